This is an optimization exercise on Yosys and OpenROAD, whose aim is small area, a short achievable clock period and few clock cycles per item, not a production implementation. RTL that was checked went through simulation tests only; none was proved equivalent to the original. The runs stand in the order in which they began. Some may have run side by side, so a run need not build on the results above it, and the first need not be the original design. The series may have gaps, and a smaller design here may also do less where the tests do not look. No functional check of the RTL was part of run 2.

==> flow/design.v <==
module full_adder(S, Cout, A, B, Cin);
   output S;
   output Cout;
   input  A;
   input  B;
   input  Cin;
   wire   w1;
   wire   w2;
   wire   w3;
   wire   w4;
   xor(w1, A, B);
   xor(S, Cin, w1);
   and(w2, A, B);   
   and(w3, A, Cin);
   and(w4, B, Cin);   
   or(Cout, w2, w3, w4);
endmodule  
module adder_4bit(Cout, S, A, B, Cin);
   output [3:0] S;    
   output 	Cout;    
   input [3:0] 	A;    
   input [3:0] 	B;    
   input	Cin;
   wire 	C0;  
   wire 	C1;  
   wire 	C2;  
   wire 	C3;  
   wire 	B0;  
   wire 	B1;  
   wire 	B2;  
   wire 	B3;  
   xor(B0, B[0], 1'b0);
   xor(B1, B[1], 1'b0);
   xor(B2, B[2], 1'b0);
   xor(B3, B[3], 1'b0);
   xor(Cout, C3, 1'b0);      
   full_adder fa0(S[0], C0, A[0], B0, Cin);     
   full_adder fa1(S[1], C1, A[1], B1, C0);
   full_adder fa2(S[2], C2, A[2], B2, C1);
   full_adder fa3(S[3], C3, A[3], B3, C2);     
endmodule  
module adder_16bit(Cout, S, A, B, Cin);
   output [15:0] S;
   output 	Cout;
   input [15:0] A;
   input [15:0] B;
   input 	Cin;
   wire 	Ca0; 
   wire 	Ca1; 
   wire 	Ca2; 
   wire 	Ca3;
   wire [3:0] carry;
   xor(Ca0, carry[0], 1'b0);
   xor(Ca1, carry[1], 1'b0);
   xor(Ca2, carry[2], 1'b0);
   xor(Ca3, carry[3], 1'b0);
   xor(Cout, Ca3, 1'b0);
   adder_4bit ad0(.Cout(carry[0]), .S(S[3:0]), .A(A[3:0]), .B(B[3:0]), .Cin(Cin));
   adder_4bit ad1(carry[1], S[7:4], A[7:4], B[7:4], Ca0);
   adder_4bit ad2(carry[2], S[11:8], A[11:8], B[11:8], Ca1);
   adder_4bit ad3(carry[3], S[15:12], A[15:12], B[15:12], Ca2);
endmodule
module adder_32bit(Cout, S, A, B, Cin);
   output [31:0] S;
   output 	Cout;
   input [31:0] A;
   input [31:0] B;
   input 	Cin;
   wire 	Ca0; 
   wire		Ca1;
   wire [1:0] carry;
   xor(Ca0, carry[0], 1'b0);
   xor(Ca1, carry[1], 1'b0);
   xor(Cout, Ca1, 1'b0);
   adder_16bit adder0(carry[0], S[15:0], A[15:0], B[15:0], Cin);
   adder_16bit adder1(carry[1], S[31:16], A[31:16], B[31:16], Ca0);
endmodule
module adder_64bit(Cout, S, A, B, Cin);
   output[63:0] S;
   output 	Cout;
   input [63:0] A;
   input [63:0] B;
   input 	Cin;
   wire 	Ca0; 
   wire		Ca1;
   wire 	Ca2; 
   wire		Ca3;
   wire [3:0] carry;
   xor(Ca0, carry[0], 1'b0);
   xor(Ca1, carry[1], 1'b0);
   xor(Ca2, carry[2], 1'b0);
   xor(Ca3, carry[3], 1'b0);
   xor(Cout, Ca3, 1'b0);
   adder_16bit adder_0(carry[0], S[15:0], A[15:0], B[15:0], Cin);
   adder_16bit adder_1(carry[1], S[31:16], A[31:16], B[31:16], Ca0);
   adder_16bit adder_2(carry[2], S[47:32], A[47:32], B[47:32], Ca1);
   adder_16bit adder_3(carry[3], S[63:48], A[63:48], B[63:48], Ca2);
endmodule
module subtractor_4bit(Cout, S, A, B, Cin);
   output [3:0] S;    
   output 	Cout;    
   input [3:0] 	A;    
   input [3:0] 	B;    
   input	Cin;
   wire 	C0;  
   wire 	C1;  
   wire 	C2;  
   wire 	C3;  
   wire 	B0;  
   wire 	B1;  
   wire 	B2;  
   wire 	B3;  
   xor(B0, B[0], 1'b1);
   xor(B1, B[1], 1'b1);
   xor(B2, B[2], 1'b1);
   xor(B3, B[3], 1'b1);
   xor(Cout, C3, 1'b1);      
   full_adder fa0(S[0], C0, A[0], B0, Cin);     
   full_adder fa1(S[1], C1, A[1], B1, C0);
   full_adder fa2(S[2], C2, A[2], B2, C1);
   full_adder fa3(S[3], C3, A[3], B3, C2);     
endmodule  
module subtractor_16bit(Cout, S, A, B, Cin);
   output [15:0] S;
   output 	Cout;
   input [15:0] A;
   input [15:0] B;
   input 	Cin;
   wire 	Ca0; 
   wire 	Ca1; 
   wire 	Ca2; 
   wire 	Ca3;
   wire [3:0] carry;
   xor(Ca0, carry[0], 1'b1);
   xor(Ca1, carry[1], 1'b1);
   xor(Ca2, carry[2], 1'b1);
   xor(Ca3, carry[3], 1'b1);
   xor(Cout, Ca3, 1'b1);
   subtractor_4bit su0(.Cout(carry[0]), .S(S[3:0]), .A(A[3:0]), .B(B[3:0]), .Cin(Cin));
   subtractor_4bit su1(carry[1], S[7:4], A[7:4], B[7:4], Ca0);
   subtractor_4bit su2(carry[2], S[11:8], A[11:8], B[11:8], Ca1);
   subtractor_4bit su3(carry[3], S[15:12], A[15:12], B[15:12], Ca2);
endmodule
module subtractor_32bit(Cout, S, A, B, Cin);
   output [31:0] S;
   output 	Cout;
   input [31:0] A;
   input [31:0] B;
   input 	Cin;
   wire 	Ca0; 
   wire		Ca1;
   wire [1:0] carry;
   xor(Ca0, carry[0], 1'b1);
   xor(Ca1, carry[1], 1'b1);
   xor(Cout, Ca1, 1'b1);
   subtractor_16bit subt0(carry[0], S[15:0], A[15:0], B[15:0], Cin);
   subtractor_16bit subt1(carry[1], S[31:16], A[31:16], B[31:16], Ca0);
endmodule
module subtractor_64bit(Cout, S, A, B, Cin);
   output [63:0] S;
   output 	Cout;
   input [63:0] A;
   input [63:0] B;
   input 	Cin;
   wire 	Ca0; 
   wire		Ca1;
   wire		Ca2;
   wire		Ca3;
   wire [3:0] carry;
   xor(Ca0, carry[0], 1'b1);
   xor(Ca1, carry[1], 1'b1);
   xor(Ca2, carry[2], 1'b1);
   xor(Ca3, carry[3], 1'b1);
   xor(Cout, Ca3, 1'b1);
   subtractor_16bit subtrac0(carry[0], S[15:0], A[15:0], B[15:0], Cin);
   subtractor_16bit subtrac1(carry[1], S[31:16], A[31:16], B[31:16], Ca0);
   subtractor_16bit subtrac2(carry[2], S[47:32], A[47:32], B[47:32], Ca1);
   subtractor_16bit subtrac3(carry[3], S[63:48], A[63:48], B[63:48], Ca2);
endmodule
module comparator(O, A, B);   
   input [63:0] 	A;   
   input [63:0] 	B;      
   output		O;
   wire [63:0]		Bnot,S;
   wire			Cout;
   xor(Bnot[0], B[0], 1'b1);
   xor(Bnot[1], B[1], 1'b1);
   xor(Bnot[2], B[2], 1'b1);
   xor(Bnot[3], B[3], 1'b1);
   xor(Bnot[4], B[4], 1'b1);
   xor(Bnot[5], B[5], 1'b1);
   xor(Bnot[6], B[6], 1'b1);
   xor(Bnot[7], B[7], 1'b1);
   xor(Bnot[8], B[8], 1'b1);
   xor(Bnot[9], B[9], 1'b1);
   xor(Bnot[10], B[10], 1'b1);
   xor(Bnot[11], B[11], 1'b1);
   xor(Bnot[12], B[12], 1'b1);
   xor(Bnot[13], B[13], 1'b1);
   xor(Bnot[14], B[14], 1'b1);
   xor(Bnot[15], B[15], 1'b1);
   xor(Bnot[16], B[16], 1'b1);
   xor(Bnot[17], B[17], 1'b1);
   xor(Bnot[18], B[18], 1'b1);
   xor(Bnot[19], B[19], 1'b1);
   xor(Bnot[20], B[20], 1'b1);
   xor(Bnot[21], B[21], 1'b1);
   xor(Bnot[22], B[22], 1'b1);
   xor(Bnot[23], B[23], 1'b1);
   xor(Bnot[24], B[24], 1'b1);
   xor(Bnot[25], B[25], 1'b1);
   xor(Bnot[26], B[26], 1'b1);
   xor(Bnot[27], B[27], 1'b1);
   xor(Bnot[28], B[28], 1'b1);
   xor(Bnot[29], B[29], 1'b1);
   xor(Bnot[30], B[30], 1'b1);
   xor(Bnot[31], B[31], 1'b1);
   xor(Bnot[32], B[32], 1'b1);
   xor(Bnot[33], B[33], 1'b1);
   xor(Bnot[34], B[34], 1'b1);
   xor(Bnot[35], B[35], 1'b1);
   xor(Bnot[36], B[36], 1'b1);
   xor(Bnot[37], B[37], 1'b1);
   xor(Bnot[38], B[38], 1'b1);
   xor(Bnot[39], B[39], 1'b1);
   xor(Bnot[40], B[40], 1'b1);
   xor(Bnot[41], B[41], 1'b1);
   xor(Bnot[42], B[42], 1'b1);
   xor(Bnot[43], B[43], 1'b1);
   xor(Bnot[44], B[44], 1'b1);
   xor(Bnot[45], B[45], 1'b1);
   xor(Bnot[46], B[46], 1'b1);
   xor(Bnot[47], B[47], 1'b1);
   xor(Bnot[48], B[48], 1'b1);
   xor(Bnot[49], B[49], 1'b1);
   xor(Bnot[50], B[50], 1'b1);
   xor(Bnot[51], B[51], 1'b1);
   xor(Bnot[52], B[52], 1'b1);
   xor(Bnot[53], B[53], 1'b1);
   xor(Bnot[54], B[54], 1'b1);
   xor(Bnot[55], B[55], 1'b1);
   xor(Bnot[56], B[56], 1'b1);
   xor(Bnot[57], B[57], 1'b1);
   xor(Bnot[58], B[58], 1'b1);
   xor(Bnot[59], B[59], 1'b1);
   xor(Bnot[60], B[60], 1'b1);
   xor(Bnot[61], B[61], 1'b1);
   xor(Bnot[62], B[62], 1'b1);
   xor(Bnot[63], B[63], 1'b1); 
   adder_64bit adder64c(Cout, S, A, Bnot, 1'b1);
   assign O= Cout?1'b0:1'b1;
endmodule 
module multiplier_32bit(Q, A, B);
    input [31:0]	A;
    input [31:0]	B;
    output [63:0]	Q;
    wire [63:0]		P;
    wire		carry;
    wire [31:0]	w0,w1,w3,w4,w6,w7,w9,w10,w12,w13,w15,w16,w18,w19,w21,w22,w24,w25,w27,w28,w30,w31,w33,w34,w36,w37,w39,w40,w42,w43,w45,w46,w48,w49,w51,w52,w54,w55,w57,w58,w60,w61,w63,w64,w66,w67,w69,w70,w72,w73,w75,w76,w78,w79,w81,w82,w84,w85,w87,w88,w90,w91;
    wire [32:0]	w2,w5,w8,w11,w14,w17,w20,w23,w26,w29,w32,w35,w38,w41,w44,w47,w50,w53,w56,w59,w62,w65,w68,w71,w74,w77,w80,w83,w86,w89;
and(P[0],A[0],B[0]);
and(w0[0],A[1],B[0]);
and(w0[1],A[2],B[0]);
and(w0[2],A[3],B[0]);
and(w0[3],A[4],B[0]);
and(w0[4],A[5],B[0]);
and(w0[5],A[6],B[0]);
and(w0[6],A[7],B[0]);
and(w0[7],A[8],B[0]);
and(w0[8],A[9],B[0]);
and(w0[9],A[10],B[0]);
and(w0[10],A[11],B[0]);
and(w0[11],A[12],B[0]);
and(w0[12],A[13],B[0]);
and(w0[13],A[14],B[0]);
and(w0[14],A[15],B[0]);
and(w0[15],A[16],B[0]);
and(w0[16],A[17],B[0]);
and(w0[17],A[18],B[0]);
and(w0[18],A[19],B[0]);
and(w0[19],A[20],B[0]);
and(w0[20],A[21],B[0]);
and(w0[21],A[22],B[0]);
and(w0[22],A[23],B[0]);
and(w0[23],A[24],B[0]);
and(w0[24],A[25],B[0]);
and(w0[25],A[26],B[0]);
and(w0[26],A[27],B[0]);
and(w0[27],A[28],B[0]);
and(w0[28],A[29],B[0]);
and(w0[29],A[30],B[0]);
nand(w0[30],A[31],B[0]);
and(w0[31],1'b1,1'b1);
and(w1[0],A[0],B[1]);
and(w1[1],A[1],B[1]);
and(w1[2],A[2],B[1]);
and(w1[3],A[3],B[1]);
and(w1[4],A[4],B[1]);
and(w1[5],A[5],B[1]);
and(w1[6],A[6],B[1]);
and(w1[7],A[7],B[1]);
and(w1[8],A[8],B[1]);
and(w1[9],A[9],B[1]);
and(w1[10],A[10],B[1]);
and(w1[11],A[11],B[1]);
and(w1[12],A[12],B[1]);
and(w1[13],A[13],B[1]);
and(w1[14],A[14],B[1]);
and(w1[15],A[15],B[1]);
and(w1[16],A[16],B[1]);
and(w1[17],A[17],B[1]);
and(w1[18],A[18],B[1]);
and(w1[19],A[19],B[1]);
and(w1[20],A[20],B[1]);
and(w1[21],A[21],B[1]);
and(w1[22],A[22],B[1]);
and(w1[23],A[23],B[1]);
and(w1[24],A[24],B[1]);
and(w1[25],A[25],B[1]);
and(w1[26],A[26],B[1]);
and(w1[27],A[27],B[1]);
and(w1[28],A[28],B[1]);
and(w1[29],A[29],B[1]);
and(w1[30],A[30],B[1]);
nand(w1[31],A[31],B[1]);
and(w3[0],A[0],B[2]);
and(w3[1],A[1],B[2]);
and(w3[2],A[2],B[2]);
and(w3[3],A[3],B[2]);
and(w3[4],A[4],B[2]);
and(w3[5],A[5],B[2]);
and(w3[6],A[6],B[2]);
and(w3[7],A[7],B[2]);
and(w3[8],A[8],B[2]);
and(w3[9],A[9],B[2]);
and(w3[10],A[10],B[2]);
and(w3[11],A[11],B[2]);
and(w3[12],A[12],B[2]);
and(w3[13],A[13],B[2]);
and(w3[14],A[14],B[2]);
and(w3[15],A[15],B[2]);
and(w3[16],A[16],B[2]);
and(w3[17],A[17],B[2]);
and(w3[18],A[18],B[2]);
and(w3[19],A[19],B[2]);
and(w3[20],A[20],B[2]);
and(w3[21],A[21],B[2]);
and(w3[22],A[22],B[2]);
and(w3[23],A[23],B[2]);
and(w3[24],A[24],B[2]);
and(w3[25],A[25],B[2]);
and(w3[26],A[26],B[2]);
and(w3[27],A[27],B[2]);
and(w3[28],A[28],B[2]);
and(w3[29],A[29],B[2]);
and(w3[30],A[30],B[2]);
nand(w3[31],A[31],B[2]);
and(w6[0],A[0],B[3]);
and(w6[1],A[1],B[3]);
and(w6[2],A[2],B[3]);
and(w6[3],A[3],B[3]);
and(w6[4],A[4],B[3]);
and(w6[5],A[5],B[3]);
and(w6[6],A[6],B[3]);
and(w6[7],A[7],B[3]);
and(w6[8],A[8],B[3]);
and(w6[9],A[9],B[3]);
and(w6[10],A[10],B[3]);
and(w6[11],A[11],B[3]);
and(w6[12],A[12],B[3]);
and(w6[13],A[13],B[3]);
and(w6[14],A[14],B[3]);
and(w6[15],A[15],B[3]);
and(w6[16],A[16],B[3]);
and(w6[17],A[17],B[3]);
and(w6[18],A[18],B[3]);
and(w6[19],A[19],B[3]);
and(w6[20],A[20],B[3]);
and(w6[21],A[21],B[3]);
and(w6[22],A[22],B[3]);
and(w6[23],A[23],B[3]);
and(w6[24],A[24],B[3]);
and(w6[25],A[25],B[3]);
and(w6[26],A[26],B[3]);
and(w6[27],A[27],B[3]);
and(w6[28],A[28],B[3]);
and(w6[29],A[29],B[3]);
and(w6[30],A[30],B[3]);
nand(w6[31],A[31],B[3]);
and(w9[0],A[0],B[4]);
and(w9[1],A[1],B[4]);
and(w9[2],A[2],B[4]);
and(w9[3],A[3],B[4]);
and(w9[4],A[4],B[4]);
and(w9[5],A[5],B[4]);
and(w9[6],A[6],B[4]);
and(w9[7],A[7],B[4]);
and(w9[8],A[8],B[4]);
and(w9[9],A[9],B[4]);
and(w9[10],A[10],B[4]);
and(w9[11],A[11],B[4]);
and(w9[12],A[12],B[4]);
and(w9[13],A[13],B[4]);
and(w9[14],A[14],B[4]);
and(w9[15],A[15],B[4]);
and(w9[16],A[16],B[4]);
and(w9[17],A[17],B[4]);
and(w9[18],A[18],B[4]);
and(w9[19],A[19],B[4]);
and(w9[20],A[20],B[4]);
and(w9[21],A[21],B[4]);
and(w9[22],A[22],B[4]);
and(w9[23],A[23],B[4]);
and(w9[24],A[24],B[4]);
and(w9[25],A[25],B[4]);
and(w9[26],A[26],B[4]);
and(w9[27],A[27],B[4]);
and(w9[28],A[28],B[4]);
and(w9[29],A[29],B[4]);
and(w9[30],A[30],B[4]);
nand(w9[31],A[31],B[4]);
and(w12[0],A[0],B[5]);
and(w12[1],A[1],B[5]);
and(w12[2],A[2],B[5]);
and(w12[3],A[3],B[5]);
and(w12[4],A[4],B[5]);
and(w12[5],A[5],B[5]);
and(w12[6],A[6],B[5]);
and(w12[7],A[7],B[5]);
and(w12[8],A[8],B[5]);
and(w12[9],A[9],B[5]);
and(w12[10],A[10],B[5]);
and(w12[11],A[11],B[5]);
and(w12[12],A[12],B[5]);
and(w12[13],A[13],B[5]);
and(w12[14],A[14],B[5]);
and(w12[15],A[15],B[5]);
and(w12[16],A[16],B[5]);
and(w12[17],A[17],B[5]);
and(w12[18],A[18],B[5]);
and(w12[19],A[19],B[5]);
and(w12[20],A[20],B[5]);
and(w12[21],A[21],B[5]);
and(w12[22],A[22],B[5]);
and(w12[23],A[23],B[5]);
and(w12[24],A[24],B[5]);
and(w12[25],A[25],B[5]);
and(w12[26],A[26],B[5]);
and(w12[27],A[27],B[5]);
and(w12[28],A[28],B[5]);
and(w12[29],A[29],B[5]);
and(w12[30],A[30],B[5]);
nand(w12[31],A[31],B[5]);
and(w15[0],A[0],B[6]);
and(w15[1],A[1],B[6]);
and(w15[2],A[2],B[6]);
and(w15[3],A[3],B[6]);
and(w15[4],A[4],B[6]);
and(w15[5],A[5],B[6]);
and(w15[6],A[6],B[6]);
and(w15[7],A[7],B[6]);
and(w15[8],A[8],B[6]);
and(w15[9],A[9],B[6]);
and(w15[10],A[10],B[6]);
and(w15[11],A[11],B[6]);
and(w15[12],A[12],B[6]);
and(w15[13],A[13],B[6]);
and(w15[14],A[14],B[6]);
and(w15[15],A[15],B[6]);
and(w15[16],A[16],B[6]);
and(w15[17],A[17],B[6]);
and(w15[18],A[18],B[6]);
and(w15[19],A[19],B[6]);
and(w15[20],A[20],B[6]);
and(w15[21],A[21],B[6]);
and(w15[22],A[22],B[6]);
and(w15[23],A[23],B[6]);
and(w15[24],A[24],B[6]);
and(w15[25],A[25],B[6]);
and(w15[26],A[26],B[6]);
and(w15[27],A[27],B[6]);
and(w15[28],A[28],B[6]);
and(w15[29],A[29],B[6]);
and(w15[30],A[30],B[6]);
nand(w15[31],A[31],B[6]);
and(w18[0],A[0],B[7]);
and(w18[1],A[1],B[7]);
and(w18[2],A[2],B[7]);
and(w18[3],A[3],B[7]);
and(w18[4],A[4],B[7]);
and(w18[5],A[5],B[7]);
and(w18[6],A[6],B[7]);
and(w18[7],A[7],B[7]);
and(w18[8],A[8],B[7]);
and(w18[9],A[9],B[7]);
and(w18[10],A[10],B[7]);
and(w18[11],A[11],B[7]);
and(w18[12],A[12],B[7]);
and(w18[13],A[13],B[7]);
and(w18[14],A[14],B[7]);
and(w18[15],A[15],B[7]);
and(w18[16],A[16],B[7]);
and(w18[17],A[17],B[7]);
and(w18[18],A[18],B[7]);
and(w18[19],A[19],B[7]);
and(w18[20],A[20],B[7]);
and(w18[21],A[21],B[7]);
and(w18[22],A[22],B[7]);
and(w18[23],A[23],B[7]);
and(w18[24],A[24],B[7]);
and(w18[25],A[25],B[7]);
and(w18[26],A[26],B[7]);
and(w18[27],A[27],B[7]);
and(w18[28],A[28],B[7]);
and(w18[29],A[29],B[7]);
and(w18[30],A[30],B[7]);
nand(w18[31],A[31],B[7]);
and(w21[0],A[0],B[8]);
and(w21[1],A[1],B[8]);
and(w21[2],A[2],B[8]);
and(w21[3],A[3],B[8]);
and(w21[4],A[4],B[8]);
and(w21[5],A[5],B[8]);
and(w21[6],A[6],B[8]);
and(w21[7],A[7],B[8]);
and(w21[8],A[8],B[8]);
and(w21[9],A[9],B[8]);
and(w21[10],A[10],B[8]);
and(w21[11],A[11],B[8]);
and(w21[12],A[12],B[8]);
and(w21[13],A[13],B[8]);
and(w21[14],A[14],B[8]);
and(w21[15],A[15],B[8]);
and(w21[16],A[16],B[8]);
and(w21[17],A[17],B[8]);
and(w21[18],A[18],B[8]);
and(w21[19],A[19],B[8]);
and(w21[20],A[20],B[8]);
and(w21[21],A[21],B[8]);
and(w21[22],A[22],B[8]);
and(w21[23],A[23],B[8]);
and(w21[24],A[24],B[8]);
and(w21[25],A[25],B[8]);
and(w21[26],A[26],B[8]);
and(w21[27],A[27],B[8]);
and(w21[28],A[28],B[8]);
and(w21[29],A[29],B[8]);
and(w21[30],A[30],B[8]);
nand(w21[31],A[31],B[8]);
and(w24[0],A[0],B[9]);
and(w24[1],A[1],B[9]);
and(w24[2],A[2],B[9]);
and(w24[3],A[3],B[9]);
and(w24[4],A[4],B[9]);
and(w24[5],A[5],B[9]);
and(w24[6],A[6],B[9]);
and(w24[7],A[7],B[9]);
and(w24[8],A[8],B[9]);
and(w24[9],A[9],B[9]);
and(w24[10],A[10],B[9]);
and(w24[11],A[11],B[9]);
and(w24[12],A[12],B[9]);
and(w24[13],A[13],B[9]);
and(w24[14],A[14],B[9]);
and(w24[15],A[15],B[9]);
and(w24[16],A[16],B[9]);
and(w24[17],A[17],B[9]);
and(w24[18],A[18],B[9]);
and(w24[19],A[19],B[9]);
and(w24[20],A[20],B[9]);
and(w24[21],A[21],B[9]);
and(w24[22],A[22],B[9]);
and(w24[23],A[23],B[9]);
and(w24[24],A[24],B[9]);
and(w24[25],A[25],B[9]);
and(w24[26],A[26],B[9]);
and(w24[27],A[27],B[9]);
and(w24[28],A[28],B[9]);
and(w24[29],A[29],B[9]);
and(w24[30],A[30],B[9]);
nand(w24[31],A[31],B[9]);
and(w27[0],A[0],B[10]);
and(w27[1],A[1],B[10]);
and(w27[2],A[2],B[10]);
and(w27[3],A[3],B[10]);
and(w27[4],A[4],B[10]);
and(w27[5],A[5],B[10]);
and(w27[6],A[6],B[10]);
and(w27[7],A[7],B[10]);
and(w27[8],A[8],B[10]);
and(w27[9],A[9],B[10]);
and(w27[10],A[10],B[10]);
and(w27[11],A[11],B[10]);
and(w27[12],A[12],B[10]);
and(w27[13],A[13],B[10]);
and(w27[14],A[14],B[10]);
and(w27[15],A[15],B[10]);
and(w27[16],A[16],B[10]);
and(w27[17],A[17],B[10]);
and(w27[18],A[18],B[10]);
and(w27[19],A[19],B[10]);
and(w27[20],A[20],B[10]);
and(w27[21],A[21],B[10]);
and(w27[22],A[22],B[10]);
and(w27[23],A[23],B[10]);
and(w27[24],A[24],B[10]);
and(w27[25],A[25],B[10]);
and(w27[26],A[26],B[10]);
and(w27[27],A[27],B[10]);
and(w27[28],A[28],B[10]);
and(w27[29],A[29],B[10]);
and(w27[30],A[30],B[10]);
nand(w27[31],A[31],B[10]);
and(w30[0],A[0],B[11]);
and(w30[1],A[1],B[11]);
and(w30[2],A[2],B[11]);
and(w30[3],A[3],B[11]);
and(w30[4],A[4],B[11]);
and(w30[5],A[5],B[11]);
and(w30[6],A[6],B[11]);
and(w30[7],A[7],B[11]);
and(w30[8],A[8],B[11]);
and(w30[9],A[9],B[11]);
and(w30[10],A[10],B[11]);
and(w30[11],A[11],B[11]);
and(w30[12],A[12],B[11]);
and(w30[13],A[13],B[11]);
and(w30[14],A[14],B[11]);
and(w30[15],A[15],B[11]);
and(w30[16],A[16],B[11]);
and(w30[17],A[17],B[11]);
and(w30[18],A[18],B[11]);
and(w30[19],A[19],B[11]);
and(w30[20],A[20],B[11]);
and(w30[21],A[21],B[11]);
and(w30[22],A[22],B[11]);
and(w30[23],A[23],B[11]);
and(w30[24],A[24],B[11]);
and(w30[25],A[25],B[11]);
and(w30[26],A[26],B[11]);
and(w30[27],A[27],B[11]);
and(w30[28],A[28],B[11]);
and(w30[29],A[29],B[11]);
and(w30[30],A[30],B[11]);
nand(w30[31],A[31],B[11]);
and(w33[0],A[0],B[12]);
and(w33[1],A[1],B[12]);
and(w33[2],A[2],B[12]);
and(w33[3],A[3],B[12]);
and(w33[4],A[4],B[12]);
and(w33[5],A[5],B[12]);
and(w33[6],A[6],B[12]);
and(w33[7],A[7],B[12]);
and(w33[8],A[8],B[12]);
and(w33[9],A[9],B[12]);
and(w33[10],A[10],B[12]);
and(w33[11],A[11],B[12]);
and(w33[12],A[12],B[12]);
and(w33[13],A[13],B[12]);
and(w33[14],A[14],B[12]);
and(w33[15],A[15],B[12]);
and(w33[16],A[16],B[12]);
and(w33[17],A[17],B[12]);
and(w33[18],A[18],B[12]);
and(w33[19],A[19],B[12]);
and(w33[20],A[20],B[12]);
and(w33[21],A[21],B[12]);
and(w33[22],A[22],B[12]);
and(w33[23],A[23],B[12]);
and(w33[24],A[24],B[12]);
and(w33[25],A[25],B[12]);
and(w33[26],A[26],B[12]);
and(w33[27],A[27],B[12]);
and(w33[28],A[28],B[12]);
and(w33[29],A[29],B[12]);
and(w33[30],A[30],B[12]);
nand(w33[31],A[31],B[12]);
and(w36[0],A[0],B[13]);
and(w36[1],A[1],B[13]);
and(w36[2],A[2],B[13]);
and(w36[3],A[3],B[13]);
and(w36[4],A[4],B[13]);
and(w36[5],A[5],B[13]);
and(w36[6],A[6],B[13]);
and(w36[7],A[7],B[13]);
and(w36[8],A[8],B[13]);
and(w36[9],A[9],B[13]);
and(w36[10],A[10],B[13]);
and(w36[11],A[11],B[13]);
and(w36[12],A[12],B[13]);
and(w36[13],A[13],B[13]);
and(w36[14],A[14],B[13]);
and(w36[15],A[15],B[13]);
and(w36[16],A[16],B[13]);
and(w36[17],A[17],B[13]);
and(w36[18],A[18],B[13]);
and(w36[19],A[19],B[13]);
and(w36[20],A[20],B[13]);
and(w36[21],A[21],B[13]);
and(w36[22],A[22],B[13]);
and(w36[23],A[23],B[13]);
and(w36[24],A[24],B[13]);
and(w36[25],A[25],B[13]);
and(w36[26],A[26],B[13]);
and(w36[27],A[27],B[13]);
and(w36[28],A[28],B[13]);
and(w36[29],A[29],B[13]);
and(w36[30],A[30],B[13]);
nand(w36[31],A[31],B[13]);
and(w39[0],A[0],B[14]);
and(w39[1],A[1],B[14]);
and(w39[2],A[2],B[14]);
and(w39[3],A[3],B[14]);
and(w39[4],A[4],B[14]);
and(w39[5],A[5],B[14]);
and(w39[6],A[6],B[14]);
and(w39[7],A[7],B[14]);
and(w39[8],A[8],B[14]);
and(w39[9],A[9],B[14]);
and(w39[10],A[10],B[14]);
and(w39[11],A[11],B[14]);
and(w39[12],A[12],B[14]);
and(w39[13],A[13],B[14]);
and(w39[14],A[14],B[14]);
and(w39[15],A[15],B[14]);
and(w39[16],A[16],B[14]);
and(w39[17],A[17],B[14]);
and(w39[18],A[18],B[14]);
and(w39[19],A[19],B[14]);
and(w39[20],A[20],B[14]);
and(w39[21],A[21],B[14]);
and(w39[22],A[22],B[14]);
and(w39[23],A[23],B[14]);
and(w39[24],A[24],B[14]);
and(w39[25],A[25],B[14]);
and(w39[26],A[26],B[14]);
and(w39[27],A[27],B[14]);
and(w39[28],A[28],B[14]);
and(w39[29],A[29],B[14]);
and(w39[30],A[30],B[14]);
nand(w39[31],A[31],B[14]);
and(w42[0],A[0],B[15]);
and(w42[1],A[1],B[15]);
and(w42[2],A[2],B[15]);
and(w42[3],A[3],B[15]);
and(w42[4],A[4],B[15]);
and(w42[5],A[5],B[15]);
and(w42[6],A[6],B[15]);
and(w42[7],A[7],B[15]);
and(w42[8],A[8],B[15]);
and(w42[9],A[9],B[15]);
and(w42[10],A[10],B[15]);
and(w42[11],A[11],B[15]);
and(w42[12],A[12],B[15]);
and(w42[13],A[13],B[15]);
and(w42[14],A[14],B[15]);
and(w42[15],A[15],B[15]);
and(w42[16],A[16],B[15]);
and(w42[17],A[17],B[15]);
and(w42[18],A[18],B[15]);
and(w42[19],A[19],B[15]);
and(w42[20],A[20],B[15]);
and(w42[21],A[21],B[15]);
and(w42[22],A[22],B[15]);
and(w42[23],A[23],B[15]);
and(w42[24],A[24],B[15]);
and(w42[25],A[25],B[15]);
and(w42[26],A[26],B[15]);
and(w42[27],A[27],B[15]);
and(w42[28],A[28],B[15]);
and(w42[29],A[29],B[15]);
and(w42[30],A[30],B[15]);
nand(w42[31],A[31],B[15]);
and(w45[0],A[0],B[16]);
and(w45[1],A[1],B[16]);
and(w45[2],A[2],B[16]);
and(w45[3],A[3],B[16]);
and(w45[4],A[4],B[16]);
and(w45[5],A[5],B[16]);
and(w45[6],A[6],B[16]);
and(w45[7],A[7],B[16]);
and(w45[8],A[8],B[16]);
and(w45[9],A[9],B[16]);
and(w45[10],A[10],B[16]);
and(w45[11],A[11],B[16]);
and(w45[12],A[12],B[16]);
and(w45[13],A[13],B[16]);
and(w45[14],A[14],B[16]);
and(w45[15],A[15],B[16]);
and(w45[16],A[16],B[16]);
and(w45[17],A[17],B[16]);
and(w45[18],A[18],B[16]);
and(w45[19],A[19],B[16]);
and(w45[20],A[20],B[16]);
and(w45[21],A[21],B[16]);
and(w45[22],A[22],B[16]);
and(w45[23],A[23],B[16]);
and(w45[24],A[24],B[16]);
and(w45[25],A[25],B[16]);
and(w45[26],A[26],B[16]);
and(w45[27],A[27],B[16]);
and(w45[28],A[28],B[16]);
and(w45[29],A[29],B[16]);
and(w45[30],A[30],B[16]);
nand(w45[31],A[31],B[16]);
and(w48[0],A[0],B[17]);
and(w48[1],A[1],B[17]);
and(w48[2],A[2],B[17]);
and(w48[3],A[3],B[17]);
and(w48[4],A[4],B[17]);
and(w48[5],A[5],B[17]);
and(w48[6],A[6],B[17]);
and(w48[7],A[7],B[17]);
and(w48[8],A[8],B[17]);
and(w48[9],A[9],B[17]);
and(w48[10],A[10],B[17]);
and(w48[11],A[11],B[17]);
and(w48[12],A[12],B[17]);
and(w48[13],A[13],B[17]);
and(w48[14],A[14],B[17]);
and(w48[15],A[15],B[17]);
and(w48[16],A[16],B[17]);
and(w48[17],A[17],B[17]);
and(w48[18],A[18],B[17]);
and(w48[19],A[19],B[17]);
and(w48[20],A[20],B[17]);
and(w48[21],A[21],B[17]);
and(w48[22],A[22],B[17]);
and(w48[23],A[23],B[17]);
and(w48[24],A[24],B[17]);
and(w48[25],A[25],B[17]);
and(w48[26],A[26],B[17]);
and(w48[27],A[27],B[17]);
and(w48[28],A[28],B[17]);
and(w48[29],A[29],B[17]);
and(w48[30],A[30],B[17]);
nand(w48[31],A[31],B[17]);
and(w51[0],A[0],B[18]);
and(w51[1],A[1],B[18]);
and(w51[2],A[2],B[18]);
and(w51[3],A[3],B[18]);
and(w51[4],A[4],B[18]);
and(w51[5],A[5],B[18]);
and(w51[6],A[6],B[18]);
and(w51[7],A[7],B[18]);
and(w51[8],A[8],B[18]);
and(w51[9],A[9],B[18]);
and(w51[10],A[10],B[18]);
and(w51[11],A[11],B[18]);
and(w51[12],A[12],B[18]);
and(w51[13],A[13],B[18]);
and(w51[14],A[14],B[18]);
and(w51[15],A[15],B[18]);
and(w51[16],A[16],B[18]);
and(w51[17],A[17],B[18]);
and(w51[18],A[18],B[18]);
and(w51[19],A[19],B[18]);
and(w51[20],A[20],B[18]);
and(w51[21],A[21],B[18]);
and(w51[22],A[22],B[18]);
and(w51[23],A[23],B[18]);
and(w51[24],A[24],B[18]);
and(w51[25],A[25],B[18]);
and(w51[26],A[26],B[18]);
and(w51[27],A[27],B[18]);
and(w51[28],A[28],B[18]);
and(w51[29],A[29],B[18]);
and(w51[30],A[30],B[18]);
nand(w51[31],A[31],B[18]);
and(w54[0],A[0],B[19]);
and(w54[1],A[1],B[19]);
and(w54[2],A[2],B[19]);
and(w54[3],A[3],B[19]);
and(w54[4],A[4],B[19]);
and(w54[5],A[5],B[19]);
and(w54[6],A[6],B[19]);
and(w54[7],A[7],B[19]);
and(w54[8],A[8],B[19]);
and(w54[9],A[9],B[19]);
and(w54[10],A[10],B[19]);
and(w54[11],A[11],B[19]);
and(w54[12],A[12],B[19]);
and(w54[13],A[13],B[19]);
and(w54[14],A[14],B[19]);
and(w54[15],A[15],B[19]);
and(w54[16],A[16],B[19]);
and(w54[17],A[17],B[19]);
and(w54[18],A[18],B[19]);
and(w54[19],A[19],B[19]);
and(w54[20],A[20],B[19]);
and(w54[21],A[21],B[19]);
and(w54[22],A[22],B[19]);
and(w54[23],A[23],B[19]);
and(w54[24],A[24],B[19]);
and(w54[25],A[25],B[19]);
and(w54[26],A[26],B[19]);
and(w54[27],A[27],B[19]);
and(w54[28],A[28],B[19]);
and(w54[29],A[29],B[19]);
and(w54[30],A[30],B[19]);
nand(w54[31],A[31],B[19]);
and(w57[0],A[0],B[20]);
and(w57[1],A[1],B[20]);
and(w57[2],A[2],B[20]);
and(w57[3],A[3],B[20]);
and(w57[4],A[4],B[20]);
and(w57[5],A[5],B[20]);
and(w57[6],A[6],B[20]);
and(w57[7],A[7],B[20]);
and(w57[8],A[8],B[20]);
and(w57[9],A[9],B[20]);
and(w57[10],A[10],B[20]);
and(w57[11],A[11],B[20]);
and(w57[12],A[12],B[20]);
and(w57[13],A[13],B[20]);
and(w57[14],A[14],B[20]);
and(w57[15],A[15],B[20]);
and(w57[16],A[16],B[20]);
and(w57[17],A[17],B[20]);
and(w57[18],A[18],B[20]);
and(w57[19],A[19],B[20]);
and(w57[20],A[20],B[20]);
and(w57[21],A[21],B[20]);
and(w57[22],A[22],B[20]);
and(w57[23],A[23],B[20]);
and(w57[24],A[24],B[20]);
and(w57[25],A[25],B[20]);
and(w57[26],A[26],B[20]);
and(w57[27],A[27],B[20]);
and(w57[28],A[28],B[20]);
and(w57[29],A[29],B[20]);
and(w57[30],A[30],B[20]);
nand(w57[31],A[31],B[20]);
and(w60[0],A[0],B[21]);
and(w60[1],A[1],B[21]);
and(w60[2],A[2],B[21]);
and(w60[3],A[3],B[21]);
and(w60[4],A[4],B[21]);
and(w60[5],A[5],B[21]);
and(w60[6],A[6],B[21]);
and(w60[7],A[7],B[21]);
and(w60[8],A[8],B[21]);
and(w60[9],A[9],B[21]);
and(w60[10],A[10],B[21]);
and(w60[11],A[11],B[21]);
and(w60[12],A[12],B[21]);
and(w60[13],A[13],B[21]);
and(w60[14],A[14],B[21]);
and(w60[15],A[15],B[21]);
and(w60[16],A[16],B[21]);
and(w60[17],A[17],B[21]);
and(w60[18],A[18],B[21]);
and(w60[19],A[19],B[21]);
and(w60[20],A[20],B[21]);
and(w60[21],A[21],B[21]);
and(w60[22],A[22],B[21]);
and(w60[23],A[23],B[21]);
and(w60[24],A[24],B[21]);
and(w60[25],A[25],B[21]);
and(w60[26],A[26],B[21]);
and(w60[27],A[27],B[21]);
and(w60[28],A[28],B[21]);
and(w60[29],A[29],B[21]);
and(w60[30],A[30],B[21]);
nand(w60[31],A[31],B[21]);
and(w63[0],A[0],B[22]);
and(w63[1],A[1],B[22]);
and(w63[2],A[2],B[22]);
and(w63[3],A[3],B[22]);
and(w63[4],A[4],B[22]);
and(w63[5],A[5],B[22]);
and(w63[6],A[6],B[22]);
and(w63[7],A[7],B[22]);
and(w63[8],A[8],B[22]);
and(w63[9],A[9],B[22]);
and(w63[10],A[10],B[22]);
and(w63[11],A[11],B[22]);
and(w63[12],A[12],B[22]);
and(w63[13],A[13],B[22]);
and(w63[14],A[14],B[22]);
and(w63[15],A[15],B[22]);
and(w63[16],A[16],B[22]);
and(w63[17],A[17],B[22]);
and(w63[18],A[18],B[22]);
and(w63[19],A[19],B[22]);
and(w63[20],A[20],B[22]);
and(w63[21],A[21],B[22]);
and(w63[22],A[22],B[22]);
and(w63[23],A[23],B[22]);
and(w63[24],A[24],B[22]);
and(w63[25],A[25],B[22]);
and(w63[26],A[26],B[22]);
and(w63[27],A[27],B[22]);
and(w63[28],A[28],B[22]);
and(w63[29],A[29],B[22]);
and(w63[30],A[30],B[22]);
nand(w63[31],A[31],B[22]);
and(w66[0],A[0],B[23]);
and(w66[1],A[1],B[23]);
and(w66[2],A[2],B[23]);
and(w66[3],A[3],B[23]);
and(w66[4],A[4],B[23]);
and(w66[5],A[5],B[23]);
and(w66[6],A[6],B[23]);
and(w66[7],A[7],B[23]);
and(w66[8],A[8],B[23]);
and(w66[9],A[9],B[23]);
and(w66[10],A[10],B[23]);
and(w66[11],A[11],B[23]);
and(w66[12],A[12],B[23]);
and(w66[13],A[13],B[23]);
and(w66[14],A[14],B[23]);
and(w66[15],A[15],B[23]);
and(w66[16],A[16],B[23]);
and(w66[17],A[17],B[23]);
and(w66[18],A[18],B[23]);
and(w66[19],A[19],B[23]);
and(w66[20],A[20],B[23]);
and(w66[21],A[21],B[23]);
and(w66[22],A[22],B[23]);
and(w66[23],A[23],B[23]);
and(w66[24],A[24],B[23]);
and(w66[25],A[25],B[23]);
and(w66[26],A[26],B[23]);
and(w66[27],A[27],B[23]);
and(w66[28],A[28],B[23]);
and(w66[29],A[29],B[23]);
and(w66[30],A[30],B[23]);
nand(w66[31],A[31],B[23]);
and(w69[0],A[0],B[24]);
and(w69[1],A[1],B[24]);
and(w69[2],A[2],B[24]);
and(w69[3],A[3],B[24]);
and(w69[4],A[4],B[24]);
and(w69[5],A[5],B[24]);
and(w69[6],A[6],B[24]);
and(w69[7],A[7],B[24]);
and(w69[8],A[8],B[24]);
and(w69[9],A[9],B[24]);
and(w69[10],A[10],B[24]);
and(w69[11],A[11],B[24]);
and(w69[12],A[12],B[24]);
and(w69[13],A[13],B[24]);
and(w69[14],A[14],B[24]);
and(w69[15],A[15],B[24]);
and(w69[16],A[16],B[24]);
and(w69[17],A[17],B[24]);
and(w69[18],A[18],B[24]);
and(w69[19],A[19],B[24]);
and(w69[20],A[20],B[24]);
and(w69[21],A[21],B[24]);
and(w69[22],A[22],B[24]);
and(w69[23],A[23],B[24]);
and(w69[24],A[24],B[24]);
and(w69[25],A[25],B[24]);
and(w69[26],A[26],B[24]);
and(w69[27],A[27],B[24]);
and(w69[28],A[28],B[24]);
and(w69[29],A[29],B[24]);
and(w69[30],A[30],B[24]);
nand(w69[31],A[31],B[24]);
and(w72[0],A[0],B[25]);
and(w72[1],A[1],B[25]);
and(w72[2],A[2],B[25]);
and(w72[3],A[3],B[25]);
and(w72[4],A[4],B[25]);
and(w72[5],A[5],B[25]);
and(w72[6],A[6],B[25]);
and(w72[7],A[7],B[25]);
and(w72[8],A[8],B[25]);
and(w72[9],A[9],B[25]);
and(w72[10],A[10],B[25]);
and(w72[11],A[11],B[25]);
and(w72[12],A[12],B[25]);
and(w72[13],A[13],B[25]);
and(w72[14],A[14],B[25]);
and(w72[15],A[15],B[25]);
and(w72[16],A[16],B[25]);
and(w72[17],A[17],B[25]);
and(w72[18],A[18],B[25]);
and(w72[19],A[19],B[25]);
and(w72[20],A[20],B[25]);
and(w72[21],A[21],B[25]);
and(w72[22],A[22],B[25]);
and(w72[23],A[23],B[25]);
and(w72[24],A[24],B[25]);
and(w72[25],A[25],B[25]);
and(w72[26],A[26],B[25]);
and(w72[27],A[27],B[25]);
and(w72[28],A[28],B[25]);
and(w72[29],A[29],B[25]);
and(w72[30],A[30],B[25]);
nand(w72[31],A[31],B[25]);
and(w75[0],A[0],B[26]);
and(w75[1],A[1],B[26]);
and(w75[2],A[2],B[26]);
and(w75[3],A[3],B[26]);
and(w75[4],A[4],B[26]);
and(w75[5],A[5],B[26]);
and(w75[6],A[6],B[26]);
and(w75[7],A[7],B[26]);
and(w75[8],A[8],B[26]);
and(w75[9],A[9],B[26]);
and(w75[10],A[10],B[26]);
and(w75[11],A[11],B[26]);
and(w75[12],A[12],B[26]);
and(w75[13],A[13],B[26]);
and(w75[14],A[14],B[26]);
and(w75[15],A[15],B[26]);
and(w75[16],A[16],B[26]);
and(w75[17],A[17],B[26]);
and(w75[18],A[18],B[26]);
and(w75[19],A[19],B[26]);
and(w75[20],A[20],B[26]);
and(w75[21],A[21],B[26]);
and(w75[22],A[22],B[26]);
and(w75[23],A[23],B[26]);
and(w75[24],A[24],B[26]);
and(w75[25],A[25],B[26]);
and(w75[26],A[26],B[26]);
and(w75[27],A[27],B[26]);
and(w75[28],A[28],B[26]);
and(w75[29],A[29],B[26]);
and(w75[30],A[30],B[26]);
nand(w75[31],A[31],B[26]);
and(w78[0],A[0],B[27]);
and(w78[1],A[1],B[27]);
and(w78[2],A[2],B[27]);
and(w78[3],A[3],B[27]);
and(w78[4],A[4],B[27]);
and(w78[5],A[5],B[27]);
and(w78[6],A[6],B[27]);
and(w78[7],A[7],B[27]);
and(w78[8],A[8],B[27]);
and(w78[9],A[9],B[27]);
and(w78[10],A[10],B[27]);
and(w78[11],A[11],B[27]);
and(w78[12],A[12],B[27]);
and(w78[13],A[13],B[27]);
and(w78[14],A[14],B[27]);
and(w78[15],A[15],B[27]);
and(w78[16],A[16],B[27]);
and(w78[17],A[17],B[27]);
and(w78[18],A[18],B[27]);
and(w78[19],A[19],B[27]);
and(w78[20],A[20],B[27]);
and(w78[21],A[21],B[27]);
and(w78[22],A[22],B[27]);
and(w78[23],A[23],B[27]);
and(w78[24],A[24],B[27]);
and(w78[25],A[25],B[27]);
and(w78[26],A[26],B[27]);
and(w78[27],A[27],B[27]);
and(w78[28],A[28],B[27]);
and(w78[29],A[29],B[27]);
and(w78[30],A[30],B[27]);
nand(w78[31],A[31],B[27]);
and(w81[0],A[0],B[28]);
and(w81[1],A[1],B[28]);
and(w81[2],A[2],B[28]);
and(w81[3],A[3],B[28]);
and(w81[4],A[4],B[28]);
and(w81[5],A[5],B[28]);
and(w81[6],A[6],B[28]);
and(w81[7],A[7],B[28]);
and(w81[8],A[8],B[28]);
and(w81[9],A[9],B[28]);
and(w81[10],A[10],B[28]);
and(w81[11],A[11],B[28]);
and(w81[12],A[12],B[28]);
and(w81[13],A[13],B[28]);
and(w81[14],A[14],B[28]);
and(w81[15],A[15],B[28]);
and(w81[16],A[16],B[28]);
and(w81[17],A[17],B[28]);
and(w81[18],A[18],B[28]);
and(w81[19],A[19],B[28]);
and(w81[20],A[20],B[28]);
and(w81[21],A[21],B[28]);
and(w81[22],A[22],B[28]);
and(w81[23],A[23],B[28]);
and(w81[24],A[24],B[28]);
and(w81[25],A[25],B[28]);
and(w81[26],A[26],B[28]);
and(w81[27],A[27],B[28]);
and(w81[28],A[28],B[28]);
and(w81[29],A[29],B[28]);
and(w81[30],A[30],B[28]);
nand(w81[31],A[31],B[28]);
and(w84[0],A[0],B[29]);
and(w84[1],A[1],B[29]);
and(w84[2],A[2],B[29]);
and(w84[3],A[3],B[29]);
and(w84[4],A[4],B[29]);
and(w84[5],A[5],B[29]);
and(w84[6],A[6],B[29]);
and(w84[7],A[7],B[29]);
and(w84[8],A[8],B[29]);
and(w84[9],A[9],B[29]);
and(w84[10],A[10],B[29]);
and(w84[11],A[11],B[29]);
and(w84[12],A[12],B[29]);
and(w84[13],A[13],B[29]);
and(w84[14],A[14],B[29]);
and(w84[15],A[15],B[29]);
and(w84[16],A[16],B[29]);
and(w84[17],A[17],B[29]);
and(w84[18],A[18],B[29]);
and(w84[19],A[19],B[29]);
and(w84[20],A[20],B[29]);
and(w84[21],A[21],B[29]);
and(w84[22],A[22],B[29]);
and(w84[23],A[23],B[29]);
and(w84[24],A[24],B[29]);
and(w84[25],A[25],B[29]);
and(w84[26],A[26],B[29]);
and(w84[27],A[27],B[29]);
and(w84[28],A[28],B[29]);
and(w84[29],A[29],B[29]);
and(w84[30],A[30],B[29]);
nand(w84[31],A[31],B[29]);
and(w87[0],A[0],B[30]);
and(w87[1],A[1],B[30]);
and(w87[2],A[2],B[30]);
and(w87[3],A[3],B[30]);
and(w87[4],A[4],B[30]);
and(w87[5],A[5],B[30]);
and(w87[6],A[6],B[30]);
and(w87[7],A[7],B[30]);
and(w87[8],A[8],B[30]);
and(w87[9],A[9],B[30]);
and(w87[10],A[10],B[30]);
and(w87[11],A[11],B[30]);
and(w87[12],A[12],B[30]);
and(w87[13],A[13],B[30]);
and(w87[14],A[14],B[30]);
and(w87[15],A[15],B[30]);
and(w87[16],A[16],B[30]);
and(w87[17],A[17],B[30]);
and(w87[18],A[18],B[30]);
and(w87[19],A[19],B[30]);
and(w87[20],A[20],B[30]);
and(w87[21],A[21],B[30]);
and(w87[22],A[22],B[30]);
and(w87[23],A[23],B[30]);
and(w87[24],A[24],B[30]);
and(w87[25],A[25],B[30]);
and(w87[26],A[26],B[30]);
and(w87[27],A[27],B[30]);
and(w87[28],A[28],B[30]);
and(w87[29],A[29],B[30]);
and(w87[30],A[30],B[30]);
nand(w87[31],A[31],B[30]);
nand(w90[0],A[0],B[31]);
nand(w90[1],A[1],B[31]);
nand(w90[2],A[2],B[31]);
nand(w90[3],A[3],B[31]);
nand(w90[4],A[4],B[31]);
nand(w90[5],A[5],B[31]);
nand(w90[6],A[6],B[31]);
nand(w90[7],A[7],B[31]);
nand(w90[8],A[8],B[31]);
nand(w90[9],A[9],B[31]);
nand(w90[10],A[10],B[31]);
nand(w90[11],A[11],B[31]);
nand(w90[12],A[12],B[31]);
nand(w90[13],A[13],B[31]);
nand(w90[14],A[14],B[31]);
nand(w90[15],A[15],B[31]);
nand(w90[16],A[16],B[31]);
nand(w90[17],A[17],B[31]);
nand(w90[18],A[18],B[31]);
nand(w90[19],A[19],B[31]);
nand(w90[20],A[20],B[31]);
nand(w90[21],A[21],B[31]);
nand(w90[22],A[22],B[31]);
nand(w90[23],A[23],B[31]);
nand(w90[24],A[24],B[31]);
nand(w90[25],A[25],B[31]);
nand(w90[26],A[26],B[31]);
nand(w90[27],A[27],B[31]);
nand(w90[28],A[28],B[31]);
nand(w90[29],A[29],B[31]);
nand(w90[30],A[30],B[31]);
and(w90[31],A[31],B[31]);
assign P[1]= w2[0];
assign w4[30:0]=w2[31:1];
assign w4[31]=w2[32];
assign P[2]= w5[0];
assign w7[30:0]=w5[31:1];
assign w7[31]=w5[32];
assign P[3]= w8[0];
assign w10[30:0]=w8[31:1];
assign w10[31]=w8[32];
assign P[4]= w11[0];
assign w13[30:0]=w11[31:1];
assign w13[31]=w11[32];
assign P[5]= w14[0];
assign w16[30:0]=w14[31:1];
assign w16[31]=w14[32];
assign P[6]= w17[0];
assign w19[30:0]=w17[31:1];
assign w19[31]=w17[32];
assign P[7]= w20[0];
assign w22[30:0]=w20[31:1];
assign w22[31]=w20[32];
assign P[8]= w23[0];
assign w25[30:0]=w23[31:1];
assign w25[31]=w23[32];
assign P[9]= w26[0];
assign w28[30:0]=w26[31:1];
assign w28[31]=w26[32];
assign P[10]= w29[0];
assign w31[30:0]=w29[31:1];
assign w31[31]=w29[32];
assign P[11]= w32[0];
assign w34[30:0]=w32[31:1];
assign w34[31]=w32[32];
assign P[12]= w35[0];
assign w37[30:0]=w35[31:1];
assign w37[31]=w35[32];
assign P[13]= w38[0];
assign w40[30:0]=w38[31:1];
assign w40[31]=w38[32];
assign P[14]= w41[0];
assign w43[30:0]=w41[31:1];
assign w43[31]=w41[32];
assign P[15]= w44[0];
assign w46[30:0]=w44[31:1];
assign w46[31]=w44[32];
assign P[16]= w47[0];
assign w49[30:0]=w47[31:1];
assign w49[31]=w47[32];
assign P[17]= w50[0];
assign w52[30:0]=w50[31:1];
assign w52[31]=w50[32];
assign P[18]= w53[0];
assign w55[30:0]=w53[31:1];
assign w55[31]=w53[32];
assign P[19]= w56[0];
assign w58[30:0]=w56[31:1];
assign w58[31]=w56[32];
assign P[20]= w59[0];
assign w61[30:0]=w59[31:1];
assign w61[31]=w59[32];
assign P[21]= w62[0];
assign w64[30:0]=w62[31:1];
assign w64[31]=w62[32];
assign P[22]= w65[0];
assign w67[30:0]=w65[31:1];
assign w67[31]=w65[32];
assign P[23]= w68[0];
assign w70[30:0]=w68[31:1];
assign w70[31]=w68[32];
assign P[24]= w71[0];
assign w73[30:0]=w71[31:1];
assign w73[31]=w71[32];
assign P[25]= w74[0];
assign w76[30:0]=w74[31:1];
assign w76[31]=w74[32];
assign P[26]= w77[0];
assign w79[30:0]=w77[31:1];
assign w79[31]=w77[32];
assign P[27]= w80[0];
assign w82[30:0]=w80[31:1];
assign w82[31]=w80[32];
assign P[28]= w83[0];
assign w85[30:0]=w83[31:1];
assign w85[31]=w83[32];
assign P[29]= w86[0];
assign w88[30:0]=w86[31:1];
assign w88[31]=w86[32];
assign P[30]= w89[0];
assign w91[30:0]=w89[31:1];
assign w91[31]=w89[32];
adder_32bit add1(w2[32],w2[31:0],w1,w0,0);
adder_32bit add2(w5[32],w5[31:0],w4,w3,0);
adder_32bit add3(w8[32],w8[31:0],w7,w6,0);
adder_32bit add4(w11[32],w11[31:0],w10,w9,0);
adder_32bit add5(w14[32],w14[31:0],w13,w12,0);
adder_32bit add6(w17[32],w17[31:0],w16,w15,0);
adder_32bit add7(w20[32],w20[31:0],w19,w18,0);
adder_32bit add8(w23[32],w23[31:0],w22,w21,0);
adder_32bit add9(w26[32],w26[31:0],w25,w24,0);
adder_32bit add10(w29[32],w29[31:0],w28,w27,0);
adder_32bit add11(w32[32],w32[31:0],w31,w30,0);
adder_32bit add12(w35[32],w35[31:0],w34,w33,0);
adder_32bit add13(w38[32],w38[31:0],w37,w36,0);
adder_32bit add14(w41[32],w41[31:0],w40,w39,0);
adder_32bit add15(w44[32],w44[31:0],w43,w42,0);
adder_32bit add16(w47[32],w47[31:0],w46,w45,0);
adder_32bit add17(w50[32],w50[31:0],w49,w48,0);
adder_32bit add18(w53[32],w53[31:0],w52,w51,0);
adder_32bit add19(w56[32],w56[31:0],w55,w54,0);
adder_32bit add20(w59[32],w59[31:0],w58,w57,0);
adder_32bit add21(w62[32],w62[31:0],w61,w60,0);
adder_32bit add22(w65[32],w65[31:0],w64,w63,0);
adder_32bit add23(w68[32],w68[31:0],w67,w66,0);
adder_32bit add24(w71[32],w71[31:0],w70,w69,0);
adder_32bit add25(w74[32],w74[31:0],w73,w72,0);
adder_32bit add26(w77[32],w77[31:0],w76,w75,0);
adder_32bit add27(w80[32],w80[31:0],w79,w78,0);
adder_32bit add28(w83[32],w83[31:0],w82,w81,0);
adder_32bit add29(w86[32],w86[31:0],w85,w84,0);
adder_32bit add30(w89[32],w89[31:0],w88,w87,0);
adder_32bit add31(P[63],P[62:31],w91,w90,0);
adder_64bit add32(carry,Q,P,64'b1000000000000000000000000000000000000000000000000000000000000000,0);
endmodule
module coll_det(x1, y1, x2, y2, vx1, vy1, vx2, vy2, r2, trial, clock, reset, in_rdy, out_rdy);
input [15:0] x1, y1, x2, y2, vx1, vy1, vx2, vy2;
input [31:0] r2;
output trial;
input clock,reset,in_rdy;
output out_rdy;
reg [31:0] X1,Y1,X2,Y2,VX1,VY1,VX2,VY2,R2;     
reg trial;  
reg [31:0] e,f,g,h;
reg [31:0] a,b,c,d,r_sq,vab_sq,M0A,M0B,M1A,M1B,P0,Q0,P1,Q1,P2,Q2,P3,Q3,P4,Q4,P5,Q5,P6,Q6;
reg [63:0] C1,C2,P7,Q7;
wire [0:10] carry;
reg [3:0] count;
wire C0;
wire[63:0] M0P,M1P,S7;
wire [31:0] S0,S1,S2,S3,S4,S5,S6;
reg output_ready;
assign out_rdy=output_ready;
multiplier_32bit mult0(M0P, M0A, M0B);
multiplier_32bit mult1(M1P, M1A, M1B);
adder_32bit add0(carry[0],S0,P0,Q0,1'b0);
adder_32bit add1(carry[1],S1,P1,Q1,1'b0);
adder_32bit add2(carry[2],S2,P2,Q2,1'b0);
subtractor_32bit sub0(carry[3],S3,P3,Q3,1'b1);
subtractor_32bit sub1(carry[4],S4,P4,Q4,1'b1);
subtractor_32bit sub2(carry[5],S5,P5,Q5,1'b1);
subtractor_32bit sub3(carry[6],S6,P6,Q6,1'b1);
subtractor_64bit sub4(carry[7],S7,P7,Q7,1'b1);
comparator comp1(C0,C1,C2);
always @(posedge clock)
 if(reset)
  begin
  count<=4'd0;
  output_ready<=1'b0;
  end
 else
  begin
  output_ready<=1'b0;      
  if(in_rdy)
  begin
  case(count)
  4'd0: begin
      X1<={{16{x1[15]}},x1};     
      Y1<={{16{y1[15]}},y1};
      X2<={{16{x2[15]}},x2};
      Y2<={{16{y2[15]}},y2};
      VX1<={{16{vx1[15]}},vx1};
      VY1<={{16{vy1[15]}},vy1};
      VX2<={{16{vx2[15]}},vx2};
      VY2<={{16{vy2[15]}},vy2};
      R2<=r2;      
     end
  4'd1:begin
     P3<=X1; Q3<=X2;
     P4<=Y1; Q4<=Y2;
     P5<=VX1; Q5<=VX2;
     P6<=VY1; Q6<=VY2;
    end
  4'd2:begin
     a<=S3;
     b<=S4;
     c<=S5;
     d<=S6;
     M0A<=S3; M0B<=S3;
     M1A<=S4; M1B<=S4;
    end
  4'd3:begin
     e<=M0P[31:0];
     f<=M1P[31:0];
     M0A<=c; M0B<=c;
     M1A<=d; M1B<=d;
    end
  4'd4:begin
     g<=M0P[31:0];
     h<=M1P[31:0];
     M0A<=a; M0B<=c;
     M1A<=b; M1B<=d;
     end
  4'd5:begin
     P0<=e; Q0<=f;
     P1<=g; Q1<=h;
     P2<=M0P[31:0]; Q2<=M1P[31:0];
    end
  4'd6:begin
     r_sq<=S0;
     vab_sq<=S1;
     M0A<=S2; M0B<=S2;
     M1A<=S0; M1B<=S1;
    end
  4'd7:begin
     P7<=M1P; Q7<=M0P;
     M0A<=vab_sq; M0B<=R2;
    end
  4'd8:begin
    if(S7<64'd1759218604)
     begin
     C1<={32'b0,r_sq}; C2<={32'b0,R2};
     end
     else
     begin
     C1<=S7; C2<=M0P;
     end
    end
  4'd9:begin
        trial<=C0;
        output_ready<=1'b1;          
    end
  default: ;
  endcase
  if(count==4'd9)
   count<=4'd0;
  else
   count<=count+4'd1;
  end
  end
endmodule
==> flow/run.sh <==
#!/bin/bash
# synth_recipe.tcl (not shown) runs the flow's synth.tcl, then flattens the netlist and writes it again
# the make line also repeats each setting of config.mk as NAME=value (left out here)
make -C /OpenROAD-flow-scripts/flow DESIGN_CONFIG=/design/flow/config.mk WORK_HOME=/design/flow/orfs CLKGATE_MAP_FILE= SYNTH_SCRIPT=/design/flow/synth_recipe.tcl finish
==> flow/config.mk <==
export PLATFORM = sky130hd
export DESIGN_NAME = coll_det
export DESIGN_NICKNAME = coll_det
export VERILOG_FILES = /design/flow/design.v
export SDC_FILE = /design/flow/constraint.sdc
export NUM_CORES = 4
export LEC_CHECK = 0
export CAP_MARGIN = 20
export CORE_MARGIN = 2
export CORE_UTILIZATION = 40
export SLEW_MARGIN = 20
==> flow/constraint.sdc <==
create_clock -name core_clock -period 45.0 [get_ports {clock}]
set_input_delay 9.0000 -clock core_clock [delete_from_list [all_inputs] [get_ports {clock}]]
set_output_delay 9.0000 -clock core_clock [all_outputs]
set_load 0.01 [all_outputs]
==> results of run 1 <==
## metal layers
metal	part of all wire (%)	routed length (um)	track usage, %	vias to the layer above
met2	49	109000	30.1	1116
met4	1.6	3590	3.60	0
li1	-	-	-	23370
met1	45	98900	25.6	29982
met3	4.7	10300	1.75	187
met5	0	0	0	-
## placed cells by master, fill, tap and decap left out, types with 14 or more instances in the layout
master / synthesis / routed
sky130_fd_sc_hd__a21oi_1: 18 / 17
sky130_fd_sc_hd__a221o_1: 26 / 26
sky130_fd_sc_hd__a222oi_1: 54 / 54
sky130_fd_sc_hd__a22oi_1: 43 / 43
sky130_fd_sc_hd__and2_1: 1549 / 1549
sky130_fd_sc_hd__buf_4: 4 / 79
sky130_fd_sc_hd__buf_8: 0 / 24
sky130_fd_sc_hd__bufinv_16: 0 / 14
sky130_fd_sc_hd__clkbuf_1: 425 / 29
sky130_fd_sc_hd__clkbuf_16: 0 / 120
sky130_fd_sc_hd__clkdlybuf4s50_1: 0 / 164
sky130_fd_sc_hd__clkinv_1: 0 / 22
sky130_fd_sc_hd__clkinv_2: 0 / 21
sky130_fd_sc_hd__edfxtp_1: 1173 / 1173
sky130_fd_sc_hd__fa_1: 2223 / 2092
sky130_fd_sc_hd__fa_2: 0 / 131
sky130_fd_sc_hd__ha_1: 72 / 72
sky130_fd_sc_hd__inv_1: 1016 / 1012
sky130_fd_sc_hd__maj3_1: 14 / 14
sky130_fd_sc_hd__mux2_1: 55 / 55
sky130_fd_sc_hd__nand2_1: 567 / 567
sky130_fd_sc_hd__nand2b_1: 51 / 51
sky130_fd_sc_hd__nor2_1: 57 / 54
sky130_fd_sc_hd__nor2b_1: 20 / 20
sky130_fd_sc_hd__o21ai_0: 54 / 54
sky130_fd_sc_hd__o22ai_1: 27 / 27
## stage by stage
step | hold slack [ns] | instance area (sq um) | std cells | setup TNS, ns | setup WS (ns)
floorplan | 0.400 | 102000 | 7594 | 0 | 2.81
global placement | 0.400 | 107000 | 10758 | -0.106 | -0.0630
detailed placement | 0.405 | 107000 | 10760 | -0.233 | -0.0971
CTS | 0.371 | 111000 | 10981 | 0 | 0.00675
global route | 0.380 | 112000 | 11015 | -0.0184 | -0.0184
finish | 0.388 | 112000 | 11015 | 0 | 1.30
## cell families after synthesis
group,synth area share [%]
compound gates,2.08
xor+xnor,0.0858
fa+ha+maj,44.6
buf+inv,5.45
flops,34.6
mux,0.685
simple gates,12.5
## sequential cells by signal, indices dropped and copies added, names as in the netlist, 64 cells and up
name  count
C1       64
Q7       64
C2       64
P7       64
## worst paths after layout
| path | startpoint | to | slack [ns] | depth (start not counted) |
|---|---|---|---|---|
| max | M0A[0] | C2[62] | 1.30 | 100 |
| min | e[0] | P0[0] | 0.39 | 0 |
| max reg2reg | M0A[0] | C2[62] | 1.30 | 100 |
| min reg2reg | e[0] | P0[0] | 0.39 | 0 |
## final cells by class
cell class | count | area [sq um]
inverters | 1016 | 3810
clock buffers | 146 | 3040
multi-input cells | 4952 | 61700
repair buffers | 277 | 2810
clock inverters | 75 | 902
flip-flops and latches | 1178 | 35300
diodes | 5 | 12.5
well taps | 3366 | 4210
fillers | 22872 | 142000
## what timing repair did
item | 4_1_cts | 5_1_grt
pin swaps | 0 | 45
endpoints found under the hold margin | 0 | 0
resized for setup | 20 | 125
endpoints found under the setup margin | 5 | 10
gates cloned | 0 | 3
setup buffers | 0 | 3
## critical path: cells and delay by family, from the launching register on
| kind | cells | cell delay [ns] |
|---|---|---|
| adder cells (fa/ha/maj) | 92 | 42.18 |
| buffers and inverters | 6 | 0.54 |
| flip-flops | 1 | 0.40 |
| AND/OR/NAND/NOR | 2 | 0.19 |
==> summary.txt, run 1 <==
Outcome
  – Run status: complete, no violations

Logic synthesis
  – Most frequent cell after synthesis: sky130_fd_sc_hd__fa_1
  – Number of flip-flops and latches in the synthesized netlist: approximately 1200
  – Share of the synthesized area in the top cell type: around 44%
  – Seq/Total Area, Yosys: about 35%
  – Top area cells in the synthesized netlist: sky130_fd_sc_hd__fa_1 (44%), sky130_fd_sc_hd__edfxtp_1 (34%), sky130_fd_sc_hd__and2_1 (9.5%)
  – Gate count of the mapped netlist: roughly 7600
  – Synthesized area divided by synthesized cell count: about 13 sq um
  – Cell type with the largest total area after synthesis: sky130_fd_sc_hd__fa_1
  – Most common flop cell mapped by yosys: sky130_fd_sc_hd__edfxtp_1
  – Cell area after synthesis: roughly 100000 sq um
  – Number of synthesized flops with an enable pin: approximately 1200
  – Leading post-synthesis cells by instance count: sky130_fd_sc_hd__fa_1 (2223), sky130_fd_sc_hd__and2_1 (1549), sky130_fd_sc_hd__edfxtp_1 (1173)
  – Yosys synthesis warning count: 33
  – Post-synth cell types: 53
  – Asr flop ratio synth: 0%

CTS
  – Insertion delay to the later sink of the worst-skew pair: between 0.7 and 0.8 ns
  – Number of CTS-inserted buffers: approximately 120
  – Root buffer selected by CTS: sky130_fd_sc_hd__clkbuf_16
  – TritonCTS sink count: between 1000 and 1500
  – Buffers from clock root to sink, at most: 3
  – Number of H-tree levels: 3
  – Number of buffers inserted for hold repair after clock tree synthesis: 0
  – Clock edge transition at the registers on the reported setup and hold paths: roughly 0.060 ns
  – CTS tree: built

Die
  – Std cell rows: about 190
  – Top-level I/O count: around 170
  – Horiz. Die Dim: around 510 um
  – Initial Util: 40.2%
  – Die span in y: roughly 500 um
  – Die area: between 200000 and 300000 sq um
  – Area of the core region: approximately 250000 sq um

Drt
  – Final Routed Wirelength: roughly 220000 um
  – Residual DRC count: 0
  – DR vias/cell: 4.96
  – Detailed Routing Iterations Pass 1: 9
  – Average routed wire per standard cell: ~20 um
  – ANT nets after route: 0
  – DR vias: 54655
  – Number of DRC markers in iteration 0: a little under 4000

Worst setup path
  – Setup CP Type: flop to flop
  – CP Launch Type: flop
  – Required arrival time at the worst endpoint: ~45 ns
  – Largest fanout on the critical path: 16
  – Cell type of the slowest stage on the worst timing path: sky130_fd_sc_hd__fa_2
  – CP most frequent cell: sky130_fd_sc_hd__fa_1
  – Worst setup EP type: flop
  – Arr. time, crit path: 44.14 ns
  – Largest stage delay on the critical path: 0.64 ns

STA
  – Relative slew margins: ~27%
  – Fraction of the cycle the final worst path needs: between 90% and 100%
  – Number of max-slew violations in the final report: 0
  – Clock period minus worst slack: around 44 ns
  – Slew of the pin with the lowest slew margin: roughly 1.1 ns
  – Max Clock Skew: 0.102 ns
  – Final Hold Viols: 0
  – Highest achievable clock rate: 22.9 MHz
  – Number of endpoints failing setup at the final stage: 0

Final layout
  – Utilization of the core after routing: between 40% and 50%
  – Post-layout net count: 10000
  – Share of cells above drive strength 1: between 5 and 6%
  – Synth-to-Final Area Change: 9.48%

Place
  – Placed wire-length estimate after detailed placement: approximately 170000 um
  – Weighted congestion reported at the end of routability-driven placement: approximately 0.84
  – Number of port buffers: about 160

Global routing
  – Vias in the first global route: approximately 62000
  – Pin count of the biggest net entering global routing: about 190
  – First-pass GRT wire length: about 360000 um
  – Initial antenna violation count: 12
  – Overflow left after global routing: 0
  – Total routing usage reported by global routing: 18.0%

Run
  – Total of max-cap violations: 0

Worst hold path
  – Min-Delay Path Class: flop to flop
Testbench counts, summed over its fixed seeds: cycles 9,600, items 960.
Power of run 1 is left out: the tool's default activity adds up to more than one toggle a clock period on the data nets, which glitch-free logic cannot reach.
==> inputs of run 2 (changes only) <==
==> flow/design.v (replaced) <==
module coll_det(x1, y1, x2, y2, vx1, vy1, vx2, vy2, r2, trial, clock, reset, in_rdy, out_rdy);
input [15:0] x1, y1, x2, y2, vx1, vy1, vx2, vy2;
input [31:0] r2;
output reg trial;
input clock, reset, in_rdy;
output reg out_rdy;
wire [31:0] a = {{16{x1[15]}}, x1} - {{16{x2[15]}}, x2};
wire [31:0] b = {{16{y1[15]}}, y1} - {{16{y2[15]}}, y2};
wire [31:0] c = {{16{vx1[15]}}, vx1} - {{16{vx2[15]}}, vx2};
wire [31:0] d = {{16{vy1[15]}}, vy1} - {{16{vy2[15]}}, vy2};
wire [31:0] r_sq   = a * a + b * b;
wire [31:0] vab_sq = c * c + d * d;
wire [31:0] k      = a * c + b * d;
wire signed [63:0] l   = $signed(r_sq) * $signed(vab_sq);
wire signed [63:0] kk  = $signed(k) * $signed(k);
wire signed [63:0] vr  = $signed(vab_sq) * $signed(r2);
wire [63:0] s7 = l - kk;
wire res = (s7 < 64'd1759218604) ? (r_sq < r2) : (s7 < vr);
always @(posedge clock)
  if (reset) out_rdy <= 1'b0;
  else begin
    out_rdy <= in_rdy;
    trial <= res;
  end
endmodule
==> summary.txt, run 2 <==
Outcome
  – Run status: complete, no violations (unchanged)

Worst setup path
  – Setup CP Type: primary input to flop (was flop to flop)
  – CP Launch Type: primary input (was flop)
  – Worst setup EP type: flop (unchanged)
  – Largest stage delay on the critical path: 0.88 ns (was 0.64 ns)
  – Cell type of the slowest stage on the worst timing path: sky130_fd_sc_hd__a2111oi_0 (was sky130_fd_sc_hd__fa_2)
  – Arr. time, crit path: 31.59 ns (was 44.14 ns)
  – Largest fanout on the critical path: 24 (was 16)
  – CP most frequent cell: sky130_fd_sc_hd__fa_1 (unchanged)
  – Origin of the worst setup path: x2[5] (was M0A[0])
  – Required arrival time at the worst endpoint: 44.95 ns (was 45.45 ns)

Final layout
  – Number of fill cells: 40607 (was 22872)
  – Post-layout net count: 24106 (was 10000)
  – Most frequent cells in the layout: sky130_fd_sc_hd__inv_1 (5438), sky130_fd_sc_hd__fa_1 (5121), sky130_fd_sc_hd__nand2_1 (2440), sky130_fd_sc_hd__nor2_1 (1244), sky130_fd_sc_hd__ha_1 (1069) (was sky130_fd_sc_hd__fa_1 (2092), sky130_fd_sc_hd__and2_1 (1549), sky130_fd_sc_hd__edfxtp_1 (1173), sky130_fd_sc_hd__inv_1 (1012), sky130_fd_sc_hd__nand2_1 (567))
  – Synth-to-Final Area Change: 5.81% (was 9.48%)
  – Commonest non-fill, non-tap cell in the layout: sky130_fd_sc_hd__inv_1 (was sky130_fd_sc_hd__fa_1)
  – Share of cells above drive strength 1: 2.99% (was 5.77%)
  – Leading registers by flop count: out_rdy (1), trial (1)

Logic synthesis
  – Most frequent cell after synthesis: sky130_fd_sc_hd__inv_1 (was sky130_fd_sc_hd__fa_1)
  – Most common flop cell mapped by yosys: sky130_fd_sc_hd__edfxtp_1 (unchanged)
  – Share of the synthesized area in the top cell type: 61.8% (was 43.6%)
  – Gate count of the mapped netlist: 17921 (was 7594)
  – Mux cell area share after synthesis: 0.0520% (was 0.685%)
  – Adder-cell share of the synthesized area: 69.9% (was 44.6%)
  – Fraction of synthesized cell area in xor and xnor cells: 2.20% (was 0.0858%)
  – Dominant combinational cell family by area after synthesis: adder cells (unchanged)
  – Cell type with the largest total area after synthesis: sky130_fd_sc_hd__fa_1 (unchanged)
  – Number of synthesized flops with an enable pin: 1 (was 1173)
  – Synthesized area divided by synthesized cell count: 9.26 sq um (was 13.4 sq um)
  – Post-synth cell types: 96 (was 53)
  – Number of flip-flops and latches in the synthesized netlist: 2 (was 1178)
  – Yosys synthesis warning count: 1 (was 33)
  – Fraction of the mapped netlist area in compound gates: 2.94% (was 2.08%)
  – Seq/Total Area, Yosys: 0.0302% (was 34.6%)
  – Asr flop ratio synth: 0% (unchanged)
  – Cell area after synthesis: 166000 sq um (was 102000 sq um)
  – Simple-Gate Fraction of Synth Area: 10.9% (was 12.5%)
  – Leading post-synthesis cells by instance count: sky130_fd_sc_hd__inv_1 (5440), sky130_fd_sc_hd__fa_1 (5122), sky130_fd_sc_hd__nand2_1 (2440) (was sky130_fd_sc_hd__fa_1 (2223), sky130_fd_sc_hd__and2_1 (1549), sky130_fd_sc_hd__edfxtp_1 (1173))
  – Top area cells in the synthesized netlist: sky130_fd_sc_hd__fa_1 (62%), sky130_fd_sc_hd__inv_1 (12%), sky130_fd_sc_hd__ha_1 (8.1%) (was sky130_fd_sc_hd__fa_1 (44%), sky130_fd_sc_hd__edfxtp_1 (34%), sky130_fd_sc_hd__and2_1 (9.5%))

Drt
  – DR vias: 118153 (was 54655)
  – Final Routed Wirelength: 525000 um (was 221000 um)
  – Residual DRC count: 0 (unchanged)
  – ANT nets after route: 0 (unchanged)
  – Number of DRC markers in iteration 0: 8579 (was 3929)
  – Average routed wire per standard cell: 22.6 um (was 20.1 um)
  – Detailed Routing Iterations Pass 1: 6 (was 9)
  – DR vias/cell: 5.09 (was 4.96)

Place
  – Placed wire-length estimate after detailed placement: 437000 um (was 175000 um)
  – Number of port buffers: 164 (unchanged)
  – Weighted congestion reported at the end of routability-driven placement: 0.955 (was 0.843)

Global routing
  – Initial antenna violation count: 27 (was 12)
  – Overflow left after global routing: 0 (unchanged)
  – Total routing usage reported by global routing: 26.1% (was 18.0%)
  – First-pass GRT wire length: 820000 um (was 362000 um)
  – Pin count of the biggest net entering global routing: 63 (was 193)
  – Vias in the first global route: 133290 (was 62244)

Worst hold path
  – Number of cells traversed by the worst hold path: 2 (was 0)
  – Worst Hold Endpoint: out_rdy (was P0[0])
  – Min-Delay Path Class: primary input to flop (was flop to flop)
  – Worst hold start: in_rdy (was e[0])

Die
  – Top-level I/O count: 165 (unchanged)
  – Die span in y: 648 um (was 509 um)
  – Area of the core region: 413000 sq um (was 254000 sq um)
  – Die area: 420000 sq um (was 259000 sq um)
  – Horiz. Die Dim: 648 um (was 509 um)
  – Std cell rows: 236 (was 185)
  – Initial Util: 40.2% (about the same)

CTS
  – Number of buffers inserted for hold repair after clock tree synthesis: 0 (unchanged)
  – TritonCTS sink count: 2 (was 1178)
  – Buffers from clock root to sink, at most: 2 (was 3)
  – Setup bufs post-CTS: 0 (unchanged)
  – Number of H-tree levels: 1 (was 3)
  – Clock edge transition at the registers on the reported setup and hold paths: 0.03 ns (was 0.06 ns)
  – Number of CTS-inserted buffers: 3 (was 117)
  – Root buffer selected by CTS: sky130_fd_sc_hd__clkbuf_16 (unchanged)
  – CTS tree: built (unchanged)
  – Number of gates resized after cts: 0 (was 20)

STA
  – Unrepaired setup endpoints after global routing: no
  – Number of max-slew violations in the final report: 0 (unchanged)
  – Slew of the pin with the lowest slew margin: 1.18 ns (was 1.10 ns)
  – Setup TNS: 0 ns (unchanged)
  – Highest achievable clock rate: 31.6 MHz (was 22.9 MHz)
  – Final Hold Viols: 0 (unchanged)
  – Fraction of the cycle the final worst path needs: 70.3% (was 97.1%)
  – Relative slew margins: 21.2% (was 26.9%)
  – Worst-case hold slack: 9.33 ns (was 0.388 ns)
  – Number of endpoints failing setup at the final stage: 0 (unchanged)
  – Clock period minus worst slack: 31.64 ns (was 43.70 ns)

Run
  – Total of max-cap violations: 0 (unchanged)
-- run 2: cell count changes after synthesis, moves of 214 or more --
| cell | previous run | this run |
|---|---|---|
| sky130_fd_sc_hd__and2_1 | 1549 | 287 |
| sky130_fd_sc_hd__nor2_1 | 57 | 1247 |
| sky130_fd_sc_hd__fa_1 | 2223 | 5122 |
| sky130_fd_sc_hd__edfxtp_1 | 1173 | 1 |
| sky130_fd_sc_hd__xnor2_1 | 6 | 303 |
| sky130_fd_sc_hd__clkbuf_1 | 425 | 654 |
| sky130_fd_sc_hd__inv_1 | 1016 | 5440 |
| sky130_fd_sc_hd__a21oi_1 | 18 | 232 |
| sky130_fd_sc_hd__nand2_1 | 567 | 2440 |
| sky130_fd_sc_hd__ha_1 | 72 | 1075 |
-- run 2: layout make-up --
| cell class | count | area (sq um) | share of cell area [%] |
|---|---|---|---|
| multi-input cells | 11750 | 144000 | 81.9 |
| inverters | 5477 | 20600 | 11.7 |
| well taps | 5474 | 6850 | 3.90 |
| repair buffers | 512 | 4260 | 2.42 |
| clock buffers | 4 | 78.8 | 0.0449 |
| flip-flops and latches | 2 | 50.0 | 0.0285 |
| diodes | 11 | 27.5 | 0.0157 |
-- run 2: cells by family after synthesis --
kind of cell | count (synthesis)
adders and majority gates | 6197
muxes | 8
xor gates and xnor gates | 416
and+or+nand+nor | 4388
buffers and inverters | 6169
DFF | 2
AOI/OAI and AO/OA | 741
-- run 2: worst max-delay path by stage --
stage                        to  cells after the start
final                     trial                     77
after global routing      trial                     71
after CTS                 trial                     76
after detailed placement  trial                     76
after global placement    trial                     76
after floorplan           trial                     75
-- run 2: metrics by stage --
step           util (%)  setup slack, ns  cells  area (sq um)
2_1_floorplan         -            15.74  17921        166000
3_3_place_gp       42.5            13.51  23213        176000
3_5_place_dp       42.5            13.42  23214        176000
4_1_cts            42.5            13.54  23218        176000
5_1_grt            42.5            12.23  23220        176000
6_report           42.5            13.36  23230        176000
-- run 2: routing by layer --
layer | GRT usage, % | wire [um] | up-vias | share of wire [%]
met5 | 0 | 80 | - | 0.015
met4 | 11.6 | 30000 | 12 | 5.7
met1 | 33.4 | 203000 | 62493 | 39
li1 | - | - | 49685 | -
met2 | 43.8 | 252000 | 4922 | 48
met3 | 3.75 | 39900 | 1041 | 7.6
-- run 2: critical path: cells and delay by family --
family          cells  cell delay (ns)
fa+ha+maj          22            11.12
buf+inv            18             3.13
simple gates       15             3.34
compound gates     19             4.16
xor+xnor            2             0.64
mux                 1             0.11
Power of run 2 is left out for the same reason.
==> run 3: too many edits to list; what changed since run 2 <==
flow/design.v: 25 -> 6926 lines; modules unchanged: 0
  coll_det: edited, 25 -> 6926 lines, shown in part
==> module coll_det, changes in run 3, first 56 of 6942 lines <==
@@ -4,22 +4,6923 @@
 output reg trial;
 input clock, reset, in_rdy;
 output reg out_rdy;
-wire [31:0] a = {{16{x1[15]}}, x1} - {{16{x2[15]}}, x2};
-wire [31:0] b = {{16{y1[15]}}, y1} - {{16{y2[15]}}, y2};
-wire [31:0] c = {{16{vx1[15]}}, vx1} - {{16{vx2[15]}}, vx2};
-wire [31:0] d = {{16{vy1[15]}}, vy1} - {{16{vy2[15]}}, vy2};
-wire [31:0] r_sq   = a * a + b * b;
-wire [31:0] vab_sq = c * c + d * d;
-wire [31:0] k      = a * c + b * d;
-wire signed [63:0] l   = $signed(r_sq) * $signed(vab_sq);
-wire signed [63:0] kk  = $signed(k) * $signed(k);
-wire signed [63:0] vr  = $signed(vab_sq) * $signed(r2);
-wire [63:0] s7 = l - kk;
-wire res = (s7 < 64'd1759218604) ? (r_sq < r2) : (s7 < vr);
-always @(posedge clock)
-  if (reset) out_rdy <= 1'b0;
-  else begin
-    out_rdy <= in_rdy;
-    trial <= res;
-  end
+wire [16:0] a = {x1[15], x1} - {x2[15], x2};
+wire [16:0] b = {y1[15], y1} - {y2[15], y2};
+wire [16:0] c = {vx1[15], vx1} - {vx2[15], vx2};
+wire [16:0] d = {vy1[15], vy1} - {vy2[15], vy2};
+wire sq1 = a[0] & a[1];
+wire sq2 = a[0] & a[2];
+wire sq3 = a[0] & a[3];
+wire sq4 = a[0] & a[4];
+wire sq5 = a[0] & a[5];
+wire sq6 = a[0] & a[6];
+wire sq7 = a[0] & a[7];
+wire sq8 = a[0] & a[8];
+wire sq9 = a[0] & a[9];
+wire sq10 = a[0] & a[10];
+wire sq11 = a[0] & a[11];
+wire sq12 = a[0] & a[12];
+wire sq13 = a[0] & a[13];
+wire sq14 = a[0] & a[14];
+wire sq15 = a[0] & a[15];
+wire sq16 = a[1] & a[2];
+wire sq17 = a[1] & a[3];
+wire sq18 = a[1] & a[4];
+wire sq19 = a[1] & a[5];
+wire sq20 = a[1] & a[6];
+wire sq21 = a[1] & a[7];
+wire sq22 = a[1] & a[8];
+wire sq23 = a[1] & a[9];
+wire sq24 = a[1] & a[10];
+wire sq25 = a[1] & a[11];
+wire sq26 = a[1] & a[12];
+wire sq27 = a[1] & a[13];
+wire sq28 = a[1] & a[14];
+wire sq29 = a[1] & a[15];
+wire sq30 = a[2] & a[3];
--- a/flow/config.mk
+++ b/flow/config.mk
@@ -5,6 +5,7 @@
 export SDC_FILE = /design/flow/constraint.sdc
 export NUM_CORES = 4
 export LEC_CHECK = 0
+export ABC_AREA = 1
 export CAP_MARGIN = 20
 export CORE_MARGIN = 2
 export CORE_UTILIZATION = 40
==> summary.txt, run 3 <==
Outcome
  – Run status: complete, no violations (unchanged)

Worst setup path
  – Timing endpoint of the critical path: trial (unchanged)
  – Largest fanout on the critical path: 25 (was 24)
  – Worst setup EP type: flop (unchanged)
  – Setup CP Type: primary input to flop (unchanged)
  – Largest stage delay on the critical path: 0.62 ns (was 0.88 ns)
  – Arr. time, crit path: 26.81 ns (was 31.59 ns)
  – Required arrival time at the worst endpoint: 45.13 ns (was 44.95 ns)
  – CP most frequent cell: sky130_fd_sc_hd__nand2_1 (was sky130_fd_sc_hd__fa_1)
  – CP Launch Type: primary input (unchanged)
  – Cell type of the slowest stage on the worst timing path: sky130_fd_sc_hd__ha_1 (was sky130_fd_sc_hd__a2111oi_0)
  – Origin of the worst setup path: vy2[9] (was x2[5])

CTS
  – Number of CTS-inserted buffers: 3 (unchanged)
  – Setup bufs post-CTS: 0 (unchanged)
  – Clock edge transition at the registers on the reported setup and hold paths: 0.04 ns (was 0.03 ns)
  – Number of H-tree levels: 1 (unchanged)
  – Root buffer selected by CTS: sky130_fd_sc_hd__clkbuf_16 (unchanged)
  – Number of gates resized after cts: 0 (unchanged)
  – Buffers from clock root to sink, at most: 2 (unchanged)
  – TritonCTS sink count: 2 (unchanged)
  – Number of buffers inserted for hold repair after clock tree synthesis: 0 (unchanged)
  – CTS tree: built (unchanged)

Die
  – Area of the core region: 244000 sq um (was 413000 sq um)
  – Horiz. Die Dim: 499 um (was 648 um)
  – Die span in y: 499 um (was 648 um)
  – Die area: 249000 sq um (was 420000 sq um)
  – Std cell rows: 181 (was 236)
  – Initial Util: 40.3% (was 40.2%)
  – Top-level I/O count: 165 (unchanged)

STA
  – Number of max-slew violations in the final report: 0 (unchanged)
  – Final Hold Viols: 0 (unchanged)
  – Number of endpoints failing setup at the final stage: 0 (unchanged)
  – Unrepaired setup endpoints after global routing: no (unchanged)
  – Setup TNS: 0 ns (unchanged)
  – Fraction of the cycle the final worst path needs: 59.3% (was 70.3%)
  – Slew of the pin with the lowest slew margin: 1.24 ns (was 1.18 ns)
  – Relative slew margins: 17.0% (was 21.2%)
  – Highest achievable clock rate: 37.5 MHz (was 31.6 MHz)
  – Clock period minus worst slack: 26.68 ns (was 31.64 ns)

Final layout
  – Leading registers by flop count: out_rdy (1), trial (1) (unchanged)
  – Post-layout net count: 15434 (was 24106)
  – Number of fill cells: 25320 (was 40607)
  – Synth-to-Final Area Change: 5.47% (was 5.81%)
  – Share of cells above drive strength 1: 3.82% (was 2.99%)
  – Most frequent cells in the layout: sky130_fd_sc_hd__inv_1 (2949), sky130_fd_sc_hd__fa_1 (1998), sky130_fd_sc_hd__nand2_1 (1732), sky130_fd_sc_hd__xor2_1 (1186), sky130_fd_sc_hd__nor2_1 (1054) (was sky130_fd_sc_hd__inv_1 (5438), sky130_fd_sc_hd__fa_1 (5121), sky130_fd_sc_hd__nand2_1 (2440), sky130_fd_sc_hd__nor2_1 (1244), sky130_fd_sc_hd__ha_1 (1069))
  – Commonest non-fill, non-tap cell in the layout: sky130_fd_sc_hd__inv_1 (unchanged)

Logic synthesis
  – Asr flop ratio synth: 0% (unchanged)
  – Number of synthesized flops with an enable pin: 0 (was 1)
  – Seq/Total Area, Yosys: 0.0408% (was 0.0302%)
  – Post-synth cell types: 64 (was 96)
  – Cell type with the largest total area after synthesis: sky130_fd_sc_hd__fa_1 (unchanged)
  – Most frequent cell after synthesis: sky130_fd_sc_hd__inv_1 (unchanged)
  – Share of the synthesized area in the top cell type: 40.8% (was 61.8%)
  – Leading post-synthesis cells by instance count: sky130_fd_sc_hd__inv_1 (2958), sky130_fd_sc_hd__fa_1 (2001), sky130_fd_sc_hd__nand2_1 (1764) (was sky130_fd_sc_hd__inv_1 (5440), sky130_fd_sc_hd__fa_1 (5122), sky130_fd_sc_hd__nand2_1 (2440))
  – Top area cells in the synthesized netlist: sky130_fd_sc_hd__fa_1 (41%), sky130_fd_sc_hd__inv_1 (11%), sky130_fd_sc_hd__xor2_1 (11%) (was sky130_fd_sc_hd__fa_1 (62%), sky130_fd_sc_hd__inv_1 (12%), sky130_fd_sc_hd__ha_1 (8.1%))
  – Cell area after synthesis: 98200 sq um (was 166000 sq um)
  – Most common flop cell mapped by yosys: sky130_fd_sc_hd__dfxtp_1 (was sky130_fd_sc_hd__edfxtp_1)
  – Yosys synthesis warning count: 1 (unchanged)
  – Synthesized area divided by synthesized cell count: 7.60 sq um (was 9.26 sq um)
  – Gate count of the mapped netlist: 12926 (was 17921)
  – Number of flip-flops and latches in the synthesized netlist: 2 (unchanged)

Place
  – Number of port buffers: 164 (unchanged)
  – Placed wire-length estimate after detailed placement: 308000 um (was 437000 um)
  – Weighted congestion reported at the end of routability-driven placement: 1.01 (was 0.955)

Global routing
  – Total routing usage reported by global routing: 33.0% (was 26.1%)
  – Overflow left after global routing: 0 (unchanged)
  – Vias in the first global route: 93630 (was 133290)
  – Pin count of the biggest net entering global routing: 53 (was 63)
  – Initial antenna violation count: 11 (was 27)
  – First-pass GRT wire length: 615000 um (was 820000 um)

Drt
  – Residual DRC count: 0 (unchanged)
  – ANT nets after route: 0 (unchanged)
  – DR vias/cell: 5.77 (was 5.09)
  – Detailed Routing Iterations Pass 1: 9 (was 6)
  – Average routed wire per standard cell: 26.3 um (was 22.6 um)
  – Number of DRC markers in iteration 0: 10845 (was 8579)
  – Final Routed Wirelength: 418000 um (was 525000 um)
  – DR vias: 91587 (was 118153)

Worst hold path
  – Min-Delay Path Class: primary input to flop (unchanged)

Run
  – Total of max-cap violations: 0 (unchanged)
[run 3: cell count changes after synthesis, moves of 85 or more]
cell	previous run	this run
sky130_fd_sc_hd__xor2_1	112	1195
sky130_fd_sc_hd__ha_1	1075	605
sky130_fd_sc_hd__nand3_1	50	175
sky130_fd_sc_hd__nand2_1	2440	1764
sky130_fd_sc_hd__fa_1	5122	2001
sky130_fd_sc_hd__inv_1	5440	2958
sky130_fd_sc_hd__nand2b_1	124	1
sky130_fd_sc_hd__a21oi_1	232	458
sky130_fd_sc_hd__nor2_1	1247	1056
sky130_fd_sc_hd__o22ai_1	2	996
sky130_fd_sc_hd__o21ai_0	132	345
sky130_fd_sc_hd__clkbuf_1	654	569
sky130_fd_sc_hd__xnor2_1	303	80
sky130_fd_sc_hd__and2_1	287	6
[run 3: cell type report]
cell class	instances	area (sq um)	area share, %
clock buffer	3	75.1	0.0725
tap	3202	4010	3.87
sequential	2	40.0	0.0387
timing repair buffer	467	3900	3.76
multi-input combinational	9160	84100	81.2
inverter	3031	11400	11.0
antenna	10	25.0	0.0242
[run 3: logic make-up after synthesis]
family	synth area share [%]
compound gates	12.5
xor+xnor	11.5
fa+ha+maj	48.5
buf+inv	14.5
flops	0.0408
simple gates	12.9
[run 3: how the worst min path moves through the flow]
stage                start  slack [ns]       to  depth (start not counted)
floorplan            reset        9.07  out_rdy                          1
global placement     reset        9.53  out_rdy                          2
detailed placement  in_rdy        9.53  out_rdy                          3
CTS                 in_rdy        9.30  out_rdy                          3
global route        in_rdy        9.31  out_rdy                          3
finish              in_rdy        9.30  out_rdy                          3
[run 3: per-stage QoR]
stage | worst slack (ns) | util [%] | hold WS (ns) | instance area, sq um | cells
2_1_floorplan | 21.73 | - | 9.07 | 98200 | 12926
3_3_place_gp | 18.52 | 42.5 | 9.53 | 103000 | 15861
3_5_place_dp | 18.43 | 42.5 | 9.53 | 103000 | 15861
4_1_cts | 18.63 | 42.5 | 9.30 | 104000 | 15864
5_1_grt | 17.49 | 42.5 | 9.31 | 104000 | 15869
6_report | 18.32 | 42.5 | 9.30 | 104000 | 15875
[run 3: per-layer routing]
metal	track usage [%]	up-vias	wire length, um
met5	0	-	36
met2	50.3	6434	177000
met3	9.21	1836	52400
li1	-	38928	-
met4	21.7	6	35900
met1	40.8	44383	152000
[run 3: critical path: cells and delay by family]
kind / cells / cell delay, ns
AOI/OAI and AO/OA: 8 / 1.58
and+or+nand+nor: 30 / 4.62
buffers and inverters: 19 / 3.64
adders and majority gates: 18 / 7.88
Testbench counts for the RTL of run 3, summed over its fixed seeds: cycles 960, items 960.
Power of run 3 is left out for the same reason.
==> inputs of run 4 (changes only) <==
==> flow/flow/run.sh (new file) <==
#!/bin/bash
# Standard layout, except that synthesis skips the quick ABC pass inside
# Yosys's "synth -run fine:" (-noabc), so that extract_fa sees the full-adder
# logic as written and maps it to sky130 full adders without inverters
# between them. Everything else is the standard flow (standard.sh).
set -euo pipefail
cd "$(dirname "$0")/.."
sed 's/yosys synth -nofsm -noshare {\*}\$args/yosys synth -nofsm -noshare -noabc {*}$args/' \
  synth_recipe.tcl > flow_synth.tcl
grep -q -- '-noabc' flow_synth.tcl
sed 's#synth_recipe\.tcl#flow_synth.tcl#g' standard.sh > flow_standard.sh
grep -q 'flow_synth.tcl' flow_standard.sh
bash flow_standard.sh > flow_make.log 2>&1
==> flow/standard.sh (new file) <==
#!/bin/bash
# synth_recipe.tcl (not shown) runs the flow's synth.tcl, then flattens the netlist and writes it again
# the make line also repeats each setting of config.mk as NAME=value (left out here)
make -C /OpenROAD-flow-scripts/flow DESIGN_CONFIG=/design/flow/config.mk WORK_HOME=/design/flow/orfs CLKGATE_MAP_FILE= SYNTH_SCRIPT=/design/flow/synth_recipe.tcl "${@:-finish}"
removed: flow/run.sh
==> summary.txt, run 4 <==
Logic synthesis
  – Number of flip-flops and latches in the synthesized netlist: 2 (unchanged)
  – Number of synthesized flops with an enable pin: 0 (unchanged)
  – Synthesized area divided by synthesized cell count: 8.16 sq um (was 7.60 sq um)
  – Cell type with the largest total area after synthesis: sky130_fd_sc_hd__fa_1 (unchanged)
  – Seq/Total Area, Yosys: 0.0433% (was 0.0408%)
  – Top area cells in the synthesized netlist: sky130_fd_sc_hd__fa_1 (44%), sky130_fd_sc_hd__xor2_1 (11%), sky130_fd_sc_hd__ha_1 (8.3%) (was sky130_fd_sc_hd__fa_1 (41%), sky130_fd_sc_hd__inv_1 (11%), sky130_fd_sc_hd__xor2_1 (11%))
  – Yosys synthesis warning count: 1 (unchanged)
  – Most frequent cell after synthesis: sky130_fd_sc_hd__fa_1 (was sky130_fd_sc_hd__inv_1)
  – Share of the synthesized area in the top cell type: 43.7% (was 40.8%)
  – Post-synth cell types: 64 (unchanged)
  – Gate count of the mapped netlist: 11313 (was 12926)
  – Cell area after synthesis: 92400 sq um (was 98200 sq um)
  – Most common flop cell mapped by yosys: sky130_fd_sc_hd__dfxtp_1 (unchanged)
  – Leading post-synthesis cells by instance count: sky130_fd_sc_hd__fa_1 (2018), sky130_fd_sc_hd__nand2_1 (1684), sky130_fd_sc_hd__nor2_1 (1555) (was sky130_fd_sc_hd__inv_1 (2958), sky130_fd_sc_hd__fa_1 (2001), sky130_fd_sc_hd__nand2_1 (1764))
  – Asr flop ratio synth: 0% (unchanged)

Drt
  – DR vias: 87566 (was 91587)
  – Final Routed Wirelength: 421000 um (was 418000 um)
  – Residual DRC count: 0 (unchanged)
  – Number of DRC markers in iteration 0: 10604 (was 10845)
  – ANT nets after route: 0 (unchanged)
  – Detailed Routing Iterations Pass 1: 7 (was 9)
  – Average routed wire per standard cell: 30.0 um (was 26.3 um)
  – DR vias/cell: 6.24 (was 5.77)

Worst setup path
  – CP most frequent cell: sky130_fd_sc_hd__fa_1 (was sky130_fd_sc_hd__nand2_1)
  – Family with the most delay on the worst path: adder cells (unchanged)
  – Crit path depth: 69 (was 75)
  – Arr. time, crit path: 26.47 ns (was 26.81 ns)
  – Required arrival time at the worst endpoint: 45.11 ns (was 45.13 ns)
  – Number of buffer and inverter stages on the critical path: 12 (was 19)
  – Largest stage delay on the critical path: 0.69 ns (was 0.62 ns)
  – Cell type of the slowest stage on the worst timing path: sky130_fd_sc_hd__inv_1 (was sky130_fd_sc_hd__ha_1)
  – Setup CP Type: primary input to flop (unchanged)
  – CP Launch Type: primary input (unchanged)
  – Worst setup EP type: flop (unchanged)
  – Largest fanout on the critical path: 21 (was 25)

Global routing
  – Total routing usage reported by global routing: 35.1% (was 33.0%)
  – Overflow left after global routing: 0 (unchanged)
  – First-pass GRT wire length: 614000 um (was 615000 um)
  – Pin count of the biggest net entering global routing: 48 (was 53)
  – Initial antenna violation count: 19 (was 11)
  – Vias in the first global route: 93074 (was 93630)

CTS
  – Root buffer selected by CTS: sky130_fd_sc_hd__clkbuf_16 (unchanged)
  – Number of CTS-inserted buffers: 3 (unchanged)
  – Number of buffers inserted for hold repair after clock tree synthesis: 0 (unchanged)
  – Number of gates resized after cts: 0 (unchanged)
  – CTS tree: built (unchanged)
  – Clock edge transition at the registers on the reported setup and hold paths: 0.03 ns (was 0.04 ns)
  – Number of H-tree levels: 1 (unchanged)
  – Setup bufs post-CTS: 0 (unchanged)
  – Buffers from clock root to sink, at most: 2 (unchanged)
  – TritonCTS sink count: 2 (unchanged)

Worst hold path
  – Min-Delay Path Class: primary input to flop (unchanged)
  – Number of cells traversed by the worst hold path: 3 (unchanged)
  – Worst hold start: in_rdy (unchanged)
  – Worst Hold Endpoint: out_rdy (unchanged)

Die
  – Std cell rows: 176 (was 181)
  – Die area: 235000 sq um (was 249000 sq um)
  – Die span in y: 485 um (was 499 um)
  – Initial Util: 40.2% (was 40.3%)
  – Horiz. Die Dim: 485 um (was 499 um)
  – Top-level I/O count: 165 (unchanged)
  – Area of the core region: 230000 sq um (was 244000 sq um)

Place
  – Number of port buffers: 164 (unchanged)
  – Weighted congestion reported at the end of routability-driven placement: 1.04 (was 1.01)
  – Placed wire-length estimate after detailed placement: 311000 um (was 308000 um)
  – Minimum setup slack after placement: 19.00 ns (was 18.43 ns)
  – Placed instance area: 97300 sq um (was 103000 sq um)

Final layout
  – Leading registers by flop count: out_rdy (1), trial (1) (unchanged)
  – Final instance area: 97400 sq um (was 104000 sq um)
  – Share of cells above drive strength 1: 4.54% (was 3.82%)
  – Most frequent cells in the layout: sky130_fd_sc_hd__fa_1 (2015), sky130_fd_sc_hd__nand2_1 (1653), sky130_fd_sc_hd__nor2_1 (1553), sky130_fd_sc_hd__xor2_1 (1170), sky130_fd_sc_hd__inv_1 (926) (was sky130_fd_sc_hd__inv_1 (2949), sky130_fd_sc_hd__fa_1 (1998), sky130_fd_sc_hd__nand2_1 (1732), sky130_fd_sc_hd__xor2_1 (1186), sky130_fd_sc_hd__nor2_1 (1054))
  – Synth-to-Final Area Change: 5.46% (was 5.47%)
  – Number of fill cells: 23032 (was 25320)
  – Post-layout net count: 13792 (was 15434)
  – Commonest non-fill, non-tap cell in the layout: sky130_fd_sc_hd__fa_1 (was sky130_fd_sc_hd__inv_1)

STA
  – Final Hold Viols: 0 (unchanged)
  – Fraction of the cycle the final worst path needs: 58.6% (was 59.3%)
  – Worst Setup Slack, final: 18.64 ns (was 18.32 ns)
  – Number of max-slew violations in the final report: 0 (unchanged)
  – Highest achievable clock rate: 37.9 MHz (was 37.5 MHz)
  – Clock period minus worst slack: 26.36 ns (was 26.68 ns)
  – Number of endpoints failing setup at the final stage: 0 (unchanged)
  – Slew of the pin with the lowest slew margin: 1.19 ns (was 1.24 ns)
  – Relative slew margins: 20.3% (was 17.0%)
  – Setup TNS: 0 ns (unchanged)
  – Unrepaired setup endpoints after global routing: no (unchanged)

Outcome
  – Run status: complete, no violations (unchanged)

Run
  – Total of max-cap violations: 0 (unchanged)
-- run 4: changes by cell type after synthesis, moves of 16 or more --
cell / delta
sky130_fd_sc_hd__inv_1: -2027
sky130_fd_sc_hd__a21oi_1: -43
sky130_fd_sc_hd__nand3_1: +117
sky130_fd_sc_hd__o22ai_1: -137
sky130_fd_sc_hd__a31oi_1: +16
sky130_fd_sc_hd__nand2_1: -80
sky130_fd_sc_hd__nor2_1: +499
sky130_fd_sc_hd__o21ai_1: +26
sky130_fd_sc_hd__o21ai_0: -34
sky130_fd_sc_hd__fa_1: +17
-- run 4: metrics by stage --
stage	utilization (%)	std cells	hold slack [ns]
3_3_place_gp	42.4	14018	9.53
2_1_floorplan	-	11313	9.07
6_report	42.4	14029	9.32
3_5_place_dp	42.4	14018	9.54
5_1_grt	42.4	14022	9.33
4_1_cts	42.4	14021	9.32
-- run 4: cell families (layout without fill, tap and decap cells) --
group,after synthesis,count (layout),share of synthesized area (%)
simple gates,3736,3736,16.1
fa+ha+maj,2631,2631,52.0
compound gates,1917,1917,12.3
buf+inv,1746,1429,7.26
xor+xnor,1280,1280,12.2
flops,2,2,0.0434
mux,1,1,0.0108
other cells,0,7,0
-- run 4: how the worst max path moves through the flow --
stage	from	to	slack, ns
floorplan	x1[0]	trial	22.16
global placement	vx2[6]	trial	19.11
detailed placement	vy1[0]	trial	19.00
CTS	vx2[3]	trial	19.17
global route	x1[0]	trial	17.67
finish	x1[0]	trial	18.64
-- run 4: worst min-delay path, stage by stage --
cell	delay, ns
sky130_fd_sc_hd__clkdlybuf4s50_1	0.41
sky130_fd_sc_hd__inv_1	0.05
sky130_fd_sc_hd__nor2_1	0.03
-- run 4: final cells by class --
| cell class | count | area [sq um] | share of cell area [%] |
|---|---|---|---|
| antenna | 7 | 17.5 | 0.0180 |
| clock buffer | 3 | 75.1 | 0.0771 |
| inverter | 990 | 3720 | 3.82 |
| multi-input combinational | 9565 | 86200 | 88.5 |
| sequential | 2 | 40.0 | 0.0411 |
| tap | 3026 | 3790 | 3.89 |
| timing repair buffer | 436 | 3610 | 3.70 |
-- run 4: per-layer routing --
layer	GRT usage [%]	wire, um	vias up
met2	54.0	182000	6361
met5	0	208	-
met3	10.3	50000	1689
li1	-	-	35858
met1	43.0	156000	43636
met4	22.6	33700	22
Power of run 4 is left out for the same reason.
==> inputs of run 5 (changes only) <==
==> flow/run.sh (new file) <==
#!/bin/bash
# synth_recipe.tcl (not shown) runs the flow's synth.tcl, then flattens the netlist and writes it again
# the make line also repeats each setting of config.mk as NAME=value (left out here)
make -C /OpenROAD-flow-scripts/flow DESIGN_CONFIG=/design/flow/config.mk WORK_HOME=/design/flow/orfs CLKGATE_MAP_FILE= SYNTH_SCRIPT=/design/flow/synth_recipe.tcl finish
--- a/flow/config.mk
+++ b/flow/config.mk
@@ -8,5 +8,5 @@
 export ABC_AREA = 1
 export CAP_MARGIN = 20
 export CORE_MARGIN = 2
-export CORE_UTILIZATION = 40
+export CORE_UTILIZATION = 60
 export SLEW_MARGIN = 20
removed: flow/flow/run.sh
removed: flow/standard.sh
==> summary.txt, run 5 <==
STA
  – Slew of the pin with the lowest slew margin: 1.25 ns (was 1.19 ns)
  – Number of max-slew violations in the final report: 0 (unchanged)
  – Unrepaired setup endpoints after global routing: no (unchanged)
  – Relative slew margins: 16.3% (was 20.3%)
  – Setup TNS: 0 ns (unchanged)
  – Fraction of the cycle the final worst path needs: 60.5% (was 58.6%)
  – Highest achievable clock rate: 36.7 MHz (was 37.9 MHz)
  – Final Hold Viols: 0 (unchanged)
  – Clock period minus worst slack: 27.23 ns (was 26.36 ns)
  – Number of endpoints failing setup at the final stage: 0 (unchanged)

Logic synthesis
  – Top area cells in the synthesized netlist: sky130_fd_sc_hd__fa_1 (41%), sky130_fd_sc_hd__inv_1 (11%), sky130_fd_sc_hd__xor2_1 (11%) (was sky130_fd_sc_hd__fa_1 (44%), sky130_fd_sc_hd__xor2_1 (11%), sky130_fd_sc_hd__ha_1 (8.3%))
  – Asr flop ratio synth: 0% (unchanged)
  – Cell type with the largest total area after synthesis: sky130_fd_sc_hd__fa_1 (unchanged)
  – Gate count of the mapped netlist: 12926 (was 11313)
  – Post-synth cell types: 64 (unchanged)
  – Cell area after synthesis: 98200 sq um (was 92400 sq um)
  – Synthesized area divided by synthesized cell count: 7.60 sq um (was 8.16 sq um)
  – Seq/Total Area, Yosys: 0.0408% (was 0.0433%)
  – Number of flip-flops and latches in the synthesized netlist: 2 (unchanged)
  – Yosys synthesis warning count: 1 (unchanged)
  – Leading post-synthesis cells by instance count: sky130_fd_sc_hd__inv_1 (2958), sky130_fd_sc_hd__fa_1 (2001), sky130_fd_sc_hd__nand2_1 (1764) (was sky130_fd_sc_hd__fa_1 (2018), sky130_fd_sc_hd__nand2_1 (1684), sky130_fd_sc_hd__nor2_1 (1555))
  – Number of synthesized flops with an enable pin: 0 (unchanged)
  – Most frequent cell after synthesis: sky130_fd_sc_hd__inv_1 (was sky130_fd_sc_hd__fa_1)
  – Share of the synthesized area in the top cell type: 40.8% (was 43.7%)
  – Most common flop cell mapped by yosys: sky130_fd_sc_hd__dfxtp_1 (unchanged)

Worst setup path
  – Largest stage delay on the critical path: 0.70 ns (was 0.69 ns)
  – Worst setup EP type: flop (unchanged)
  – Cell type of the slowest stage on the worst timing path: sky130_fd_sc_hd__o22ai_1 (was sky130_fd_sc_hd__inv_1)
  – CP Launch Type: primary input (unchanged)
  – Required arrival time at the worst endpoint: 45.12 ns (was 45.11 ns)
  – Largest fanout on the critical path: 31 (was 21)
  – Arr. time, crit path: 27.35 ns (was 26.47 ns)
  – Setup CP Type: primary input to flop (unchanged)

CTS
  – CTS tree: built (unchanged)
  – Buffers from clock root to sink, at most: 2 (unchanged)
  – Setup bufs post-CTS: 0 (unchanged)
  – Number of CTS-inserted buffers: 3 (unchanged)
  – Clock edge transition at the registers on the reported setup and hold paths: 0.03 ns (about the same)
  – TritonCTS sink count: 2 (unchanged)
  – Number of buffers inserted for hold repair after clock tree synthesis: 0 (unchanged)
  – Number of gates resized after cts: 0 (unchanged)
  – Number of H-tree levels: 1 (unchanged)
  – Root buffer selected by CTS: sky130_fd_sc_hd__clkbuf_16 (unchanged)

Final layout
  – Post-layout net count: 15402 (was 13792)
  – Leading registers by flop count: out_rdy (1), trial (1) (unchanged)
  – Commonest non-fill, non-tap cell in the layout: sky130_fd_sc_hd__inv_1 (was sky130_fd_sc_hd__fa_1)
  – Most frequent cells in the layout: sky130_fd_sc_hd__inv_1 (2954), sky130_fd_sc_hd__fa_1 (1998), sky130_fd_sc_hd__nand2_1 (1729), sky130_fd_sc_hd__xor2_1 (1186), sky130_fd_sc_hd__nor2_1 (1056) (was sky130_fd_sc_hd__fa_1 (2015), sky130_fd_sc_hd__nand2_1 (1653), sky130_fd_sc_hd__nor2_1 (1553), sky130_fd_sc_hd__xor2_1 (1170), sky130_fd_sc_hd__inv_1 (926))
  – Synth-to-Final Area Change: 3.92% (was 5.46%)
  – Share of cells above drive strength 1: 3.55% (was 4.54%)

Worst hold path
  – Worst Hold Endpoint: out_rdy (unchanged)
  – Number of cells traversed by the worst hold path: 2 (was 3)
  – Min-Delay Path Class: primary input to flop (unchanged)
  – Worst hold start: reset (was in_rdy)

Drt
  – Average routed wire per standard cell: 29.4 um (was 30.0 um)
  – Residual DRC count: 0 (unchanged)
  – ANT nets after route: 0 (unchanged)
  – Final Routed Wirelength: 436000 um (was 421000 um)
  – DR vias: 97192 (was 87566)
  – Number of DRC markers in iteration 0: 13903 (was 10604)
  – DR vias/cell: 6.56 (was 6.24)
  – Detailed Routing Iterations Pass 1: 14 (was 7)

Die
  – Initial Util: 60.4% (was 40.2%)
  – Horiz. Die Dim: 409 um (was 485 um)
  – Std cell rows: 148 (was 176)
  – Top-level I/O count: 165 (unchanged)
  – Die area: 167000 sq um (was 235000 sq um)
  – Die span in y: 409 um (was 485 um)
  – Area of the core region: 163000 sq um (was 230000 sq um)

Place
  – Weighted congestion reported at the end of routability-driven placement: 1.09 (was 1.04)
  – Number of port buffers: 164 (unchanged)
  – Placed wire-length estimate after detailed placement: 314000 um (was 311000 um)

Global routing
  – Total routing usage reported by global routing: 51.7% (was 35.1%)
  – Vias in the first global route: 100729 (was 93074)
  – Pin count of the biggest net entering global routing: 56 (was 48)
  – Overflow left after global routing: 0 (unchanged)
  – First-pass GRT wire length: 639000 um (was 614000 um)
  – Initial antenna violation count: 13 (was 19)

Run
  – Total of max-cap violations: 0 (unchanged)

Outcome
  – Run status: complete, no violations (unchanged)
## run 5: layout make-up
class | count | area [sq um]
diodes | 10 | 25.0
clock buffers | 3 | 75.1
fillers | 14863 | 60500
inverters | 3031 | 11400
multi-input cells | 9160 | 84100
flip-flops and latches | 2 | 40.0
well taps | 2175 | 2720
repair buffers | 435 | 3700
## run 5: layer usage
layer	GRT usage [%]	wire length, um
met4	43.5	50900
met3	19.4	66900
met5	0.345	192
met1	59.0	138000
met2	76.7	180000
## run 5: worst max path at each step
stage / startpoint / to / slack [ns] / cells past startpoint
after floorplan: y2[2] / trial / 21.73 / 80
after global placement: vx2[2] / trial / 18.07 / 76
after global routing: vx2[2] / trial / 17.06 / 76
after detailed placement: vx2[2] / trial / 18.08 / 73
after CTS: vx2[2] / trial / 18.27 / 73
final: vx2[2] / trial / 17.77 / 73
## run 5: logic make-up (layout without fill, tap and decap cells)
| kind of cell | count (synthesis) | in the layout | share of synthesized area [%] |
|---|---|---|---|
| buffers and inverters | 3764 | 3469 | 14.5 |
| flip-flops | 2 | 2 | 0.0408 |
| other | 0 | 10 | 0 |
| AO/OA/AOI/OAI | 2075 | 2075 | 12.5 |
| XOR/XNOR | 1279 | 1279 | 11.5 |
| adder cells (fa/ha/maj) | 2606 | 2606 | 48.5 |
| AND/OR/NAND/NOR | 3200 | 3200 | 12.9 |
## run 5: per-stage QoR
| stage | setup WS, ns | util [%] | cells | hold slack, ns | instance area (sq um) |
|---|---|---|---|---|---|
| after floorplan | 21.73 | - | 12926 | 9.07 | 98200 |
| after global placement | 18.07 | 62.6 | 14798 | 9.52 | 102000 |
| after detailed placement | 18.08 | 62.6 | 14799 | 9.54 | 102000 |
| after CTS | 18.27 | 62.7 | 14802 | 9.31 | 102000 |
| after global routing | 17.06 | 62.7 | 14806 | 9.32 | 102000 |
| final | 17.77 | 62.8 | 14816 | 9.31 | 102000 |
## run 5: critical path: cells and delay by family
family | cells | cell delay [ns]
xor+xnor | 3 | 0.97
fa+ha+maj | 17 | 8.16
buf+inv | 17 | 2.47
simple gates | 23 | 3.01
compound gates | 13 | 3.66
Power of run 5 is left out for the same reason.
==> inputs of run 6 (changes only) <==
==> flow/flow/run.sh (new file) <==
#!/bin/bash
# Standard layout, except that synthesis skips the quick ABC pass inside
# Yosys's "synth -run fine:" (-noabc), so that extract_fa sees the full-adder
# logic as written and maps it to sky130 full adders without inverters
# between them. Everything else is the standard flow (standard.sh).
set -euo pipefail
cd "$(dirname "$0")/.."
sed 's/yosys synth -nofsm -noshare {\*}\$args/yosys synth -nofsm -noshare -noabc {*}$args/' \
  synth_recipe.tcl > flow_synth.tcl
grep -q -- '-noabc' flow_synth.tcl
sed 's#synth_recipe\.tcl#flow_synth.tcl#g' standard.sh > flow_standard.sh
grep -q 'flow_synth.tcl' flow_standard.sh
bash flow_standard.sh SETUP_SLACK_MARGIN=20 finish > flow_make.log 2>&1
==> flow/standard.sh (new file) <==
#!/bin/bash
# synth_recipe.tcl (not shown) runs the flow's synth.tcl, then flattens the netlist and writes it again
# the make line also repeats each setting of config.mk as NAME=value (left out here)
make -C /OpenROAD-flow-scripts/flow DESIGN_CONFIG=/design/flow/config.mk WORK_HOME=/design/flow/orfs CLKGATE_MAP_FILE= SYNTH_SCRIPT=/design/flow/synth_recipe.tcl "${@:-finish}"
--- a/flow/config.mk
+++ b/flow/config.mk
@@ -8,5 +8,5 @@
 export ABC_AREA = 1
 export CAP_MARGIN = 20
 export CORE_MARGIN = 2
-export CORE_UTILIZATION = 60
+export CORE_UTILIZATION = 40
 export SLEW_MARGIN = 20
removed: flow/run.sh
==> summary.txt, run 6 <==
Worst setup path
  – Required arrival time at the worst endpoint: 45.11 ns (was 45.12 ns)
  – Largest fanout on the critical path: 18 (was 31)
  – CP Launch Type: primary input (unchanged)
  – Family with the most delay on the worst path: adder cells (unchanged)
  – Cell type of the slowest stage on the worst timing path: sky130_fd_sc_hd__fa_1 (was sky130_fd_sc_hd__o22ai_1)
  – Largest stage delay on the critical path: 0.90 ns (was 0.70 ns)
  – Number of buffer and inverter stages on the critical path: 10 (was 17)
  – CP most frequent cell: sky130_fd_sc_hd__nand2_1
  – Worst setup EP type: flop (unchanged)
  – Setup CP Type: primary input to flop (unchanged)
  – Arr. time, crit path: 24.72 ns (was 27.35 ns)

Die
  – Top-level I/O count: 165 (unchanged)
  – Area of the core region: 230000 sq um (was 163000 sq um)
  – Die span in y: 485 um (was 409 um)
  – Horiz. Die Dim: 485 um (was 409 um)
  – Initial Util: 40.2% (was 60.4%)
  – Die area: 235000 sq um (was 167000 sq um)
  – Std cell rows: 176 (was 148)

CTS
  – Number of H-tree levels: 1 (unchanged)
  – Number of buffers inserted for hold repair after clock tree synthesis: 0 (unchanged)
  – Root buffer selected by CTS: sky130_fd_sc_hd__clkbuf_16 (unchanged)
  – TritonCTS sink count: 2 (unchanged)
  – Number of CTS-inserted buffers: 3 (unchanged)
  – CTS tree: built (unchanged)
  – Clock edge transition at the registers on the reported setup and hold paths: 0.03 ns (about the same)
  – Buffers from clock root to sink, at most: 2 (unchanged)

Final layout
  – Post-layout net count: 13857 (was 15402)
  – Share of cells above drive strength 1: 6.34% (was 3.55%)
  – Number of fill cells: 22817 (was 14863)
  – Leading registers by flop count: out_rdy (1), trial (1) (unchanged)
  – Area of combinational cells with multiple inputs: 86900 sq um (was 84100 sq um)
  – Synth-to-Final Area Change: 7.79% (was 3.92%)
  – Commonest non-fill, non-tap cell in the layout: sky130_fd_sc_hd__fa_1 (was sky130_fd_sc_hd__inv_1)
  – Storage element area: 40.0 sq um (unchanged)
  – Most frequent cells in the layout: sky130_fd_sc_hd__fa_1 (2012), sky130_fd_sc_hd__nand2_1 (1638), sky130_fd_sc_hd__nor2_1 (1543), sky130_fd_sc_hd__xor2_1 (1161), sky130_fd_sc_hd__inv_1 (908) (was sky130_fd_sc_hd__inv_1 (2954), sky130_fd_sc_hd__fa_1 (1998), sky130_fd_sc_hd__nand2_1 (1729), sky130_fd_sc_hd__xor2_1 (1186), sky130_fd_sc_hd__nor2_1 (1056))

STA
  – Setup TNS: 0 ns (unchanged)
  – Relative slew margins: 21.4% (was 16.3%)
  – Number of endpoints failing setup at the final stage: 0 (unchanged)
  – Fraction of the cycle the final worst path needs: 54.7% (was 60.5%)
  – Unrepaired setup endpoints after global routing: no (unchanged)
  – Worst-case hold slack: 9.32 ns (was 9.31 ns)
  – Number of max-slew violations in the final report: 0 (unchanged)
  – Final Hold Viols: 0 (unchanged)
  – Highest achievable clock rate: 40.6 MHz (was 36.7 MHz)
  – Clock period minus worst slack: 24.62 ns (was 27.23 ns)
  – Slew of the pin with the lowest slew margin: 1.17 ns (was 1.25 ns)

Logic synthesis
  – Share of the synthesized area in the top cell type: 43.7% (was 40.8%)
  – Top area cells in the synthesized netlist: sky130_fd_sc_hd__fa_1 (44%), sky130_fd_sc_hd__xor2_1 (11%), sky130_fd_sc_hd__ha_1 (8.3%) (was sky130_fd_sc_hd__fa_1 (41%), sky130_fd_sc_hd__inv_1 (11%), sky130_fd_sc_hd__xor2_1 (11%))
  – Synthesized area divided by synthesized cell count: 8.16 sq um (was 7.60 sq um)
  – Asr flop ratio synth: 0% (unchanged)
  – Number of flip-flops and latches in the synthesized netlist: 2 (unchanged)
  – Cell type with the largest total area after synthesis: sky130_fd_sc_hd__fa_1 (unchanged)
  – Seq/Total Area, Yosys: 0.0433% (was 0.0408%)
  – Yosys synthesis warning count: 1 (unchanged)
  – Most frequent cell after synthesis: sky130_fd_sc_hd__fa_1 (was sky130_fd_sc_hd__inv_1)
  – Leading post-synthesis cells by instance count: sky130_fd_sc_hd__fa_1 (2018), sky130_fd_sc_hd__nand2_1 (1684), sky130_fd_sc_hd__nor2_1 (1555) (was sky130_fd_sc_hd__inv_1 (2958), sky130_fd_sc_hd__fa_1 (2001), sky130_fd_sc_hd__nand2_1 (1764))
  – Gate count of the mapped netlist: 11313 (was 12926)
  – Post-synth cell types: 64 (unchanged)
  – Cell area after synthesis: 92400 sq um (was 98200 sq um)
  – Number of synthesized flops with an enable pin: 0 (unchanged)
  – Most common flop cell mapped by yosys: sky130_fd_sc_hd__dfxtp_1 (unchanged)

Drt
  – ANT nets after route: 0 (unchanged)
  – Met2 routed wirelength: 183000 um (was 180000 um)
  – Detailed Routing Iterations Pass 1: 9 (was 14)
  – Residual DRC count: 0 (unchanged)
  – DR vias/cell: 6.28 (was 6.56)
  – Uppermost metal layer occupied by signal nets: met5 (unchanged)
  – DR vias: 88534 (was 97192)
  – Average routed wire per standard cell: 30.2 um (was 29.4 um)
  – Met1 Wirelength: 155000 um (was 138000 um)
  – Final Routed Wirelength: 425000 um (was 436000 um)
  – Wire length on met3: 51500 um (was 66900 um)
  – Number of DRC markers in iteration 0: 10401 (was 13903)

Place
  – Number of port buffers: 164 (unchanged)
  – Weighted congestion reported at the end of routability-driven placement: 1.04 (was 1.09)
  – Placed wire-length estimate after detailed placement: 311000 um (was 314000 um)

Global routing
  – Initial antenna violation count: 23 (was 13)
  – Overflow left after global routing: 0 (unchanged)
  – Total routing usage reported by global routing: 35.2% (was 51.7%)
  – Pin count of the biggest net entering global routing: 48 (was 56)
  – Vias in the first global route: 93183 (was 100729)
  – First-pass GRT wire length: 615000 um (was 639000 um)

Run
  – Total of max-cap violations: 0 (unchanged)

Outcome
  – Run status: complete, no violations (unchanged)

Worst hold path
  – Min-Delay Path Class: primary input to flop (unchanged)
run 6: cell types whose count changed after synthesis, sizes merged, moves of 24 or more:
cell / previous run / this run
nand3: 179 / 294
nand2: 1773 / 1699
buf: 164 / 188
a21oi: 459 / 417
nor2: 1057 / 1558
inv: 2986 / 959
o22ai: 1000 / 859
run 6: cell type report:
| type | instances | share of cell area (%) |
|---|---|---|
| multi-input combinational | 9565 | 87.3 |
| timing repair buffer | 501 | 4.90 |
| inverter | 990 | 3.85 |
| tap | 3026 | 3.80 |
| clock buffer | 3 | 0.0754 |
| sequential | 2 | 0.0402 |
| antenna | 16 | 0.0402 |
run 6: kinds of logic (layout without fill, tap and decap cells):
kind of cell / after synthesis / count (layout) / synth area share [%]
multiplexers: 1 / 1 / 0.0108
flip-flops: 2 / 2 / 0.0434
XOR/XNOR: 1280 / 1280 / 12.2
other: 0 / 16 / 0
buffers and inverters: 1746 / 1494 / 7.26
adder cells (fa/ha/maj): 2631 / 2631 / 52.0
AO/OA/AOI/OAI: 1917 / 1917 / 12.3
AND/OR/NAND/NOR: 3736 / 3736 / 16.1
run 6: path summary, 6_finish.rpt:
kind,startpoint,endpoint,depth (start not counted)
max,y2[2],trial,64
min,in_rdy,out_rdy,3
run 6: metrics by stage:
| step | utilization, % | worst slack, ns | instance area [sq um] | std cells |
|---|---|---|---|---|
| 2_1_floorplan | - | 22.16 | 92400 | 11313 |
| 5_1_grt | 43.3 | 19.88 | 99500 | 14087 |
| 3_5_place_dp | 42.4 | 19.00 | 97300 | 14018 |
| 6_report | 43.3 | 20.38 | 99600 | 14103 |
| 3_3_place_gp | 42.4 | 19.11 | 97300 | 14018 |
| 4_1_cts | 42.5 | 20.00 | 97700 | 14038 |
run 6: routing by layer:
layer  up-vias  track usage (%)
li1      36011                -
met1     43943             43.1
met2      6760             54.0
met3      1798             10.3
met4        22             22.7
met5         -                0
run 6: timing repair:
item                                    4_1_cts  5_1_grt
gates resized for setup                      49      323
gates cloned                                  0       10
pin swaps                                     1       13
buffers inserted                             17       39
endpoints found under the setup margin        1        1
Power of run 6 is left out for the same reason.
==> inputs of run 7 (changes only) <==
--- a/flow/flow/run.sh
+++ b/flow/flow/run.sh
@@ -10,4 +10,4 @@
 grep -q -- '-noabc' flow_synth.tcl
 sed 's#synth_recipe\.tcl#flow_synth.tcl#g' standard.sh > flow_standard.sh
 grep -q 'flow_synth.tcl' flow_standard.sh
-bash flow_standard.sh SETUP_SLACK_MARGIN=20 finish > flow_make.log 2>&1
+bash flow_standard.sh SETUP_SLACK_MARGIN=24 finish > flow_make.log 2>&1
==> summary.txt, run 7 <==
Outcome
  – Run status: complete, no violations (unchanged)

Global routing
  – Overflow left after global routing: 0 (unchanged)
  – Total routing usage reported by global routing: 36.1% (was 35.2%)
  – First-pass GRT wire length: 630000 um (was 615000 um)
  – Vias in the first global route: 94412 (was 93183)
  – Initial antenna violation count: 23 (unchanged)
  – Pin count of the biggest net entering global routing: 48 (unchanged)

Die
  – Die span in y: 485 um (unchanged)
  – Horiz. Die Dim: 485 um (unchanged)
  – Std cell rows: 176 (unchanged)
  – Die area: 235000 sq um (unchanged)
  – Initial Util: 40.2% (unchanged)
  – Top-level I/O count: 165 (unchanged)
  – Area of the core region: 230000 sq um (unchanged)

Drt
  – Residual DRC count: 0 (unchanged)
  – Average routed wire per standard cell: 30.9 um (was 30.2 um)
  – DR vias/cell: 6.35 (was 6.28)
  – DR vias: 90015 (was 88534)
  – Number of DRC markers in iteration 0: 11707 (was 10401)
  – Final Routed Wirelength: 438000 um (was 425000 um)
  – ANT nets after route: 0 (unchanged)
  – Detailed Routing Iterations Pass 1: 9 (unchanged)

Place
  – Post-placement cell count: 14006 (was 14018)
  – Number of port buffers: 164 (unchanged)
  – Placed wire-length estimate after detailed placement: 310000 um (was 311000 um)
  – Placed instance area: 97400 sq um (was 97300 sq um)
  – Weighted congestion reported at the end of routability-driven placement: 1.02 (was 1.04)

Final layout
  – Final instance area: 102000 sq um (was 99600 sq um)
  – Commonest non-fill, non-tap cell in the layout: sky130_fd_sc_hd__fa_1 (unchanged)
  – Non-Filler Instances: 14175 (was 14103)
  – Leading registers by flop count: out_rdy (1), trial (1) (unchanged)
  – Number of fill cells: 22660 (was 22817)
  – Synth-to-Final Area Change: 10.8% (was 7.79%)
  – Area of combinational cells with multiple inputs: 88200 sq um (was 86900 sq um)
  – Most frequent cells in the layout: sky130_fd_sc_hd__fa_1 (1966), sky130_fd_sc_hd__nand2_1 (1612), sky130_fd_sc_hd__nor2_1 (1516), sky130_fd_sc_hd__xor2_1 (1151), sky130_fd_sc_hd__inv_1 (894) (was sky130_fd_sc_hd__fa_1 (2012), sky130_fd_sc_hd__nand2_1 (1638), sky130_fd_sc_hd__nor2_1 (1543), sky130_fd_sc_hd__xor2_1 (1161), sky130_fd_sc_hd__inv_1 (908))
  – Storage element area: 40.0 sq um (unchanged)
  – Share of cells above drive strength 1: 9.06% (was 6.34%)
  – Post-layout net count: 13936 (was 13857)

CTS
  – Number of H-tree levels: 1 (unchanged)
  – TritonCTS sink count: 2 (unchanged)
  – Number of buffers inserted for hold repair after clock tree synthesis: 0 (unchanged)
  – Number of CTS-inserted buffers: 3 (unchanged)
  – Buffers from clock root to sink, at most: 2 (unchanged)
  – CTS tree: built (unchanged)
  – Root buffer selected by CTS: sky130_fd_sc_hd__clkbuf_16 (unchanged)
  – Clock edge transition at the registers on the reported setup and hold paths: 0.03 ns (about the same)

STA
  – Number of endpoints failing setup at the final stage: 0 (unchanged)
  – Clock period minus worst slack: 23.85 ns (was 24.62 ns)
  – Worst-case hold slack: 9.30 ns (was 9.32 ns)
  – Slew of the pin with the lowest slew margin: 1.16 ns (was 1.17 ns)
  – Highest achievable clock rate: 41.9 MHz (was 40.6 MHz)
  – Setup TNS: 0 ns (unchanged)
  – Relative slew margins: 22.0% (was 21.4%)
  – Fraction of the cycle the final worst path needs: 53.0% (was 54.7%)
  – Unrepaired setup endpoints after global routing: yes (was no)
  – Final Hold Viols: 0 (unchanged)
  – Number of max-slew violations in the final report: 0 (unchanged)

Logic synthesis
  – Mux cell area share after synthesis: 0.0108% (unchanged)
  – Gate count of the mapped netlist: 11313 (unchanged)
  – Share of the synthesized area in the top cell type: 43.7% (unchanged)
  – Asr flop ratio synth: 0% (unchanged)
  – Synthesized area divided by synthesized cell count: 8.16 sq um (unchanged)
  – Fraction of synthesized cell area in xor and xnor cells: 12.2% (unchanged)
  – Top area cells in the synthesized netlist: sky130_fd_sc_hd__fa_1 (44%), sky130_fd_sc_hd__xor2_1 (11%), sky130_fd_sc_hd__ha_1 (8.3%) (unchanged)
  – Post-synth cell types: 64 (unchanged)
  – Leading post-synthesis cells by instance count: sky130_fd_sc_hd__fa_1 (2018), sky130_fd_sc_hd__nand2_1 (1684), sky130_fd_sc_hd__nor2_1 (1555) (unchanged)
  – Cell type with the largest total area after synthesis: sky130_fd_sc_hd__fa_1 (unchanged)
  – Number of flip-flops and latches in the synthesized netlist: 2 (unchanged)
  – Yosys synthesis warning count: 1 (unchanged)
  – Number of synthesized flops with an enable pin: 0 (unchanged)
  – Cell area after synthesis: 92400 sq um (unchanged)
  – Most frequent cell after synthesis: sky130_fd_sc_hd__fa_1 (unchanged)
  – Most common flop cell mapped by yosys: sky130_fd_sc_hd__dfxtp_1 (unchanged)
  – Seq/Total Area, Yosys: 0.0433% (unchanged)
  – Fraction of the mapped netlist area in compound gates: 12.3% (unchanged)
  – Dominant combinational cell family by area after synthesis: adder cells (unchanged)
  – Adder-cell share of the synthesized area: 52.0% (unchanged)
  – Simple-Gate Fraction of Synth Area: 16.1% (unchanged)

Worst setup path
  – Arr. time, crit path: 23.96 ns (was 24.72 ns)
  – Setup CP Type: primary input to flop (unchanged)
  – Largest fanout on the critical path: 25 (was 18)
  – Number of buffer and inverter stages on the critical path: 11 (was 10)
  – Largest stage delay on the critical path: 0.82 ns (was 0.90 ns)
  – Required arrival time at the worst endpoint: 45.11 ns (about the same)
  – Crit path depth: 62 (was 64)
  – Cell type of the slowest stage on the worst timing path: sky130_fd_sc_hd__clkinv_1 (was sky130_fd_sc_hd__fa_1)
  – Timing endpoint of the critical path: trial (unchanged)
  – CP Launch Type: primary input (unchanged)
  – Worst setup EP type: flop (unchanged)
  – CP most frequent cell: sky130_fd_sc_hd__fa_1 (was sky130_fd_sc_hd__nand2_1)
  – Family with the most delay on the worst path: adder cells (unchanged)
  – Origin of the worst setup path: vy1[0] (was y2[2])

Worst hold path
  – Min-Delay Path Class: primary input to flop (unchanged)

Run
  – Total of max-cap violations: 0 (unchanged)
-- run 7: cell counts after synthesis --
Identical to the previous run, type by type.
-- run 7: timing repair --
item	4_1_cts	5_1_grt
setup endpoints to repair	1	1
buffers inserted	74	48
resized for setup	543	156
cloned	25	10
pin swaps	54	68
-- run 7: kinds of logic after synthesis --
group           count (synthesis)
xor+xnor                     1280
buf+inv                      1746
flops                           2
compound gates               1917
mux                             1
fa+ha+maj                    2631
simple gates                 3736
-- run 7: layout make-up --
type	instances	area share, %
sequential	2	0.0391
timing repair buffer	576	6.16
inverter	990	3.80
antenna	9	0.0220
tap	3026	3.70
clock buffer	3	0.0733
multi-input combinational	9566	86.2
timing repair inverter	3	0.0220
-- run 7: tightest hold or removal path: cells and delay by family --
kind | cells | cell delay [ns]
buffers and inverters | 2 | 0.44
AND/OR/NAND/NOR | 1 | 0.03
-- run 7: worst min path at each step --
stage	start	end	slack [ns]	depth (start not counted)
final	in_rdy	out_rdy	9.30	3
after global routing	in_rdy	out_rdy	9.32	3
after CTS	in_rdy	out_rdy	9.31	3
after detailed placement	reset	out_rdy	9.52	2
after global placement	reset	out_rdy	9.52	2
after floorplan	reset	out_rdy	9.07	1
-- run 7: routing by layer --
layer	track usage (%)	vias to the layer above	share of wire (%)
li1	-	36131	-
met1	44.3	44716	36
met2	55.6	7133	43
met3	10.5	2005	13
met4	22.5	30	8.1
met5	0	-	0.041
-- run 7: stage by stage --
| stage | util [%] | worst slack [ns] |
|---|---|---|
| after floorplan | - | 22.86 |
| after global placement | 42.4 | 19.02 |
| after detailed placement | 42.4 | 18.99 |
| after CTS | 44.0 | 21.37 |
| after global routing | 44.6 | 20.60 |
| final | 44.6 | 21.15 |
Power of run 7 is left out for the same reason.
==> inputs of run 8 (changes only) <==
--- a/flow/flow/run.sh
+++ b/flow/flow/run.sh
@@ -10,4 +10,4 @@
 grep -q -- '-noabc' flow_synth.tcl
 sed 's#synth_recipe\.tcl#flow_synth.tcl#g' standard.sh > flow_standard.sh
 grep -q 'flow_synth.tcl' flow_standard.sh
-bash flow_standard.sh SETUP_SLACK_MARGIN=24 finish > flow_make.log 2>&1
+bash flow_standard.sh SETUP_SLACK_MARGIN=30 finish > flow_make.log 2>&1
==> summary.txt, run 8 <==
Logic synthesis
  – Seq/Total Area, Yosys: 0.0433% (unchanged)
  – Number of synthesized flops with an enable pin: 0 (unchanged)
  – Share of the synthesized area in the top cell type: 43.7% (unchanged)
  – Leading post-synthesis cells by instance count: sky130_fd_sc_hd__fa_1 (2018), sky130_fd_sc_hd__nand2_1 (1684), sky130_fd_sc_hd__nor2_1 (1555) (unchanged)
  – Number of flip-flops and latches in the synthesized netlist: 2 (unchanged)
  – Asr flop ratio synth: 0% (unchanged)
  – Post-synth cell types: 64 (unchanged)
  – Synthesized area divided by synthesized cell count: 8.16 sq um (unchanged)
  – Cell type with the largest total area after synthesis: sky130_fd_sc_hd__fa_1 (unchanged)
  – Top area cells in the synthesized netlist: sky130_fd_sc_hd__fa_1 (44%), sky130_fd_sc_hd__xor2_1 (11%), sky130_fd_sc_hd__ha_1 (8.3%) (unchanged)
  – Most frequent cell after synthesis: sky130_fd_sc_hd__fa_1 (unchanged)
  – Gate count of the mapped netlist: 11313 (unchanged)
  – Most common flop cell mapped by yosys: sky130_fd_sc_hd__dfxtp_1 (unchanged)
  – Cell area after synthesis: 92400 sq um (unchanged)
  – Yosys synthesis warning count: 1 (unchanged)

CTS
  – TritonCTS sink count: 2 (unchanged)
  – Number of CTS-inserted buffers: 3 (unchanged)
  – Clock edge transition at the registers on the reported setup and hold paths: 0.03 ns (about the same)
  – Buffers from clock root to sink, at most: 2 (unchanged)
  – Root buffer selected by CTS: sky130_fd_sc_hd__clkbuf_16 (unchanged)
  – CTS tree: built (unchanged)
  – Number of H-tree levels: 1 (unchanged)
  – Number of buffers inserted for hold repair after clock tree synthesis: 0 (unchanged)

Worst hold path
  – Worst hold start: in_rdy (unchanged)
  – Min-Delay Path Class: primary input to flop (unchanged)
  – Number of cells traversed by the worst hold path: 3 (unchanged)
  – Worst Hold Endpoint: out_rdy (unchanged)

Global routing
  – First-pass GRT wire length: 630000 um (unchanged)
  – Overflow left after global routing: 0 (unchanged)
  – Initial antenna violation count: 23 (unchanged)
  – Vias in the first global route: 94412 (unchanged)
  – Pin count of the biggest net entering global routing: 48 (unchanged)
  – Total routing usage reported by global routing: 36.1% (unchanged)

Drt
  – Final Routed Wirelength: 438000 um (unchanged)
  – Detailed Routing Iterations Pass 1: 9 (unchanged)
  – DR vias/cell: 6.35 (unchanged)
  – Number of DRC markers in iteration 0: 11707 (unchanged)
  – Residual DRC count: 0 (unchanged)
  – ANT nets after route: 0 (unchanged)
  – Average routed wire per standard cell: 30.9 um (unchanged)
  – DR vias: 90015 (unchanged)

STA
  – Relative slew margins: 22.0% (unchanged)
  – Number of max-slew violations in the final report: 0 (unchanged)
  – Unrepaired setup endpoints after global routing: yes (unchanged)
  – Number of endpoints failing setup at the final stage: 0 (unchanged)
  – Fraction of the cycle the final worst path needs: 53.0% (unchanged)
  – Highest achievable clock rate: 41.9 MHz (unchanged)
  – Slew of the pin with the lowest slew margin: 1.16 ns (unchanged)
  – Final Hold Viols: 0 (unchanged)
  – Setup TNS: 0 ns (unchanged)
  – Clock period minus worst slack: 23.85 ns (unchanged)

Place
  – Placed wire-length estimate after detailed placement: 310000 um (unchanged)
  – Weighted congestion reported at the end of routability-driven placement: 1.02 (unchanged)
  – Number of port buffers: 164 (unchanged)

Final layout
  – Post-layout net count: 13936 (unchanged)
  – Storage element area: 40.0 sq um (unchanged)
  – Synth-to-Final Area Change: 10.8% (unchanged)
  – Share of cells above drive strength 1: 9.06% (unchanged)
  – Commonest non-fill, non-tap cell in the layout: sky130_fd_sc_hd__fa_1 (unchanged)
  – Area of combinational cells with multiple inputs: 88200 sq um (unchanged)
  – Leading registers by flop count: out_rdy (1), trial (1) (unchanged)
  – Utilization of the core after routing: 44.6% (unchanged)
  – Number of fill cells: 22660 (unchanged)
  – Most frequent cells in the layout: sky130_fd_sc_hd__fa_1 (1966), sky130_fd_sc_hd__nand2_1 (1612), sky130_fd_sc_hd__nor2_1 (1516), sky130_fd_sc_hd__xor2_1 (1151), sky130_fd_sc_hd__inv_1 (894) (unchanged)

Die
  – Horiz. Die Dim: 485 um (unchanged)
  – Area of the core region: 230000 sq um (unchanged)
  – Std cell rows: 176 (unchanged)
  – Die span in y: 485 um (unchanged)
  – Top-level I/O count: 165 (unchanged)
  – Initial Util: 40.2% (unchanged)
  – Die area: 235000 sq um (unchanged)

Worst setup path
  – Largest fanout on the critical path: 25 (unchanged)
  – CP most frequent cell: sky130_fd_sc_hd__fa_1 (unchanged)
  – Arr. time, crit path: 23.96 ns (about the same)
  – Worst setup EP type: flop (unchanged)
  – Largest stage delay on the critical path: 0.82 ns (about the same)
  – Cell type of the slowest stage on the worst timing path: sky130_fd_sc_hd__clkinv_1 (unchanged)
  – Required arrival time at the worst endpoint: 45.11 ns (about the same)
  – CP Launch Type: primary input (unchanged)
  – Setup CP Type: primary input to flop (unchanged)

Outcome
  – Run status: complete, no violations (unchanged)

Run
  – Total of max-cap violations: 0 (unchanged)
[run 8: cell counts in the layout (fill, tap and decap cells not counted)]
Identical to the previous run, type by type.
[run 8: timing repair]
action,CTS,global route
setup buffers,74,48
setup endpoints to repair,1,1
resized for setup,543,156
cloned,25,10
pin swaps,54,68
[run 8: per-layer routing]
layer | share of wire, % | GRT usage (%)
met5 | 0.041 | 0
met4 | 8.1 | 22.5
met3 | 13 | 10.5
met2 | 43 | 55.6
met1 | 36 | 44.3
[run 8: cell families after synthesis]
group	Yosys count	share of synthesized area [%]
flops	2	0.0434
fa+ha+maj	2631	52.0
simple gates	3736	16.1
mux	1	0.0108
buf+inv	1746	7.26
xor+xnor	1280	12.2
compound gates	1917	12.3
[run 8: how the worst max path moves through the flow]
stage,cells after the start,slack (ns),startpoint,to
3_5_place_dp,73,18.99,vx1[0],trial
5_1_grt,72,20.60,vx1[0],trial
6_report,62,21.15,vy1[0],trial
4_1_cts,64,21.37,vx2[6],trial
2_1_floorplan,79,22.86,x1[0],trial
3_3_place_gp,67,19.02,vx2[1],trial
[run 8: cell type report]
class                           instances  area share (%)
Timing Repair Buffer                  576            6.16
Timing Repair inverter                  3          0.0220
Antenna cell                            9          0.0220
Sequential cell                         2          0.0391
Clock buffer                            3          0.0733
Tap cell                             3026            3.70
Multi-Input combinational cell       9566            86.2
Inverter                              990            3.80
[run 8: through the flow]
step	setup slack (ns)	hold WS, ns	cell area, sq um	std cells
after global placement	19.02	9.52	97400	14006
final	21.15	9.30	102000	14175
after global routing	20.60	9.32	102000	14166
after floorplan	22.86	9.07	92600	11313
after detailed placement	18.99	9.52	97400	14006
after CTS	21.37	9.31	101000	14108
[run 8: critical path, delay by kind of cell]
kind | cells | cell delay (ns)
adders and majority gates | 15 | 6.95
xor gates and xnor gates | 2 | 0.35
AOI/OAI and AO/OA | 9 | 1.49
buffers and inverters | 11 | 2.59
and+or+nand+nor | 25 | 3.53
Power of run 8 is left out for the same reason.
==> inputs of run 9 (changes only) <==
==> flow/flow/run.sh (replaced) <==
#!/bin/bash
set -euo pipefail
cd "$(dirname "$0")/.."
sed 's/yosys synth -nofsm -noshare {\*}\$args/yosys synth -nofsm -noshare -noabc {*}$args/' \
  synth_recipe.tcl > flow_synth.tcl
grep -q -- '-noabc' flow_synth.tcl
sed 's#synth_recipe\.tcl#flow_synth.tcl#g' standard.sh > flow_standard.sh
grep -q 'flow_synth.tcl' flow_standard.sh
bash flow_standard.sh SETUP_SLACK_MARGIN=24 finish > flow_make.log 2>&1
==> summary.txt, run 9 <==
Outcome
  – Run status: complete, no violations (unchanged)

STA
  – Unrepaired setup endpoints after global routing: yes (unchanged)
  – Relative slew margins: 22.0% (unchanged)
  – Clock period minus worst slack: 23.85 ns (unchanged)
  – Number of endpoints failing setup at the final stage: 0 (unchanged)
  – Highest achievable clock rate: 41.9 MHz (unchanged)
  – Fraction of the cycle the final worst path needs: 53.0% (unchanged)
  – Slew of the pin with the lowest slew margin: 1.16 ns (unchanged)
  – Number of max-slew violations in the final report: 0 (unchanged)
  – Final Hold Viols: 0 (unchanged)
  – Setup TNS: 0 ns (unchanged)

Drt
  – Detailed Routing Iterations Pass 1: 9 (unchanged)
  – ANT nets after route: 0 (unchanged)
  – Average routed wire per standard cell: 30.9 um (unchanged)
  – DR vias: 90015 (unchanged)
  – Residual DRC count: 0 (unchanged)
  – Number of DRC markers in iteration 0: 11707 (unchanged)
  – Final Routed Wirelength: 438000 um (unchanged)
  – DR vias/cell: 6.35 (unchanged)

Worst setup path
  – Arr. time, crit path: 23.96 ns (about the same)
  – Origin of the worst setup path: vy1[0] (unchanged)
  – Largest stage delay on the critical path: 0.82 ns (about the same)
  – Largest fanout on the critical path: 25 (unchanged)
  – CP Launch Type: primary input (unchanged)
  – Required arrival time at the worst endpoint: 45.11 ns (about the same)
  – Cell type of the slowest stage on the worst timing path: sky130_fd_sc_hd__clkinv_1 (unchanged)
  – CP most frequent cell: sky130_fd_sc_hd__fa_1 (unchanged)
  – Family with the most delay on the worst path: adder cells (unchanged)
  – Number of buffer and inverter stages on the critical path: 11 (unchanged)
  – Worst setup EP type: flop (unchanged)
  – Setup CP Type: primary input to flop (unchanged)

Die
  – Top-level I/O count: 165 (unchanged)
  – Area of the core region: 230000 sq um (unchanged)
  – Initial Util: 40.2% (unchanged)
  – Die area: 235000 sq um (unchanged)
  – Horiz. Die Dim: 485 um (unchanged)
  – Std cell rows: 176 (unchanged)
  – Die span in y: 485 um (unchanged)

Place
  – Weighted congestion reported at the end of routability-driven placement: 1.02 (unchanged)
  – Placed wire-length estimate after detailed placement: 310000 um (unchanged)
  – Number of port buffers: 164 (unchanged)

Global routing
  – Vias in the first global route: 94412 (unchanged)
  – Pin count of the biggest net entering global routing: 48 (unchanged)
  – Initial antenna violation count: 23 (unchanged)
  – Overflow left after global routing: 0 (unchanged)
  – First-pass GRT wire length: 630000 um (unchanged)
  – Total routing usage reported by global routing: 36.1% (unchanged)

CTS
  – Buffers from clock root to sink, at most: 2 (unchanged)
  – Number of H-tree levels: 1 (unchanged)
  – Number of CTS-inserted buffers: 3 (unchanged)
  – Root buffer selected by CTS: sky130_fd_sc_hd__clkbuf_16 (unchanged)
  – CTS tree: built (unchanged)
  – Clock edge transition at the registers on the reported setup and hold paths: 0.03 ns (about the same)
  – TritonCTS sink count: 2 (unchanged)
  – Number of buffers inserted for hold repair after clock tree synthesis: 0 (unchanged)

Logic synthesis
  – Mux cell area share after synthesis: 0.0108% (unchanged)
  – Simple-Gate Fraction of Synth Area: 16.1% (unchanged)
  – Dominant combinational cell family by area after synthesis: adder cells (unchanged)
  – Top area cells in the synthesized netlist: sky130_fd_sc_hd__fa_1 (44%), sky130_fd_sc_hd__xor2_1 (11%), sky130_fd_sc_hd__ha_1 (8.3%) (unchanged)
  – Number of flip-flops and latches in the synthesized netlist: 2 (unchanged)
  – Yosys synthesis warning count: 1 (unchanged)
  – Number of synthesized flops with an enable pin: 0 (unchanged)
  – Cell area after synthesis: 92400 sq um (unchanged)
  – Fraction of synthesized cell area in xor and xnor cells: 12.2% (unchanged)
  – Fraction of the mapped netlist area in compound gates: 12.3% (unchanged)
  – Share of the synthesized area in the top cell type: 43.7% (unchanged)
  – Most frequent cell after synthesis: sky130_fd_sc_hd__fa_1 (unchanged)
  – Gate count of the mapped netlist: 11313 (unchanged)
  – Most common flop cell mapped by yosys: sky130_fd_sc_hd__dfxtp_1 (unchanged)
  – Post-synth cell types: 64 (unchanged)
  – Cell type with the largest total area after synthesis: sky130_fd_sc_hd__fa_1 (unchanged)
  – Asr flop ratio synth: 0% (unchanged)
  – Synthesized area divided by synthesized cell count: 8.16 sq um (unchanged)
  – Leading post-synthesis cells by instance count: sky130_fd_sc_hd__fa_1 (2018), sky130_fd_sc_hd__nand2_1 (1684), sky130_fd_sc_hd__nor2_1 (1555) (unchanged)
  – Adder-cell share of the synthesized area: 52.0% (unchanged)
  – Seq/Total Area, Yosys: 0.0433% (unchanged)

Final layout
  – Most frequent cells in the layout: sky130_fd_sc_hd__fa_1 (1966), sky130_fd_sc_hd__nand2_1 (1612), sky130_fd_sc_hd__nor2_1 (1516), sky130_fd_sc_hd__xor2_1 (1151), sky130_fd_sc_hd__inv_1 (894) (unchanged)
  – Commonest non-fill, non-tap cell in the layout: sky130_fd_sc_hd__fa_1 (unchanged)
  – Leading registers by flop count: out_rdy (1), trial (1) (unchanged)
  – Synth-to-Final Area Change: 10.8% (unchanged)
  – Share of cells above drive strength 1: 9.06% (unchanged)
  – Post-layout net count: 13936 (unchanged)
  – Utilization of the core after routing: 44.6% (unchanged)

Worst hold path
  – Worst hold start: in_rdy (unchanged)
  – Min-Delay Path Class: primary input to flop (unchanged)

Run
  – Total of max-cap violations: 0 (unchanged)
==> run 9: cell counts after synthesis <==
No cell type changed its count.
==> run 9: worst paths after layout <==
check | endpoint | slack [ns] | cells past startpoint
worst min-delay path | out_rdy | 9.30 | 3
worst max-delay path | trial | 21.15 | 62
==> run 9: per-stage QoR <==
stage / std cells / setup WS [ns] / cell area, sq um / hold WS (ns)
2_1_floorplan: 11313 / 22.86 / 92600 / 9.07
3_3_place_gp: 14006 / 19.02 / 97400 / 9.52
3_5_place_dp: 14006 / 18.99 / 97400 / 9.52
4_1_cts: 14108 / 21.37 / 101000 / 9.31
5_1_grt: 14166 / 20.60 / 102000 / 9.32
6_report: 14175 / 21.15 / 102000 / 9.30
==> run 9: cell families after synthesis <==
logic type / Yosys count
xor gates and xnor gates: 1280
adders and majority gates: 2631
AOI/OAI and AO/OA: 1917
muxes: 1
DFF: 2
and+or+nand+nor: 3736
buffers and inverters: 1746
==> run 9: final cells by class <==
| class | count | area, sq um |
|---|---|---|
| diodes | 9 | 22.5 |
| multi-input cells | 9566 | 88200 |
| clock buffers | 3 | 75.1 |
| inverters | 990 | 3890 |
| repair inverters | 3 | 22.5 |
| well taps | 3026 | 3790 |
| repair buffers | 576 | 6310 |
| flip-flops and latches | 2 | 40.0 |
| fillers | 22660 | 127000 |
==> run 9: metal layers <==
layer / global-route usage, % / part of all wire, % / wire, um / vias to the layer above
met5: 0 / 0.041 / 181 / -
met4: 22.5 / 8.1 / 35400 / 30
met3: 10.5 / 13 / 54800 / 2005
met2: 55.6 / 43 / 189000 / 7133
met1: 44.3 / 36 / 158000 / 44716
li1: - / - / - / 36131
==> run 9: timing repair <==
action                                 4_1_cts  5_1_grt
setup endpoints to repair                    1        1
setup buffers                               74       48
pin swaps                                   54       68
resized for setup                          543      156
cloned                                      25       10
endpoints found under the hold margin        0        0
Power of run 9 is left out for the same reason.
==> inputs of run 10 (changes only) <==
--- a/flow/flow/run.sh
+++ b/flow/flow/run.sh
@@ -6,4 +6,4 @@
 grep -q -- '-noabc' flow_synth.tcl
 sed 's#synth_recipe\.tcl#flow_synth.tcl#g' standard.sh > flow_standard.sh
 grep -q 'flow_synth.tcl' flow_standard.sh
-bash flow_standard.sh SETUP_SLACK_MARGIN=24 finish > flow_make.log 2>&1
+bash flow_standard.sh SETUP_SLACK_MARGIN=24 'BUFFER_PORTS_ARGS=-buffer_cell sky130_fd_sc_hd__buf_2' finish > flow_make.log 2>&1
==> summary.txt, run 10 <==
Logic synthesis
  – Adder-cell share of the synthesized area: 52.0% (unchanged)
  – Dominant combinational cell family by area after synthesis: adder cells (unchanged)
  – Post-synth cell types: 64 (unchanged)
  – Fraction of synthesized cell area in xor and xnor cells: 12.2% (unchanged)
  – Simple-Gate Fraction of Synth Area: 16.1% (unchanged)
  – Yosys synthesis warning count: 1 (unchanged)
  – Number of synthesized flops with an enable pin: 0 (unchanged)
  – Seq/Total Area, Yosys: 0.0433% (unchanged)
  – Mux cell area share after synthesis: 0.0108% (unchanged)
  – Share of the synthesized area in the top cell type: 43.7% (unchanged)
  – Number of flip-flops and latches in the synthesized netlist: 2 (unchanged)
  – Leading post-synthesis cells by instance count: sky130_fd_sc_hd__fa_1 (2018), sky130_fd_sc_hd__nand2_1 (1684), sky130_fd_sc_hd__nor2_1 (1555) (unchanged)
  – Gate count of the mapped netlist: 11313 (unchanged)
  – Cell area after synthesis: 92400 sq um (unchanged)
  – Top area cells in the synthesized netlist: sky130_fd_sc_hd__fa_1 (44%), sky130_fd_sc_hd__xor2_1 (11%), sky130_fd_sc_hd__ha_1 (8.3%) (unchanged)
  – Asr flop ratio synth: 0% (unchanged)
  – Synthesized area divided by synthesized cell count: 8.16 sq um (unchanged)
  – Most common flop cell mapped by yosys: sky130_fd_sc_hd__dfxtp_1 (unchanged)
  – Most frequent cell after synthesis: sky130_fd_sc_hd__fa_1 (unchanged)
  – Fraction of the mapped netlist area in compound gates: 12.3% (unchanged)
  – Cell type with the largest total area after synthesis: sky130_fd_sc_hd__fa_1 (unchanged)

Global routing
  – Overflow left after global routing: 0 (unchanged)
  – Initial antenna violation count: 24 (was 23)
  – Vias in the first global route: 93602 (was 94412)
  – First-pass GRT wire length: 622000 um (was 630000 um)
  – Total routing usage reported by global routing: 35.6% (was 36.1%)
  – Pin count of the biggest net entering global routing: 47 (was 48)

Final layout
  – Commonest non-fill, non-tap cell in the layout: sky130_fd_sc_hd__fa_1 (unchanged)
  – Non-Filler Instances: 14109 (was 14175)
  – Leading registers by flop count: out_rdy (1), trial (1) (unchanged)
  – Post-layout net count: 13864 (was 13936)
  – Share of cells above drive strength 1: 8.22% (was 9.06%)
  – Most frequent cells in the layout: sky130_fd_sc_hd__fa_1 (1999), sky130_fd_sc_hd__nand2_1 (1636), sky130_fd_sc_hd__nor2_1 (1537), sky130_fd_sc_hd__xor2_1 (1160), sky130_fd_sc_hd__inv_1 (899) (was sky130_fd_sc_hd__fa_1 (1966), sky130_fd_sc_hd__nand2_1 (1612), sky130_fd_sc_hd__nor2_1 (1516), sky130_fd_sc_hd__xor2_1 (1151), sky130_fd_sc_hd__inv_1 (894))
  – Synth-to-Final Area Change: 7.74% (was 10.8%)

Worst setup path
  – CP most frequent cell: sky130_fd_sc_hd__nand2_1 (was sky130_fd_sc_hd__fa_1)
  – Family with the most delay on the worst path: adder cells (unchanged)
  – Cell type of the slowest stage on the worst timing path: sky130_fd_sc_hd__fa_1 (was sky130_fd_sc_hd__clkinv_1)
  – Crit path depth: 65 (was 62)
  – Largest stage delay on the critical path: 0.57 ns (was 0.82 ns)
  – Largest fanout on the critical path: 35 (was 25)
  – Setup CP Type: primary input to flop (unchanged)
  – Origin of the worst setup path: vy1[2] (was vy1[0])
  – Worst setup EP type: flop (unchanged)
  – Arr. time, crit path: 24.14 ns (was 23.96 ns)
  – Required arrival time at the worst endpoint: 45.10 ns (was 45.11 ns)
  – CP Launch Type: primary input (unchanged)
  – Timing endpoint of the critical path: trial (unchanged)
  – Number of buffer and inverter stages on the critical path: 12 (was 11)

CTS
  – Number of buffers inserted for hold repair after clock tree synthesis: 0 (unchanged)
  – Buffers from clock root to sink, at most: 2 (unchanged)
  – TritonCTS sink count: 2 (unchanged)
  – Number of H-tree levels: 1 (unchanged)
  – Number of CTS-inserted buffers: 3 (unchanged)
  – CTS tree: built (unchanged)
  – Clock edge transition at the registers on the reported setup and hold paths: 0.03 ns (about the same)
  – Root buffer selected by CTS: sky130_fd_sc_hd__clkbuf_16 (unchanged)

STA
  – Number of endpoints failing setup at the final stage: 0 (unchanged)
  – Relative slew margins: 22.5% (was 22.0%)
  – Fraction of the cycle the final worst path needs: 53.4% (was 53.0%)
  – Highest achievable clock rate: 41.6 MHz (was 41.9 MHz)
  – Worst Setup Slack, final: 20.97 ns (was 21.15 ns)
  – Slew of the pin with the lowest slew margin: 1.16 ns (about the same)
  – Setup TNS: 0 ns (unchanged)
  – Unrepaired setup endpoints after global routing: yes (unchanged)
  – Final Hold Viols: 0 (unchanged)
  – Clock period minus worst slack: 24.03 ns (was 23.85 ns)
  – Number of max-slew violations in the final report: 0 (unchanged)

Drt
  – Detailed Routing Iterations Pass 1: 8 (was 9)
  – DR vias: 88985 (was 90015)
  – Residual DRC count: 0 (unchanged)
  – Final Routed Wirelength: 429000 um (was 438000 um)
  – Average routed wire per standard cell: 30.4 um (was 30.9 um)
  – ANT nets after route: 0 (unchanged)
  – Number of DRC markers in iteration 0: 11046 (was 11707)
  – DR vias/cell: 6.31 (was 6.35)

Outcome
  – Run status: complete, no violations (unchanged)

Die
  – Die area: 235000 sq um (unchanged)
  – Initial Util: 40.2% (unchanged)
  – Die span in y: 485 um (unchanged)
  – Std cell rows: 176 (unchanged)
  – Area of the core region: 230000 sq um (unchanged)
  – Horiz. Die Dim: 485 um (unchanged)
  – Top-level I/O count: 165 (unchanged)

Place
  – Minimum setup slack after placement: 19.32 ns (was 18.99 ns)
  – Number of port buffers: 164 (unchanged)
  – Post-placement cell count: 14011 (was 14006)
  – Placed wire-length estimate after detailed placement: 312000 um (was 310000 um)
  – Weighted congestion reported at the end of routability-driven placement: 1.01 (was 1.02)

Worst hold path
  – Worst hold start: reset (was in_rdy)
  – Min-Delay Path Class: primary input to flop (unchanged)

Run
  – Total of max-cap violations: 0 (unchanged)
[run 10: cell count changes in the layout (fill, tap and decap cells not counted), moves of 30 or more]
| cell | before | now |
|---|---|---|
| sky130_fd_sc_hd__fa_1 | 1966 | 1999 |
| sky130_fd_sc_hd__buf_2 | 16 | 164 |
| sky130_fd_sc_hd__fa_2 | 52 | 19 |
| sky130_fd_sc_hd__ha_4 | 51 | 21 |
| sky130_fd_sc_hd__buf_4 | 279 | 248 |
| sky130_fd_sc_hd__ha_1 | 530 | 565 |
| sky130_fd_sc_hd__clkdlybuf4s50_1 | 148 | 0 |
[run 10: cell families after synthesis]
logic type / count (synthesis)
and+or+nand+nor: 3736
adders and majority gates: 2631
AOI/OAI and AO/OA: 1917
buffers and inverters: 1746
xor gates and xnor gates: 1280
DFF: 2
muxes: 1
[run 10: timing repair]
item,in CTS,in global routing
setup endpoints to repair,1,1
cloned,11,6
buffers inserted,50,13
gates resized for setup,301,85
pin swaps,12,19
[run 10: per-layer routing]
layer  share of wire [%]  track usage [%]  up-vias  wire length [um]
met2                  43             54.7     7043            186000
met5               0.041                0        -               178
met1                  36             43.4    44023            154000
met4                 7.7             21.9       24             33200
li1                    -                -    36044                 -
met3                  13             11.4     1851             55900
[run 10: worst min path at each step]
| stage | slack, ns | end | depth (start not counted) |
|---|---|---|---|
| 2_1_floorplan | 9.07 | out_rdy | 1 |
| 3_3_place_gp | 9.15 | out_rdy | 2 |
| 3_5_place_dp | 9.16 | out_rdy | 2 |
| 4_1_cts | 8.93 | out_rdy | 2 |
| 5_1_grt | 8.94 | out_rdy | 2 |
| 6_report | 8.93 | out_rdy | 2 |
[run 10: final cells by class]
type / count / area (sq um)
Fill cell: 22925 / 130000
Multi-Input combinational cell: 9565 / 87100
Timing Repair Buffer: 508 / 4550
Inverter: 990 / 3880
Tap cell: 3026 / 3790
Clock buffer: 3 / 75.1
Sequential cell: 2 / 40.0
Antenna cell: 15 / 37.5
[run 10: metrics by stage]
stage | area (sq um) | utilization [%] | hold WS, ns
after global routing | 99500 | 43.3 | 8.94
final | 99500 | 43.3 | 8.93
after floorplan | 92600 | - | 9.07
after global placement | 96700 | 42.1 | 9.15
after detailed placement | 96800 | 42.1 | 9.16
after CTS | 98900 | 43.1 | 8.93
Power of run 10 is left out for the same reason.
==> run 11: too many edits to list; what changed since run 10 <==
flow/design.v: 6926 -> 6938 lines; modules unchanged: 0
  coll_det: edited, 6926 -> 6926 lines, shown in part
  cd_fa: new, 6 lines
  cd_ha: new, 6 lines
==> module coll_det as of run 11, first 64 of 6926 lines <==
module coll_det(x1, y1, x2, y2, vx1, vy1, vx2, vy2, r2, trial, clock, reset, in_rdy, out_rdy);
input [15:0] x1, y1, x2, y2, vx1, vy1, vx2, vy2;
input [31:0] r2;
output reg trial;
input clock, reset, in_rdy;
output reg out_rdy;
wire [16:0] a = {x1[15], x1} - {x2[15], x2};
wire [16:0] b = {y1[15], y1} - {y2[15], y2};
wire [16:0] c = {vx1[15], vx1} - {vx2[15], vx2};
wire [16:0] d = {vy1[15], vy1} - {vy2[15], vy2};
wire sq1 = a[0] & a[1];
wire sq2 = a[0] & a[2];
wire sq3 = a[0] & a[3];
wire sq4 = a[0] & a[4];
wire sq5 = a[0] & a[5];
wire sq6 = a[0] & a[6];
wire sq7 = a[0] & a[7];
wire sq8 = a[0] & a[8];
wire sq9 = a[0] & a[9];
wire sq10 = a[0] & a[10];
wire sq11 = a[0] & a[11];
wire sq12 = a[0] & a[12];
wire sq13 = a[0] & a[13];
wire sq14 = a[0] & a[14];
wire sq15 = a[0] & a[15];
wire sq16 = a[1] & a[2];
wire sq17 = a[1] & a[3];
wire sq18 = a[1] & a[4];
wire sq19 = a[1] & a[5];
wire sq20 = a[1] & a[6];
wire sq21 = a[1] & a[7];
wire sq22 = a[1] & a[8];
wire sq23 = a[1] & a[9];
wire sq24 = a[1] & a[10];
wire sq25 = a[1] & a[11];
wire sq26 = a[1] & a[12];
wire sq27 = a[1] & a[13];
wire sq28 = a[1] & a[14];
wire sq29 = a[1] & a[15];
wire sq30 = a[2] & a[3];
wire sq31 = a[2] & a[4];
wire sq32 = a[2] & a[5];
wire sq33 = a[2] & a[6];
wire sq34 = a[2] & a[7];
wire sq35 = a[2] & a[8];
wire sq36 = a[2] & a[9];
wire sq37 = a[2] & a[10];
wire sq38 = a[2] & a[11];
wire sq39 = a[2] & a[12];
wire sq40 = a[2] & a[13];
wire sq41 = a[2] & a[14];
wire sq42 = a[2] & a[15];
wire sq43 = a[3] & a[4];
wire sq44 = a[3] & a[5];
wire sq45 = a[3] & a[6];
wire sq46 = a[3] & a[7];
wire sq47 = a[3] & a[8];
wire sq48 = a[3] & a[9];
wire sq49 = a[3] & a[10];
wire sq50 = a[3] & a[11];
wire sq51 = a[3] & a[12];
wire sq52 = a[3] & a[13];
wire sq53 = a[3] & a[14];
wire sq54 = a[3] & a[15];
==> module cd_fa as of run 11 <==
module cd_fa(a, b, c, s, co);
input a, b, c;
output s, co;
assign s = a ^ b ^ c;
assign co = (a & b) | (a & c) | (b & c);
endmodule
==> module cd_ha as of run 11 <==
module cd_ha(a, b, s, co);
input a, b;
output s, co;
assign s = a ^ b;
assign co = a & b;
endmodule
==> flow/flow/run.sh (replaced) <==
#!/bin/bash
set -euo pipefail
cd "$(dirname "$0")/.."
bash standard.sh SETUP_SLACK_MARGIN=24 'BUFFER_PORTS_ARGS=-buffer_cell sky130_fd_sc_hd__buf_2' finish > flow_make.log 2>&1
--- a/flow/config.mk
+++ b/flow/config.mk
@@ -10,3 +10,4 @@
 export CORE_MARGIN = 2
 export CORE_UTILIZATION = 40
 export SLEW_MARGIN = 20
+export SYNTH_HIERARCHICAL = 1
==> summary.txt, run 11 <==
Outcome
  – Run status: complete, no violations (unchanged)

Final layout
  – Leading registers by flop count: out_rdy (1), trial (1) (unchanged)
  – Commonest non-fill, non-tap cell in the layout: sky130_fd_sc_hd__nand2_1 (was sky130_fd_sc_hd__fa_1)
  – Share of cells above drive strength 1: 10.3% (was 8.22%)
  – Post-layout net count: 14559 (was 13864)
  – Utilization of the core after routing: 44.8% (was 43.3%)
  – Most frequent cells in the layout: sky130_fd_sc_hd__nand2_1 (2114), sky130_fd_sc_hd__fa_1 (2005), sky130_fd_sc_hd__nor2_1 (1476), sky130_fd_sc_hd__xor2_1 (944), sky130_fd_sc_hd__inv_1 (869) (was sky130_fd_sc_hd__fa_1 (1999), sky130_fd_sc_hd__nand2_1 (1636), sky130_fd_sc_hd__nor2_1 (1537), sky130_fd_sc_hd__xor2_1 (1160), sky130_fd_sc_hd__inv_1 (899))
  – Synth-to-Final Area Change: 11.2% (was 7.74%)

CTS
  – Clock edge transition at the registers on the reported setup and hold paths: 0.03 ns (about the same)
  – Number of buffers inserted for hold repair after clock tree synthesis: 0 (unchanged)
  – Buffers from clock root to sink, at most: 2 (unchanged)
  – Number of H-tree levels: 1 (unchanged)
  – Root buffer selected by CTS: sky130_fd_sc_hd__clkbuf_16 (unchanged)
  – CTS tree: built (unchanged)
  – Number of CTS-inserted buffers: 3 (unchanged)
  – TritonCTS sink count: 2 (unchanged)

Global routing
  – Pin count of the biggest net entering global routing: 51 (was 47)
  – Initial antenna violation count: 21 (was 24)
  – Overflow left after global routing: 0 (unchanged)
  – Vias in the first global route: 97640 (was 93602)
  – First-pass GRT wire length: 649000 um (was 622000 um)
  – Total routing usage reported by global routing: 36.8% (was 35.6%)

Worst setup path
  – Arr. time, crit path: 22.71 ns (was 24.14 ns)
  – CP Launch Type: primary input (unchanged)
  – Timing endpoint of the critical path: trial (unchanged)
  – CP most frequent cell: sky130_fd_sc_hd__nand2_1 (unchanged)
  – Worst setup EP type: flop (unchanged)
  – Cell type of the slowest stage on the worst timing path: sky130_fd_sc_hd__fa_2 (was sky130_fd_sc_hd__fa_1)
  – Origin of the worst setup path: vx1[0] (was vy1[2])
  – Required arrival time at the worst endpoint: 45.11 ns (was 45.10 ns)
  – Largest fanout on the critical path: 35 (unchanged)
  – Setup CP Type: primary input to flop (unchanged)
  – Largest stage delay on the critical path: 0.92 ns (was 0.57 ns)

STA
  – Clock period minus worst slack: 22.60 ns (was 24.03 ns)
  – Highest achievable clock rate: 44.3 MHz (was 41.6 MHz)
  – Relative slew margins: 18.9% (was 22.5%)
  – Final Hold Viols: 0 (unchanged)
  – Slew of the pin with the lowest slew margin: 1.21 ns (was 1.16 ns)
  – Number of max-slew violations in the final report: 0 (unchanged)
  – Fraction of the cycle the final worst path needs: 50.2% (was 53.4%)
  – Unrepaired setup endpoints after global routing: yes (unchanged)
  – Worst Setup Slack, final: 22.40 ns (was 20.97 ns)
  – Number of endpoints failing setup at the final stage: 0 (unchanged)
  – Setup TNS: 0 ns (unchanged)

Drt
  – DR vias: 93769 (was 88985)
  – DR vias/cell: 6.29 (was 6.31)
  – ANT nets after route: 0 (unchanged)
  – Number of DRC markers in iteration 0: 11859 (was 11046)
  – Final Routed Wirelength: 445000 um (was 429000 um)
  – Detailed Routing Iterations Pass 1: 8 (unchanged)
  – Residual DRC count: 0 (unchanged)
  – Average routed wire per standard cell: 29.8 um (was 30.4 um)

Logic synthesis
  – Cell area after synthesis: 93800 sq um (was 92400 sq um)
  – Post-synth cell types: 58 (was 64)
  – Seq/Total Area, Yosys: 0.0427% (was 0.0433%)
  – Synthesized area divided by synthesized cell count: 7.92 sq um (was 8.16 sq um)
  – Gate count of the mapped netlist: 11846 (was 11313)
  – Cell type with the largest total area after synthesis: sky130_fd_sc_hd__fa_1 (unchanged)
  – Leading post-synthesis cells by instance count: sky130_fd_sc_hd__nand2_1 (2188), sky130_fd_sc_hd__fa_1 (2050), sky130_fd_sc_hd__nor2_1 (1511) (was sky130_fd_sc_hd__fa_1 (2018), sky130_fd_sc_hd__nand2_1 (1684), sky130_fd_sc_hd__nor2_1 (1555))
  – Number of flip-flops and latches in the synthesized netlist: 2 (unchanged)
  – Asr flop ratio synth: 0% (unchanged)
  – Number of synthesized flops with an enable pin: 0 (unchanged)
  – Yosys synthesis warning count: 7 (was 1)
  – Most common flop cell mapped by yosys: sky130_fd_sc_hd__dfxtp_1 (unchanged)
  – Top area cells in the synthesized netlist: sky130_fd_sc_hd__fa_1 (44%), sky130_fd_sc_hd__xor2_1 (9.1%), sky130_fd_sc_hd__nand2_1 (8.8%) (was sky130_fd_sc_hd__fa_1 (44%), sky130_fd_sc_hd__xor2_1 (11%), sky130_fd_sc_hd__ha_1 (8.3%))
  – Share of the synthesized area in the top cell type: 43.7% (about the same)
  – Most frequent cell after synthesis: sky130_fd_sc_hd__nand2_1 (was sky130_fd_sc_hd__fa_1)

Die
  – Top-level I/O count: 165 (unchanged)
  – Die span in y: 488 um (was 485 um)
  – Horiz. Die Dim: 488 um (was 485 um)
  – Initial Util: 40.3% (was 40.2%)
  – Area of the core region: 233000 sq um (was 230000 sq um)
  – Std cell rows: 177 (was 176)
  – Die area: 239000 sq um (was 235000 sq um)

Run
  – Total of max-cap violations: 0 (unchanged)

Place
  – Number of port buffers: 164 (unchanged)
  – Placed wire-length estimate after detailed placement: 314000 um (was 312000 um)
  – Weighted congestion reported at the end of routability-driven placement: 1.02 (was 1.01)
  – Minimum setup slack after placement: 19.56 ns (was 19.32 ns)

Worst hold path
  – Worst hold start: reset (unchanged)
  – Min-Delay Path Class: primary input to flop (unchanged)
==> run 11: metal layers <==
layer | share of wire, % | routed length [um] | global-route usage (%) | vias up
met2 | 42 | 187000 | 54.8 | 7390
met4 | 8.3 | 36800 | 23.9 | 22
met5 | 0.073 | 323 | 0.469 | -
li1 | - | - | - | 38166
met1 | 36 | 161000 | 44.9 | 46143
met3 | 13 | 59400 | 13.0 | 2048
==> run 11: cells by family after synthesis <==
logic type                 count (synthesis)  share of synthesized area, %
AOI/OAI and AO/OA                       1948                          12.3
xor gates and xnor gates                1063                          9.98
adders and majority gates               2635                          51.5
buffers and inverters                   1739                          7.08
DFF                                        2                        0.0427
other                                      1                       0.00400
and+or+nand+nor                         4458                          19.1
==> run 11: metrics by stage <==
step / area [sq um] / instances / hold slack [ns]
floorplan: 94400 / 11879 / 9.07
global placement: 98600 / 14700 / 9.16
detailed placement: 98600 / 14700 / 9.16
CTS: 104000 / 14879 / 8.93
global route: 104000 / 14891 / 8.94
finish: 104000 / 14909 / 8.93
==> run 11: repair_timing <==
item	CTS	global route
setup endpoints to repair	1	1
pin swaps	140	30
buffers inserted	145	10
gates cloned	31	2
resized for setup	715	75
endpoints found under the hold margin	0	0
==> run 11: critical path, delay by kind of cell <==
family	cells	cell delay (ns)
buf+inv	9	1.29
fa+ha+maj	19	8.57
xor+xnor	2	0.51
compound gates	7	1.01
simple gates	22	2.27
==> run 11: worst min-delay path by stage <==
stage | to | slack (ns) | depth (start not counted)
floorplan | out_rdy | 9.07 | 1
global placement | out_rdy | 9.16 | 2
detailed placement | out_rdy | 9.16 | 2
CTS | out_rdy | 8.93 | 2
global route | out_rdy | 8.94 | 2
finish | out_rdy | 8.93 | 2
==> run 11: layout make-up <==
class	instances	area [sq um]
antenna	18	45.0
clock buffer	3	75.1
fill	23138	129000
inverter	967	3810
multi-input combinational	10139	90100
sequential	2	40.0
tap	3132	3920
timing repair buffer	643	6300
timing repair inverter	5	56.3
==> run 11: per-module statistics from Yosys (local to each module, per instance) <==
module	flip-flops and latches	area [sq um]	cells	copies in the design
coll_det	2	51000	9645	1
cd_ha	0	12.5	1	159
cd_fa	0	20.0	1	2042
Testbench counts for the RTL of run 11, summed over its fixed seeds: cycles 960, items 960.
Power of run 11 is left out for the same reason.

re-timing with driven ports:
The flow's constraints put no driver on any port. The routed layouts listed below were extracted and timed again, unchanged, in two steps. Step 1 sets driving cells, clkbuf_16 on the clock port and buf_2 on the other inputs (assumed; they add their load-dependent delay and slew). Step 2 moves the port delays by t, midway between the first and last clock arrival at a register: inputs arrive t later, outputs are due t later. That takes back most of the time a late clock gives input paths. Slacks: no drivers / after step 1 / after step 2; pairs: no drivers / after step 1.
| run | t, ns | slack for setup (ns) | worst setup path at the end |
|---|---|---|---|
| run 1 | 0.819 | 1.301 / 1.301 / 1.301 | register to register |
| run 2 | 0.261 | 13.365 / 13.374 / 13.113 | input to register |
| run 3 | 0.276 | 18.321 / 18.335 / 18.060 | input to register |
| run 4 | 0.253 | 18.637 / 18.643 / 18.390 | input to register |
| run 5 | 0.272 | 17.769 / 17.789 / 17.517 | input to register |
| run 6 | 0.252 | 20.384 / 20.382 / 20.130 | input to register |
| run 7 | 0.253 | 21.152 / 21.157 / 20.904 | input to register |
| run 8 | 0.253 | 21.152 / 21.157 / 20.904 | input to register |
| run 9 | 0.253 | 21.152 / 21.157 / 20.904 | input to register |
| run 10 | 0.253 | 20.966 / 20.964 / 20.712 | input to register |
| run 11 | 0.257 | 22.402 / 22.411 / 22.155 | input to register |
After both steps every run listed still meets setup and hold. The setup slack of run 3, which loses most, moves by +0.014 ns with the drivers and by -0.261 ns with both steps.
